Source: an optimization exercise on an open RTL-to-GDS flow (aim: small area). Production flows keep margins and buffers that such runs may drop.
In this exercise RTL edits were held to simulation tests only and were not proved equivalent to the original.
Runs are listed by start time; runs that overlapped did not see each other's results, and the first one shown may already differ from the original design.
Not every run is shown, and edits may drop behaviour that the tests do not exercise.

===== run.sh =====
#!/bin/bash
# synth_recipe.tcl (not shown) runs the flow's synth.tcl, then flattens the netlist and writes it again
# the make line also repeats each setting of config.mk as NAME=value (left out here)
make -C /OpenROAD-flow-scripts/flow DESIGN_CONFIG=/design/flow/config.mk WORK_HOME=/design/flow/orfs CLKGATE_MAP_FILE= SYNTH_SCRIPT=/design/flow/synth_recipe.tcl finish

===== design.v =====
module BCDtoSSeg (BCD, SSeg, an);
  input [3:0] BCD;
  output reg [6:0] SSeg;
  output [1:0] an;
assign an=2'b10;
always @ ( * ) begin
  case (BCD)
   4'b0000: SSeg = 7'b0000001;  
	4'b0001: SSeg = 7'b1001111;  
	4'b0010: SSeg = 7'b0010010;  
	4'b0011: SSeg = 7'b0000110;  
	4'b0100: SSeg = 7'b1001100;  
	4'b0101: SSeg = 7'b0100100;  
	4'b0110: SSeg = 7'b0100000;  
	4'b0111: SSeg = 7'b0001111;  
	4'b1000: SSeg = 7'b0000000;  
	4'b1001: SSeg = 7'b0000100;  
   4'ha: SSeg = 7'b0001000;  
   4'hb: SSeg = 7'b1100000;
   4'hc: SSeg = 7'b0110001;
   4'hd: SSeg = 7'b1000010;
   4'he: SSeg = 7'b0110000;
   4'hf: SSeg = 7'b0111000;
    default:
    SSeg = 0;
  endcase
end
endmodule
module sensor_luz (
    input LDR_signal,   
    output reg sensor       
);
always @ (LDR_signal) begin
    if (LDR_signal) begin
        sensor <= 1'b1;   
    end else begin
        sensor <= 1'b0;   
    end
end
endmodule
module Temporizador7seg (
    input clk,
    input reset,
    input fast_button,  
    output [1:0] an,
    output [6:0] sseg,
    output reg bandera
);
    reg [3:0] BCD;
    parameter count_limit_normal = 40;  
    parameter count_limit_fast = 10;     
    reg [31:0] count_limit;   
    reg [31:0] counter_seg;
    reg freq;
    reg [5:0] segundero;
    wire freq_rise = (counter_seg > count_limit) & ~freq;
    always @(posedge clk) begin
        if (reset) begin
            counter_seg  <= 0;
            freq <= 'b0;
            count_limit <= 0;
        end 
		  else begin
				if (counter_seg > count_limit) begin
					freq <= ~freq;
					counter_seg <= 'd0;
				end
				else begin
					counter_seg <= counter_seg + 1;
					count_limit <= (fast_button)?count_limit_fast:count_limit_normal;
				end
		  end
    end
    always @(posedge clk) begin
        if (reset) begin
            segundero <= 'd0;
            BCD <= 4'b1001;
            bandera <= 0;   
        end 
		  else if (freq_rise) begin
			if (segundero == 60) begin
					segundero <= 0;
					if(BCD == 0)begin
						BCD <= 9;
					end
					else begin
						BCD <= BCD - 1;
					end
         end else begin
            segundero <= segundero + 1;
				if(segundero == 59 & BCD == 0)begin
					bandera <= 1;
				end
				else begin
					bandera <= 0;
				end
         end
		end  
    end
    BCDtoSSeg visualizador (.BCD(BCD), .SSeg(sseg), .an(an));
endmodule
module UltrasonicSensor(
    input clk,
    input rst,
    output reg trigger,
    input echo,
    output reg object_detected
);
    reg [31:0] counter;  
    reg [31:0] pulse_width;  
    reg echo_start, echo_end;
    reg [19:0] trig_counter;  
    reg trig_state;  
    parameter integer clk_freq = 500000;
    parameter integer pulse_duration = clk_freq / 100000;
    parameter integer max_distance_cm = 20;
    parameter integer time_threshold = (max_distance_cm * clk_freq * 2) / 34000;
    always @(posedge clk) begin
        if (rst) begin
            trigger <= 0;
            trig_state <= 0;
            trig_counter <= 0;
        end else if (trig_state == 0) begin
            trigger <= 0;
            trig_counter <= trig_counter + 1;
            if (trig_counter == pulse_duration) begin
                trigger <= 1;
                trig_state <= 1;
                trig_counter <= 0;
            end
        end else begin
            trigger <= 0;
            trig_state <= 0;
        end
    end
    always @(posedge clk) begin
        if (rst) begin
            echo_start <= 0;
            echo_end <= 0;
            counter <= 0;
            pulse_width <= 0;
        end else if (echo == 1 && echo_start == 0) begin
            echo_start <= 1;
            counter <= 0;
        end else if (echo == 0 && echo_start == 1) begin
            echo_end <= 1;
            pulse_width <= counter;
            echo_start <= 0;
        end else if (echo_start == 1) begin
            counter <= counter + 1;
        end
    end
    always @(pulse_width) begin
        if (pulse_width <= time_threshold)
            object_detected <= 1;
        else
            object_detected <= 0;
    end
endmodule
module control_fsm (
    input wire clk,           
    input wire rst,           
    input wire boton_jugar,   
    input wire boton_alimentar,
    input wire boton_dormir,
    input wire boton_curar,
    input wire boton_caricia,
    input wire fast_button,
    output reg [3:0] saciedad,     
    output reg [3:0] diversion,     
    output reg [3:0] descanso,     
    output reg [3:0] salud,     
    output reg [3:0] felicidad,    
    output reg [2:0] state,    
    output wire [1:0] an,     
    output wire [6:0] sseg   
);
localparam ESTADO_IDEAL     = 3'b000;
localparam ESTADO_NEUTRO    = 3'b001;
localparam ESTADO_DIVERSION = 3'b010;
localparam ESTADO_ALIMENTAR = 3'b011;
localparam ESTADO_DESCANSO  = 3'b100;
localparam ESTADO_SALUD     = 3'b101;
localparam ESTADO_FELIZ     = 3'b110;
localparam ESTADO_MUERTO	= 3'b111;
localparam T_IDEAL  = 400;
localparam T_ACCION = 240;
localparam T_MEDIO  = 120;
reg [31:0] timer;   
wire bandera;
reg bandera_prev;
Temporizador7seg temporizador_inst (
    .clk(clk),
    .reset(rst),
    .fast_button(fast_button),
    .an(an),
    .sseg(sseg),
    .bandera(bandera)    
);
always @(posedge clk) begin
    if (rst) begin
        saciedad <= 4'd15;
        diversion <= 4'd15;
        descanso <= 4'd15;
        salud <= 4'd15;
        felicidad <= 4'd15;
        state <= ESTADO_IDEAL;
        timer <= 32'd0;
        bandera_prev <= 0;
    end 
	 else begin
        case (state)
            ESTADO_IDEAL: begin
                saciedad <= 4'd15;
                diversion <= 4'd15;
                descanso <= 4'd15;
                salud <= 4'd15;
                felicidad <= 4'd15;
                if (timer == T_IDEAL) begin   
                    state <= ESTADO_NEUTRO;
                    timer <= 31'd0;
                end else begin
                    timer <= timer + 1;
                end
            end
            ESTADO_NEUTRO: begin
                if (bandera ) begin   
						  if(!bandera_prev)begin
								bandera_prev <= 1;
								saciedad <= (saciedad > 3) ? saciedad - 4 : 0;
								diversion <= (diversion > 3) ? diversion - 4 : 0;
								descanso <= (descanso > 3) ? descanso - 4 : 0;
								salud <= (salud > 3) ? salud - 4 : 0;
								felicidad <= (felicidad > 3) ? felicidad - 4 : 0;
						 end
                end
					 else begin
						if(saciedad == 0 | salud == 0)begin
							state <= ESTADO_MUERTO;
						end
						else begin
						bandera_prev <= 0;
						if (boton_jugar == 1) begin
                    state <= ESTADO_DIVERSION;
						 end
						 else begin
							if (boton_alimentar == 1)begin
								state <= ESTADO_ALIMENTAR;
							end
							else begin
								if(boton_dormir == 0)begin
									state<= ESTADO_DESCANSO;
								end
								else begin
									if(boton_curar == 1)begin
										state <= ESTADO_SALUD;
									end
									else begin
										if (boton_caricia == 1)begin
											state <= ESTADO_FELIZ;
										end
										else begin
											state <= ESTADO_NEUTRO;
										end
									end
								end
							end
							end
						 end
					 end
            end
            ESTADO_DIVERSION: begin
					if(timer == T_ACCION)begin
						timer <= 0;
						state <= ESTADO_NEUTRO;
					end
					else begin
						timer <= timer + 1;
						state <= ESTADO_DIVERSION;
						if(timer == T_MEDIO | bandera)begin
							diversion <= (diversion < 11) ? diversion + 4 : 15;
							felicidad <= (felicidad < 11) ? felicidad + 4 : 15;
							descanso <= (descanso > 1) ? descanso - 4 : 0;
						end
						if(bandera)begin
							timer <= 0;
							state <= ESTADO_NEUTRO;
						end
					end 
            end
            ESTADO_ALIMENTAR: begin
					 if(timer == T_ACCION)begin
						timer <= 0;
						state <= ESTADO_NEUTRO;
					end
					else begin
						timer <= timer + 1;
						state <= ESTADO_ALIMENTAR;
						if(timer == T_MEDIO | bandera)begin
							saciedad <= (saciedad<11)?saciedad+4:15;   
						end
						if(bandera)begin
							timer <= 0;
							state <= ESTADO_NEUTRO;
						end
					end 
            end
            ESTADO_DESCANSO: begin
                if(timer == T_ACCION)begin
						timer <= 0;
						state <= ESTADO_NEUTRO;
					end
					else begin
						timer <= timer + 1;
						state <= ESTADO_DESCANSO;
						if(timer == T_MEDIO | bandera)begin
							descanso <= (descanso < 11)?descanso + 4:15;
						end
						if(bandera)begin
							timer <= 0;
							state <= ESTADO_NEUTRO;
						end
					end 
            end
            ESTADO_SALUD: begin
                if(timer == T_ACCION)begin
						timer <= 0;
						state <= ESTADO_NEUTRO;
					end
					else begin
						timer <= timer + 1;
						state <= ESTADO_SALUD;
						if(timer == T_MEDIO | bandera)begin
							salud <= (salud < 11)? salud + 4:15;
						end
						if(bandera)begin
							timer <= 0;
							state <= ESTADO_NEUTRO;
						end
					end 
            end
            ESTADO_FELIZ: begin 	
					 if(timer == T_ACCION)begin
						timer <= 0;
						state <= ESTADO_NEUTRO;
					end
					else begin
						timer <= timer + 1;
						state <= ESTADO_FELIZ;
						if(timer == T_MEDIO | bandera)begin
							felicidad <=(felicidad < 11)?felicidad+4:15;
						end
						if(bandera)begin
							timer <= 0;
							state <= ESTADO_NEUTRO;
						end
					end 
            end
				ESTADO_MUERTO:begin
					saciedad <= 0;
					salud <= 0;
					felicidad <= 0;
					descanso <= 0;
					diversion <= 0;
					state <= ESTADO_MUERTO;
				end
            default: begin
                state <= ESTADO_IDEAL;
            end
        endcase
    end
end
endmodule
module visualizacion_personalizada#(parameter num_commands = 3,  
                                      num_data_all = 64,   
                                      char_data = 8,  
                                      num_cgram_addrs = 8,
                                      COUNT_MAX = 4)(
    input clk,            
    input rst,          
	input [2:0]estado,
	input [3:0]saciedad,
	input [3:0]diversion,
    input [3:0]descanso,
    input [3:0]salud ,
    input [3:0]felicidad,
	 input luz,
	 input cercania,
	 input fast,
    output reg rs,        
    output rw,
    output enable,    
    output reg [7:0] data
);
localparam IDLE = 0;
localparam INIT_CONFIG = 1;
localparam CLEAR_COUNTERS0 = 2;
localparam CREATE_CHARS = 3;
localparam CLEAR_COUNTERS1 = 4;
localparam SET_CURSOR_AND_WRITE = 5;
localparam SET_CGRAM_ADDR = 0;
localparam WRITE_CHARS = 1;
localparam SET_CURSOR = 2;
localparam WRITE_LCD = 3;
localparam CHANGE_LINE = 4;
localparam CGRAM_ADDR0 = 8'h40;
localparam CGRAM_ADDR1 = 8'h48;
localparam CGRAM_ADDR2 = 8'h50;
localparam CGRAM_ADDR3 = 8'h58;
localparam CGRAM_ADDR4 = 8'h60;
localparam CGRAM_ADDR5 = 8'h68;
localparam CGRAM_ADDR6 = 8'h70;
localparam CGRAM_ADDR7 = 8'h78;
reg [3:0] fsm_state;
reg [3:0] next;
reg clk_16ms;
reg [$clog2(COUNT_MAX)-1:0] counter_div_freq;
localparam CLEAR_DISPLAY = 8'h01;
localparam SHIFT_CURSOR_RIGHT = 8'h06;
localparam DISPON_CURSOROFF = 8'h0C;
localparam DISPON_CURSORBLINK = 8'h0E;
localparam LINES2_MATRIX5x8_MODE8bit = 8'h38;
localparam LINES2_MATRIX5x8_MODE4bit = 8'h28;
localparam LINES1_MATRIX5x8_MODE8bit = 8'h30;
localparam LINES1_MATRIX5x8_MODE4bit = 8'h20;
localparam START_2LINE = 8'hC0;
reg [$clog2(num_commands):0] command_counter;
reg [$clog2(num_data_all):0] data_counter;
reg [$clog2(char_data):0] char_counter;
reg [15:0] cgram_addrs_counter;
reg [7:0] data_memory [0: 8*num_data_all-1];
initial $readmemb("caras.mem", data_memory);
reg [7:0] config_memory;
reg [7:0] cgram_addrs;
always @(*) begin
    case (command_counter)
        0: config_memory = LINES2_MATRIX5x8_MODE8bit;
        1: config_memory = DISPON_CURSOROFF;
        default: config_memory = CLEAR_DISPLAY;
    endcase
    cgram_addrs = CGRAM_ADDR0 + {2'b00, cgram_addrs_counter[2:0], 3'b000};
end
reg [1:0] create_char_task;
reg init_config_executed;
wire done_cgram_write;
reg done_lcd_write;
assign rw = 1'b0;
wire tick_16ms;  
always @(posedge clk) begin
    if (rst) begin
        clk_16ms <= 'b0;
        counter_div_freq <= 'b0;
    end else if (counter_div_freq == COUNT_MAX-1) begin
        clk_16ms <= ~clk_16ms;
        counter_div_freq <= 0;
    end else begin
        counter_div_freq <= counter_div_freq + 1;
    end
end
assign tick_16ms = (counter_div_freq == COUNT_MAX-1) & ~clk_16ms;
always @(posedge clk)begin
    if(rst)begin
        fsm_state <= IDLE;
    end else if (tick_16ms) begin
        fsm_state <= next;
    end
end
always @(*) begin
    case(fsm_state)
        IDLE: begin
            next <= (init_config_executed)? CREATE_CHARS : INIT_CONFIG;
        end
        INIT_CONFIG: begin 
            next <= (command_counter == num_commands)? CLEAR_COUNTERS0 : INIT_CONFIG;
        end
        CLEAR_COUNTERS0: begin
            next <= CREATE_CHARS;
        end
        CREATE_CHARS:begin
            next <= (done_cgram_write)? CLEAR_COUNTERS1 : CREATE_CHARS;
        end
        CLEAR_COUNTERS1: begin
            next <= SET_CURSOR_AND_WRITE;
        end
        SET_CURSOR_AND_WRITE: begin 
            next <= (done_lcd_write)? CLEAR_COUNTERS0 : SET_CURSOR_AND_WRITE;
        end
        default: next = IDLE;
    endcase
end
always @(posedge clk) begin
    if (rst) begin
        rs <= 'b0;
        create_char_task <= SET_CGRAM_ADDR;
        command_counter <= 'b0;
        data_counter <= 'b0;
		  data <= 'b0;
        char_counter <= 'b0;
        init_config_executed <= 'b0;
        cgram_addrs_counter <= 'b0;
        done_lcd_write <= 1'b0; 
    end else if (tick_16ms) begin
        case (next)
            IDLE: begin
                char_counter <= 'b0;
                command_counter <= 'b0;
                data_counter <= 'b0;
                rs <= 'b0;
                cgram_addrs_counter <= 'b0;
                done_lcd_write <= 1'b0;
            end
            INIT_CONFIG: begin
                rs <= 'b0;
                command_counter <= command_counter + 1;
					 data <= config_memory;
                if(command_counter == num_commands-1) begin
                    init_config_executed <= 1'b1;
                end
            end
            CLEAR_COUNTERS0: begin
                data_counter <= 'b0;
                char_counter <= 'b0;
                create_char_task <= SET_CGRAM_ADDR;
                cgram_addrs_counter <= 'b0;
                done_lcd_write <= 1'b0;
                rs <= 'b0;
                data <= 'b0;
            end
				CREATE_CHARS: begin
					case(create_char_task)
						SET_CGRAM_ADDR: begin
							rs <= 'b0;
							data <= cgram_addrs;
							create_char_task <= WRITE_CHARS; 
						end
						WRITE_CHARS: begin
							rs <= 1;
							data <= data_memory[{estado, data_counter[5:0]}];
							data_counter <= data_counter + 1;
							if(char_counter == char_data -1) begin
								char_counter = 0;
								if (cgram_addrs_counter == num_cgram_addrs-1) begin
									done_lcd_write <= 1'b0;
								end else begin
									cgram_addrs_counter <= cgram_addrs_counter + 1;
								end
								create_char_task <= SET_CGRAM_ADDR;
							end else begin
								char_counter <= char_counter + 1;
							end
					end
				endcase
			end
            CLEAR_COUNTERS1: begin
                data_counter <= 'b0;
                char_counter <= 'b0;
                create_char_task <= SET_CURSOR;
                cgram_addrs_counter <= 8'h80;
            end
            SET_CURSOR_AND_WRITE: begin
					case(create_char_task)
						SET_CURSOR: begin
							rs <= 0;
							data<= cgram_addrs_counter;
							create_char_task <= WRITE_LCD;
						end
						WRITE_LCD: begin
							rs <= 1; 
								case(cgram_addrs_counter)  
									8'h80:data <= 8'h00;
									8'h91:data <= 8'h00;
									8'h81:data <= 8'h01;
									8'h92:data <= 8'h01;
									8'h82:data <= 8'h02;
									8'h93:data <= 8'h02;
									8'hC0:data <= 8'h03;
									8'hD1:data <= 8'h03;
									8'hC1:data <= 8'h04;
									8'hD2:data <= 8'h04;
									8'hC2:data <= 8'h05;
									8'hD3:data <= 8'h05;
									8'h94:data <= 8'h06;
									8'hA5:data <= 8'h06;
									8'h95:data <= 8'h07;
									8'hA6:data <= 8'h07;
									8'h96:data <= 8'h06;
									8'hA7:data <= 8'h06;
									8'h8E:data <= (luz)?8'h2A:8'hA0;
									8'h8F:data <= (luz)?8'h2A:8'hA0;
									8'hA2:data <= (cercania)?8'hFC:8'hA0;
									8'hA3:data <= (cercania)?8'hFC:8'hA0;
									8'hCE:data <= (fast)?8'h3E:8'hA0;
									8'hCF:data <= (fast)?8'h3E:8'hA0;
									8'h84:data <= (saciedad > 12)?8'hFF:8'hA0;
									8'hC4:data <= (saciedad > 8)?8'hFF:8'hA0;
									8'h98:data <= (saciedad > 4)?8'hFF:8'hA0;
									8'hD8:data <= (saciedad > 0)?8'hFF:8'hA0;
									8'h86:data <= (diversion >12)?8'hFF:8'hA0;
									8'hC6:data <= (diversion> 8)?8'hFF:8'hA0;
									8'h9A:data <= (diversion > 4)?8'hFF:8'hA0;
									8'hDA:data <= (diversion > 0)?8'hFF:8'hA0;
									8'h88:data <= (descanso >12)?8'hFF:8'hA0;
									8'hC8:data <= (descanso > 8)?8'hFF:8'hA0;
									8'h9C:data <= (descanso > 4)?8'hFF:8'hA0;
									8'hDC:data <= (descanso > 0)?8'hFF:8'hA0;
									8'h8A:data <= (salud >12)?8'hFF:8'hA0;
									8'hCA:data <= (salud > 8)?8'hFF:8'hA0;
									8'h9E:data <= (salud > 4)?8'hFF:8'hA0;
									8'hDE:data <= (salud > 0)?8'hFF:8'hA0;
									8'h8C:data <= (felicidad >12)?8'hFF:8'hA0;
									8'hCC:data <= (felicidad > 8)?8'hFF:8'hA0;
									8'hA0:data <= (felicidad > 4)?8'hFF:8'hA0;
									8'hE0:data <= (felicidad > 0)?8'hFF:8'hA0;
									default: data<= 8'hA0;
								endcase
								if(cgram_addrs_counter == 8'hE7) begin
									done_lcd_write <= 1'b1;
								end else begin
									if(cgram_addrs_counter == 8'hA7)
                                    cgram_addrs_counter <= 8'hC0;  
									else cgram_addrs_counter <= cgram_addrs_counter + 1;
								end
								create_char_task <= SET_CURSOR; 
						end
					endcase
				end
       endcase
   end
end
assign enable = clk_16ms;
assign done_cgram_write = (data_counter == num_data_all-1)? 'b1 : 'b0;
endmodule
module TamaguchiUpdateNewPro(
	input boton_jugar,
    input boton_alimentar,
    input sensor_luz,
    input boton_curar,
    input echo,
	input rst_neg,
	input clk,
	input boton_acelerar,
	 output trigger,
	 output [6:0] segment,
	 output [1:0] anodos,
	 output rs,        
    output rw,
    output enable,    
    output [7:0] data,
	 output prb
);
wire rst;
assign rst = ~rst_neg;
assign prb = boton_acelerar;
wire bandera_iluminacion;
wire object_detected;
wire[3:0] saciedad;     
wire[3:0] diversion;     
wire[3:0] descanso;     
wire[3:0] salud;     
wire[3:0] felicidad;    
wire[2:0] state;
sensor_luz fnsba(
	.LDR_signal(sensor_luz),
	.sensor(bandera_iluminacion)
);
control_fsm modulo_principal(
	.clk(clk),
	.rst(rst),
	.boton_jugar(boton_jugar),
	.boton_alimentar(boton_alimentar),
	.boton_curar(boton_curar),
	.boton_dormir(!bandera_iluminacion),
	.boton_caricia(object_detected),
	.fast_button(boton_acelerar),
	.saciedad(saciedad),
	.diversion(diversion),
	.descanso(descanso),
	.salud(salud),
	.felicidad(felicidad),
	.state(state),
	.an(anodos),
	.sseg(segment)
);
UltrasonicSensor dhaissdnas(
	.clk(clk),
	.rst(rst),
	.trigger(trigger),
	.echo(echo),
	.object_detected(object_detected)
);
visualizacion_personalizada diahdias(
	.clk(clk),
	.rst(rst),
	.estado(state),
	.saciedad(saciedad),
	.diversion(diversion),
	.descanso(descanso),
	.salud(salud),
	.felicidad(felicidad),
	.luz(!bandera_iluminacion),
	.cercania(object_detected),
	.fast(boton_acelerar),
	.rs(rs),
	.rw(rw),
	.enable(enable),
	.data(data)
);
endmodule

===== config.mk =====
export PLATFORM = sky130hd
export DESIGN_NAME = TamaguchiUpdateNewPro
export DESIGN_NICKNAME = TamaguchiUpdateNewPro
export VERILOG_FILES = /design/flow/design.v
export SDC_FILE = /design/flow/constraint.sdc
export NUM_CORES = 4
export LEC_CHECK = 0
export CAP_MARGIN = 20
export CORE_MARGIN = 2
export CORE_UTILIZATION = 40
export PLACE_DENSITY = 0.6
export SLEW_MARGIN = 20

===== constraint.sdc =====
create_clock -name core_clock -period 10.0 [get_ports {clk}]
set_input_delay 2.0000 -clock core_clock [delete_from_list [all_inputs] [get_ports {clk}]]
set_output_delay 2.0000 -clock core_clock [all_outputs]
set_load 0.01 [all_outputs]

===== caras.mem =====
00011111
00010001
00010111
00010001
00011101
00011101
00010001
00011111
00011111
00010001
00010101
00010101
00010011
00010101
00010101
00011111
00011111
00010011
00010101
00010101
00010101
00010101
00010011
00011111
00011111
00010001
00010111
00010111
00010101
00010101
00010001
00011111
00011111
00011011
00010011
00011011
00011011
00011011
00010001
00011111
00011111
00010001
00010101
00010101
00010101
00010101
00010001
00011111
00001010
00010101
00001010
00010101
00001010
00010101
00001010
00010101
00001010
00010101
00001010
00010101
00001010
00010101
00001010
00010101
00000011
00000111
00001111
00011100
00011111
00011111
00011111
00011111
00011111
00011111
00011111
00000100
00011111
00011111
00011111
00011111
00011000
00011100
00011110
00000111
00011111
00011111
00011111
00011111
00011111
00011111
00011111
00011111
00011111
00011111
00011111
00011111
00011111
00000000
00000000
00000000
00000000
00000000
00000000
00011111
00011111
00011111
00011111
00011111
00011111
00011111
00011111
00011111
00011111
00011111
00011111
00011111
00011111
00001110
00001110
00000100
00011111
00011111
00011111
00011111
00011111
00001110
00001110
00000100
00000011
00000111
00001111
00011110
00011110
00011111
00011111
00011111
00011111
00011111
00011111
00001110
00001110
00011111
00011111
00011111
00011000
00011100
00011110
00001111
00001111
00011111
00011111
00011111
00011111
00011000
00011100
00011110
00011111
00011111
00011111
00011111
00011111
00000000
00000000
00000000
00000000
00011111
00011111
00011111
00011111
00000011
00000111
00001111
00011111
00011111
00011111
00011111
00011111
00011111
00011111
00011111
00011111
00001110
00001110
00000100
00011111
00011111
00011111
00011111
00011111
00001110
00001110
00000100
00011111
00011111
00011100
00011011
00010011
00010111
00010111
00010111
00011101
00011011
00001010
00010001
00011011
00011111
00011111
00011111
00011111
00011111
00000111
00011011
00011101
00011101
00011101
00011101
00010111
00010111
00010111
00010111
00010111
00011011
00011100
00011111
00011111
00011111
00011111
00011111
00011111
00011111
00000000
00011111
00011101
00011101
00011101
00011101
00011101
00011011
00000111
00011111
00011111
00011011
00011011
00010001
00011011
00011011
00011111
00011111
00011111
00010001
00010111
00010111
00010111
00010111
00010001
00011111
00000011
00000111
00001111
00011100
00011111
00011111
00011111
00011111
00011111
00011111
00011111
00000100
00011111
00011111
00011111
00011111
00011000
00011100
00011110
00000111
00011111
00011111
00011111
00011111
00011111
00011111
00011111
00011111
00011111
00011111
00011111
00011111
00011111
00011111
00011111
00011111
00010001
00011111
00011111
00011111
00011111
00011111
00011111
00011111
00011111
00011111
00011111
00011111
00011111
00011111
00011111
00011111
00011111
00001110
00001110
00000100
00011111
00011111
00011111
00011111
00011111
00001110
00001110
00000100
00011111
00011111
00011111
00011111
00011111
00011111
00011111
00011111
00011111
00011111
00010001
00010001
00010001
00010001
00010001
00010001
00011111
00011111
00011111
00011111
00011111
00011111
00011111
00011111
00011111
00011000
00011000
00011000
00011000
00011000
00011111
00011111
00010001
00000000
00000000
00000000
00000000
00000000
00010001
00010001
00011111
00000011
00000011
00000011
00000011
00000011
00011111
00011111
00011111
00011111
00011111
00011111
00011111
00011111
00011111
00011111
00010001
00010001
00010001
00010001
00010001
00010001
00011111
00011111
00000011
00000111
00001110
00011110
00011110
00011111
00011111
00011111
00011111
00011111
00001110
00001110
00001110
00011111
00011111
00011111
00011000
00011100
00001110
00001111
00001111
00011111
00011111
00011111
00011111
00011111
00011111
00011111
00011111
00011111
00011111
00011111
00011111
00011111
00011101
00011011
00010111
00011011
00011101
00011111
00011111
00011111
00011111
00011111
00011111
00011111
00011111
00011111
00011111
00011111
00011111
00011111
00001110
00000100
00000000
00000000
00011111
00011111
00011111
00011111
00001110
00000100
00000000
00000000
00011111
00011111
00011111
00011111
00011111
00011111
00011111
00011111
00011111
00011111
00011111
00011111
00011111
00011111
00011111
00011111
00011111
00011111
00011111
00011111
00011111
00011111
00011111
00011111
00011111
00010001
00010101
00010101
00010011
00010101
00010101
00011111
00011111
00010001
00011011
00011011
00011011
00011011
00010001
00011111
00011111
00010001
00010101
00010101
00010001
00010111
00010111
00011111
00011111
00011111
00011111
00011111
00011111
00011111
00011111
00011111
00011111
00011111
00011111
00011111
00011111
00011111
00011111
00011111

==> notes.md, run 1 <==
row count=67; hold path endpoint=diahdias.counter_div_freq[0]$_SDFF_PP0_; Vias/cell=5.591; CTS tree=built; Syn. warnings=6; Mapped Cells=1721; DRC Markers=0; postcts setup bufs=0; setup skew after layout=0.01622 ns; Worst Tran Pin Value=1.098 ns; worst hold path depth=1; kind of cell adding the most delay to the critical path=buffers and inverters; Routed WL=34950 um; CP max stage cell=clkdlybuf4s50_1; max frequency=0.1924 GHz; Crit Path Category=input pin to output port; total number of vias=12.28k; Final Cell Area=15270 um2; Resize count post-CTS=0; GPL Wtd Cong=0.9573; DRT Pass-1 Iters=6; RSZ-0062 raised after global routing=no; clock root cell=clkbuf_16; Slew Limit Fails=0; Synth cell types=94; placeable core region=33620 um2; hold path startpoint=diahdias.counter_div_freq[0]$_SDFF_PP0_; fraction of layout cells with a size suffix above 1=5.034%; register bit count reported by yosys=240; fin nets=1800; r2r setup slk=6.48 ns; Die X=188.9 um; Post-synth ARST share=0%; most used cell, CP=clkdlybuf4s50_1; CP required=8.00 ns; largest net degree at the start of global routing=59; grt ovf=0; Buf/Inv on CP=2; initial core utilization=40.68%; Die Height=188.9 um; CP endpoint kind=output port; critical-path cell list=clkdlybuf4s50_1 > clkdlybuf4s50_1; Max clock buf depth=3; final HPWL from detailed placement=24450 um; Worst R2R Start=diahdias.data_counter[3]$_SDFFE_PN0P_; setup_tns=0 ns; final count of negative-setup-slack endpoints=0; CP arrival=3.20 ns; DP Area=14350 um2; Mapped Avg Cell Area=7.946 um2; clock sink total=240; min-delay worst type=flop to flop; Max stage delay on crit path=0.61 ns; dominant synthesized flop cell=dfxtp_1; Post-synth EDFFs=0; cell depth of the worst flop-to-flop path=8; CTS buffer count=27; Antenna Cells=0; minimum clock period=5.197 ns; Tot GR Track Use=19.19%; sequential area share after synthesis=35.14%; IO Count=30; Final Hold Fails=0; CTS Hold Bufs=0; final period utilization=51.97%; DRT antenna net count=0; Worst setup SP type=input pin; clock latency on the worst-skew pair=0.55 ns; first-pass GRT wire length=57860 um; # Max-Cap Violations=0; drt wl/cell=15.92 um; Worst slew margin=26.33%; die footprint=35680 um2; Post-Syn Area=13670 um2; RR Endpoint=diahdias.data[1]$_SDFFE_PN0P_; outcome=no timing/DRC/antenna violations; First DRT Iteration DRCs=1235; initial antenna violation count=0; area grow syn2layout=11.65%; post-place setup slack=4.780 ns; vias in the first global route=11.50k; final setup margin=4.803 ns; Port Buffers=26; largest fanout on the critical path=6; H-tree depth=1; Reg clk slew, reported paths=0.06 ns
[registers in the layout (all words and copies together), names as in the netlist, 3 cells and up]
signal,cells
modulo_principal.temporizador_inst.count_limit,3
modulo_principal.felicidad,3
modulo_principal.state,3
diahdias.fsm_state,3
segment,7
modulo_principal.descanso,3
diahdias.char_counter,4
modulo_principal.temporizador_inst.counter_seg,32
modulo_principal.diversion,3
diahdias.data,8
modulo_principal.timer,32
diahdias.data_counter,7
modulo_principal.temporizador_inst.segundero,6
diahdias.cgram_addrs_counter,16
modulo_principal.saciedad,3
dhaissdnas.pulse_width,32
modulo_principal.salud,3
dhaissdnas.trig_counter,20
modulo_principal.temporizador_inst.BCD,4
dhaissdnas.counter,32
diahdias.command_counter,3
[kinds of logic after synthesis]
group                      synth area share [%]
AOI/OAI and AO/OA                         16.74
xor gates and xnor gates                  6.597
adders and majority gates                 5.765
buffers and inverters                     4.557
DFF                                       35.14
muxes                                     4.685
other                                   0.05492
and+or+nand+nor                           26.46
[cells in the final DEF (no fill, tap or decap), types with 6 or more instances in the layout]
| cell | count |
|---|---|
| a2111oi_0 | 6 |
| buf_4 | 14 |
| a211oi_1 | 11 |
| xnor2_1 | 35 |
| a21o_1 | 7 |
| nor4_1 | 31 |
| clkbuf_1 | 8 |
| nand3_1 | 84 |
| or3_1 | 16 |
| and4_1 | 6 |
| dfxtp_1 | 240 |
| or4_1 | 8 |
| and3_1 | 30 |
| conb_1 | 28 |
| o21ai_0 | 74 |
| nor4b_1 | 7 |
| and2_1 | 11 |
| nor3_1 | 40 |
| xor2_1 | 68 |
| o211ai_1 | 11 |
| o22ai_1 | 16 |
| a21oi_1 | 98 |
| clkbuf_16 | 27 |
| mux2i_1 | 55 |
| inv_1 | 66 |
| o31ai_1 | 10 |
| nor2_1 | 255 |
| clkdlybuf4s50_1 | 25 |
| nand4_1 | 41 |
| a31oi_1 | 18 |
| nor2b_1 | 16 |
| nand2_1 | 155 |
| nand2b_1 | 22 |
| ha_1 | 62 |
| o21a_1 | 8 |
[how the worst max path moves through the flow]
| stage | from | end | slack (ns) | depth (start not counted) |
|---|---|---|---|---|
| 2_1_floorplan | boton_acelerar | prb | 5.88 | 1 |
| 3_3_place_gp | boton_acelerar | prb | 4.81 | 2 |
| 3_5_place_dp | boton_acelerar | prb | 4.78 | 2 |
| 4_1_cts | boton_acelerar | prb | 4.77 | 2 |
| 5_1_grt | boton_acelerar | prb | 4.75 | 2 |
| 6_report | boton_acelerar | prb | 4.80 | 2 |
[layer usage]
metal | vias to the layer above | GRT usage, % | part of all wire [%]
met5 | - | 0 | 0
met1 | 5703 | 26.31 | 46
met4 | 0 | 6.400 | 2.9
met2 | 394 | 31.01 | 44
met3 | 70 | 2.706 | 6.4
li1 | 6110 | - | -
[synth_stat cells, drive strengths merged (9+ instances only)]
master    n  share of area, %
clkbuf   60               1.6
a21oi    98               3.6
or3      16              0.73
nor4     33               1.6
nand3    84               3.1
nor2b    16              0.73
and3     30               1.4
o211ai   11              0.60
and2     11              0.50
nor3     42               1.6
ha       63               5.8
o21ai    79               2.9
xnor2    35               2.2
nand2   157               4.3
nor2    256               7.1
nand4    41               1.9
o311ai    9              0.76
nand2b   22               1.0
inv      67               1.8
mux2i    56               4.2
a31oi    18              0.82
a211oi   12              0.70
xor2     68               4.4
o31ai    11              0.70
buf      27              0.99
o22ai    16              0.73
dfxtp   240                35
[cell type report]
class,count,area (um2)
Timing Repair Buffer,40,360.3
Clock inverter,8,140.1
Clock buffer,40,774.5
Fill cell,3320,18350
Sequential cell,240,4805
Inverter,70,262.8
Multi-Input combinational cell,1350,8364
Tap cell,448,560.5
[per-stage QoR]
step	hold WS [ns]	utilization [%]	instances
finish	0.4192	45.42	2196
floorplan	0.3977	-	1747
global placement	0.4065	42.70	2148
global route	0.4551	45.42	2196
CTS	0.4237	45.42	2196
detailed placement	0.4127	42.70	2148
Power of run 1 is not shown: the default activity estimate is doubtful for this run.
==> run 2: changes to the inputs <==
==> design.v (replaced) <==
module BCDtoSSeg (input [3:0] BCD, output reg [6:0] SSeg);
always @(*) begin
  case (BCD)
    4'd0: SSeg = 7'b0000001;
    4'd1: SSeg = 7'b1001111;
    4'd2: SSeg = 7'b0010010;
    4'd3: SSeg = 7'b0000110;
    4'd4: SSeg = 7'b1001100;
    4'd5: SSeg = 7'b0100100;
    4'd6: SSeg = 7'b0100000;
    4'd7: SSeg = 7'b0001111;
    4'd8: SSeg = 7'b0000000;
    4'd9: SSeg = 7'b0000100;
    4'ha: SSeg = 7'b0001000;
    4'hb: SSeg = 7'b1100000;
    4'hc: SSeg = 7'b0110001;
    4'hd: SSeg = 7'b1000010;
    4'he: SSeg = 7'b0110000;
    default: SSeg = 7'b0111000;
  endcase
end
endmodule
module Temporizador7seg (
    input clk,
    input reset,
    input fast_button,
    output [1:0] an,
    output [6:0] sseg,
    output reg bandera
);
    reg [3:0] BCD;
    reg [5:0] counter_seg;    
    reg fast_q;               
    reg freq;
    reg [5:0] segundero;      
    wire wrap = fast_q ? (counter_seg > 6'd10) : (counter_seg[5] & counter_seg[3] & counter_seg[0]);
    wire freq_rise = wrap & ~freq;
    always @(posedge clk) begin
        if (reset | wrap) counter_seg <= 6'd0;
        else counter_seg <= counter_seg + 6'd1;
        if (!wrap) fast_q <= fast_button;
        if (reset) freq <= 1'b0;
        else freq <= freq ^ wrap;
    end
    always @(posedge clk) begin
        if (reset) begin
            segundero <= 6'd0;
            BCD <= 4'd9;
            bandera <= 1'b0;
        end else if (freq_rise) begin
            if (segundero == 6'd60) begin
                segundero <= 6'd0;
                BCD <= (BCD == 4'd0) ? 4'd9 : BCD - 4'd1;
            end else begin
                segundero <= segundero + 6'd1;
                bandera <= (segundero == 6'd59) & (BCD == 4'd0);
            end
        end
    end
    assign an = 2'b10;
    BCDtoSSeg visualizador (.BCD(BCD), .SSeg(sseg));
endmodule
module UltrasonicSensor(
    input clk,
    input rst,
    output trigger,
    input echo,
    output reg object_detected
);
    reg [2:0] trig_counter;
    assign trigger = trig_counter[2] & trig_counter[1];
    always @(posedge clk) begin
        if (rst | trigger) trig_counter <= 3'd0;
        else trig_counter <= trig_counter + 3'd1;
    end
    reg echo_q;
    reg [9:0] counter;
    wire sat = counter[9] & counter[6] & counter[3] & counter[2] & counter[0];
    always @(posedge clk) begin
        echo_q <= echo & ~rst;
        if (!echo_q) counter <= 10'd0;
        else if (!sat) counter <= counter + 10'd1;
        if (rst) object_detected <= 1'b1;
        else if (echo_q & ~echo) object_detected <= ~sat;
    end
endmodule
module control_fsm (
    input wire clk,
    input wire rst,
    input wire boton_jugar,
    input wire boton_alimentar,
    input wire sensor_luz,      
    input wire boton_curar,
    input wire boton_caricia,
    input wire fast_button,
    output reg [2:0] sac,
    output reg [2:0] div,
    output reg [1:0] des_h,
    output reg des_l,
    output reg [2:0] sal,
    output reg [2:0] fel,
    output reg [2:0] state,
    output wire [1:0] an,
    output wire [6:0] sseg
);
localparam ESTADO_IDEAL     = 3'b000;
localparam ESTADO_NEUTRO    = 3'b001;
localparam ESTADO_DIVERSION = 3'b010;
localparam ESTADO_ALIMENTAR = 3'b011;
localparam ESTADO_DESCANSO  = 3'b100;
localparam ESTADO_SALUD     = 3'b101;
localparam ESTADO_FELIZ     = 3'b110;
localparam ESTADO_MUERTO    = 3'b111;
reg [8:0] timer;
wire bandera;
reg bandera_prev;
Temporizador7seg temporizador_inst (
    .clk(clk),
    .reset(rst),
    .fast_button(fast_button),
    .an(an),
    .sseg(sseg),
    .bandera(bandera)
);
function [2:0] lvl_inc(input [2:0] n);
    lvl_inc = n[2] ? 3'd4 : n + 3'd1;
endfunction
function [2:0] lvl_dec(input [2:0] n);
    lvl_dec = (n == 3'd0) ? 3'd0 : n - 3'd1;
endfunction
wire t400 = timer[8] & timer[7] & timer[4];
wire t240 = timer[7] & timer[6] & timer[5] & timer[4];
wire t120 = (timer[7:0] == 8'd120);
wire accion = (state != ESTADO_IDEAL) & (state != ESTADO_NEUTRO) & (state != ESTADO_MUERTO);
wire bump = ~t240 & (t120 | bandera);
always @(posedge clk) begin
    if (rst) begin
        timer <= 9'd0;
    end else if ((state == ESTADO_IDEAL & ~t400) | (accion & ~t240 & ~bandera)) begin
        timer <= timer + 9'd1;
    end else begin
        timer <= 9'd0;
    end
end
always @(posedge clk) begin
    if (rst) begin
        sac <= 3'd4; div <= 3'd4; sal <= 3'd4; fel <= 3'd4;
        des_h <= 2'd3; des_l <= 1'b1;
        state <= ESTADO_IDEAL;
        bandera_prev <= 1'b0;
    end else begin
        case (state)
            ESTADO_IDEAL: begin
                if (t400) state <= ESTADO_NEUTRO;
            end
            ESTADO_NEUTRO: begin
                if (bandera) begin
                    if (!bandera_prev) begin
                        bandera_prev <= 1'b1;
                        sac <= lvl_dec(sac);
                        div <= lvl_dec(div);
                        sal <= lvl_dec(sal);
                        fel <= lvl_dec(fel);
                        if (des_h != 2'd0) des_h <= des_h - 2'd1;
                        else des_l <= 1'b0;
                    end
                end else if (sac == 3'd0 || sal == 3'd0) begin
                    state <= ESTADO_MUERTO;
                end else begin
                    bandera_prev <= 1'b0;
                    if (boton_jugar) state <= ESTADO_DIVERSION;
                    else if (boton_alimentar) state <= ESTADO_ALIMENTAR;
                    else if (sensor_luz) state <= ESTADO_DESCANSO;
                    else if (boton_curar) state <= ESTADO_SALUD;
                    else if (boton_caricia) state <= ESTADO_FELIZ;
                end
            end
            ESTADO_MUERTO: begin
                sac <= 3'd0; div <= 3'd0; sal <= 3'd0; fel <= 3'd0;
                des_h <= 2'd0; des_l <= 1'b0;
            end
            default: begin   
                if (t240 | bandera) state <= ESTADO_NEUTRO;
                if (bump) begin
                    case (state)
                        ESTADO_DIVERSION: begin
                            div <= lvl_inc(div);
                            fel <= lvl_inc(fel);
                            if (des_h != 2'd0) des_h <= des_h - 2'd1;
                            else if (des_l) des_h <= 2'd3;
                        end
                        ESTADO_ALIMENTAR: sac <= lvl_inc(sac);
                        ESTADO_DESCANSO: begin
                            if (~des_h[1] | (~des_h[0] & ~des_l)) des_h <= des_h + 2'd1;
                            else begin des_h <= 2'd3; des_l <= 1'b1; end
                        end
                        ESTADO_SALUD: sal <= lvl_inc(sal);
                        default: fel <= lvl_inc(fel);
                    endcase
                end
            end
        endcase
    end
end
endmodule
module visualizacion_personalizada (
    input clk,
    input rst,
    input [2:0] estado,
    input [2:0] sac,
    input [2:0] div,
    input [1:0] des_h,
    input des_l,
    input [2:0] sal,
    input [2:0] fel,
    input luz,
    input cercania,
    input fast,
    output rs,
    output enable,
    output reg [7:0] data
);
function [4:0] face_rom(input [2:0] st, input [5:0] i);
  begin
    case ({st, i})
      9'd0: face_rom = 5'b11111;
      9'd1: face_rom = 5'b10001;
      9'd2: face_rom = 5'b10111;
      9'd3: face_rom = 5'b10001;
      9'd4: face_rom = 5'b11101;
      9'd5: face_rom = 5'b11101;
      9'd6: face_rom = 5'b10001;
      9'd7: face_rom = 5'b11111;
      9'd8: face_rom = 5'b11111;
      9'd9: face_rom = 5'b10001;
      9'd10: face_rom = 5'b10101;
      9'd11: face_rom = 5'b10101;
      9'd12: face_rom = 5'b10011;
      9'd13: face_rom = 5'b10101;
      9'd14: face_rom = 5'b10101;
      9'd15: face_rom = 5'b11111;
      9'd16: face_rom = 5'b11111;
      9'd17: face_rom = 5'b10011;
      9'd18: face_rom = 5'b10101;
      9'd19: face_rom = 5'b10101;
      9'd20: face_rom = 5'b10101;
      9'd21: face_rom = 5'b10101;
      9'd22: face_rom = 5'b10011;
      9'd23: face_rom = 5'b11111;
      9'd24: face_rom = 5'b11111;
      9'd25: face_rom = 5'b10001;
      9'd26: face_rom = 5'b10111;
      9'd27: face_rom = 5'b10111;
      9'd28: face_rom = 5'b10101;
      9'd29: face_rom = 5'b10101;
      9'd30: face_rom = 5'b10001;
      9'd31: face_rom = 5'b11111;
      9'd32: face_rom = 5'b11111;
      9'd33: face_rom = 5'b11011;
      9'd34: face_rom = 5'b10011;
      9'd35: face_rom = 5'b11011;
      9'd36: face_rom = 5'b11011;
      9'd37: face_rom = 5'b11011;
      9'd38: face_rom = 5'b10001;
      9'd39: face_rom = 5'b11111;
      9'd40: face_rom = 5'b11111;
      9'd41: face_rom = 5'b10001;
      9'd42: face_rom = 5'b10101;
      9'd43: face_rom = 5'b10101;
      9'd44: face_rom = 5'b10101;
      9'd45: face_rom = 5'b10101;
      9'd46: face_rom = 5'b10001;
      9'd47: face_rom = 5'b11111;
      9'd48: face_rom = 5'b01010;
      9'd49: face_rom = 5'b10101;
      9'd50: face_rom = 5'b01010;
      9'd51: face_rom = 5'b10101;
      9'd52: face_rom = 5'b01010;
      9'd53: face_rom = 5'b10101;
      9'd54: face_rom = 5'b01010;
      9'd55: face_rom = 5'b10101;
      9'd56: face_rom = 5'b01010;
      9'd57: face_rom = 5'b10101;
      9'd58: face_rom = 5'b01010;
      9'd59: face_rom = 5'b10101;
      9'd60: face_rom = 5'b01010;
      9'd61: face_rom = 5'b10101;
      9'd62: face_rom = 5'b01010;
      9'd63: face_rom = 5'b01010;
      9'd64: face_rom = 5'b00011;
      9'd65: face_rom = 5'b00111;
      9'd66: face_rom = 5'b01111;
      9'd67: face_rom = 5'b11100;
      9'd68: face_rom = 5'b11111;
      9'd69: face_rom = 5'b11111;
      9'd70: face_rom = 5'b11111;
      9'd71: face_rom = 5'b11111;
      9'd72: face_rom = 5'b11111;
      9'd73: face_rom = 5'b11111;
      9'd74: face_rom = 5'b11111;
      9'd75: face_rom = 5'b00100;
      9'd76: face_rom = 5'b11111;
      9'd77: face_rom = 5'b11111;
      9'd78: face_rom = 5'b11111;
      9'd79: face_rom = 5'b11111;
      9'd80: face_rom = 5'b11000;
      9'd81: face_rom = 5'b11100;
      9'd82: face_rom = 5'b11110;
      9'd83: face_rom = 5'b00111;
      9'd84: face_rom = 5'b11111;
      9'd85: face_rom = 5'b11111;
      9'd86: face_rom = 5'b11111;
      9'd87: face_rom = 5'b11111;
      9'd88: face_rom = 5'b11111;
      9'd89: face_rom = 5'b11111;
      9'd90: face_rom = 5'b11111;
      9'd91: face_rom = 5'b11111;
      9'd92: face_rom = 5'b11111;
      9'd93: face_rom = 5'b11111;
      9'd94: face_rom = 5'b11111;
      9'd95: face_rom = 5'b11111;
      9'd96: face_rom = 5'b11111;
      9'd97: face_rom = 5'b00000;
      9'd98: face_rom = 5'b00000;
      9'd99: face_rom = 5'b00000;
      9'd100: face_rom = 5'b00000;
      9'd101: face_rom = 5'b00000;
      9'd102: face_rom = 5'b00000;
      9'd103: face_rom = 5'b11111;
      9'd104: face_rom = 5'b11111;
      9'd105: face_rom = 5'b11111;
      9'd106: face_rom = 5'b11111;
      9'd107: face_rom = 5'b11111;
      9'd108: face_rom = 5'b11111;
      9'd109: face_rom = 5'b11111;
      9'd110: face_rom = 5'b11111;
      9'd111: face_rom = 5'b11111;
      9'd112: face_rom = 5'b11111;
      9'd113: face_rom = 5'b11111;
      9'd114: face_rom = 5'b11111;
      9'd115: face_rom = 5'b11111;
      9'd116: face_rom = 5'b11111;
      9'd117: face_rom = 5'b01110;
      9'd118: face_rom = 5'b01110;
      9'd119: face_rom = 5'b00100;
      9'd120: face_rom = 5'b11111;
      9'd121: face_rom = 5'b11111;
      9'd122: face_rom = 5'b11111;
      9'd123: face_rom = 5'b11111;
      9'd124: face_rom = 5'b11111;
      9'd125: face_rom = 5'b01110;
      9'd126: face_rom = 5'b01110;
      9'd127: face_rom = 5'b01110;
      9'd128: face_rom = 5'b00011;
      9'd129: face_rom = 5'b00111;
      9'd130: face_rom = 5'b01111;
      9'd131: face_rom = 5'b11110;
      9'd132: face_rom = 5'b11110;
      9'd133: face_rom = 5'b11111;
      9'd134: face_rom = 5'b11111;
      9'd135: face_rom = 5'b11111;
      9'd136: face_rom = 5'b11111;
      9'd137: face_rom = 5'b11111;
      9'd138: face_rom = 5'b11111;
      9'd139: face_rom = 5'b01110;
      9'd140: face_rom = 5'b01110;
      9'd141: face_rom = 5'b11111;
      9'd142: face_rom = 5'b11111;
      9'd143: face_rom = 5'b11111;
      9'd144: face_rom = 5'b11000;
      9'd145: face_rom = 5'b11100;
      9'd146: face_rom = 5'b11110;
      9'd147: face_rom = 5'b01111;
      9'd148: face_rom = 5'b01111;
      9'd149: face_rom = 5'b11111;
      9'd150: face_rom = 5'b11111;
      9'd151: face_rom = 5'b11111;
      9'd152: face_rom = 5'b11111;
      9'd153: face_rom = 5'b11000;
      9'd154: face_rom = 5'b11100;
      9'd155: face_rom = 5'b11110;
      9'd156: face_rom = 5'b11111;
      9'd157: face_rom = 5'b11111;
      9'd158: face_rom = 5'b11111;
      9'd159: face_rom = 5'b11111;
      9'd160: face_rom = 5'b11111;
      9'd161: face_rom = 5'b00000;
      9'd162: face_rom = 5'b00000;
      9'd163: face_rom = 5'b00000;
      9'd164: face_rom = 5'b00000;
      9'd165: face_rom = 5'b11111;
      9'd166: face_rom = 5'b11111;
      9'd167: face_rom = 5'b11111;
      9'd168: face_rom = 5'b11111;
      9'd169: face_rom = 5'b00011;
      9'd170: face_rom = 5'b00111;
      9'd171: face_rom = 5'b01111;
      9'd172: face_rom = 5'b11111;
      9'd173: face_rom = 5'b11111;
      9'd174: face_rom = 5'b11111;
      9'd175: face_rom = 5'b11111;
      9'd176: face_rom = 5'b11111;
      9'd177: face_rom = 5'b11111;
      9'd178: face_rom = 5'b11111;
      9'd179: face_rom = 5'b11111;
      9'd180: face_rom = 5'b11111;
      9'd181: face_rom = 5'b01110;
      9'd182: face_rom = 5'b01110;
      9'd183: face_rom = 5'b00100;
      9'd184: face_rom = 5'b11111;
      9'd185: face_rom = 5'b11111;
      9'd186: face_rom = 5'b11111;
      9'd187: face_rom = 5'b11111;
      9'd188: face_rom = 5'b11111;
      9'd189: face_rom = 5'b01110;
      9'd190: face_rom = 5'b01110;
      9'd191: face_rom = 5'b01110;
      9'd192: face_rom = 5'b11111;
      9'd193: face_rom = 5'b11111;
      9'd194: face_rom = 5'b11100;
      9'd195: face_rom = 5'b11011;
      9'd196: face_rom = 5'b10011;
      9'd197: face_rom = 5'b10111;
      9'd198: face_rom = 5'b10111;
      9'd199: face_rom = 5'b10111;
      9'd200: face_rom = 5'b11101;
      9'd201: face_rom = 5'b11011;
      9'd202: face_rom = 5'b01010;
      9'd203: face_rom = 5'b10001;
      9'd204: face_rom = 5'b11011;
      9'd205: face_rom = 5'b11111;
      9'd206: face_rom = 5'b11111;
      9'd207: face_rom = 5'b11111;
      9'd208: face_rom = 5'b11111;
      9'd209: face_rom = 5'b11111;
      9'd210: face_rom = 5'b00111;
      9'd211: face_rom = 5'b11011;
      9'd212: face_rom = 5'b11101;
      9'd213: face_rom = 5'b11101;
      9'd214: face_rom = 5'b11101;
      9'd215: face_rom = 5'b11101;
      9'd216: face_rom = 5'b10111;
      9'd217: face_rom = 5'b10111;
      9'd218: face_rom = 5'b10111;
      9'd219: face_rom = 5'b10111;
      9'd220: face_rom = 5'b10111;
      9'd221: face_rom = 5'b11011;
      9'd222: face_rom = 5'b11100;
      9'd223: face_rom = 5'b11111;
      9'd224: face_rom = 5'b11111;
      9'd225: face_rom = 5'b11111;
      9'd226: face_rom = 5'b11111;
      9'd227: face_rom = 5'b11111;
      9'd228: face_rom = 5'b11111;
      9'd229: face_rom = 5'b11111;
      9'd230: face_rom = 5'b00000;
      9'd231: face_rom = 5'b11111;
      9'd232: face_rom = 5'b11101;
      9'd233: face_rom = 5'b11101;
      9'd234: face_rom = 5'b11101;
      9'd235: face_rom = 5'b11101;
      9'd236: face_rom = 5'b11101;
      9'd237: face_rom = 5'b11011;
      9'd238: face_rom = 5'b00111;
      9'd239: face_rom = 5'b11111;
      9'd240: face_rom = 5'b11111;
      9'd241: face_rom = 5'b11011;
      9'd242: face_rom = 5'b11011;
      9'd243: face_rom = 5'b10001;
      9'd244: face_rom = 5'b11011;
      9'd245: face_rom = 5'b11011;
      9'd246: face_rom = 5'b11111;
      9'd247: face_rom = 5'b11111;
      9'd248: face_rom = 5'b11111;
      9'd249: face_rom = 5'b10001;
      9'd250: face_rom = 5'b10111;
      9'd251: face_rom = 5'b10111;
      9'd252: face_rom = 5'b10111;
      9'd253: face_rom = 5'b10111;
      9'd254: face_rom = 5'b10001;
      9'd255: face_rom = 5'b10001;
      9'd256: face_rom = 5'b00011;
      9'd257: face_rom = 5'b00111;
      9'd258: face_rom = 5'b01111;
      9'd259: face_rom = 5'b11100;
      9'd260: face_rom = 5'b11111;
      9'd261: face_rom = 5'b11111;
      9'd262: face_rom = 5'b11111;
      9'd263: face_rom = 5'b11111;
      9'd264: face_rom = 5'b11111;
      9'd265: face_rom = 5'b11111;
      9'd266: face_rom = 5'b11111;
      9'd267: face_rom = 5'b00100;
      9'd268: face_rom = 5'b11111;
      9'd269: face_rom = 5'b11111;
      9'd270: face_rom = 5'b11111;
      9'd271: face_rom = 5'b11111;
      9'd272: face_rom = 5'b11000;
      9'd273: face_rom = 5'b11100;
      9'd274: face_rom = 5'b11110;
      9'd275: face_rom = 5'b00111;
      9'd276: face_rom = 5'b11111;
      9'd277: face_rom = 5'b11111;
      9'd278: face_rom = 5'b11111;
      9'd279: face_rom = 5'b11111;
      9'd280: face_rom = 5'b11111;
      9'd281: face_rom = 5'b11111;
      9'd282: face_rom = 5'b11111;
      9'd283: face_rom = 5'b11111;
      9'd284: face_rom = 5'b11111;
      9'd285: face_rom = 5'b11111;
      9'd286: face_rom = 5'b11111;
      9'd287: face_rom = 5'b11111;
      9'd288: face_rom = 5'b11111;
      9'd289: face_rom = 5'b11111;
      9'd290: face_rom = 5'b11111;
      9'd291: face_rom = 5'b11111;
      9'd292: face_rom = 5'b10001;
      9'd293: face_rom = 5'b11111;
      9'd294: face_rom = 5'b11111;
      9'd295: face_rom = 5'b11111;
      9'd296: face_rom = 5'b11111;
      9'd297: face_rom = 5'b11111;
      9'd298: face_rom = 5'b11111;
      9'd299: face_rom = 5'b11111;
      9'd300: face_rom = 5'b11111;
      9'd301: face_rom = 5'b11111;
      9'd302: face_rom = 5'b11111;
      9'd303: face_rom = 5'b11111;
      9'd304: face_rom = 5'b11111;
      9'd305: face_rom = 5'b11111;
      9'd306: face_rom = 5'b11111;
      9'd307: face_rom = 5'b11111;
      9'd308: face_rom = 5'b11111;
      9'd309: face_rom = 5'b01110;
      9'd310: face_rom = 5'b01110;
      9'd311: face_rom = 5'b00100;
      9'd312: face_rom = 5'b11111;
      9'd313: face_rom = 5'b11111;
      9'd314: face_rom = 5'b11111;
      9'd315: face_rom = 5'b11111;
      9'd316: face_rom = 5'b11111;
      9'd317: face_rom = 5'b01110;
      9'd318: face_rom = 5'b01110;
      9'd319: face_rom = 5'b01110;
      9'd320: face_rom = 5'b11111;
      9'd321: face_rom = 5'b11111;
      9'd322: face_rom = 5'b11111;
      9'd323: face_rom = 5'b11111;
      9'd324: face_rom = 5'b11111;
      9'd325: face_rom = 5'b11111;
      9'd326: face_rom = 5'b11111;
      9'd327: face_rom = 5'b11111;
      9'd328: face_rom = 5'b11111;
      9'd329: face_rom = 5'b11111;
      9'd330: face_rom = 5'b10001;
      9'd331: face_rom = 5'b10001;
      9'd332: face_rom = 5'b10001;
      9'd333: face_rom = 5'b10001;
      9'd334: face_rom = 5'b10001;
      9'd335: face_rom = 5'b10001;
      9'd336: face_rom = 5'b11111;
      9'd337: face_rom = 5'b11111;
      9'd338: face_rom = 5'b11111;
      9'd339: face_rom = 5'b11111;
      9'd340: face_rom = 5'b11111;
      9'd341: face_rom = 5'b11111;
      9'd342: face_rom = 5'b11111;
      9'd343: face_rom = 5'b11111;
      9'd344: face_rom = 5'b11111;
      9'd345: face_rom = 5'b11000;
      9'd346: face_rom = 5'b11000;
      9'd347: face_rom = 5'b11000;
      9'd348: face_rom = 5'b11000;
      9'd349: face_rom = 5'b11000;
      9'd350: face_rom = 5'b11111;
      9'd351: face_rom = 5'b11111;
      9'd352: face_rom = 5'b10001;
      9'd353: face_rom = 5'b00000;
      9'd354: face_rom = 5'b00000;
      9'd355: face_rom = 5'b00000;
      9'd356: face_rom = 5'b00000;
      9'd357: face_rom = 5'b00000;
      9'd358: face_rom = 5'b10001;
      9'd359: face_rom = 5'b10001;
      9'd360: face_rom = 5'b11111;
      9'd361: face_rom = 5'b00011;
      9'd362: face_rom = 5'b00011;
      9'd363: face_rom = 5'b00011;
      9'd364: face_rom = 5'b00011;
      9'd365: face_rom = 5'b00011;
      9'd366: face_rom = 5'b11111;
      9'd367: face_rom = 5'b11111;
      9'd368: face_rom = 5'b11111;
      9'd369: face_rom = 5'b11111;
      9'd370: face_rom = 5'b11111;
      9'd371: face_rom = 5'b11111;
      9'd372: face_rom = 5'b11111;
      9'd373: face_rom = 5'b11111;
      9'd374: face_rom = 5'b11111;
      9'd375: face_rom = 5'b11111;
      9'd376: face_rom = 5'b10001;
      9'd377: face_rom = 5'b10001;
      9'd378: face_rom = 5'b10001;
      9'd379: face_rom = 5'b10001;
      9'd380: face_rom = 5'b10001;
      9'd381: face_rom = 5'b10001;
      9'd382: face_rom = 5'b11111;
      9'd383: face_rom = 5'b11111;
      9'd384: face_rom = 5'b00011;
      9'd385: face_rom = 5'b00111;
      9'd386: face_rom = 5'b01110;
      9'd387: face_rom = 5'b11110;
      9'd388: face_rom = 5'b11110;
      9'd389: face_rom = 5'b11111;
      9'd390: face_rom = 5'b11111;
      9'd391: face_rom = 5'b11111;
      9'd392: face_rom = 5'b11111;
      9'd393: face_rom = 5'b11111;
      9'd394: face_rom = 5'b01110;
      9'd395: face_rom = 5'b01110;
      9'd396: face_rom = 5'b01110;
      9'd397: face_rom = 5'b11111;
      9'd398: face_rom = 5'b11111;
      9'd399: face_rom = 5'b11111;
      9'd400: face_rom = 5'b11000;
      9'd401: face_rom = 5'b11100;
      9'd402: face_rom = 5'b01110;
      9'd403: face_rom = 5'b01111;
      9'd404: face_rom = 5'b01111;
      9'd405: face_rom = 5'b11111;
      9'd406: face_rom = 5'b11111;
      9'd407: face_rom = 5'b11111;
      9'd408: face_rom = 5'b11111;
      9'd409: face_rom = 5'b11111;
      9'd410: face_rom = 5'b11111;
      9'd411: face_rom = 5'b11111;
      9'd412: face_rom = 5'b11111;
      9'd413: face_rom = 5'b11111;
      9'd414: face_rom = 5'b11111;
      9'd415: face_rom = 5'b11111;
      9'd416: face_rom = 5'b11111;
      9'd417: face_rom = 5'b11111;
      9'd418: face_rom = 5'b11101;
      9'd419: face_rom = 5'b11011;
      9'd420: face_rom = 5'b10111;
      9'd421: face_rom = 5'b11011;
      9'd422: face_rom = 5'b11101;
      9'd423: face_rom = 5'b11111;
      9'd424: face_rom = 5'b11111;
      9'd425: face_rom = 5'b11111;
      9'd426: face_rom = 5'b11111;
      9'd427: face_rom = 5'b11111;
      9'd428: face_rom = 5'b11111;
      9'd429: face_rom = 5'b11111;
      9'd430: face_rom = 5'b11111;
      9'd431: face_rom = 5'b11111;
      9'd432: face_rom = 5'b11111;
      9'd433: face_rom = 5'b11111;
      9'd434: face_rom = 5'b11111;
      9'd435: face_rom = 5'b11111;
      9'd436: face_rom = 5'b01110;
      9'd437: face_rom = 5'b00100;
      9'd438: face_rom = 5'b00000;
      9'd439: face_rom = 5'b00000;
      9'd440: face_rom = 5'b11111;
      9'd441: face_rom = 5'b11111;
      9'd442: face_rom = 5'b11111;
      9'd443: face_rom = 5'b11111;
      9'd444: face_rom = 5'b01110;
      9'd445: face_rom = 5'b00100;
      9'd446: face_rom = 5'b00000;
      9'd447: face_rom = 5'b00000;
      9'd448: face_rom = 5'b11111;
      9'd449: face_rom = 5'b11111;
      9'd450: face_rom = 5'b11111;
      9'd451: face_rom = 5'b11111;
      9'd452: face_rom = 5'b11111;
      9'd453: face_rom = 5'b11111;
      9'd454: face_rom = 5'b11111;
      9'd455: face_rom = 5'b11111;
      9'd456: face_rom = 5'b11111;
      9'd457: face_rom = 5'b11111;
      9'd458: face_rom = 5'b11111;
      9'd459: face_rom = 5'b11111;
      9'd460: face_rom = 5'b11111;
      9'd461: face_rom = 5'b11111;
      9'd462: face_rom = 5'b11111;
      9'd463: face_rom = 5'b11111;
      9'd464: face_rom = 5'b11111;
      9'd465: face_rom = 5'b11111;
      9'd466: face_rom = 5'b11111;
      9'd467: face_rom = 5'b11111;
      9'd468: face_rom = 5'b11111;
      9'd469: face_rom = 5'b11111;
      9'd470: face_rom = 5'b11111;
      9'd471: face_rom = 5'b11111;
      9'd472: face_rom = 5'b11111;
      9'd473: face_rom = 5'b10001;
      9'd474: face_rom = 5'b10101;
      9'd475: face_rom = 5'b10101;
      9'd476: face_rom = 5'b10011;
      9'd477: face_rom = 5'b10101;
      9'd478: face_rom = 5'b10101;
      9'd479: face_rom = 5'b11111;
      9'd480: face_rom = 5'b11111;
      9'd481: face_rom = 5'b10001;
      9'd482: face_rom = 5'b11011;
      9'd483: face_rom = 5'b11011;
      9'd484: face_rom = 5'b11011;
      9'd485: face_rom = 5'b11011;
      9'd486: face_rom = 5'b10001;
      9'd487: face_rom = 5'b11111;
      9'd488: face_rom = 5'b11111;
      9'd489: face_rom = 5'b10001;
      9'd490: face_rom = 5'b10101;
      9'd491: face_rom = 5'b10101;
      9'd492: face_rom = 5'b10001;
      9'd493: face_rom = 5'b10111;
      9'd494: face_rom = 5'b10111;
      9'd495: face_rom = 5'b11111;
      9'd496: face_rom = 5'b11111;
      9'd497: face_rom = 5'b11111;
      9'd498: face_rom = 5'b11111;
      9'd499: face_rom = 5'b11111;
      9'd500: face_rom = 5'b11111;
      9'd501: face_rom = 5'b11111;
      9'd502: face_rom = 5'b11111;
      9'd503: face_rom = 5'b11111;
      9'd504: face_rom = 5'b11111;
      9'd505: face_rom = 5'b11111;
      9'd506: face_rom = 5'b11111;
      9'd507: face_rom = 5'b11111;
      9'd508: face_rom = 5'b11111;
      9'd509: face_rom = 5'b11111;
      9'd510: face_rom = 5'b11111;
      9'd511: face_rom = 5'b11111;
      default: face_rom = 5'b00000;
    endcase
  end
endfunction
reg [2:0] div_cnt;
assign enable = div_cnt[2];
wire tick = ~div_cnt[2] & div_cnt[1] & div_cnt[0];
always @(posedge clk) begin
    if (rst) div_cnt <= 3'd0;
    else div_cnt <= div_cnt + 3'd1;
end
reg [1:0] ph;
reg t;
reg [6:0] x;
reg [2:0] s;    
wire c39 = x[5] & x[2] & x[1] & x[0];
always @(posedge clk) begin
    if (rst) begin
        ph <= 2'd0;
        x[2:0] <= 3'd0;
    end else if (tick) begin
        case (ph)
            2'd0: begin
                if (x[2]) begin ph <= 2'd1; x <= 7'd0; t <= 1'b0; end
                else x[2:0] <= x[2:0] + 3'd1;
            end
            2'd1: begin
                if (!t) t <= 1'b1;
                else if (x[5:0] == 6'd63) begin ph <= 2'd2; x <= 7'd0; t <= 1'b0; end
                else begin x <= x + 7'd1; t <= (x[2:0] != 3'd7); end
            end
            default: begin
                if (!t) t <= 1'b1;
                else if (c39) begin
                    if (x[6]) ph <= 2'd0;
                    else begin x <= 7'd64; t <= 1'b0; end
                end else begin x <= x + 7'd1; t <= 1'b0; end
            end
        endcase
    end
end
reg flag;
always @(*) begin
    case (x)
        7'h0E, 7'h0F: flag = luz;
        7'h22, 7'h23: flag = cercania;
        7'h4E, 7'h4F: flag = fast;
        7'h04: flag = (sac == 3'd4);
        7'h44: flag = (sac >= 3'd3);
        7'h18: flag = (sac >= 3'd2);
        7'h58: flag = (sac != 3'd0);
        7'h06: flag = (div == 3'd4);
        7'h46: flag = (div >= 3'd3);
        7'h1A: flag = (div >= 3'd2);
        7'h5A: flag = (div != 3'd0);
        7'h08: flag = (des_h == 2'd3) & des_l;
        7'h48: flag = (des_h == 2'd3) | ((des_h == 2'd2) & des_l);
        7'h1C: flag = des_h[1] | ((des_h == 2'd1) & des_l);
        7'h5C: flag = (des_h != 2'd0) | des_l;
        7'h0A: flag = (sal == 3'd4);
        7'h4A: flag = (sal >= 3'd3);
        7'h1E: flag = (sal >= 3'd2);
        7'h5E: flag = (sal != 3'd0);
        7'h0C: flag = (fel == 3'd4);
        7'h4C: flag = (fel >= 3'd3);
        7'h20: flag = (fel >= 3'd2);
        7'h60: flag = (fel != 3'd0);
        default: flag = 1'b0;
    endcase
end
always @(posedge clk) begin
    if (tick & ~(ph == 2'd1 & t & x[5:0] == 6'd62)) begin
        s[2:1] <= estado[2:1];
        s[0] <= (ph == 2'd2 & ~t) ? flag : estado[0];
    end
end
reg [7:0] chr;
always @(*) begin
    case (x)
        7'h00, 7'h11: chr = 8'h00;
        7'h01, 7'h12: chr = 8'h01;
        7'h02, 7'h13: chr = 8'h02;
        7'h40, 7'h51: chr = 8'h03;
        7'h41, 7'h52: chr = 8'h04;
        7'h42, 7'h53: chr = 8'h05;
        7'h14, 7'h25: chr = 8'h06;
        7'h15, 7'h26: chr = 8'h07;
        7'h16, 7'h27: chr = 8'h06;
        7'h0E, 7'h0F: chr = s[0] ? 8'h2A : 8'hA0;
        7'h22, 7'h23: chr = s[0] ? 8'hFC : 8'hA0;
        7'h4E, 7'h4F: chr = s[0] ? 8'h3E : 8'hA0;
        default: chr = s[0] ? 8'hFF : 8'hA0;
    endcase
end
assign rs = t & (ph != 2'd0);
always @(*) begin
    case (ph)
        2'd0: case (x[2:0])
                  3'd1: data = 8'h38;
                  3'd2: data = 8'h0C;
                  3'd3: data = 8'h01;
                  default: data = 8'h00;
              endcase
        2'd1: data = t ? {3'b000, face_rom(s, x[5:0])} : {2'b01, x[5:0]};
        default: data = t ? chr : {1'b1, x};
    endcase
end
endmodule
module TamaguchiUpdateNewPro(
    input boton_jugar,
    input boton_alimentar,
    input sensor_luz,
    input boton_curar,
    input echo,
    input rst_neg,
    input clk,
    input boton_acelerar,
    output trigger,
    output [6:0] segment,
    output [1:0] anodos,
    output rs,
    output rw,
    output enable,
    output [7:0] data,
    output prb
);
wire rst = ~rst_neg;
assign prb = boton_acelerar;
assign rw = 1'b0;
wire object_detected;
wire [2:0] state;
wire [2:0] sac, div, sal, fel;   
wire [1:0] des_h;                
wire des_l;
control_fsm modulo_principal(
    .clk(clk),
    .rst(rst),
    .boton_jugar(boton_jugar),
    .boton_alimentar(boton_alimentar),
    .boton_curar(boton_curar),
    .sensor_luz(sensor_luz),
    .boton_caricia(object_detected),
    .fast_button(boton_acelerar),
    .sac(sac), .div(div), .des_h(des_h), .des_l(des_l), .sal(sal), .fel(fel),
    .state(state),
    .an(anodos),
    .sseg(segment)
);
UltrasonicSensor dhaissdnas(
    .clk(clk),
    .rst(rst),
    .trigger(trigger),
    .echo(echo),
    .object_detected(object_detected)
);
visualizacion_personalizada diahdias(
    .clk(clk),
    .rst(rst),
    .estado(state),
    .sac(sac), .div(div), .des_h(des_h), .des_l(des_l), .sal(sal), .fel(fel),
    .luz(~sensor_luz),
    .cercania(object_detected),
    .fast(boton_acelerar),
    .rs(rs),
    .enable(enable),
    .data(data)
);
endmodule
removed: caras.mem
==> notes.md, run 2 <==
Vias/cell=6.094; final period utilization=60.21%; complex-gate fraction of the synthesized area=23.59%; final HPWL from detailed placement=14380 um; Tot GR Track Use=20.80%; min-delay worst type=flop to flop; RSZ-0062 raised after global routing=no; fin nets=963; CTS tree=built; WHS=0.4285 ns; Die Height=139.0 um; CP endpoint kind=output port; Mapped Cells=921; share of the synthesized area in the top cell type=20.86%; Worst setup SP type=flop; Post-synth EDFFs=9; Synth Area in XOR/XNOR=3.844%; area grow syn2layout=7.018%; GPL Wtd Cong=1.007; grt ovf=0; initial core utilization=40.73%; top post-synthesis cells by area=dfxtp_1 (21%), ha_1 (9.6%), nor2_1 (4.7%); die footprint=19330 um2; Slew Limit Fails=0; CTS buffer count=9; clock sink total=85; largest fanout on the critical path=20; total number of vias=6904; placeable core region=17900 um2; initial antenna violation count=0; clock latency on the worst-skew pair=0.35 ns; Final Cell Area=7804 um2; DP Area=7517 um2; postcts setup bufs=0; # Max-Cap Violations=0; most frequent cell after synthesis=nor2_1; max FFs per register=10; Port Buffers=26; sequential area share after synthesis=24.57%; CTS Hold Bufs=0; Worst slew margin=33.55%; fraction of layout cells with a size suffix above 1=5.752%; Reg clk slew, reported paths=0.07 ns; main combinational cell family by area after synthesis=simple AND/OR/NAND/NOR gates; Die X=139.0 um; minimum clock period=6.021 ns; DRT antenna net count=0; Layout Utilization=43.59%; vias in the first global route=6352; outcome=no timing/DRC/antenna violations; Antenna Cells=0; Final Hold Fails=0; Simple-Gate Fraction of Synth Area=25.93%; register bit count reported by yosys=85; largest net degree at the start of global routing=61; DRC Markers=0; Synth cell types=95; fillers=1818; drt wl/cell=17.93 um; most frequent cells in the layout=nor2_1 (91), dfxtp_1 (75), nand2_1 (64); Worst Tran Pin Value=0.9967 ns; setup skew after layout=0.01388 ns; CP required=8.00 ns; clock root cell=clkbuf_16; Max clock buf depth=2; H-tree depth=3; Post-synth ARST share=0%; setup_tns=0 ns; First DRT Iteration DRCs=673; DRT Pass-1 Iters=6; dominant synthesized flop cell=dfxtp_1; largest register by flop count=dhaissdnas.counter; IO Count=30; Syn. warnings=5; Synth area leader=dfxtp_1; Synth Area in Adders=9.609%; Resize count post-CTS=0; CP arrival=4.02 ns; max frequency=0.1661 GHz; Routed WL=20320 um; row count=49; final count of negative-setup-slack endpoints=0; mux contribution to synthesized area=4.272%; Crit Path Category=flop to output port; biggest regs=dhaissdnas.counter (10), modulo_principal.timer (9); Post-synth top cells=nor2_1 (91), dfxtp_1 (76), nand2_1 (64), inv_1 (57), ha_1 (56); Post-Syn Area=7292 um2; commonest non-fill, non-tap cell in the layout=nor2_1; Mapped Avg Cell Area=7.917 um2; first-pass GRT wire length=33440 um
run 2: cell count changes in the layout (fill, tap and decap cells not counted), sizes merged, moves of 17 or more:
cell    change
nor2      -164
o21ai      -40
nand2      -93
nand3      -55
xor2       -56
clkbuf     -28
a21oi      -59
and3       -17
mux2i      -35
dfxtp     -164
nor4       -25
conb       -25
nand4      -22
run 2: path summary, 6_finish.rpt:
kind	startpoint	endpoint	slack, ns	depth (start not counted)
min reg2reg	dhaissdnas.trig_counter[0]$_SDFF_PP0_	dhaissdnas.trig_counter[0]$_SDFF_PP0_	0.43	1
max	diahdias.x[0]$_SDFFE_PN0P_	data[2]	3.98	9
min	dhaissdnas.trig_counter[0]$_SDFF_PP0_	dhaissdnas.trig_counter[0]$_SDFF_PP0_	0.43	1
max reg2reg	modulo_principal.temporizador_inst.counter_seg[0]$_SDFF_PP0_	segment[3]$_DFF_P_	6.69	16
run 2: metal layers:
metal / GRT usage (%) / wire (um) / part of all wire, % / vias to the layer above
met5: 0 / 0 / 0 / -
met4: 9.835 / 802 / 3.9 / 0
li1: - / - / - / 3318
met3: 3.384 / 1293 / 6.4 / 71
met2: 30.98 / 8690 / 43 / 285
met1: 29.34 / 9531 / 47 / 3230
run 2: layout make-up:
type	instances	area (um2)	area share (%)
repair buffers	31	297.8	3.816
well taps	229	286.5	3.672
clock inverters	4	30.03	0.3848
clock buffers	12	256.5	3.287
flip-flops and latches	85	1793	22.98
inverters	60	225.2	2.886
multi-input cells	712	4915	62.98
run 2: cells by family (layout without fill, tap and decap cells):
family	after synthesis	in the layout
DFF	85	85
and+or+nand+nor	352	352
AOI/OAI and AO/OA	239	239
other	2	3
buffers and inverters	125	107
adders and majority gates	56	56
muxes	30	30
xor gates and xnor gates	32	32
run 2: worst max-delay path: stages (launching register included):
cell	delay, ns
dfxtp_1	0.63
inv_1	0.23
ha_1	0.52
nor2_2	0.40
nor3_4	0.10
nor4_2	0.43
a31oi_2	0.20
a21boi_0	0.16
o311ai_1	0.39
clkdlybuf4s50_1	0.60
run 2: stage by stage:
stage          cells  setup slack (ns)
2_1_floorplan    922             5.318
6_report        1133             3.979
3_5_place_dp    1117             4.402
4_1_cts         1133             4.006
5_1_grt         1133             3.761
3_3_place_gp    1117             4.483
Power of run 2 is not shown: the default activity estimate is doubtful for this run.
==> run 3: changes to the inputs <==
==> design.v (replaced) <==
module BCDtoSSeg (input [3:0] BCD, output reg [6:0] SSeg);
always @(*) begin
  case (BCD)
    4'd0: SSeg = 7'b0000001;
    4'd1: SSeg = 7'b1001111;
    4'd2: SSeg = 7'b0010010;
    4'd3: SSeg = 7'b0000110;
    4'd4: SSeg = 7'b1001100;
    4'd5: SSeg = 7'b0100100;
    4'd6: SSeg = 7'b0100000;
    4'd7: SSeg = 7'b0001111;
    4'd8: SSeg = 7'b0000000;
    4'd9: SSeg = 7'b0000100;
    4'ha: SSeg = 7'b0001000;
    4'hb: SSeg = 7'b1100000;
    4'hc: SSeg = 7'b0110001;
    4'hd: SSeg = 7'b1000010;
    4'he: SSeg = 7'b0110000;
    default: SSeg = 7'b0111000;
  endcase
end
endmodule
module Temporizador7seg (
    input clk,
    input reset,
    input fast_button,
    output [1:0] an,
    output [6:0] sseg,
    output reg bandera
);
    reg [3:0] BCD;
    reg [5:0] counter_seg;    
    reg fast_q;               
    reg freq;
    reg [5:0] segundero;      
    wire wrap = fast_q ? (counter_seg > 6'd10) : (counter_seg[5] & counter_seg[3] & counter_seg[0]);
    wire freq_rise = wrap & ~freq;
    wire seg59 = ~segundero[0] & ~segundero[1] & ~segundero[3] & segundero[4] & ~segundero[5];
    wire seg60 = ~segundero[0] & ~segundero[1] & ~segundero[2] & ~segundero[4] & segundero[5];
    always @(posedge clk) begin
        if (reset | wrap) counter_seg <= 6'd0;
        else counter_seg <= counter_seg + 6'd1;
        if (!wrap) fast_q <= fast_button;
        if (reset) freq <= 1'b0;
        else freq <= freq ^ wrap;
    end
    always @(posedge clk) begin
        if (reset) begin
            segundero <= 6'd0;
            BCD <= 4'd9;
            bandera <= 1'b0;
        end else if (freq_rise) begin
            if (seg60) begin
                segundero <= 6'd0;
                BCD <= (BCD == 4'd0) ? 4'd9 : BCD - 4'd1;
            end else begin
                segundero <= {segundero[4:0], ~(segundero[5] ^ segundero[4])};
                bandera <= seg59 & (BCD == 4'd0);
            end
        end
    end
    assign an = 2'b10;
    BCDtoSSeg visualizador (.BCD(BCD), .SSeg(sseg));
endmodule
module UltrasonicSensor(
    input clk,
    input rst,
    output trigger,
    input echo,
    output reg object_detected
);
    reg [2:0] trig_lfsr;
    assign trigger = trig_lfsr[2] & ~trig_lfsr[1] & ~trig_lfsr[0];
    always @(posedge clk) begin
        if (rst) trig_lfsr <= 3'd0;
        else trig_lfsr <= {trig_lfsr[1:0], ~(trig_lfsr[2] ^ trig_lfsr[0])};
    end
    reg echo_q;
    reg [9:0] L;
    reg over;
    wire s588 = L[0] & ~L[1] & ~L[2] & ~L[4] & ~L[5] & ~L[6] & L[7] & L[9];
    always @(posedge clk) begin
        echo_q <= echo & ~rst;
        if (!echo_q) begin
            L <= 10'd0;
            over <= 1'b0;
        end else begin
            L <= {L[8:0], ~(L[9] ^ L[2])};
            over <= over | s588;
        end
        if (rst) object_detected <= 1'b1;
        else if (echo_q & ~echo) object_detected <= ~over;
    end
endmodule
module control_fsm (
    input wire clk,
    input wire rst,
    input wire boton_jugar,
    input wire boton_alimentar,
    input wire sensor_luz,      
    input wire boton_curar,
    input wire boton_caricia,
    input wire fast_button,
    output reg [2:0] sac,
    output reg [2:0] div,
    output reg [1:0] des_h,
    output reg des_l,
    output reg [2:0] sal,
    output reg [2:0] fel,
    output reg [2:0] state,
    output wire [1:0] an,
    output wire [6:0] sseg
);
localparam ESTADO_IDEAL     = 3'b000;
localparam ESTADO_NEUTRO    = 3'b001;
localparam ESTADO_DIVERSION = 3'b010;
localparam ESTADO_ALIMENTAR = 3'b011;
localparam ESTADO_DESCANSO  = 3'b100;
localparam ESTADO_SALUD     = 3'b101;
localparam ESTADO_FELIZ     = 3'b110;
localparam ESTADO_MUERTO    = 3'b111;
reg [8:0] timer;
wire bandera;
reg bandera_prev;
Temporizador7seg temporizador_inst (
    .clk(clk),
    .reset(rst),
    .fast_button(fast_button),
    .an(an),
    .sseg(sseg),
    .bandera(bandera)
);
function [2:0] lvl_inc(input [2:0] n);
    lvl_inc = n[2] ? 3'd4 : n + 3'd1;
endfunction
function [2:0] lvl_dec(input [2:0] n);
    lvl_dec = (n == 3'd0) ? 3'd0 : n - 3'd1;
endfunction
wire t400 = ~timer[0] & ~timer[1] & ~timer[2] & timer[3] & timer[4] & ~timer[6] & timer[7];
wire t240 = timer[0] & ~timer[1] & timer[3] & timer[4] & timer[6] & timer[8];
wire t120 = timer[0] & timer[1] & timer[2] & timer[4] & timer[6] & timer[8];
wire accion = (state != ESTADO_IDEAL) & (state != ESTADO_NEUTRO) & (state != ESTADO_MUERTO);
wire bump = ~t240 & (t120 | bandera);
always @(posedge clk) begin
    if (rst) begin
        timer <= 9'd0;
    end else if ((state == ESTADO_IDEAL & ~t400) | (accion & ~t240 & ~bandera)) begin
        timer <= {timer[7:0], ~(timer[8] ^ timer[3])};
    end else begin
        timer <= 9'd0;
    end
end
always @(posedge clk) begin
    if (rst) begin
        sac <= 3'd4; div <= 3'd4; sal <= 3'd4; fel <= 3'd4;
        des_h <= 2'd3; des_l <= 1'b1;
        state <= ESTADO_IDEAL;
        bandera_prev <= 1'b0;
    end else begin
        case (state)
            ESTADO_IDEAL: begin
                if (t400) state <= ESTADO_NEUTRO;
            end
            ESTADO_NEUTRO: begin
                if (bandera) begin
                    if (!bandera_prev) begin
                        bandera_prev <= 1'b1;
                        sac <= lvl_dec(sac);
                        div <= lvl_dec(div);
                        sal <= lvl_dec(sal);
                        fel <= lvl_dec(fel);
                        if (des_h != 2'd0) des_h <= des_h - 2'd1;
                        else des_l <= 1'b0;
                    end
                end else if (sac == 3'd0 || sal == 3'd0) begin
                    state <= ESTADO_MUERTO;
                end else begin
                    bandera_prev <= 1'b0;
                    if (boton_jugar) state <= ESTADO_DIVERSION;
                    else if (boton_alimentar) state <= ESTADO_ALIMENTAR;
                    else if (sensor_luz) state <= ESTADO_DESCANSO;
                    else if (boton_curar) state <= ESTADO_SALUD;
                    else if (boton_caricia) state <= ESTADO_FELIZ;
                end
            end
            ESTADO_MUERTO: begin
                sac <= 3'd0; div <= 3'd0; sal <= 3'd0; fel <= 3'd0;
                des_h <= 2'd0; des_l <= 1'b0;
            end
            default: begin   
                if (t240 | bandera) state <= ESTADO_NEUTRO;
                if (bump) begin
                    case (state)
                        ESTADO_DIVERSION: begin
                            div <= lvl_inc(div);
                            fel <= lvl_inc(fel);
                            if (des_h != 2'd0) des_h <= des_h - 2'd1;
                            else if (des_l) des_h <= 2'd3;
                        end
                        ESTADO_ALIMENTAR: sac <= lvl_inc(sac);
                        ESTADO_DESCANSO: begin
                            if (~des_h[1] | (~des_h[0] & ~des_l)) des_h <= des_h + 2'd1;
                            else begin des_h <= 2'd3; des_l <= 1'b1; end
                        end
                        ESTADO_SALUD: sal <= lvl_inc(sal);
                        default: fel <= lvl_inc(fel);
                    endcase
                end
            end
        endcase
    end
end
endmodule
module visualizacion_personalizada (
    input clk,
    input rst,
    input [2:0] estado,
    input [2:0] sac,
    input [2:0] div,
    input [1:0] des_h,
    input des_l,
    input [2:0] sal,
    input [2:0] fel,
    input luz,
    input cercania,
    input fast,
    output rs,
    output enable,
    output reg [7:0] data
);
reg [2:0] div_cnt;
assign enable = div_cnt[2];
wire tick = ~div_cnt[2] & div_cnt[1] & div_cnt[0];
always @(posedge clk) begin
    if (rst) div_cnt <= 3'd0;
    else div_cnt <= div_cnt + 3'd1;
end
reg [1:0] ph;
reg t;
reg [6:0] x;
reg [2:0] s;    
wire c39 = x[5] & x[2] & x[1] & x[0];
always @(posedge clk) begin
    if (rst) begin
        ph <= 2'd0;
        x[2:0] <= 3'd0;
    end else if (tick) begin
        case (ph)
            2'd0: begin
                if (x[2]) begin ph <= 2'd1; x <= 7'd0; t <= 1'b0; end
                else x[2:0] <= x[2:0] + 3'd1;
            end
            2'd1: begin
                if (!t) t <= 1'b1;
                else if (x[5:0] == 6'd62) ph <= 2'd3;
                else begin x <= x + 7'd1; t <= (x[2:0] != 3'd7); end
            end
            2'd3: begin ph <= 2'd2; x <= 7'd0; t <= 1'b0; end
            default: begin
                if (!t) t <= 1'b1;
                else if (c39) begin
                    if (x[6]) ph <= 2'd0;
                    else begin x <= 7'd64; t <= 1'b0; end
                end else begin x <= x + 7'd1; t <= 1'b0; end
            end
        endcase
    end
end
wire [4:0] face;
caras_rom rom (.st(s), .i(x[5:0]), .o(face));
reg flag;
always @(*) begin
    case (x)
        7'h0E, 7'h0F: flag = luz;
        7'h22, 7'h23: flag = cercania;
        7'h4E, 7'h4F: flag = fast;
        7'h04: flag = (sac == 3'd4);
        7'h44: flag = (sac >= 3'd3);
        7'h18: flag = (sac >= 3'd2);
        7'h58: flag = (sac != 3'd0);
        7'h06: flag = (div == 3'd4);
        7'h46: flag = (div >= 3'd3);
        7'h1A: flag = (div >= 3'd2);
        7'h5A: flag = (div != 3'd0);
        7'h08: flag = (des_h == 2'd3) & des_l;
        7'h48: flag = (des_h == 2'd3) | ((des_h == 2'd2) & des_l);
        7'h1C: flag = des_h[1] | ((des_h == 2'd1) & des_l);
        7'h5C: flag = (des_h != 2'd0) | des_l;
        7'h0A: flag = (sal == 3'd4);
        7'h4A: flag = (sal >= 3'd3);
        7'h1E: flag = (sal >= 3'd2);
        7'h5E: flag = (sal != 3'd0);
        7'h0C: flag = (fel == 3'd4);
        7'h4C: flag = (fel >= 3'd3);
        7'h20: flag = (fel >= 3'd2);
        7'h60: flag = (fel != 3'd0);
        default: flag = 1'b0;
    endcase
end
always @(posedge clk) begin
    if (tick & ~(ph == 2'd1 & t & x[5:0] == 6'd62)) begin
        s[2:1] <= estado[2:1];
        s[0] <= (ph == 2'd2 & ~t) ? flag : estado[0];
    end
end
reg [7:0] chr;
always @(*) begin
    case (x)
        7'h00, 7'h11: chr = 8'h00;
        7'h01, 7'h12: chr = 8'h01;
        7'h02, 7'h13: chr = 8'h02;
        7'h40, 7'h51: chr = 8'h03;
        7'h41, 7'h52: chr = 8'h04;
        7'h42, 7'h53: chr = 8'h05;
        7'h14, 7'h25: chr = 8'h06;
        7'h15, 7'h26: chr = 8'h07;
        7'h16, 7'h27: chr = 8'h06;
        7'h0E, 7'h0F: chr = s[0] ? 8'h2A : 8'hA0;
        7'h22, 7'h23: chr = s[0] ? 8'hFC : 8'hA0;
        7'h4E, 7'h4F: chr = s[0] ? 8'h3E : 8'hA0;
        default: chr = s[0] ? 8'hFF : 8'hA0;
    endcase
end
assign rs = t & (ph != 2'd0);
always @(*) begin
    case (ph)
        2'd0: case (x[2:0])
                  3'd1: data = 8'h38;
                  3'd2: data = 8'h0C;
                  3'd3: data = 8'h01;
                  default: data = 8'h00;
              endcase
        2'd2: data = t ? chr : {1'b1, x};
        default: data = t ? {3'b000, face} : {2'b01, x[5:0]};
    endcase
end
endmodule
module caras_rom (input [2:0] st, input [5:0] i, output [4:0] o);
  wire x0, x1, x2, x3, x4, x5, x6, x7, x8;
  wire z0, z1, z2, z3, z4;
  assign x0 = st[2];
  assign x1 = st[1];
  assign x2 = st[0];
  assign x3 = i[5];
  assign x4 = i[4];
  assign x5 = i[3];
  assign x6 = i[2];
  assign x7 = i[1];
  assign x8 = i[0];
wire new_n15, new_n16, new_n17, new_n18, new_n19, new_n20, new_n21,
    new_n22, new_n23, new_n24, new_n25, new_n26, new_n27, new_n28, new_n29,
    new_n30, new_n31, new_n32, new_n33, new_n34, new_n35, new_n36, new_n37,
    new_n38, new_n39, new_n40, new_n41, new_n42, new_n43, new_n44, new_n45,
    new_n46, new_n47, new_n48, new_n49, new_n50, new_n51, new_n52, new_n53,
    new_n54, new_n55, new_n56, new_n57, new_n58, new_n59, new_n60, new_n61,
    new_n62, new_n63, new_n64, new_n65, new_n66, new_n67, new_n68, new_n69,
    new_n70, new_n71, new_n72, new_n73, new_n74, new_n75, new_n76, new_n77,
    new_n78, new_n79, new_n80, new_n81, new_n82, new_n83, new_n84, new_n85,
    new_n86, new_n87, new_n88, new_n89, new_n90, new_n92, new_n93, new_n94,
    new_n95, new_n96, new_n97, new_n98, new_n99, new_n100, new_n101,
    new_n102, new_n103, new_n104, new_n105, new_n106, new_n107, new_n108,
    new_n109, new_n110, new_n111, new_n112, new_n113, new_n114, new_n115,
    new_n116, new_n117, new_n118, new_n119, new_n120, new_n121, new_n122,
    new_n123, new_n124, new_n125, new_n126, new_n127, new_n128, new_n129,
    new_n130, new_n131, new_n132, new_n133, new_n134, new_n135, new_n136,
    new_n137, new_n138, new_n139, new_n140, new_n141, new_n142, new_n143,
    new_n144, new_n145, new_n146, new_n147, new_n148, new_n149, new_n150,
    new_n151, new_n152, new_n153, new_n154, new_n155, new_n156, new_n157,
    new_n158, new_n159, new_n160, new_n161, new_n162, new_n163, new_n164,
    new_n165, new_n166, new_n167, new_n168, new_n169, new_n170, new_n171,
    new_n172, new_n173, new_n174, new_n175, new_n176, new_n177, new_n178,
    new_n179, new_n180, new_n181, new_n183, new_n184, new_n185, new_n186,
    new_n187, new_n188, new_n189, new_n190, new_n191, new_n192, new_n193,
    new_n194, new_n195, new_n196, new_n197, new_n198, new_n199, new_n200,
    new_n201, new_n202, new_n203, new_n204, new_n205, new_n206, new_n207,
    new_n208, new_n209, new_n210, new_n211, new_n212, new_n213, new_n214,
    new_n215, new_n216, new_n217, new_n218, new_n219, new_n220, new_n221,
    new_n222, new_n223, new_n224, new_n225, new_n226, new_n227, new_n228,
    new_n229, new_n230, new_n231, new_n232, new_n233, new_n234, new_n236,
    new_n237, new_n238, new_n239, new_n240, new_n241, new_n242, new_n243,
    new_n244, new_n245, new_n246, new_n247, new_n248, new_n249, new_n251,
    new_n252, new_n253, new_n254, new_n255, new_n256;
  assign new_n15 = ~x4 & ~x5;
  assign new_n16 = x3 & new_n15;
  assign new_n17 = x6 & ~x7;
  assign new_n18 = ~x7 & ~x8;
  assign new_n19 = ~x6 & ~new_n18;
  assign new_n20 = ~new_n17 & ~new_n19;
  assign new_n21 = x1 & ~x5;
  assign new_n22 = ~new_n20 & ~new_n21;
  assign new_n23 = x7 & ~x8;
  assign new_n24 = ~x5 & x6;
  assign new_n25 = new_n23 & new_n24;
  assign new_n26 = ~x7 & x8;
  assign new_n27 = x1 & ~new_n26;
  assign new_n28 = x0 & ~new_n27;
  assign new_n29 = ~new_n25 & ~new_n28;
  assign new_n30 = ~new_n22 & new_n29;
  assign new_n31 = x1 & x6;
  assign new_n32 = x8 & new_n31;
  assign new_n33 = x2 & ~new_n32;
  assign new_n34 = ~new_n30 & new_n33;
  assign new_n35 = new_n16 & new_n34;
  assign new_n36 = x3 & x4;
  assign new_n37 = ~new_n35 & ~new_n36;
  assign new_n38 = ~x0 & ~x1;
  assign new_n39 = ~x2 & new_n38;
  assign new_n40 = ~x8 & new_n39;
  assign new_n41 = x2 & ~new_n38;
  assign new_n42 = ~new_n39 & ~new_n41;
  assign new_n43 = x0 & x1;
  assign new_n44 = new_n18 & ~new_n43;
  assign new_n45 = x6 & ~new_n44;
  assign new_n46 = new_n42 & new_n45;
  assign new_n47 = ~new_n40 & ~new_n46;
  assign new_n48 = ~new_n37 & ~new_n47;
  assign new_n49 = ~x3 & ~x4;
  assign new_n50 = x5 & new_n49;
  assign new_n51 = ~x3 & ~x5;
  assign new_n52 = x4 & new_n51;
  assign new_n53 = ~new_n50 & ~new_n52;
  assign new_n54 = x6 & new_n18;
  assign new_n55 = ~x6 & x7;
  assign new_n56 = x0 & new_n55;
  assign new_n57 = ~new_n54 & ~new_n56;
  assign new_n58 = x1 & ~x2;
  assign new_n59 = ~new_n57 & new_n58;
  assign new_n60 = x7 & x8;
  assign new_n61 = ~x6 & new_n60;
  assign new_n62 = new_n42 & new_n61;
  assign new_n63 = ~x0 & x1;
  assign new_n64 = x2 & new_n63;
  assign new_n65 = ~x6 & new_n64;
  assign new_n66 = new_n23 & new_n65;
  assign new_n67 = ~new_n62 & ~new_n66;
  assign new_n68 = ~new_n59 & new_n67;
  assign new_n69 = ~new_n53 & ~new_n68;
  assign new_n70 = ~x0 & x5;
  assign new_n71 = ~x1 & x2;
  assign new_n72 = ~new_n70 & new_n71;
  assign new_n73 = ~x5 & ~x8;
  assign new_n74 = x6 & ~new_n73;
  assign new_n75 = ~x0 & ~x2;
  assign new_n76 = x1 & new_n75;
  assign new_n77 = ~new_n74 & new_n76;
  assign new_n78 = ~new_n72 & ~new_n77;
  assign new_n79 = ~new_n20 & ~new_n78;
  assign new_n80 = x6 & new_n64;
  assign new_n81 = new_n23 & new_n80;
  assign new_n82 = ~new_n79 & ~new_n81;
  assign new_n83 = x3 & ~new_n82;
  assign new_n84 = new_n51 & new_n60;
  assign new_n85 = ~x6 & ~new_n84;
  assign new_n86 = new_n42 & new_n51;
  assign new_n87 = new_n85 & new_n86;
  assign new_n88 = ~new_n83 & ~new_n87;
  assign new_n89 = ~x4 & ~new_n88;
  assign new_n90 = ~new_n69 & ~new_n89;
  assign z0 = ~new_n48 & new_n90;
  assign new_n92 = ~x5 & new_n66;
  assign new_n93 = ~x6 & ~x7;
  assign new_n94 = x0 & x2;
  assign new_n95 = ~x1 & x5;
  assign new_n96 = new_n94 & new_n95;
  assign new_n97 = ~new_n93 & new_n96;
  assign new_n98 = ~x1 & x7;
  assign new_n99 = ~new_n94 & new_n98;
  assign new_n100 = new_n61 & new_n99;
  assign new_n101 = ~new_n97 & ~new_n100;
  assign new_n102 = ~new_n92 & new_n101;
  assign new_n103 = ~x4 & ~new_n102;
  assign new_n104 = ~x7 & new_n24;
  assign new_n105 = ~x4 & new_n26;
  assign new_n106 = ~new_n104 & ~new_n105;
  assign new_n107 = new_n39 & ~new_n106;
  assign new_n108 = ~x3 & ~new_n107;
  assign new_n109 = ~new_n103 & new_n108;
  assign new_n110 = ~x4 & new_n109;
  assign new_n111 = ~x7 & new_n15;
  assign new_n112 = new_n40 & ~new_n111;
  assign new_n113 = ~new_n83 & ~new_n112;
  assign new_n114 = ~new_n36 & ~new_n113;
  assign new_n115 = new_n60 & new_n70;
  assign new_n116 = ~new_n18 & ~new_n115;
  assign new_n117 = new_n114 & new_n116;
  assign new_n118 = ~new_n38 & ~new_n43;
  assign new_n119 = ~new_n36 & ~new_n49;
  assign new_n120 = ~new_n118 & ~new_n119;
  assign new_n121 = ~new_n36 & ~new_n43;
  assign new_n122 = x2 & x5;
  assign new_n123 = ~new_n121 & new_n122;
  assign new_n124 = ~new_n120 & new_n123;
  assign new_n125 = x8 & ~new_n15;
  assign new_n126 = new_n39 & new_n125;
  assign new_n127 = ~new_n124 & ~new_n126;
  assign new_n128 = ~new_n30 & ~new_n127;
  assign new_n129 = ~x6 & ~new_n128;
  assign new_n130 = ~new_n117 & new_n129;
  assign new_n131 = new_n75 & new_n130;
  assign new_n132 = x5 & new_n94;
  assign new_n133 = ~new_n131 & ~new_n132;
  assign new_n134 = new_n18 & ~new_n36;
  assign new_n135 = x1 & ~new_n134;
  assign new_n136 = ~new_n133 & ~new_n135;
  assign new_n137 = ~new_n60 & ~new_n98;
  assign new_n138 = ~new_n127 & new_n137;
  assign new_n139 = x6 & ~new_n138;
  assign new_n140 = new_n40 & new_n139;
  assign new_n141 = new_n75 & new_n137;
  assign new_n142 = ~new_n94 & ~new_n141;
  assign new_n143 = ~new_n18 & ~new_n142;
  assign new_n144 = ~new_n139 & new_n143;
  assign new_n145 = ~new_n140 & ~new_n144;
  assign new_n146 = x5 & ~new_n145;
  assign new_n147 = new_n130 & ~new_n146;
  assign new_n148 = ~new_n36 & new_n93;
  assign new_n149 = ~new_n147 & new_n148;
  assign new_n150 = ~new_n136 & ~new_n149;
  assign new_n151 = ~new_n110 & ~new_n150;
  assign new_n152 = new_n42 & new_n93;
  assign new_n153 = new_n39 & new_n55;
  assign new_n154 = ~new_n80 & ~new_n153;
  assign new_n155 = ~new_n152 & new_n154;
  assign new_n156 = ~x5 & ~new_n155;
  assign new_n157 = ~new_n151 & ~new_n156;
  assign new_n158 = new_n49 & ~new_n157;
  assign new_n159 = ~x5 & ~new_n23;
  assign new_n160 = ~x3 & ~new_n159;
  assign new_n161 = new_n36 & new_n60;
  assign new_n162 = ~new_n160 & ~new_n161;
  assign new_n163 = ~x4 & ~new_n60;
  assign new_n164 = new_n64 & ~new_n163;
  assign new_n165 = ~new_n162 & new_n164;
  assign new_n166 = x0 & ~x2;
  assign new_n167 = new_n16 & new_n166;
  assign new_n168 = ~new_n165 & ~new_n167;
  assign new_n169 = new_n18 & ~new_n168;
  assign new_n170 = ~new_n43 & ~new_n60;
  assign new_n171 = ~new_n18 & new_n36;
  assign new_n172 = ~new_n41 & new_n171;
  assign new_n173 = ~new_n170 & new_n172;
  assign new_n174 = new_n139 & ~new_n173;
  assign new_n175 = ~new_n169 & new_n174;
  assign new_n176 = ~new_n114 & new_n175;
  assign new_n177 = ~x1 & new_n69;
  assign new_n178 = ~new_n165 & ~new_n177;
  assign new_n179 = new_n130 & new_n178;
  assign new_n180 = ~new_n176 & ~new_n179;
  assign new_n181 = ~new_n35 & ~new_n180;
  assign z1 = ~new_n158 & new_n181;
  assign new_n183 = x7 & new_n43;
  assign new_n184 = ~new_n44 & ~new_n183;
  assign new_n185 = new_n48 & ~new_n184;
  assign new_n186 = ~x7 & ~new_n50;
  assign new_n187 = x7 & new_n50;
  assign new_n188 = ~new_n186 & ~new_n187;
  assign new_n189 = new_n140 & new_n188;
  assign new_n190 = x5 & new_n23;
  assign new_n191 = ~new_n104 & ~new_n190;
  assign new_n192 = new_n36 & ~new_n191;
  assign new_n193 = x5 & new_n26;
  assign new_n194 = new_n119 & new_n193;
  assign new_n195 = new_n49 & new_n54;
  assign new_n196 = ~new_n19 & ~new_n195;
  assign new_n197 = ~new_n194 & new_n196;
  assign new_n198 = ~new_n192 & new_n197;
  assign new_n199 = x5 & x7;
  assign new_n200 = new_n36 & ~new_n199;
  assign new_n201 = ~new_n50 & ~new_n200;
  assign new_n202 = new_n85 & new_n201;
  assign new_n203 = new_n64 & ~new_n202;
  assign new_n204 = ~new_n198 & new_n203;
  assign new_n205 = new_n87 & new_n198;
  assign new_n206 = ~new_n35 & ~new_n205;
  assign new_n207 = ~new_n204 & new_n206;
  assign new_n208 = ~new_n189 & new_n207;
  assign new_n209 = ~new_n185 & new_n208;
  assign new_n210 = ~x5 & new_n118;
  assign new_n211 = ~new_n20 & ~new_n210;
  assign new_n212 = ~new_n146 & ~new_n156;
  assign new_n213 = x4 & ~new_n212;
  assign new_n214 = new_n109 & ~new_n213;
  assign new_n215 = ~new_n63 & new_n73;
  assign new_n216 = x5 & ~x6;
  assign new_n217 = ~x2 & ~new_n216;
  assign new_n218 = ~new_n215 & new_n217;
  assign new_n219 = x1 & new_n209;
  assign new_n220 = ~x1 & ~new_n209;
  assign new_n221 = new_n113 & ~new_n220;
  assign new_n222 = ~new_n219 & new_n221;
  assign new_n223 = ~new_n218 & ~new_n222;
  assign new_n224 = new_n167 & new_n223;
  assign new_n225 = x7 & new_n224;
  assign new_n226 = new_n180 & ~new_n223;
  assign new_n227 = x3 & ~new_n226;
  assign new_n228 = ~new_n225 & new_n227;
  assign new_n229 = ~new_n214 & ~new_n228;
  assign new_n230 = ~new_n211 & ~new_n229;
  assign new_n231 = new_n16 & ~new_n93;
  assign new_n232 = ~new_n224 & new_n231;
  assign new_n233 = ~new_n151 & ~new_n232;
  assign new_n234 = ~new_n230 & ~new_n233;
  assign z2 = new_n209 & ~new_n234;
  assign new_n236 = ~x5 & ~x6;
  assign new_n237 = new_n18 & new_n65;
  assign new_n238 = new_n23 & new_n39;
  assign new_n239 = x2 & x4;
  assign new_n240 = ~new_n238 & ~new_n239;
  assign new_n241 = ~new_n237 & new_n240;
  assign new_n242 = ~new_n236 & ~new_n241;
  assign new_n243 = ~new_n95 & ~new_n109;
  assign new_n244 = ~new_n165 & ~new_n243;
  assign new_n245 = new_n34 & ~new_n244;
  assign new_n246 = ~new_n242 & ~new_n245;
  assign new_n247 = x5 & ~new_n82;
  assign new_n248 = x4 & ~new_n247;
  assign new_n249 = ~new_n246 & ~new_n248;
  assign z3 = ~new_n229 & ~new_n249;
  assign new_n251 = ~x3 & ~new_n248;
  assign new_n252 = ~new_n87 & ~new_n251;
  assign new_n253 = ~x4 & new_n68;
  assign new_n254 = ~new_n252 & ~new_n253;
  assign new_n255 = new_n15 & new_n83;
  assign new_n256 = ~new_n48 & ~new_n255;
  assign z4 = ~new_n254 & new_n256;
  assign o[4] = z0;
  assign o[3] = z1;
  assign o[2] = z2;
  assign o[1] = z3;
  assign o[0] = z4;
endmodule
module TamaguchiUpdateNewPro(
    input boton_jugar,
    input boton_alimentar,
    input sensor_luz,
    input boton_curar,
    input echo,
    input rst_neg,
    input clk,
    input boton_acelerar,
    output trigger,
    output [6:0] segment,
    output [1:0] anodos,
    output rs,
    output rw,
    output enable,
    output [7:0] data,
    output prb
);
wire rst = ~rst_neg;
assign prb = boton_acelerar;
assign rw = 1'b0;
wire object_detected;
wire [2:0] state;
wire [2:0] sac, div, sal, fel;   
wire [1:0] des_h;                
wire des_l;
control_fsm modulo_principal(
    .clk(clk),
    .rst(rst),
    .boton_jugar(boton_jugar),
    .boton_alimentar(boton_alimentar),
    .boton_curar(boton_curar),
    .sensor_luz(sensor_luz),
    .boton_caricia(object_detected),
    .fast_button(boton_acelerar),
    .sac(sac), .div(div), .des_h(des_h), .des_l(des_l), .sal(sal), .fel(fel),
    .state(state),
    .an(anodos),
    .sseg(segment)
);
UltrasonicSensor dhaissdnas(
    .clk(clk),
    .rst(rst),
    .trigger(trigger),
    .echo(echo),
    .object_detected(object_detected)
);
visualizacion_personalizada diahdias(
    .clk(clk),
    .rst(rst),
    .estado(state),
    .sac(sac), .div(div), .des_h(des_h), .des_l(des_l), .sal(sal), .fel(fel),
    .luz(~sensor_luz),
    .cercania(object_detected),
    .fast(boton_acelerar),
    .rs(rs),
    .enable(enable),
    .data(data)
);
endmodule
--- a/config.mk
+++ b/config.mk
@@ -5,6 +5,7 @@
 export SDC_FILE = /design/flow/constraint.sdc
 export NUM_CORES = 4
 export LEC_CHECK = 0
+export ABC_AREA = 1
 export CAP_MARGIN = 20
 export CORE_MARGIN = 2
 export CORE_UTILIZATION = 40
==> notes.md, run 3 <==
die footprint=16910 um2; CTS Hold Bufs=0; vias in the first global route=5707; Tot GR Track Use=20.57%; grt ovf=0; GPL Wtd Cong=0.9790; IO Count=30; Synth area leader=dfxtp_1; Port Buffers=26; GR Util met1=27.06%; setup skew after layout=0.008768 ns; Resize count post-CTS=0; Post-synth EDFFs=9; Syn. warnings=5; top post-synthesis cells by area=dfxtp_1 (24%), ha_1 (11%), nand2_1 (11%); Final Cell Area=7047 um2; drt wl/cell=14.59 um; Non-Filler Instances=1172; Routed WL=17100 um; final period utilization=59.33%; Worst setup SP type=flop; met3 Resource Use GR=3.936%; Crit Path Category=flop to output port; RSZ-0062 raised after global routing=no; largest fanout on the critical path=16; final count of negative-setup-slack endpoints=0; DRT antenna net count=0; Reg clk slew, reported paths=0.07 ns; clock latency on the worst-skew pair=0.34 ns; Post-synth ARST share=0%; most frequent cell after synthesis=nand2_1; Post-synth top cells=nand2_1 (182), inv_1 (139), nor2_1 (105), dfxtp_1 (77), o21ai_0 (71); outcome=no timing/DRC/antenna violations; postcts setup bufs=0; CP required=8.00 ns; max frequency=0.1686 GHz; Most Used Layer, Global Route=met2; clock root cell=clkbuf_16; CP endpoint kind=output port; Worst slew margin=35.35%; First DRT Iteration DRCs=409; first-pass GRT wire length=27640 um; largest register by flop count=dhaissdnas.L; Slew Limit Fails=0; Antenna Cells=0; row count=46; initial core utilization=40.44%; largest net degree at the start of global routing=26; max FFs per register=10; minimum clock period=5.933 ns; Mapped Cells=938; DRC Markers=0; biggest regs=dhaissdnas.L (10), modulo_principal.timer (9); Final Hold Fails=0; H-tree depth=3; register bit count reported by yosys=86; most frequent cells in the layout=nand2_1 (182), inv_1 (139), nor2_1 (105); # Max-Cap Violations=0; cell depth of the worst flop-to-flop path=14; fraction of layout cells with a size suffix above 1=6.381%; CP arrival=3.93 ns; DRT Pass-1 Iters=5; CTS buffer count=9; min-delay worst type=flop to flop; DP Area=6726 um2; Max clock buf depth=2; sequential area share after synthesis=28.51%; setup_tns=0 ns; clock sink total=86; Placed Cells=1156; total number of vias=6214; fin nets=1017; final HPWL from detailed placement=12860 um; dominant synthesized flop cell=dfxtp_1; Post-Syn Area=6355 um2; Worst Tran Pin Value=0.9662 ns; initial antenna violation count=0; Synth cell types=62; Vias/cell=5.302; CTS tree=built; Die Height=130.0 um; grt met2 use=33.94%; share of the synthesized area in the top cell type=24.26%; Die X=130.0 um; worst hold path depth=2; placeable core region=15710 um2; area grow syn2layout=10.89%; commonest non-fill, non-tap cell in the layout=nand2_1; Mapped Avg Cell Area=6.775 um2
==> run 3: changes by cell type after synthesis, moves of 19 or more <==
cell,previous run,this run
nand2b_1,20,0
nand2_1,64,182
clkbuf_1,27,8
mux2i_1,21,0
xnor2_1,20,1
o21ai_0,37,71
inv_1,57,139
==> run 3: cell type report <==
class                   count  area (um2)
clock buffers              10       229.0
clock inverters             6       91.34
fillers                  1631        8666
inverters                 152       581.8
multi-input cells         674        3787
flip-flops and latches     86        1812
well taps                 216       270.3
repair buffers             28       275.3
==> run 3: final timing paths <==
kind | startpoint | end | slack (ns)
setup / recovery | diahdias.x[1]$_SDFFE_PN0P_ | data[2] | 4.07
hold / removal | modulo_principal.timer[5]$_SDFF_PN0_ | modulo_principal.timer[6]$_SDFF_PN0_ | 0.41
setup reg to reg | modulo_principal.state[2]$_SDFFE_PN0P_ | modulo_principal.div[1]$_SDFFE_PN0P_ | 6.63
hold reg to reg | modulo_principal.timer[5]$_SDFF_PN0_ | modulo_principal.timer[6]$_SDFF_PN0_ | 0.41
==> run 3: cell families (layout without fill, tap and decap cells) <==
| logic type | after synthesis | count (layout) | share of synthesized area, % |
|---|---|---|---|
| other | 2 | 3 | 0.1182 |
| AOI/OAI and AO/OA | 201 | 201 | 18.90 |
| adders and majority gates | 58 | 58 | 11.42 |
| buffers and inverters | 179 | 196 | 11.95 |
| and+or+nand+nor | 405 | 405 | 28.14 |
| DFF | 86 | 86 | 28.51 |
| xor gates and xnor gates | 7 | 7 | 0.9648 |
==> run 3: critical path, stage by stage, from the launching register on <==
cell             delay (ns)
dfxtp_1                0.72
inv_1                  0.33
ha_1                   0.33
nand2_1                0.16
nor2_1                 0.06
nor2_1                 0.24
nand2_1                0.09
nand2_1                0.07
nand3_1                0.07
nor2_2                 0.10
nand3_1                0.10
nand3_2                0.12
nand2_1                0.05
nand2_1                0.10
nand3_1                0.08
nand2_1                0.10
nand2_1                0.05
nand2_1                0.06
nand2_1                0.04
nand2_1                0.06
nand2_1                0.05
nand2_1                0.06
clkdlybuf4s50_1        0.52
==> run 3: metrics by stage <==
stage                     hold slack, ns  util [%]  setup WS [ns]
after global routing              0.4440     44.85          3.725
after floorplan                   0.3905         -          5.672
after CTS                         0.4120     44.85          4.130
final                             0.4104     44.85          4.067
after global placement            0.4037     42.81          4.448
after detailed placement          0.3974     42.81          4.489
==> run 3: layer usage <==
layer / part of all wire (%) / wire, um
met1: 46 / 7889
met3: 6.0 / 1024
met5: 0 / 0
met4: 2.1 / 352
met2: 46 / 7832
Power of run 3 is not shown: the default activity estimate is doubtful for this run.
==> run 4: changes to the inputs <==
==> flow/run.sh (new file) <==
#!/bin/bash
# Own flow: the standard layout, except that the synthesis maps the logic
# with an area-oriented ABC script (flow/area.abc) instead of ORFS's
# abc_area.script. Everything before ABC (and so every register, its name and
# cell) is the standard synthesis; everything after synthesis is standard.sh.
set -euo pipefail
work=$PWD
export MY_ABC_SCRIPT=$work/flow/area.abc
export FLOW_WORK=$work
# the standard make command, with flow/synth.tcl as the synthesis script
sed -e "s#SYNTH_SCRIPT=[^ ]*#SYNTH_SCRIPT=$work/flow/synth.tcl#" standard.sh > $work/synth_std.sh
bash $work/synth_std.sh synth > $work/synth.log 2>&1
bash standard.sh > $work/layout.log 2>&1
==> flow/area.abc (new file) <==
strash
dc2
&get -n
&deepsyn -T 180
&put
dch -f
map -a
==> flow/synth.tcl (new file) <==
# synth_recipe.tcl with one change: ABC runs flow/area.abc in place of the
# script ORFS passes it. The other ABC arguments (liberty, dont_use, constraints)
# are kept.
proc abc {args} {
  set i [lsearch $args -script]
  if {$i >= 0} { set args [lreplace $args [expr {$i+1}] [expr {$i+1}] $::env(MY_ABC_SCRIPT)] }
  yosys abc {*}$args
}
source $::env(FLOW_WORK)/synth_recipe.tcl
==> standard.sh (new file) <==
#!/bin/bash
# synth_recipe.tcl (not shown) runs the flow's synth.tcl, then flattens the netlist and writes it again
# the make line also repeats each setting of config.mk as NAME=value (left out here)
make -C /OpenROAD-flow-scripts/flow DESIGN_CONFIG=/design/flow/config.mk WORK_HOME=/design/flow/orfs CLKGATE_MAP_FILE= SYNTH_SCRIPT=/design/flow/synth_recipe.tcl "${@:-finish}"
--- a/config.mk
+++ b/config.mk
@@ -5,7 +5,6 @@
 export SDC_FILE = /design/flow/constraint.sdc
 export NUM_CORES = 4
 export LEC_CHECK = 0
-export ABC_AREA = 1
 export CAP_MARGIN = 20
 export CORE_MARGIN = 2
 export CORE_UTILIZATION = 40
removed: run.sh
==> notes.md, run 4 <==
dominant synthesized flop cell=dfxtp_1; minimum clock period=7.399 ns; CTS tree=built; Post-synth EDFFs=9; Vias/cell=5.757; fillers=1433; Synth area leader=dfxtp_1; cell depth of the worst flop-to-flop path=10; Mapped Avg Cell Area=7.105 um2; hold path startpoint=dhaissdnas.L[3]$_SDFF_PN0_; Mapped Cells=803; DRC Markers=0; FF/Latch Area=1812 um2; Die Height=123.4 um; most frequent cells in the layout=clkinv_1 (142), nor2_1 (135), nand2_1 (79); CP endpoint kind=output port; grt ovf=0; initial core utilization=41.10%; Antenna Cells=0; largest register by flop count=dhaissdnas.L; crit path from=diahdias.x[2]$_SDFFE_PN0P_; Worst R2R Start=diahdias.x[2]$_SDFFE_PN0P_; RR Endpoint=diahdias.ph[0]$_SDFFE_PN0P_; # Max-Cap Violations=0; Post-Syn Area=5705 um2; H-tree depth=3; worst hold path depth=2; area occupied by multi-input gates=3327 um2; Worst slew margin=47.94%; setup_tns=0 ns; IO Count=30; clock latency on the worst-skew pair=0.36 ns; DRT antenna net count=0; CP arrival=5.40 ns; CTS buffer count=9; sequential area share after synthesis=31.75%; Syn. warnings=5; postcts setup bufs=0; CTS Hold Bufs=0; Final Hold Fails=0; GPL Wtd Cong=0.9937; Worst Tran Pin Value=0.7761 ns; Die X=123.4 um; drt wl/cell=17.67 um; Post-synth ARST share=0%; total number of vias=5878; final count of negative-setup-slack endpoints=0; largest fanout on the critical path=19; hold path endpoint=dhaissdnas.L[4]$_SDFF_PN0_; max FFs per register=10; First DRT Iteration DRCs=725; setup skew after layout=0.01219 ns; fin nets=902; Routed WL=18040 um; row count=43; clock root cell=clkbuf_16; placeable core region=13880 um2; share of the synthesized area in the top cell type=27.02%; initial antenna violation count=0; first-pass GRT wire length=28880 um; top post-synthesis cells by area=dfxtp_1 (27%), ha_1 (13%), clkinv_1 (9.3%); vias in the first global route=5544; Synth cell types=45; r2r setup slk=5.97 ns; area grow syn2layout=13.49%; min-delay worst type=flop to flop; Resize count post-CTS=0; biggest regs=dhaissdnas.L (10), modulo_principal.timer (9); Worst setup SP type=flop; register bit count reported by yosys=86; die footprint=15240 um2; Reg clk slew, reported paths=0.07 ns; Post-synth top cells=clkinv_1 (142), nor2_1 (135), nand2_1 (79), dfxtp_1 (77); commonest non-fill, non-tap cell in the layout=clkinv_1; Crit Path Category=flop to output port; final period utilization=73.99%; RSZ-0062 raised after global routing=no; DRT Pass-1 Iters=5; max frequency=0.1352 GHz; most frequent cell after synthesis=clkinv_1; Port Buffers=26; CP required=8.00 ns; Tot GR Track Use=24.62%; largest net degree at the start of global routing=25; fraction of layout cells with a size suffix above 1=3.329%; final HPWL from detailed placement=13780 um; clock sink total=86; outcome=no timing/DRC/antenna violations; Max clock buf depth=2; Slew Limit Fails=0
-- run 4: changes by cell type after synthesis, sizes merged, moves of 8 or more --
cell / change
inv: -150
clkinv: +140
nand2: -114
nor2: +26
nand3: -18
o21ai: -16
buf: -12
clkbuf: -9
a21oi: +8
-- run 4: per-layer routing --
layer  track usage, %  share of wire, %  vias to the layer above
met5                0                 0                        -
met4            9.801               3.4                        0
met3            5.304               7.2                       54
met2            38.43                45                      277
met1            33.06                44                     2711
li1                 -                 -                     2836
-- run 4: worst max-delay path by stage --
stage | endpoint | slack, ns | depth (start not counted)
5_1_grt | data[2] | 2.25 | 17
4_1_cts | data[2] | 2.79 | 17
6_report | data[2] | 2.60 | 17
2_1_floorplan | data[2] | 4.65 | 16
3_3_place_gp | data[2] | 3.33 | 22
3_5_place_dp | data[2] | 3.19 | 17
-- run 4: final cells by class --
cell class,instances,share of cell area (%)
Inverter,142,8.232
Multi-Input combinational cell,570,51.38
Tap cell,180,3.478
Clock buffer,12,3.981
Sequential cell,86,27.98
Timing Repair Buffer,27,4.135
Clock inverter,4,0.8116
-- run 4: stage by stage --
stage	std cells	hold WS, ns	area [um2]	worst slack (ns)	utilization, %
finish	1021	0.3985	6475	2.601	46.65
global route	1021	0.4188	6475	2.246	46.65
CTS	1021	0.4034	6475	2.788	46.65
detailed placement	1005	0.3954	6165	3.189	44.41
global placement	1005	0.3885	6165	3.334	44.41
floorplan	804	0.3833	5709	4.647	-
-- run 4: cells by family (layout without fill, tap and decap cells) --
| logic type | Yosys count | count (layout) | synth area share (%) |
|---|---|---|---|
| AOI/OAI and AO/OA | 212 | 212 | 23.09 |
| adders and majority gates | 58 | 58 | 12.72 |
| DFF | 86 | 86 | 31.75 |
| buffers and inverters | 148 | 185 | 10.00 |
| xor gates and xnor gates | 4 | 4 | 0.6141 |
| other | 2 | 3 | 0.1316 |
| and+or+nand+nor | 293 | 293 | 21.69 |
-- run 4: critical path, stage by stage (launching register included) --
cell	delay [ns]
dfxtp_1	0.82
clkinv_1	0.71
nor2_1	0.54
clkinv_1	0.19
a31oi_1	0.18
o22a_2	0.16
nor2_1	0.06
a21oi_1	0.21
nor2_1	0.09
a221oi_1	0.39
nand3_1	0.12
o21a_1	0.15
a21boi_0	0.13
o32a_2	0.40
a21oi_1	0.12
o211ai_1	0.11
nand3_1	0.11
clkdlybuf4s50_1	0.53
Power of run 4 is not shown: the default activity estimate is doubtful for this run.
==> run 5: changes to the inputs <==
--- a/design.v
+++ b/design.v
@@ -1,24 +1,12 @@
-module BCDtoSSeg (input [3:0] BCD, output reg [6:0] SSeg);
-always @(*) begin
-  case (BCD)
-    4'd0: SSeg = 7'b0000001;
-    4'd1: SSeg = 7'b1001111;
-    4'd2: SSeg = 7'b0010010;
-    4'd3: SSeg = 7'b0000110;
-    4'd4: SSeg = 7'b1001100;
-    4'd5: SSeg = 7'b0100100;
-    4'd6: SSeg = 7'b0100000;
-    4'd7: SSeg = 7'b0001111;
-    4'd8: SSeg = 7'b0000000;
-    4'd9: SSeg = 7'b0000100;
-    4'ha: SSeg = 7'b0001000;
-    4'hb: SSeg = 7'b1100000;
-    4'hc: SSeg = 7'b0110001;
-    4'hd: SSeg = 7'b1000010;
-    4'he: SSeg = 7'b0110000;
-    default: SSeg = 7'b0111000;
-  endcase
-end
+module BCDtoSSeg (input [3:0] BCD, output [6:0] SSeg);
+wire [3:0] b = BCD;
+assign SSeg[6] = (b[0] & ~b[1] & ~b[2] & ~b[3]) | (~b[0] & ~b[1] & b[2]);
+assign SSeg[5] = (b[0] & ~b[1] & b[2]) | (~b[0] & b[1] & b[2]);
+assign SSeg[4] = (~b[0] & b[1] & ~b[2]);
+assign SSeg[3] = (b[0] & ~b[1] & ~b[2] & ~b[3]) | (~b[0] & ~b[1] & b[2]) | (b[0] & b[1] & b[2]);
+assign SSeg[2] = (b[0]) | (~b[1] & b[2]);
+assign SSeg[1] = (b[0] & ~b[2] & ~b[3]) | (b[1] & ~b[2]) | (b[0] & b[1]);
+assign SSeg[0] = (~b[1] & ~b[2] & ~b[3]) | (b[0] & b[1] & b[2]);
 endmodule
 module Temporizador7seg (
     input clk,
@@ -131,10 +119,10 @@
     .bandera(bandera)
 );
 function [2:0] lvl_inc(input [2:0] n);
-    lvl_inc = n[2] ? 3'd4 : n + 3'd1;
+    lvl_inc = {n[2] | (n[1] & n[0]), ~n[2] & (n[1] ^ n[0]), ~n[2] & ~n[0]};
 endfunction
 function [2:0] lvl_dec(input [2:0] n);
-    lvl_dec = (n == 3'd0) ? 3'd0 : n - 3'd1;
+    lvl_dec = {1'b0, n[2] | (n[1] & n[0]), n[2] | (n[1] & ~n[0])};
 endfunction
 wire t400 = ~timer[0] & ~timer[1] & ~timer[2] & timer[3] & timer[4] & ~timer[6] & timer[7];
 wire t240 = timer[0] & ~timer[1] & timer[3] & timer[4] & timer[6] & timer[8];
@@ -169,7 +157,7 @@
                         div <= lvl_dec(div);
                         sal <= lvl_dec(sal);
                         fel <= lvl_dec(fel);
-                        if (des_h != 2'd0) des_h <= des_h - 2'd1;
+                        if (des_h != 2'd0) des_h <= {des_h[1] & des_h[0], ~des_h[0]};
                         else des_l <= 1'b0;
                     end
                 end else if (sac == 3'd0 || sal == 3'd0) begin
@@ -194,12 +182,12 @@
                         ESTADO_DIVERSION: begin
                             div <= lvl_inc(div);
                             fel <= lvl_inc(fel);
-                            if (des_h != 2'd0) des_h <= des_h - 2'd1;
+                            if (des_h != 2'd0) des_h <= {des_h[1] & des_h[0], ~des_h[0]};
                             else if (des_l) des_h <= 2'd3;
                         end
                         ESTADO_ALIMENTAR: sac <= lvl_inc(sac);
                         ESTADO_DESCANSO: begin
-                            if (~des_h[1] | (~des_h[0] & ~des_l)) des_h <= des_h + 2'd1;
+                            if (~des_h[1] | (~des_h[0] & ~des_l)) des_h <= {des_h[1] ^ des_h[0], ~des_h[0]};
                             else begin des_h <= 2'd3; des_l <= 1'b1; end
                         end
                         ESTADO_SALUD: sal <= lvl_inc(sal);
==> flow/run.sh (replaced) <==
#!/bin/bash
# Own flow: the standard layout, with three changes:
#  - synthesis maps the logic with an area-oriented ABC script (flow/area.abc)
#    instead of ORFS's abc script; everything before ABC (and so every register,
#    its name and cell) is the standard synthesis;
#  - port buffers are buf_1 (every input and output still gets one);
#  - CTS builds the clock tree from clkbuf_8 and adds no dummy loads.
set -euo pipefail
work=$PWD
export MY_ABC_SCRIPT=$work/flow/area.abc
export FLOW_WORK=$work
sed -e "s#SYNTH_SCRIPT=[^ ]*#SYNTH_SCRIPT=$work/flow/synth.tcl#" standard.sh > $work/synth_std.sh
sed -e "s#\"\${@:-finish}\"#'BUFFER_PORTS_ARGS=-buffer_cell sky130_fd_sc_hd__buf_1' 'CTS_ARGS=-sink_clustering_enable -repair_clock_nets -dont_use_dummy_load -buf_list sky130_fd_sc_hd__clkbuf_8' \"\${@:-finish}\"#" standard.sh > $work/layout_std.sh
bash $work/synth_std.sh synth > $work/synth.log 2>&1
bash $work/layout_std.sh > $work/layout.log 2>&1
==> notes.md, run 5 <==
worst hold path depth=2; Crit Path Category=flop to output port; CTS buffer count=9; grt ovf=0; first-pass GRT wire length=27170 um; hold path startpoint=modulo_principal.timer[5]$_SDFF_PN0_; final setup margin=3.406 ns; Worst R2R Start=diahdias.x[2]$_SDFFE_PN0P_; Post-Syn Area=5256 um2; clock latency on the worst-skew pair=0.36 ns; GPL Wtd Cong=0.9403; Slew Limit Fails=0; final count of negative-setup-slack endpoints=0; Antenna Cells=0; Port Buffers=26; Post-synth ARST share=0%; DP Area=5558 um2; max FFs per register=10; outcome=no timing/DRC/antenna violations; Mapped Avg Cell Area=6.880 um2; r2r setup slk=6.51 ns; post-place setup slack=3.883 ns; DRT Pass-1 Iters=5; placeable core region=12720 um2; Worst Tran Pin Value=0.7918 ns; fraction of layout cells with a size suffix above 1=2.005%; postcts setup bufs=0; Syn. warnings=4; CP required=8.00 ns; Worst setup SP type=flop; fillers=1360; Vias/cell=5.726; DRT antenna net count=0; largest net degree at the start of global routing=23; Worst slew margin=47.05%; RR Endpoint=diahdias.ph[1]$_SDFFE_PN0P_; drt wl/cell=16.98 um; sequential area share after synthesis=31.80%; min-delay worst type=flop to flop; die footprint=14070 um2; CTS tree=built; CP arrival=4.59 ns; Post-synth EDFFs=9; Resize count post-CTS=0; RSZ-0062 raised after global routing=no; IO Count=30; fin nets=852; total number of vias=5554; row count=41; share of the synthesized area in the top cell type=26.66%; biggest regs=dhaissdnas.L (10), modulo_principal.timer (9), diahdias.x (7); top post-synthesis cells by area=dfxtp_1 (27%), ha_1 (10%), clkinv_1 (9.7%); clock root cell=clkbuf_8; clock sink total=79; minimum clock period=6.594 ns; dominant synthesized flop cell=dfxtp_1; vias in the first global route=5522; Mapped Cells=764; setup skew after layout=0.02295 ns; CP endpoint kind=output port; CTS Hold Bufs=0; Max clock buf depth=2; area grow syn2layout=8.093%; largest register by flop count=dhaissdnas.L; largest fanout on the critical path=12; Layout Utilization=44.66%; Tot GR Track Use=23.98%; setup_tns=0 ns; Final Hold Fails=0; First DRT Iteration DRCs=498; Final Cell Area=5682 um2; Synth cell types=38; cell depth of the worst flop-to-flop path=12; Die Height=118.6 um; final HPWL from detailed placement=12610 um; most frequent cells in the layout=clkinv_1 (136), nor2_1 (136), dfxtp_1 (70); Die X=118.6 um; Routed WL=16470 um; hold path endpoint=modulo_principal.timer[6]$_SDFF_PN0_; register bit count reported by yosys=79; max frequency=0.1517 GHz; DRC Markers=0; final period utilization=65.94%; initial core utilization=41.32%; H-tree depth=3; Post-synth top cells=clkinv_1 (136), nor2_1 (136), dfxtp_1 (70), nand2_1 (68), a21oi_1 (67); initial antenna violation count=0; Reg clk slew, reported paths=0.08 ns; Synth area leader=dfxtp_1; # Max-Cap Violations=0
-- run 5: cell types whose count changed after synthesis, sizes merged, moves of 5 or more --
cell / before / now
nor3: 22 / 28
o211ai: 6 / 12
a221oi: 7 / 2
clkinv: 142 / 136
dfxtp: 77 / 70
o2111ai: 6 / 1
nand2: 79 / 68
ha: 58 / 44
a21oi: 59 / 67
o21ai: 59 / 65
-- run 5: per-layer routing --
layer / routed length (um) / track usage [%] / vias to the layer above
li1: - / - / 2707
met1: 7099 / 30.53 / 2527
met2: 7453 / 38.76 / 256
met3: 1257 / 4.488 / 64
met4: 663 / 11.90 / 0
met5: 0 / 0 / -
-- run 5: metrics by stage --
stage / instances / hold slack, ns
after floorplan: 765 / 0.3833
after global routing: 970 / 0.4177
after global placement: 961 / 0.3925
after detailed placement: 961 / 0.3903
final: 970 / 0.3922
after CTS: 970 / 0.3934
-- run 5: how the worst max path moves through the flow --
stage | startpoint | depth (start not counted) | slack (ns) | to
after floorplan | diahdias.x[1]$_SDFFE_PN0P_ | 20 | 4.99 | data[2]
after global placement | diahdias.x[1]$_SDFFE_PN0P_ | 21 | 3.94 | data[2]
after detailed placement | diahdias.x[1]$_SDFFE_PN0P_ | 21 | 3.88 | data[2]
after CTS | diahdias.x[1]$_SDFFE_PN0P_ | 21 | 3.50 | data[2]
after global routing | diahdias.x[1]$_SDFFE_PN0P_ | 21 | 2.95 | data[2]
final | diahdias.x[1]$_SDFFE_PN0P_ | 21 | 3.41 | data[2]
-- run 5: cell type report --
class                   count  area [um2]  area share (%)
repair buffers             28       112.6           1.982
inverters                 136       510.5           8.985
multi-input cells         546        3048           53.64
well taps                 172       215.2           3.788
clock buffers               9       123.9           2.180
flip-flops and latches     79        1672           29.42
-- run 5: cells by family (layout without fill, tap and decap cells) --
kind of cell	Yosys count	in the layout	share of synthesized area (%)
AOI/OAI and AO/OA	217	217	24.71
xor gates and xnor gates	2	2	0.3333
adders and majority gates	44	44	10.47
buffers and inverters	140	173	10.28
DFF	79	79	31.80
other	2	3	0.1429
and+or+nand+nor	280	280	22.26
-- run 5: critical path, cell delays in order, from the launching register on --
cell	delay (ns)
dfxtp_1	0.63
clkinv_1	0.45
ha_1	0.49
o21ai_0	0.44
o21ai_0	0.16
nand3_1	0.12
nand3_1	0.12
nor2_1	0.22
nor2_1	0.06
nor2_1	0.19
o211ai_1	0.12
nand3_1	0.13
clkinv_1	0.10
nand2_1	0.06
nand3_1	0.11
nand2_1	0.09
a21oi_1	0.06
a21oi_1	0.18
a21oi_1	0.07
o211ai_1	0.23
nand4_1	0.11
buf_1	0.14
Power of run 5 is not shown: the default activity estimate is doubtful for this run.
==> run 6: changes to the inputs <==
==> flow/area.abc (replaced) <==
strash
dc2
&get -n
&deepsyn -T 300
&put
strash
&get -n
&dch -f
&nf -R 1000
&put
--- a/config.mk
+++ b/config.mk
@@ -7,6 +7,6 @@
 export LEC_CHECK = 0
 export CAP_MARGIN = 20
 export CORE_MARGIN = 2
-export CORE_UTILIZATION = 40
-export PLACE_DENSITY = 0.6
+export CORE_UTILIZATION = 65
+export PLACE_DENSITY = 0.75
 export SLEW_MARGIN = 20
==> notes.md, run 6 <==
Antenna Cells=0; critical-path cell list=clkinv_1 > ha_1 > nor2b_1 > a21oi_1 > o21ai_0 > o211ai_1 > and3_1 > nor2b_1 > o22ai_1 > o21ai_0 > xnor2_1 > o32a_1 > nor2b_1 > nand2_1 > o211ai_1 > o21ai_0 > a21oi_1 > o311ai_0 > buf_1; DP Area=5416 um2; Buf/Inv on CP=2; Worst Tran Pin Value=0.8901 ns; postcts setup bufs=0; grt ovf=0; CTS buffer count=9; setup_tns=0 ns; mux contribution to synthesized area=0.8177%; clock root cell=clkbuf_8; top post-synthesis cells by area=dfxtp_1 (27%), ha_1 (11%), nor2_1 (5.6%); First DRT Iteration DRCs=723; CTS tree=built; Final Cell Area=5540 um2; max frequency=0.1443 GHz; DRT antenna net count=0; most frequent cells in the layout=nor2_1 (77), dfxtp_1 (70), nand2_1 (66); final period utilization=69.32%; Slew Limit Fails=0; complex-gate fraction of the synthesized area=24.27%; clock latency on the worst-skew pair=0.37 ns; sequential area share after synthesis=32.13%; Worst setup SP type=flop; Die X=93.47 um; outcome=no timing/DRC/antenna violations; drt wl/cell=20.07 um; DRT Pass-1 Iters=6; vias in the first global route=5370; fraction of layout cells with a size suffix above 1=1.571%; Post-synth EDFFs=9; GPL Wtd Cong=1.053; Crit Path Category=flop to output port; min-delay worst type=flop to flop; CP max stage cell=dfxtp_1; Max stage delay on crit path=0.78 ns; largest register by flop count=dhaissdnas.L; Syn. warnings=4; max FFs per register=10; Max clock buf depth=2; biggest regs=dhaissdnas.L (10), modulo_principal.timer (9), diahdias.x (7); dominant synthesized flop cell=dfxtp_1; minimum clock period=6.932 ns; Die Height=93.47 um; setup skew after layout=0.02898 ns; Port Buffers=26; fin nets=754; main combinational cell family by area after synthesis=simple AND/OR/NAND/NOR gates; final HPWL from detailed placement=11500 um; Final Hold Fails=0; Synth Area in XOR/XNOR=2.020%; most frequent cell after synthesis=nor2_1; kind of cell adding the most delay to the critical path=compound AO/OA/AOI/OAI gates; Synth area leader=dfxtp_1; fillers=555; share of the synthesized area in the top cell type=26.94%; die footprint=8736 um2; initial core utilization=67.33%; Mapped Cells=666; placeable core region=7727 um2; largest net degree at the start of global routing=42; total number of vias=5568; Post-synth top cells=nor2_1 (77), dfxtp_1 (70), nand2_1 (66), o21ai_0 (54), a21oi_1 (50); Vias/cell=6.943; area grow syn2layout=6.493%; Routed WL=16100 um; CP arrival=4.93 ns; Simple-Gate Fraction of Synth Area=26.58%; final count of negative-setup-slack endpoints=0; CP required=8.00 ns; Post-synth ARST share=0%; commonest non-fill, non-tap cell in the layout=nor2_1; Synth cell types=57; # Max-Cap Violations=0; initial antenna violation count=0; Worst slew margin=39.12%; Mapped Avg Cell Area=7.812 um2; Post-Syn Area=5202 um2; RSZ-0062 raised after global routing=no; CP endpoint kind=output port; Resize count post-CTS=0; IO Count=30; Reg clk slew, reported paths=0.08 ns; H-tree depth=3; Synth Area in Adders=10.58%; Tot GR Track Use=37.62%; DRC Markers=0; row count=32; largest fanout on the critical path=18; clock sink total=79; CTS Hold Bufs=0; first-pass GRT wire length=25970 um; register bit count reported by yosys=79
## run 6: cell count changes after synthesis, moves of 7 or more
cell,delta
xnor2_1,+7
o22ai_1,-7
nor3_1,-14
o21ai_0,-11
a21oi_1,-17
nor2_1,-59
clkinv_1,-96
and2_0,+28
a32o_1,+7
nand2b_1,+14
nor2b_1,+21
## run 6: per-layer routing
metal	share of wire, %	routed length, um	vias up	track usage [%]
met2	46	7420	420	62.83
met1	37	6015	2553	44.16
met3	11	1763	108	8.944
met4	5.6	895	0	21.08
li1	-	-	2487	-
met5	0	0	-	0
## run 6: area by class of cell
class | instances | area, um2 | area share (%)
Sequential cell | 79 | 1672 | 30.17
Multi-Input combinational cell | 544 | 3354 | 60.55
Tap cell | 102 | 127.6 | 2.304
Timing Repair Buffer | 28 | 112.6 | 2.033
Inverter | 40 | 150.1 | 2.710
Clock buffer | 9 | 123.9 | 2.236
## run 6: metrics by stage
step	std cells	worst slack, ns	util, %	hold slack, ns
finish	802	3.068	71.70	0.4454
global route	802	2.683	71.70	0.4655
CTS	802	3.189	71.70	0.4493
detailed placement	793	3.549	70.09	0.4384
global placement	793	3.689	70.09	0.4155
floorplan	667	4.271	-	0.4072
## run 6: cell families after synthesis
family | after synthesis
xor+xnor | 12
mux | 4
other cells | 2
simple gates | 285
flops | 79
buf+inv | 44
compound gates | 196
fa+ha+maj | 44
## run 6: final timing paths
check,start,slack [ns],endpoint,depth (start not counted)
worst max-delay path,diahdias.x[1]$_SDFFE_PN0P_,3.07,data[2],19
worst min-delay path,dhaissdnas.L[9]$_SDFF_PN0_,0.45,dhaissdnas.L[0]$_SDFF_PN0_,2
worst max register to register,diahdias.x[0]$_SDFFE_PN0P_,6.86,diahdias.ph[0]$_SDFFE_PN0P_,11
worst min register to register,dhaissdnas.L[9]$_SDFF_PN0_,0.45,dhaissdnas.L[0]$_SDFF_PN0_,2
## run 6: worst reg2reg max path: stages, from the launching register on
cell and delay (ns):
dfxtp_1 0.57, clkinv_1 0.30, ha_1 0.49, nand3_1 0.16, nor2_1 0.07, a21oi_1 0.32, o21ai_0 0.20, a31o_1 0.27
o21ai_0 0.30, nor2_1 0.12, o21ai_0 0.19, nor2_1 0.05
Power of run 6 is not shown: the default activity estimate is doubtful for this run.
==> run 7: changes to the inputs <==
--- a/design.v
+++ b/design.v
@@ -1,12 +1,12 @@
-module BCDtoSSeg (input [3:0] BCD, output [6:0] SSeg);
-wire [3:0] b = BCD;
-assign SSeg[6] = (b[0] & ~b[1] & ~b[2] & ~b[3]) | (~b[0] & ~b[1] & b[2]);
-assign SSeg[5] = (b[0] & ~b[1] & b[2]) | (~b[0] & b[1] & b[2]);
-assign SSeg[4] = (~b[0] & b[1] & ~b[2]);
-assign SSeg[3] = (b[0] & ~b[1] & ~b[2] & ~b[3]) | (~b[0] & ~b[1] & b[2]) | (b[0] & b[1] & b[2]);
-assign SSeg[2] = (b[0]) | (~b[1] & b[2]);
-assign SSeg[1] = (b[0] & ~b[2] & ~b[3]) | (b[1] & ~b[2]) | (b[0] & b[1]);
-assign SSeg[0] = (~b[1] & ~b[2] & ~b[3]) | (b[0] & b[1] & b[2]);
+module BCDtoSSeg (input [4:0] BCD, output [6:0] SSeg);
+wire [4:0] j = BCD;
+assign SSeg[6] = (~j[2] & j[3]) | (j[0] & j[4]);
+assign SSeg[5] = (j[2] & ~j[4]);
+assign SSeg[4] = (~j[1] & j[2]);
+assign SSeg[3] = (j[1] & ~j[2]) | (~j[2] & j[3]) | (j[0] & j[4]);
+assign SSeg[2] = (~j[0] & ~j[4]) | (j[1] & ~j[2]) | (j[1] & j[3]) | (~j[2] & j[3]);
+assign SSeg[1] = (j[1] & ~j[2]) | (~j[0] & j[3]);
+assign SSeg[0] = (j[1] & ~j[2]) | (~j[2] & j[4]);
 endmodule
 module Temporizador7seg (
     input clk,
@@ -16,7 +16,7 @@
     output [6:0] sseg,
     output reg bandera
 );
-    reg [3:0] BCD;
+    reg [4:0] BCD;
     reg [5:0] counter_seg;    
     reg fast_q;               
     reg freq;
@@ -35,15 +35,15 @@
     always @(posedge clk) begin
         if (reset) begin
             segundero <= 6'd0;
-            BCD <= 4'd9;
+            BCD <= 5'd0;
             bandera <= 1'b0;
         end else if (freq_rise) begin
             if (seg60) begin
                 segundero <= 6'd0;
-                BCD <= (BCD == 4'd0) ? 4'd9 : BCD - 4'd1;
+                BCD <= {BCD[3:0], ~BCD[4]};
             end else begin
                 segundero <= {segundero[4:0], ~(segundero[5] ^ segundero[4])};
-                bandera <= seg59 & (BCD == 4'd0);
+                bandera <= seg59 & BCD[4] & ~BCD[3];
             end
         end
     end
==> notes.md, run 7 <==
First DRT Iteration DRCs=568; Post-synth top cells=nor2_1 (75), nand2_1 (72), dfxtp_1 (71), o21ai_0 (62), a21oi_1 (51); IO Count=30; Final Hold Fails=0; row count=32; GPL Wtd Cong=0.9662; clock latency on the worst-skew pair=0.35 ns; WHS=0.4431 ns; dominant synthesized flop cell=dfxtp_1; final period utilization=66.59%; Mapped Avg Cell Area=7.859 um2; H-tree depth=3; vias in the first global route=4976; CTS tree=built; drt wl/cell=19.11 um; largest fanout on the critical path=17; Max stage delay on crit path=0.74 ns; max FFs per register=10; initial core utilization=66.55%; minimum clock period=6.659 ns; Synth cell types=57; CP arrival=4.66 ns; Die X=92.72 um; CP required=8.00 ns; Routed WL=15060 um; total number of vias=5296; Port Buffers=26; DRT Pass-1 Iters=6; register bit count reported by yosys=80; postcts setup bufs=0; Reg clk slew, reported paths=0.07 ns; Tot GR Track Use=35.84%; DRT antenna net count=0; die footprint=8597 um2; critical-path cell list=clkinv_1 > ha_1 > mux2i_1 > o21ai_0 > nand2_1 > a31oi_1 > nor3_1 > o22ai_1 > o21ai_0 > xnor2_1 > a21oi_1 > nand2b_1 > a32o_1 > a21oi_1 > o31ai_1 > buf_1; most frequent cell after synthesis=nor2_1; largest net degree at the start of global routing=40; commonest non-fill, non-tap cell in the layout=nor2_1; final HPWL from detailed placement=11020 um; CP endpoint kind=output port; Slew Limit Fails=0; min-delay worst type=flop to flop; Syn. warnings=4; Post-synth ARST share=0%; DRC Markers=0; CP max stage cell=dfxtp_1; initial antenna violation count=0; Worst Tran Pin Value=0.7689 ns; Mapped Cells=651; Post-Syn Area=5116 um2; RSZ-0062 raised after global routing=no; Max clock buf depth=2; Synth area leader=dfxtp_1; sequential area share after synthesis=33.06%; area grow syn2layout=6.750%; setup_tns=0 ns; CTS buffer count=9; setup skew after layout=0.02484 ns; Worst setup SP type=flop; first-pass GRT wire length=24500 um; clock sink total=80; Resize count post-CTS=0; Vias/cell=6.721; Crit Path Category=flop to output port; clock root cell=clkbuf_8; fin nets=739; share of the synthesized area in the top cell type=27.78%; placeable core region=7687 um2; final count of negative-setup-slack endpoints=0; outcome=no timing/DRC/antenna violations; largest register by flop count=dhaissdnas.L; Post-synth EDFFs=9; grt ovf=0; Die Height=92.72 um; CTS Hold Bufs=0; max frequency=0.1502 GHz; biggest regs=dhaissdnas.L (10), modulo_principal.timer (9), diahdias.x (7); Worst slew margin=48.74%; Antenna Cells=0; # Max-Cap Violations=0; most frequent cells in the layout=nor2_1 (75), nand2_1 (72), dfxtp_1 (71); fraction of layout cells with a size suffix above 1=1.749%; top post-synthesis cells by area=dfxtp_1 (28%), ha_1 (11%), o21ai_0 (6.1%)
-- run 7: cell count changes after synthesis, sizes merged, moves of 6 or more --
cell / change
a211oi: +6
nand2: +6
nand2b: -6
nand3: -13
o21ai: +8
-- run 7: kinds of logic after synthesis --
logic type | Yosys count | share of synthesized area, %
simple gates | 254 | 23.45
compound gates | 209 | 26.02
flops | 80 | 33.06
buf+inv | 46 | 3.668
fa+ha+maj | 43 | 10.52
xor+xnor | 9 | 1.541
mux | 8 | 1.590
other cells | 2 | 0.1468
-- run 7: path summary, 6_finish.rpt --
kind / start / cells after the start / slack [ns] / endpoint
hold / removal: dhaissdnas.trig_lfsr[2]$_SDFF_PN0_ / 2 / 0.44 / dhaissdnas.trig_lfsr[0]$_SDFF_PN0_
setup / recovery: diahdias.x[1]$_SDFFE_PN0P_ / 16 / 3.34 / data[2]
hold reg to reg: dhaissdnas.trig_lfsr[2]$_SDFF_PN0_ / 2 / 0.44 / dhaissdnas.trig_lfsr[0]$_SDFF_PN0_
setup reg to reg: diahdias.x[0]$_SDFFE_PN0P_ / 10 / 6.29 / diahdias.ph[0]$_SDFFE_PN0P_
-- run 7: layout make-up --
class / count / area [um2]
inverter: 42 / 157.7
clock buffer: 9 / 123.9
fill: 568 / 2226
sequential: 80 / 1692
multi-input combinational: 526 / 3241
tap: 102 / 127.6
timing repair buffer: 29 / 120.1
-- run 7: through the flow --
step	worst slack [ns]	instances	util, %	cell area, um2
floorplan	4.725	652	-	5120
global placement	3.968	779	69.43	5338
detailed placement	3.839	779	69.43	5338
CTS	3.469	788	71.04	5461
global route	3.044	788	71.04	5461
finish	3.341	788	71.04	5461
-- run 7: critical path, delay by kind of cell, from the launching register on --
family                   cells  cell delay (ns)
AND/OR/NAND/NOR              3             0.66
multiplexers                 1             0.24
flip-flops                   1             0.74
buffers and inverters        2             0.63
AO/OA/AOI/OAI                8             1.51
adder cells (fa/ha/maj)      1             0.42
XOR/XNOR                     1             0.13
-- run 7: routing by layer --
layer | vias up | GRT usage, % | part of all wire [%]
li1 | 2435 | - | -
met1 | 2460 | 45.31 | 41
met2 | 336 | 59.85 | 47
met3 | 65 | 5.289 | 7.7
met4 | 0 | 17.65 | 4.4
met5 | - | 0 | 0
Power of run 7 is not shown: the default activity estimate is doubtful for this run.
==> run 8: changes to the inputs <==
==> flow/area.abc (replaced) <==
strash
dc2
&get -n
&deepsyn -T 300
&put
dch -f
map -a
==> notes.md, run 8 <==
drt wl/cell=18.23 um; postcts setup bufs=0; DRC Markers=0; CP required=8.00 ns; clock sink total=80; largest fanout on the critical path=13; Crit Path Category=flop to output port; Worst slew margin=34.47%; largest net degree at the start of global routing=20; # Max-Cap Violations=0; H-tree depth=3; final count of negative-setup-slack endpoints=0; r2r setup slk=6.29 ns; share of the synthesized area in the top cell type=27.38%; CTS Hold Bufs=0; max FFs per register=10; Final Hold Fails=0; Die X=93.37 um; Mapped Avg Cell Area=6.959 um2; setup skew after layout=0.03918 ns; CTS buffer count=9; Port Buffers=26; Die Height=93.37 um; Post-synth ARST share=0%; Synth area leader=dfxtp_1; Post-synth EDFFs=9; clock latency on the worst-skew pair=0.37 ns; clock root cell=clkbuf_8; Antenna Cells=0; fraction of layout cells with a size suffix above 1=2.308%; area grow syn2layout=6.508%; DRT antenna net count=0; register bit count reported by yosys=80; GPL Wtd Cong=1.030; setup_tns=0 ns; max frequency=0.1472 GHz; grt ovf=0; outcome=no timing/DRC/antenna violations; placeable core region=7727 um2; fin nets=833; total number of vias=5679; Post-synth top cells=clkinv_1 (137), nor2_1 (131), nand2_1 (75), dfxtp_1 (71), o21ai_0 (70); min-delay worst type=flop to flop; Tot GR Track Use=37.87%; final period utilization=67.94%; Resize count post-CTS=0; most frequent cell after synthesis=clkinv_1; top post-synthesis cells by area=dfxtp_1 (27%), ha_1 (10%), clkinv_1 (9.9%); die footprint=8717 um2; Mapped Cells=746; Vias/cell=6.439; First DRT Iteration DRCs=715; row count=32; initial antenna violation count=0; dominant synthesized flop cell=dfxtp_1; Slew Limit Fails=0; vias in the first global route=5391; final HPWL from detailed placement=11880 um; Worst Tran Pin Value=0.9830 ns; Reg clk slew, reported paths=0.08 ns; CP endpoint kind=output port; Max clock buf depth=2; largest register by flop count=dhaissdnas.L; Routed WL=16080 um; first-pass GRT wire length=26010 um; WHS=0.3983 ns; Post-Syn Area=5191 um2; Syn. warnings=4; IO Count=30; initial core utilization=67.18%; biggest regs=dhaissdnas.L (10), modulo_principal.timer (9), diahdias.x (7); Worst setup SP type=flop; DRT Pass-1 Iters=5; CTS tree=built; commonest non-fill, non-tap cell in the layout=clkinv_1; CP arrival=4.79 ns; most frequent cells in the layout=clkinv_1 (137), nor2_1 (131), nand2_1 (75); minimum clock period=6.794 ns; Synth cell types=38; sequential area share after synthesis=32.59%; RSZ-0062 raised after global routing=no
-- run 8: worst paths after layout --
check	cells after the start	to	start
max	20	data[2]	diahdias.x[1]$_SDFFE_PN0P_
min	2	dhaissdnas.L[5]$_SDFF_PN0_	dhaissdnas.L[4]$_SDFF_PN0_
max reg2reg	12	diahdias.ph[1]$_SDFFE_PN0P_	diahdias.x[3]$_DFFE_PP_
min reg2reg	2	dhaissdnas.L[5]$_SDFF_PN0_	dhaissdnas.L[4]$_SDFF_PN0_
-- run 8: stage by stage --
stage,area [um2],util [%],setup WS [ns],instances
after floorplan,5195,-,4.612,747
final,5529,71.55,3.206,882
after global routing,5529,71.55,2.821,882
after CTS,5529,71.55,3.382,882
after global placement,5405,69.95,3.821,873
after detailed placement,5405,69.95,3.794,873
-- run 8: layout make-up --
class                   count  area (um2)
inverters                 137       514.2
well taps                 102       127.6
fillers                   574        2198
clock buffers               9       123.9
repair buffers             28       112.6
multi-input cells         526        2959
flip-flops and latches     80        1692
-- run 8: worst max-delay path: stages, from the launching register on --
cell      delay (ns)
dfxtp_1         0.67
clkinv_1        0.46
ha_1            0.42
clkinv_1        0.09
nor2_1          0.07
a21oi_1         0.26
o21ai_0         0.13
nand2_1         0.12
o211ai_1        0.11
nor3_1          0.18
clkinv_1        0.17
a21oi_1         0.21
o211ai_1        0.12
nand3_1         0.13
nor2_1          0.05
o21ai_0         0.31
a21oi_1         0.12
o22ai_1         0.17
a22oi_1         0.10
o311ai_0        0.32
buf_1           0.21
-- run 8: layer usage --
layer | part of all wire (%) | GRT usage (%) | up-vias | wire length, um
met3 | 9.7 | 6.930 | 78 | 1557
met4 | 4.4 | 19.36 | 0 | 707
met5 | 0 | 0 | - | 0
li1 | - | - | 2620 | -
met2 | 47 | 62.47 | 394 | 7555
met1 | 39 | 47.24 | 2587 | 6254
-- run 8: kinds of logic after synthesis --
family	Yosys count	share of synthesized area, %
adder cells (fa/ha/maj)	43	10.36
flip-flops	80	32.59
AND/OR/NAND/NOR	260	20.78
AO/OA/AOI/OAI	216	24.97
buffers and inverters	141	10.48
XOR/XNOR	4	0.6750
other	2	0.1447
Power of run 8 is not shown: the default activity estimate is doubtful for this run.
==> run 9: changes to the inputs <==
--- a/flow/run.sh
+++ b/flow/run.sh
@@ -10,6 +10,6 @@
 export MY_ABC_SCRIPT=$work/flow/area.abc
 export FLOW_WORK=$work
 sed -e "s#SYNTH_SCRIPT=[^ ]*#SYNTH_SCRIPT=$work/flow/synth.tcl#" standard.sh > $work/synth_std.sh
-sed -e "s#\"\${@:-finish}\"#'BUFFER_PORTS_ARGS=-buffer_cell sky130_fd_sc_hd__buf_1' 'CTS_ARGS=-sink_clustering_enable -repair_clock_nets -dont_use_dummy_load -buf_list sky130_fd_sc_hd__clkbuf_8' \"\${@:-finish}\"#" standard.sh > $work/layout_std.sh
+sed -e "s#\"\${@:-finish}\"#'BUFFER_PORTS_ARGS=-buffer_cell sky130_fd_sc_hd__buf_1' 'CTS_ARGS=-sink_clustering_enable -repair_clock_nets -dont_use_dummy_load -sink_clustering_size 16 -sink_clustering_max_diameter 200 -buf_list sky130_fd_sc_hd__clkbuf_8' \"\${@:-finish}\"#" standard.sh > $work/layout_std.sh
 bash $work/synth_std.sh synth > $work/synth.log 2>&1
 bash $work/layout_std.sh > $work/layout.log 2>&1
==> flow/area.abc (replaced) <==
strash
dc2
&get -n
&deepsyn -T 300
&put
strash
&get -n
&dch -f
&nf -R 1000
&put
==> notes.md, run 9 <==
CTS tree=built; postcts setup bufs=0; Reg clk slew, reported paths=0.07 ns; fin nets=739; die footprint=8597 um2; fraction of layout cells with a size suffix above 1=1.749%; Tot GR Track Use=35.84%; Synth Area in Adders=10.52%; top post-synthesis cells by area=dfxtp_1 (28%), ha_1 (11%), o21ai_0 (6.1%); initial core utilization=66.55%; Resize count post-CTS=0; minimum clock period=6.659 ns; initial antenna violation count=0; CTS Hold Bufs=0; commonest non-fill, non-tap cell in the layout=nor2_1; CP endpoint kind=output port; drt wl/cell=19.11 um; Worst Tran Pin Value=0.7689 ns; Post-Syn Area=5116 um2; Routed WL=15060 um; Synth Area in XOR/XNOR=1.541%; share of the synthesized area in the top cell type=27.78%; DRC Markers=0; Syn. warnings=4; IO Count=30; Post-synth ARST share=0%; Simple-Gate Fraction of Synth Area=23.45%; most frequent cell after synthesis=nor2_1; Worst setup SP type=flop; largest register by flop count=dhaissdnas.L; Crit Path Category=flop to output port; Slew Limit Fails=0; row count=32; Die Height=92.72 um; area grow syn2layout=6.750%; max FFs per register=10; dominant synthesized flop cell=dfxtp_1; grt ovf=0; setup skew after layout=0.02484 ns; DRT antenna net count=0; outcome=no timing/DRC/antenna violations; main combinational cell family by area after synthesis=compound AO/OA/AOI/OAI gates; total number of vias=5296; final count of negative-setup-slack endpoints=0; Max clock buf depth=2; H-tree depth=3; GPL Wtd Cong=0.9662; Synth area leader=dfxtp_1; vias in the first global route=4976; Synth cell types=57; Vias/cell=6.721; largest fanout on the critical path=17; DRT Pass-1 Iters=6; Worst slew margin=48.74%; Post-synth top cells=nor2_1 (75), nand2_1 (72), dfxtp_1 (71), o21ai_0 (62), a21oi_1 (51); Mapped Cells=651; max frequency=0.1502 GHz; clock latency on the worst-skew pair=0.35 ns; RSZ-0062 raised after global routing=no; largest net degree at the start of global routing=40; clock sink total=80; Mapped Avg Cell Area=7.859 um2; placeable core region=7687 um2; biggest regs=dhaissdnas.L (10), modulo_principal.timer (9), diahdias.x (7); sequential area share after synthesis=33.06%; mux contribution to synthesized area=1.590%; CP required=8.00 ns; register bit count reported by yosys=80; # Max-Cap Violations=0; Antenna Cells=0; Final Hold Fails=0; most frequent cells in the layout=nor2_1 (75), nand2_1 (72), dfxtp_1 (71); Port Buffers=26; complex-gate fraction of the synthesized area=26.02%; First DRT Iteration DRCs=568; final period utilization=66.59%; min-delay worst type=flop to flop; CP arrival=4.66 ns; setup_tns=0 ns; final HPWL from detailed placement=11020 um; CTS buffer count=9; Post-synth EDFFs=9; Die X=92.72 um; clock root cell=clkbuf_8; first-pass GRT wire length=24500 um
run 9: cell types whose count changed after synthesis, moves of 16 or more:
| cell | delta |
|---|---|
| and2_0 | +27 |
| nor2_1 | -56 |
| nor2b_1 | +16 |
| clkinv_1 | -95 |
run 9: through the flow:
stage | setup WS (ns) | instances | cell area (um2) | hold WS, ns | util (%)
6_report | 3.341 | 788 | 5461 | 0.4431 | 71.04
5_1_grt | 3.044 | 788 | 5461 | 0.4599 | 71.04
4_1_cts | 3.469 | 788 | 5461 | 0.4510 | 71.04
3_5_place_dp | 3.839 | 779 | 5338 | 0.4391 | 69.43
3_3_place_gp | 3.968 | 779 | 5338 | 0.4152 | 69.43
2_1_floorplan | 4.725 | 652 | 5120 | 0.4072 | -
run 9: final timing paths:
check | startpoint | end | slack (ns) | cells after the start
max reg2reg | diahdias.x[0]$_SDFFE_PN0P_ | diahdias.ph[0]$_SDFFE_PN0P_ | 6.29 | 10
min | dhaissdnas.trig_lfsr[2]$_SDFF_PN0_ | dhaissdnas.trig_lfsr[0]$_SDFF_PN0_ | 0.44 | 2
min reg2reg | dhaissdnas.trig_lfsr[2]$_SDFF_PN0_ | dhaissdnas.trig_lfsr[0]$_SDFF_PN0_ | 0.44 | 2
max | diahdias.x[1]$_SDFFE_PN0P_ | data[2] | 3.34 | 16
run 9: kinds of logic (layout without fill, tap and decap cells):
logic type,after synthesis,count (layout)
compound gates,209,209
xor+xnor,9,9
fa+ha+maj,43,43
buf+inv,46,80
flops,80,80
mux,8,8
other cells,2,3
simple gates,254,254
run 9: critical path, stage by stage (launching register included):
cell      delay (ns)
dfxtp_1         0.74
clkinv_1        0.44
ha_1            0.42
mux2i_1         0.24
o21ai_0         0.13
nand2_1         0.10
a31oi_1         0.06
nor3_1          0.41
o22ai_1         0.16
o21ai_0         0.38
xnor2_1         0.13
a21oi_1         0.24
nand2b_1        0.15
a32o_1          0.18
a21oi_1         0.07
o31ai_1         0.29
buf_1           0.19
run 9: cell type report:
cell class | count | area (um2)
Clock buffer | 9 | 123.9
Fill cell | 568 | 2226
Inverter | 42 | 157.7
Multi-Input combinational cell | 526 | 3241
Sequential cell | 80 | 1692
Tap cell | 102 | 127.6
Timing Repair Buffer | 29 | 120.1
run 9: routing by layer:
metal	global-route usage (%)	vias up	routed length (um)
met4	17.65	0	668
met3	5.289	65	1155
met1	45.31	2460	6217
met2	59.85	336	7021
li1	-	2435	-
met5	0	-	0
Power of run 9 is not shown: the default activity estimate is doubtful for this run.
==> run 10: changes to the inputs <==
--- a/flow/run.sh
+++ b/flow/run.sh
@@ -10,6 +10,6 @@
 export MY_ABC_SCRIPT=$work/flow/area.abc
 export FLOW_WORK=$work
 sed -e "s#SYNTH_SCRIPT=[^ ]*#SYNTH_SCRIPT=$work/flow/synth.tcl#" standard.sh > $work/synth_std.sh
-sed -e "s#\"\${@:-finish}\"#'BUFFER_PORTS_ARGS=-buffer_cell sky130_fd_sc_hd__buf_1' 'CTS_ARGS=-sink_clustering_enable -repair_clock_nets -dont_use_dummy_load -sink_clustering_size 16 -sink_clustering_max_diameter 200 -buf_list sky130_fd_sc_hd__clkbuf_8' \"\${@:-finish}\"#" standard.sh > $work/layout_std.sh
+sed -e "s#\"\${@:-finish}\"#'BUFFER_PORTS_ARGS=-buffer_cell sky130_fd_sc_hd__buf_1' 'CTS_ARGS=-sink_clustering_enable -repair_clock_nets -dont_use_dummy_load -sink_clustering_size 25 -sink_clustering_max_diameter 200 -buf_list sky130_fd_sc_hd__clkbuf_8' \"\${@:-finish}\"#" standard.sh > $work/layout_std.sh
 bash $work/synth_std.sh synth > $work/synth.log 2>&1
 bash $work/layout_std.sh > $work/layout.log 2>&1
==> notes.md, run 10 <==
die footprint=8597 um2; CTS tree=built; area grow syn2layout=6.750%; CP required=8.00 ns; initial core utilization=66.55%; clock latency on the worst-skew pair=0.35 ns; GPL Wtd Cong=0.9662; max FFs per register=10; minimum clock period=6.659 ns; first-pass GRT wire length=24500 um; clock sink total=80; clock root cell=clkbuf_8; Synth area leader=dfxtp_1; Worst slew margin=48.74%; final setup margin=3.341 ns; Die Height=92.72 um; DRT antenna net count=0; Worst Tran Pin Value=0.7689 ns; grt ovf=0; largest fanout on the critical path=17; # Max-Cap Violations=0; row count=32; critical-path cell list=clkinv_1 > ha_1 > mux2i_1 > o21ai_0 > nand2_1 > a31oi_1 > nor3_1 > o22ai_1 > o21ai_0 > xnor2_1 > a21oi_1 > nand2b_1 > a32o_1 > a21oi_1 > o31ai_1 > buf_1; most frequent cells in the layout=nor2_1 (75), nand2_1 (72), dfxtp_1 (71); final count of negative-setup-slack endpoints=0; largest register by flop count=dhaissdnas.L; postcts setup bufs=0; post-place setup slack=3.839 ns; share of the synthesized area in the top cell type=27.78%; final HPWL from detailed placement=11020 um; vias in the first global route=4976; Post-synth EDFFs=9; fraction of layout cells with a size suffix above 1=1.749%; Worst setup SP type=flop; setup skew after layout=0.02484 ns; placeable core region=7687 um2; Post-Syn Area=5116 um2; Syn. warnings=4; Mapped Avg Cell Area=7.859 um2; setup_tns=0 ns; RSZ-0062 raised after global routing=no; IO Count=30; CTS Hold Bufs=0; final period utilization=66.59%; min-delay worst type=flop to flop; Max stage delay on crit path=0.74 ns; CP arrival=4.66 ns; Mapped Cells=651; CP max stage cell=dfxtp_1; Routed WL=15060 um; sequential area share after synthesis=33.06%; Synth cell types=57; Post-synth top cells=nor2_1 (75), nand2_1 (72), dfxtp_1 (71), o21ai_0 (62), a21oi_1 (51); Layout Utilization=71.04%; Post-synth ARST share=0%; Die X=92.72 um; Resize count post-CTS=0; CP endpoint kind=output port; Vias/cell=6.721; most frequent cell after synthesis=nor2_1; max frequency=0.1502 GHz; Port Buffers=26; total number of vias=5296; initial antenna violation count=0; Non-Filler Instances=788; largest net degree at the start of global routing=40; Tot GR Track Use=35.84%; register bit count reported by yosys=80; Final Hold Fails=0; CTS buffer count=9; crit path from=diahdias.x[1]$_SDFFE_PN0P_; Crit Path Category=flop to output port; Placed Cells=779; outcome=no timing/DRC/antenna violations; First DRT Iteration DRCs=568; fin nets=739; Antenna Cells=0; Max clock buf depth=2; commonest non-fill, non-tap cell in the layout=nor2_1; dominant synthesized flop cell=dfxtp_1; hold path startpoint=dhaissdnas.trig_lfsr[2]$_SDFF_PN0_; biggest regs=dhaissdnas.L (10), modulo_principal.timer (9), diahdias.x (7); top post-synthesis cells by area=dfxtp_1 (28%), ha_1 (11%), o21ai_0 (6.1%); Reg clk slew, reported paths=0.07 ns; DRC Markers=0; H-tree depth=3; DRT Pass-1 Iters=6; Worst R2R Start=diahdias.x[0]$_SDFFE_PN0P_; Slew Limit Fails=0; drt wl/cell=19.11 um
==> run 10: cell counts after synthesis <==
No cell type changed its count.
==> run 10: critical path: cells and delay by family (launching register included) <==
kind            cells  cell delay [ns]
mux                 1             0.24
flops               1             0.74
simple gates        3             0.66
xor+xnor            1             0.13
compound gates      8             1.51
fa+ha+maj           1             0.42
buf+inv             2             0.63
==> run 10: layout make-up <==
| type | instances | area (um2) |
|---|---|---|
| tap | 102 | 127.6 |
| clock buffer | 9 | 123.9 |
| inverter | 42 | 157.7 |
| multi-input combinational | 526 | 3241 |
| timing repair buffer | 29 | 120.1 |
| fill | 568 | 2226 |
| sequential | 80 | 1692 |
==> run 10: logic make-up after synthesis <==
group	after synthesis	synth area share, %
AO/OA/AOI/OAI	209	26.02
XOR/XNOR	9	1.541
adder cells (fa/ha/maj)	43	10.52
buffers and inverters	46	3.668
flip-flops	80	33.06
multiplexers	8	1.590
other	2	0.1468
AND/OR/NAND/NOR	254	23.45
==> run 10: metal layers <==
layer	vias to the layer above	wire [um]	GRT usage, %
met1	2460	6217	45.31
met4	0	668	17.65
met5	-	0	0
met3	65	1155	5.289
li1	2435	-	-
met2	336	7021	59.85
==> run 10: final timing paths <==
check / to / cells after the start / slack, ns
setup reg to reg: diahdias.ph[0]$_SDFFE_PN0P_ / 10 / 6.29
hold / removal: dhaissdnas.trig_lfsr[0]$_SDFF_PN0_ / 2 / 0.44
hold reg to reg: dhaissdnas.trig_lfsr[0]$_SDFF_PN0_ / 2 / 0.44
setup / recovery: data[2] / 16 / 3.34
==> run 10: through the flow <==
stage	instance area, um2	hold WS, ns
floorplan	5120	0.4072
global placement	5338	0.4152
detailed placement	5338	0.4391
CTS	5461	0.4510
global route	5461	0.4599
finish	5461	0.4431
Power of run 10 is not shown: the default activity estimate is doubtful for this run.
==> run 11: changes to the inputs <==
--- a/design.v
+++ b/design.v
@@ -28,7 +28,7 @@
     always @(posedge clk) begin
         if (reset | wrap) counter_seg <= 6'd0;
         else counter_seg <= counter_seg + 6'd1;
-        if (!wrap) fast_q <= fast_button;
+        fast_q <= fast_button;
         if (reset) freq <= 1'b0;
         else freq <= freq ^ wrap;
     end
--- a/flow/run.sh
+++ b/flow/run.sh
@@ -10,6 +10,6 @@
 export MY_ABC_SCRIPT=$work/flow/area.abc
 export FLOW_WORK=$work
 sed -e "s#SYNTH_SCRIPT=[^ ]*#SYNTH_SCRIPT=$work/flow/synth.tcl#" standard.sh > $work/synth_std.sh
-sed -e "s#\"\${@:-finish}\"#'BUFFER_PORTS_ARGS=-buffer_cell sky130_fd_sc_hd__buf_1' 'CTS_ARGS=-sink_clustering_enable -repair_clock_nets -dont_use_dummy_load -sink_clustering_size 25 -sink_clustering_max_diameter 200 -buf_list sky130_fd_sc_hd__clkbuf_8' \"\${@:-finish}\"#" standard.sh > $work/layout_std.sh
+sed -e "s#\"\${@:-finish}\"#'BUFFER_PORTS_ARGS=-buffer_cell sky130_fd_sc_hd__buf_1' 'CTS_ARGS=-sink_clustering_enable -repair_clock_nets -dont_use_dummy_load -buf_list sky130_fd_sc_hd__clkbuf_8' \"\${@:-finish}\"#" standard.sh > $work/layout_std.sh
 bash $work/synth_std.sh synth > $work/synth.log 2>&1
 bash $work/layout_std.sh > $work/layout.log 2>&1
==> notes.md, run 11 <==
outcome=no timing/DRC/antenna violations; initial core utilization=66.48%; Slew Limit Fails=0; hold path endpoint=modulo_principal.timer[6]$_SDFF_PN0_; initial antenna violation count=0; most frequent cell after synthesis=nor2_1; row count=32; register bit count reported by yosys=80; clock latency on the worst-skew pair=0.36 ns; Syn. warnings=4; cell depth of the worst flop-to-flop path=11; total number of vias=5361; largest register by flop count=dhaissdnas.L; H-tree depth=3; Post-synth top cells=nor2_1 (87), o21ai_0 (73), dfxtp_1 (72), nand2_1 (66), a21oi_1 (47); First DRT Iteration DRCs=654; Worst setup SP type=flop; mux contribution to synthesized area=0.8368%; vias in the first global route=5211; CP arrival=4.58 ns; final count of negative-setup-slack endpoints=0; Worst R2R Start=diahdias.x[0]$_SDFFE_PN0P_; largest net degree at the start of global routing=28; Worst slew margin=49.29%; complex-gate fraction of the synthesized area=26.80%; Synth Area in Adders=10.58%; Tot GR Track Use=37.02%; final HPWL from detailed placement=11280 um; die footprint=8544 um2; Antenna Cells=0; main combinational cell family by area after synthesis=compound AO/OA/AOI/OAI gates; Port Buffers=26; crit path from=diahdias.x[0]$_SDFFE_PN0P_; most used cell, CP=a21oi_1; Post-synth ARST share=0%; top post-synthesis cells by area=dfxtp_1 (28%), ha_1 (11%), o21ai_0 (7.2%); biggest regs=dhaissdnas.L (10), modulo_principal.timer (9), diahdias.x (7); Die Height=92.44 um; Mapped Cells=654; DRC Markers=0; Buf/Inv on CP=2; commonest non-fill, non-tap cell in the layout=nor2_1; placeable core region=7647 um2; clock sink total=80; sequential area share after synthesis=33.08%; GPL Wtd Cong=1.003; RSZ-0062 raised after global routing=no; CP max stage cell=dfxtp_1; setup skew after layout=0.02696 ns; Crit Path Category=flop to output port; Die X=92.44 um; Post-synth EDFFs=8; Reg clk slew, reported paths=0.08 ns; area grow syn2layout=6.941%; RR Endpoint=diahdias.ph[1]$_SDFFE_PN0P_; Simple-Gate Fraction of Synth Area=23.60%; final period utilization=65.80%; postcts setup bufs=0; DRT antenna net count=0; DRT Pass-1 Iters=5; final setup margin=3.420 ns; Worst Tran Pin Value=0.7606 ns; CTS tree=built; CTS Hold Bufs=0; setup_tns=0 ns; # Max-Cap Violations=0; CP required=8.00 ns; fraction of layout cells with a size suffix above 1=1.884%; critical-path cell list=clkinv_1 > ha_1 > nor2b_1 > a21o_1 > o21ai_0 > o21a_1 > nor2b_1 > nor2_1 > nor2_1 > a21oi_1 > xnor2_1 > a21oi_1 > and2_0 > a21oi_1 > a211oi_1 > o22ai_1 > nand4_1 > nand2_1 > buf_1; Final Hold Fails=0; most frequent cells in the layout=nor2_1 (87), o21ai_0 (73), dfxtp_1 (72); share of the synthesized area in the top cell type=28.35%; CTS buffer count=9; Max stage delay on crit path=0.60 ns; dominant synthesized flop cell=dfxtp_1; IO Count=30; clock root cell=clkbuf_8; r2r setup slk=6.43 ns; Mapped Avg Cell Area=7.773 um2; Routed WL=15480 um; first-pass GRT wire length=25210 um; minimum clock period=6.580 ns; max FFs per register=10; post-place setup slack=3.975 ns; Synth cell types=58; worst hold path depth=1; CP endpoint kind=output port; Synth area leader=dfxtp_1; min-delay worst type=flop to flop; largest fanout on the critical path=11; Vias/cell=6.769; max frequency=0.1520 GHz; Synth Area in XOR/XNOR=1.551%; fin nets=743; kind of cell adding the most delay to the critical path=compound AO/OA/AOI/OAI gates; Max clock buf depth=2; drt wl/cell=19.54 um; Resize count post-CTS=0; Post-Syn Area=5084 um2; hold path startpoint=modulo_principal.timer[5]$_SDFF_PN0_; grt ovf=0
-- run 11: final cells by class --
| class | instances | area, um2 |
|---|---|---|
| clock buffers | 9 | 123.9 |
| fillers | 578 | 2211 |
| inverters | 38 | 142.6 |
| multi-input cells | 533 | 3233 |
| flip-flops and latches | 80 | 1682 |
| well taps | 102 | 127.6 |
| repair buffers | 30 | 127.6 |
-- run 11: worst max path at each step --
stage	to	slack (ns)	cells past startpoint
final	data[2]	3.42	19
after global routing	data[2]	3.19	19
after CTS	data[2]	3.61	19
after detailed placement	data[2]	3.97	19
after global placement	data[2]	4.13	19
after floorplan	data[2]	4.56	18
-- run 11: metal layers --
| layer | up-vias | wire length [um] | track usage, % |
|---|---|---|---|
| met2 | 362 | 7107 | 60.28 |
| met5 | - | 0 | 0 |
| met3 | 74 | 1461 | 6.916 |
| met1 | 2471 | 6155 | 45.56 |
| met4 | 0 | 751 | 22.01 |
| li1 | 2454 | - | - |
-- run 11: cell families (layout without fill, tap and decap cells) --
group,Yosys count,after routing
AOI/OAI and AO/OA,217,217
xor gates and xnor gates,9,9
adders and majority gates,43,43
buffers and inverters,42,77
DFF,80,80
muxes,4,4
other,2,3
and+or+nand+nor,257,257
-- run 11: per-stage QoR --
step / utilization [%] / hold WS [ns] / cell area [um2] / cells
2_1_floorplan: - / 0.4072 / 5087 / 655
3_3_place_gp: 69.47 / 0.4181 / 5313 / 783
3_5_place_dp: 69.47 / 0.4292 / 5313 / 783
4_1_cts: 71.09 / 0.4494 / 5436 / 792
5_1_grt: 71.09 / 0.4721 / 5436 / 792
6_report: 71.09 / 0.4421 / 5436 / 792
Power of run 11 is not shown: the default activity estimate is doubtful for this run.
==> run 12: changes to the inputs <==
==> flow/area.abc (replaced) <==
strash
dc2
&get -n
&deepsyn -T 600
&put
strash
&get -n
&dch -f
&nf -R 1000
&put
==> notes.md, run 12 <==
outcome=no timing/DRC/antenna violations; critical-path cell list=clkinv_1 > ha_1 > nor2b_1 > a21o_1 > o21ai_0 > a31oi_1 > a311oi_1 > nand3_1 > clkinv_1 > o22ai_1 > o211ai_1 > xnor2_1 > a21oi_1 > nor2b_1 > nand2_1 > o211ai_1 > o311ai_0 > nand2_1 > o21ai_0 > nand3_1 > o211ai_1 > buf_1; setup skew after layout=0.03831 ns; clock root cell=clkbuf_8; sequential area share after synthesis=33.22%; Routed WL=14050 um; Layout Utilization=70.71%; register bit count reported by yosys=80; minimum clock period=6.887 ns; Non-Filler Instances=790; RSZ-0062 raised after global routing=no; Post-synth ARST share=0%; DP Area=5284 um2; Die Height=92.25 um; drt wl/cell=17.78 um; dominant synthesized flop cell=dfxtp_1; area grow syn2layout=6.822%; Post-synth top cells=nor2_1 (85), nand2_1 (75), dfxtp_1 (72), o21ai_0 (70), ha_1 (43); Crit Path Category=flop to output port; min-delay worst type=flop to flop; CP max stage cell=dfxtp_1; CP required=8.00 ns; fin nets=741; top post-synthesis cells by area=dfxtp_1 (28%), ha_1 (11%), o21ai_0 (6.9%); H-tree depth=3; initial antenna violation count=0; Buf/Inv on CP=3; Worst slew margin=44.92%; Slew Limit Fails=0; final count of negative-setup-slack endpoints=0; placeable core region=7647 um2; Port Buffers=26; area occupied by multi-input gates=3212 um2; Antenna Cells=0; CTS buffer count=9; Worst setup SP type=flop; initial core utilization=66.20%; largest register by flop count=dhaissdnas.L; fraction of layout cells with a size suffix above 1=1.744%; Resize count post-CTS=0; Mapped Cells=653; total number of vias=5175; Max stage delay on crit path=0.69 ns; max frequency=0.1452 GHz; setup_tns=0 ns; First DRT Iteration DRCs=651; CTS tree=built; largest net degree at the start of global routing=36; hold path startpoint=dhaissdnas.trig_lfsr[2]$_SDFF_PN0_; Synth cell types=53; GPL Wtd Cong=0.9894; most used cell, CP=o211ai_1; first-pass GRT wire length=23410 um; GR Util met1=42.50%; grt ovf=0; final HPWL from detailed placement=10030 um; Post-Syn Area=5062 um2; fillers=620; biggest regs=dhaissdnas.L (10), modulo_principal.timer (9), diahdias.x (7); Reg clk slew, reported paths=0.09 ns; Vias/cell=6.551; met3 Resource Use GR=5.094%; vias in the first global route=4932; most frequent cell after synthesis=nor2_1; r2r setup slk=6.71 ns; Synth area leader=dfxtp_1; DRC Markers=0; Most Used Layer, Global Route=met2; cell depth of the worst flop-to-flop path=10; Final Hold Fails=0; CP arrival=4.89 ns; postcts setup bufs=0; Syn. warnings=4; share of the synthesized area in the top cell type=28.47%; kind of cell adding the most delay to the critical path=compound AO/OA/AOI/OAI gates; Worst Tran Pin Value=0.8262 ns; RR Endpoint=diahdias.x[1]$_SDFFE_PN0P_; CP endpoint kind=output port; # Max-Cap Violations=0; row count=32; Tot GR Track Use=33.97%; hold path endpoint=dhaissdnas.trig_lfsr[0]$_SDFF_PN0_; commonest non-fill, non-tap cell in the layout=nor2_1; Max clock buf depth=2; max FFs per register=10; die footprint=8510 um2; Placed Cells=781; largest fanout on the critical path=15; DRT antenna net count=0; grt met2 use=57.84%; IO Count=30; Mapped Avg Cell Area=7.752 um2; Worst R2R Start=diahdias.x[0]$_SDFFE_PN0P_; CTS Hold Bufs=0; DRT Pass-1 Iters=7; Final Cell Area=5408 um2; worst hold path depth=2; clock latency on the worst-skew pair=0.36 ns; FF/Latch Area=1682 um2; clock sink total=80; Die X=92.25 um; Post-synth EDFFs=8; most frequent cells in the layout=nor2_1 (85), nand2_1 (75), dfxtp_1 (72); final period utilization=68.87%
run 12: cell types whose count changed after synthesis, moves of 3 or more:
cell / delta
nor3_1: -4
nand2_1: +9
and3_1: -3
a311oi_1: +4
o311ai_0: +3
nand4_1: +3
o21ai_0: -3
a21oi_1: -5
nand3_1: +7
run 12: worst max-delay path by stage:
stage	startpoint	to	slack, ns	cells after the start
4_1_cts	diahdias.x[1]$_SDFFE_PN0P_	data[2]	3.24	22
3_3_place_gp	diahdias.x[1]$_SDFFE_PN0P_	data[2]	3.72	22
5_1_grt	diahdias.x[1]$_SDFFE_PN0P_	data[2]	2.74	22
6_report	diahdias.x[1]$_SDFFE_PN0P_	data[2]	3.11	22
3_5_place_dp	diahdias.x[1]$_SDFFE_PN0P_	data[2]	3.61	22
2_1_floorplan	diahdias.x[1]$_SDFFE_PN0P_	data[2]	4.35	21
run 12: routing by layer:
layer / part of all wire, % / vias up
met5: 0 / -
met4: 4.3 / 0
met3: 6.7 / 64
met2: 47 / 260
met1: 42 / 2423
li1: - / 2428
run 12: final cells by class:
type	count	share of cell area, %
clock buffer	9	2.291
inverter	38	2.638
multi-input combinational	532	59.39
sequential	80	31.10
tap	102	2.360
timing repair buffer	29	2.221
run 12: worst register-to-register path: stages, from the launching register on:
cell,delay (ns)
dfxtp_1,0.60
clkinv_1,0.33
ha_1,0.49
nand4_1,0.21
nor2_1,0.07
nor2_1,0.33
o21ai_0,0.28
a41o_1,0.31
or2_0,0.23
nor2_1,0.17
a32o_1,0.19
run 12: cells by family (layout without fill, tap and decap cells):
logic type      count (synthesis)  in the layout  synth area share, %
simple gates                  265            265                24.32
buf+inv                        42             76                3.411
fa+ha+maj                      43             43                10.63
xor+xnor                        9              9                1.557
compound gates                208            208                25.90
other cells                     2              3               0.1483
flops                          80             80                33.22
mux                             4              4               0.8156
run 12: metrics by stage:
step | hold WS [ns] | setup WS (ns)
final | 0.4425 | 3.113
after floorplan | 0.4072 | 4.347
after CTS | 0.4484 | 3.240
after global placement | 0.4151 | 3.723
after global routing | 0.4599 | 2.740
after detailed placement | 0.4269 | 3.613
Power of run 12 is not shown: the default activity estimate is doubtful for this run.
==> run 13: changes to the inputs <==
==> flow/area.abc (replaced) <==
strash
dc2
&get -n
&deepsyn -T 900
&put
strash
&get -n
&dch -f
&nf -R 1000
&put
==> notes.md, run 13 <==
Most Used Layer, Global Route=met2; minimum clock period=6.887 ns; largest register by flop count=dhaissdnas.L; CTS tree=built; share of the synthesized area in the top cell type=28.47%; CTS buffer count=9; initial core utilization=66.20%; biggest regs=dhaissdnas.L (10), modulo_principal.timer (9), diahdias.x (7); CP required=8.00 ns; Slew Limit Fails=0; dominant synthesized flop cell=dfxtp_1; outcome=no timing/DRC/antenna violations; initial antenna violation count=0; Vias/cell=6.551; DRC Markers=0; Max stage delay on crit path=0.69 ns; CTS Hold Bufs=0; grt met2 use=57.84%; setup_tns=0 ns; Die X=92.25 um; Mapped Cells=653; placeable core region=7647 um2; vias in the first global route=4932; Worst Tran Pin Value=0.8262 ns; clock sink total=80; clock latency on the worst-skew pair=0.36 ns; Worst slew margin=44.92%; DRT Pass-1 Iters=7; most used cell, CP=o211ai_1; Synth area leader=dfxtp_1; Port Buffers=26; max frequency=0.1452 GHz; Reg clk slew, reported paths=0.09 ns; final setup margin=3.113 ns; Post-synth ARST share=0%; row count=32; final HPWL from detailed placement=10030 um; CP max stage cell=dfxtp_1; Max clock buf depth=2; CP endpoint kind=output port; Post-synth EDFFs=8; WHS=0.4425 ns; area grow syn2layout=6.822%; register bit count reported by yosys=80; met3 Resource Use GR=5.094%; Synth cell types=53; sequential area share after synthesis=33.22%; DRT antenna net count=0; largest net degree at the start of global routing=36; Post-Syn Area=5062 um2; critical-path cell list=clkinv_1 > ha_1 > nor2b_1 > a21o_1 > o21ai_0 > a31oi_1 > a311oi_1 > nand3_1 > clkinv_1 > o22ai_1 > o211ai_1 > xnor2_1 > a21oi_1 > nor2b_1 > nand2_1 > o211ai_1 > o311ai_0 > nand2_1 > o21ai_0 > nand3_1 > o211ai_1 > buf_1; First DRT Iteration DRCs=651; GR Util met1=42.50%; Mapped Avg Cell Area=7.752 um2; first-pass GRT wire length=23410 um; Syn. warnings=4; grt ovf=0; # Max-Cap Violations=0; area occupied by multi-input gates=3212 um2; postcts setup bufs=0; Die Height=92.25 um; Final Hold Fails=0; IO Count=30; largest fanout on the critical path=15; clock root cell=clkbuf_8; CP arrival=4.89 ns; Routed WL=14050 um; final period utilization=68.87%; Worst setup SP type=flop; die footprint=8510 um2; fillers=620; setup skew after layout=0.03831 ns; fraction of layout cells with a size suffix above 1=1.744%; GPL Wtd Cong=0.9894; H-tree depth=3; top post-synthesis cells by area=dfxtp_1 (28%), ha_1 (11%), o21ai_0 (6.9%); min-delay worst type=flop to flop; Crit Path Category=flop to output port; RSZ-0062 raised after global routing=no; Post-synth top cells=nor2_1 (85), nand2_1 (75), dfxtp_1 (72), o21ai_0 (70), ha_1 (43); Resize count post-CTS=0; Tot GR Track Use=33.97%; FF/Latch Area=1682 um2; drt wl/cell=17.78 um; total number of vias=5175; Layout Utilization=70.71%; post-place setup slack=3.613 ns; max FFs per register=10; most frequent cells in the layout=nor2_1 (85), nand2_1 (75), dfxtp_1 (72); fin nets=741; Antenna Cells=0; commonest non-fill, non-tap cell in the layout=nor2_1; most frequent cell after synthesis=nor2_1; final count of negative-setup-slack endpoints=0
-- run 13: cell counts in the layout (fill, tap and decap cells not counted) --
Identical to the previous run, type by type.
-- run 13: metrics by stage --
| stage | cell area, um2 | cells |
|---|---|---|
| finish | 5408 | 790 |
| global route | 5408 | 790 |
| CTS | 5408 | 790 |
| detailed placement | 5284 | 781 |
| global placement | 5284 | 781 |
| floorplan | 5066 | 654 |
-- run 13: logic make-up (layout without fill, tap and decap cells) --
group	count (synthesis)	count (layout)	synth area share, %
and+or+nand+nor	265	265	24.32
adders and majority gates	43	43	10.63
muxes	4	4	0.8156
buffers and inverters	42	76	3.411
AOI/OAI and AO/OA	208	208	25.90
DFF	80	80	33.22
xor gates and xnor gates	9	9	1.557
other	2	3	0.1483
-- run 13: final timing paths --
kind                                      startpoint                                 end  slack (ns)  depth (start not counted)
setup / recovery          diahdias.x[1]$_SDFFE_PN0P_                             data[2]        3.11                         22
setup reg to reg          diahdias.x[0]$_SDFFE_PN0P_          diahdias.x[1]$_SDFFE_PN0P_        6.71                         10
hold reg to reg   dhaissdnas.trig_lfsr[2]$_SDFF_PN0_  dhaissdnas.trig_lfsr[0]$_SDFF_PN0_        0.44                          2
hold / removal    dhaissdnas.trig_lfsr[2]$_SDFF_PN0_  dhaissdnas.trig_lfsr[0]$_SDFF_PN0_        0.44                          2
-- run 13: cell type report --
class,instances,share of cell area (%)
Multi-Input combinational cell,532,59.39
Clock buffer,9,2.291
Inverter,38,2.638
Tap cell,102,2.360
Timing Repair Buffer,29,2.221
Sequential cell,80,31.10
-- run 13: layer usage --
layer / up-vias / part of all wire (%)
li1: 2428 / -
met4: 0 / 4.3
met5: - / 0
met2: 260 / 47
met3: 64 / 6.7
met1: 2423 / 42
-- run 13: critical path: cells and delay by family, from the launching register on --
family,cells,cell delay [ns]
adders and majority gates,1,0.40
buffers and inverters,3,0.62
DFF,1,0.69
AOI/OAI and AO/OA,11,1.89
and+or+nand+nor,6,0.86
xor gates and xnor gates,1,0.10
Power of run 13 is not shown: the default activity estimate is doubtful for this run.

==> re-timing with driven ports <==
How much do the figures lean on ideal ports? The routed layouts below were timed once more, with nothing changed but the port constraints. Step 1: set_driving_cell puts a clkbuf_16 on clk and a buf_2 on each other input, an assumption about the parent block. Step 2 also shifts input and output timing later by t, the mid clock arrival at the registers, as if the neighbouring blocks saw the same clock. Slacks: ideal ports / drivers / drivers and shift; pairs: ideal ports / drivers.
run | t, ns | setup WS [ns] | worst setup path after step 2 | worst register clock-pin slew, ns
run 1 | 0.593 | 4.803 / 4.771 / 4.771 | input to output | 0.07 / 0.07
run 2 | 0.382 | 3.979 / 3.935 / 4.317 | register to output | 0.07 / 0.07
run 3 | 0.381 | 4.067 / 4.027 / 4.408 | register to output | 0.07 / 0.07
run 4 | 0.392 | 2.601 / 2.559 / 2.950 | register to output | 0.07 / 0.07
run 5 | 0.382 | 3.406 / 3.371 / 3.753 | register to output | 0.08 / 0.08
run 6 | 0.381 | 3.068 / 3.039 / 3.419 | register to output | 0.09 / 0.09
run 7 | 0.371 | 3.341 / 3.303 / 3.675 | register to output | 0.09 / 0.09
run 8 | 0.386 | 3.206 / 3.168 / 3.554 | register to output | 0.10 / 0.10
run 9 | 0.371 | 3.341 / 3.303 / 3.675 | register to output | 0.09 / 0.09
run 10 | 0.371 | 3.341 / 3.303 / 3.675 | register to output | 0.09 / 0.09
run 11 | 0.383 | 3.420 / 3.386 / 3.769 | register to output | 0.09 / 0.09
run 12 | 0.368 | 3.113 / 3.082 / 3.450 | register to output | 0.09 / 0.09
run 13 | 0.368 | 3.113 / 3.082 / 3.450 | register to output | 0.09 / 0.09
After both steps setup and hold are still met in every run listed. For run 1, which loses most, drivers alone change the setup slack by -0.032 ns; drivers and shift together by -0.032 ns.
